What follows belongs to an exercise in optimizing a design on an open flow for small area; a production flow would make more cautious choices. Where RTL was checked, it was by simulation tests only, not by an equivalence proof against the original. Order is by start time. A run may have started before the one above it ended, and the first run may already hold edits. Not every run is shown, and edits may drop behaviour that the tests do not exercise. Only the layout flow was run in runs 10, 17 and 18; the RTL was not checked for function there. No activity file was given, so power comes from the tool's default toggle rates.

===== flow/config.mk =====
export PLATFORM = sky130hd
export DESIGN_NAME = iq_to_fifo_shifted
export DESIGN_NICKNAME = iq_to_fifo_shifted
export VERILOG_FILES = /design/flow/design.v
export SDC_FILE = /design/flow/constraint.sdc
export NUM_CORES = 4
export LEC_CHECK = 0
export CAP_MARGIN = 20
export CORE_MARGIN = 2
export CORE_UTILIZATION = 40
export SLEW_MARGIN = 20

===== flow/constraint.sdc =====
create_clock -name core_clock -period 5.0 [get_ports {axis_aclk}]
set_input_delay 1.0000 -clock core_clock [delete_from_list [all_inputs] [get_ports {axis_aclk}]]
set_output_delay 1.0000 -clock core_clock [all_outputs]
set_load 0.01 [all_outputs]

===== flow/design.v =====
module iq_to_fifo_shifted #
(
    parameter iq_width = 56 
)
(
    input wire axis_aclk,
    input wire aresetn,
    input [7:0] distance,
    input s00_axis_i48_tvalid,
    input [iq_width-1 : 0] s00_axis_i48_tdata,
    input s01_axis_q48_tvalid,
    input [iq_width-1 : 0] s01_axis_q48_tdata,
	input s02_axis_i48_sub_tvalid,
    input [iq_width-1 : 0] s02_axis_i48_sub_tdata,
    input s03_axis_q48_sub_tvalid,
    input [iq_width-1 : 0] s03_axis_q48_sub_tdata,
    input s04_axis_i96_tvalid,
    input [31 : 0] s04_axis_i96_tdata,
    input s05_axis_q96_tvalid,
    input [31 : 0] s05_axis_q96_tdata,
    input wire m00_axis_tready,
    output reg [31 : 0] m00_axis_tdata,
    output reg m00_axis_tlast,
    output reg m00_axis_tvalid
);
localparam S0 = 0;  
localparam S1 = 1; 
localparam S2 = 2;  
localparam S3 = 3;
localparam S4 = 4;
localparam S5 = 5;
localparam S6 = 6;
localparam S7 = 7;
localparam S8 = 8;
localparam S9 = 9;
localparam S10 = 10;
localparam S11 = 11;
localparam S12 = 12;
localparam S13 = 13;
localparam S14 = 14;
localparam S15 = 15;
localparam S16 = 16;
localparam RX0I	= 0;
localparam RX0Q	= 1;
localparam RX1I	= 2;
localparam RX1Q	= 3;
localparam RTS0I = 4;
localparam RTS0Q = 5;
localparam RTS1I = 6;
localparam RTS1Q = 7;
reg [2:0] step_96k;
reg [7:0] state;
reg data48k_ready;
reg data48k_sub_ready;
reg data96k_ready;
reg [31:0] data [0:7];
reg [31:0] data_shifted;
wire [287:0] pad_i48     = {{(256-iq_width){1'b0}}, s00_axis_i48_tdata, 32'b0};
wire [287:0] pad_q48     = {{(256-iq_width){1'b0}}, s01_axis_q48_tdata, 32'b0};
wire [287:0] pad_i48_sub = {{(256-iq_width){1'b0}}, s02_axis_i48_sub_tdata, 32'b0};
wire [287:0] pad_q48_sub = {{(256-iq_width){1'b0}}, s03_axis_q48_sub_tdata, 32'b0};
always @(posedge axis_aclk) 
begin
    if (aresetn == 0)
    begin
        state <= S0;
        step_96k <= 0;
        data48k_ready <= 0;
        data48k_sub_ready <= 0;
        data96k_ready <= 0;
        m00_axis_tvalid <= 0;
        m00_axis_tlast <= 0;
        m00_axis_tdata <= 32'b0;
    end
    else
    case (state)
    S0: begin
        m00_axis_tvalid <= 0;
        m00_axis_tlast <= 0;
        m00_axis_tdata <= 32'b0;
        if (s00_axis_i48_tvalid == 1)
        begin         
            data_shifted = pad_i48[distance +: 32];
			data [RX0I] <= data_shifted;
            data_shifted = pad_q48[distance +: 32];
            data [RX0Q] <= data_shifted;
            data48k_ready <= 1;
        end
		if (s02_axis_i48_sub_tvalid == 1)
        begin     
			data_shifted = pad_i48_sub[distance +: 32];
            data [RX1I] <= data_shifted;
            data_shifted = pad_q48_sub[distance +: 32];
            data [RX1Q] <= data_shifted;
            data48k_sub_ready <= 1;
        end 
        if (s04_axis_i96_tvalid == 1 && step_96k == 0)
        begin
            data [RTS0I] <= s04_axis_i96_tdata;
            data [RTS0Q] <= s05_axis_q96_tdata;
            step_96k <= 1;
        end
        else if (s04_axis_i96_tvalid == 1 && step_96k == 1)
        begin
            data [RTS1I] <= s04_axis_i96_tdata;
            data [RTS1Q] <= s05_axis_q96_tdata;
            step_96k <= 0;
            data96k_ready <= 1;
        end
        if (data48k_ready == 1 && data48k_sub_ready == 1 && data96k_ready == 1)
        begin
            state <= S1;
        end
    end
    S1: begin
        if (m00_axis_tready == 1)
        begin
            m00_axis_tvalid <= 1;
            m00_axis_tdata <= data [RX0I];
            state <= S3;
        end
    end
    S2: begin
        m00_axis_tvalid <= 0;
        state <= S3;
    end
    S3: begin
        if (m00_axis_tready == 1)
        begin
            m00_axis_tvalid <= 1;
            m00_axis_tdata <= data [RX0Q];
            state <= S5;
        end
    end
    S4: begin
        m00_axis_tvalid <= 0;
        state <= S5;
    end
    S5: begin
        if (m00_axis_tready == 1)
        begin
            m00_axis_tvalid <= 1;
            m00_axis_tdata <= data [RX1I];
            state <= S7;
        end 
    end
    S6: begin
        m00_axis_tvalid <= 0;
        state <= S7;
    end
    S7: begin
        if (m00_axis_tready == 1)
        begin
            m00_axis_tvalid <= 1;
            m00_axis_tdata <= data [RX1Q];
            state <= S9;
        end 
    end
    S8: begin
        m00_axis_tvalid <= 0;
        state <= S9;
    end
    S9: begin
        if (m00_axis_tready == 1)
        begin
            m00_axis_tvalid <= 1;
            m00_axis_tdata <= data [RTS0I];
            state <= S11;
        end
    end
    S10: begin
        m00_axis_tvalid <= 0;
        state <= S11;
    end
    S11: begin
        if (m00_axis_tready == 1)
        begin
            m00_axis_tvalid <= 1;
            m00_axis_tdata <= data [RTS0Q];
            state <= S13;
        end        
    end
    S12: begin
        m00_axis_tvalid <= 0;
        state <= S13;
    end
    S13: begin
        if (m00_axis_tready == 1)
        begin
            m00_axis_tvalid <= 1;
            m00_axis_tdata <= data [RTS1I];
            state <= S15;
        end
    end
    S14: begin
        m00_axis_tvalid <= 0;
        state <= S15;
    end
    S15: begin
        if (m00_axis_tready == 1)
        begin
            m00_axis_tvalid <= 1;
            m00_axis_tlast <= 1;
            m00_axis_tdata <= data [RTS1Q];
            state <= S16;
        end        
    end
    S16: begin
        if (m00_axis_tready == 1)
        begin
            m00_axis_tvalid <= 0;
            m00_axis_tlast <= 0;
            state <= S0;
            data48k_ready <= 0;
			data48k_sub_ready <= 0;
            data96k_ready <= 0;
        end
    end
    endcase
end
endmodule

===== flow/run.sh =====
#!/bin/bash
# synth_recipe.tcl (not shown) runs the flow's synth.tcl, then flattens the netlist and writes it again
# the make line also repeats each setting of config.mk as NAME=value (left out here)
make -C /OpenROAD-flow-scripts/flow DESIGN_CONFIG=/design/flow/config.mk WORK_HOME=/design/flow/orfs CLKGATE_MAP_FILE= SYNTH_SCRIPT=/design/flow/synth_recipe.tcl finish

==> results.txt, run 1 <==
status=finished clean; Pwr Density=262 nW/µm²; Num CTS Buffers=25; reg2reg start=state[0]; area leader, netlist=edfxtp_1; IO buf count=335; sw frac=0.343; fin nets=2,957; first-pass GRT wire length=163,000 µm; # IOs=about 340; initial core utilization=0.404; H-Tree Level Count=1; Via Count=23,500; final non-filler cell total=between 3,000 and 4,000; CP Max Fanout=103; CP Capture Type=flip-flop; top cells by area, synth=edfxtp_1 (31%), mux4_2 (17%), mux2i_1 (8.3%); Slew Viols, Final=0; CORE AREA=61,600 µm²; Crit path required time=5.24 ns; cell row count=a little over 90; Final Hold Viols=0; largest net degree at the start of global routing=124; routed wire length=117,000 µm; Tmin final=between 3 and 4 ns; synthesis-stage register bit count=299; clock latency (worst-skew pair)=0.54 ns; Post-CTS Repair Setup Buffers=0; layout cell share with drive strength beyond 1=0.185; Hold WS=around 0.45 ns; MaxCap Viol Count=0; clock buffer depth=3; Post-DRT Antenna Nets=0; CTS tree=done; post-DP HPWL=92,000 µm; sequential power share=0.402; crit path DAT=3.82 ns; post-cts sizing count=0; Post-synth EDFFs=256; Net Sw Power=2.72 mW; initial antenna violation count=10; DR pass1 iterations=6; period utilisation layout=0.717; setup TNS=0 ns; Worst R2R Setup Slack=between 1.5 and 2 ns; Seq/Total Area, Yosys=0.343; hold path depth=2; Leak=roughly 11 nW; Crit Path Class=in2reg; clk slew on worst S/H paths=0.07 ns; syn nets=2,698; syn_area_per_cell=10.4 µm²; GRT overflow=0; Hold WC Path Type=reg2reg; Die ar.=~64,000 µm²; Worst Skew=0.0236 ns; ys flop type=edfxtp_1; relative max-transition margin=0.247; GPL Wtd Cong=1.00; placed cell count=3,462; combinational power share=0.346; Syn Inst Count=2,393; Synth warnings=2; Cell Area, Synth=roughly 25,000 µm²; RSZ-0062 raised after global routing=false; vias in the first global route=21,800; cell-internal power=5.21 mW; Area Overhead vs Synth=21.4%; HP Start=m00_axis_tdata[4]; top cell type's share of synthesized area=0.309; R2R depth=7; Tot Pwr=7.93 mW; CP startpoint kind=input pin; via/cell ratio=6.69; fmax=279 MHz; Die X=254 µm; Routed WL per cell=33.3 µm; setup ws final=1.42 ns; Die H=approximately 250 µm; worst slack at placement=a little over 1 ns; clock power share=0.252; DRC Markers=0; CTS Root Cell=clkbuf_16; Yosys cell types=74; hold_buf cts=0; Tot GR Track Use=0.355; Hold Path Sink=m00_axis_tdata[4]; Slew @ Worst Pin=1.12 ns; FF-to-FF End=m00_axis_tdata[25]; Max IR drop VDD=216 µV; setup violators final=0; CTS sink count=between 200 and 300; violation count after the first detailed-routing iteration=3,158; asr flop ratio synth=0
==> synthesized netlist by cell type (10+ instances only) <==
cell type,count
dfxtp_1,43
clkbuf_1,135
a211oi_1,11
a31oi_1,10
and2_1,16
buf_4,11
mux2i_1,207
edfxtp_1,256
o22a_1,31
o2bb2ai_1,12
nor2_1,157
o21ai_0,106
o21ai_1,14
a21o_1,14
buf_1,34
o211ai_1,31
or3_1,10
a2bb2oi_1,15
o221ai_1,57
mux4_2,186
buf_2,36
nand3_1,20
a211o_1,18
a21oi_1,85
nor3_1,23
a22oi_1,162
buf_6,16
mux2_2,99
a41o_1,32
o22ai_1,57
a21boi_1,10
nand2_1,360
==> routing by layer <==
metal  global-route usage  share of wire
met5               0.0139         0.0014
met3               0.0689           0.10
met2                0.520           0.43
met4               0.0808          0.025
met1                0.538           0.44
==> state kept, by name, indices dropped and copies added (netlist names) <==
register / cells
data: 256
data48k_ready: 1
data48k_sub_ready: 1
data96k_ready: 1
m00_axis_tdata: 32
m00_axis_tlast: 1
m00_axis_tvalid: 1
state: 5
step_96k: 1
==> worst max-delay path: stages <==
cell	delay, ns
buf_6	0.47
buf_12	0.46
mux4_2	0.44
and2_1	0.19
o31ai_1	0.46
nor2_1	0.08
or4_1	0.61
==> cell usage in the layout, fill, tap and decap left out, types with 31 or more instances in the layout <==
cell type | synthesis | routed
mux4_2 | 186 | 186
edfxtp_1 | 256 | 256
mux2i_1 | 207 | 207
a41o_1 | 32 | 32
nor2_1 | 157 | 154
mux2_2 | 99 | 99
dfxtp_1 | 43 | 43
a21oi_1 | 85 | 85
o22ai_1 | 57 | 57
o22a_1 | 31 | 31
a22oi_1 | 162 | 162
o21ai_0 | 106 | 106
nand2_1 | 360 | 357
clkdlybuf4s50_1 | 0 | 331
o211ai_1 | 31 | 31
buf_4 | 11 | 122
o221ai_1 | 57 | 57
==> power by group through the flow <==
stage	Combinational, mW	Sequential [mW]	Clock, mW
after global placement	2.63	3.24	0
after global routing	2.87	3.20	2.11
after floorplan	1.54	3.17	0
after detailed placement	2.66	3.24	0
after CTS	2.67	3.19	2.02
final	2.74	3.19	2.00
==> logic make-up (layout without fill, tap and decap cells) <==
kind of cell,Yosys count,in the layout,share of synthesized area
mux,494,494,0.297
other cells,0,1,0
buf+inv,245,523,0.0457
simple gates,629,629,0.106
compound gates,725,725,0.208
xor+xnor,1,1,0.000352
flops,299,299,0.343
==> area by class of cell <==
type | instances | area, µm²
Antenna cell | 1 | 2.50
Clock buffer | 35 | 703
Clock inverter | 11 | 133
Fill cell | 5622 | 31400
Inverter | 12 | 55.1
Multi-Input combinational cell | 1849 | 15300
Sequential cell | 299 | 8550
Tap cell | 837 | 1050
Timing Repair Buffer | 465 | 4450
==> through the flow <==
stage,utilization,cell area [µm²]
global route,0.491,30200
floorplan,-,24900
detailed placement,0.477,29400
finish,0.491,30200
CTS,0.491,30200
global placement,0.477,29400
==> how the worst max path moves through the flow <==
stage                      startpoint     endpoint  slack [ns]  depth (start not counted)
after floorplan               aresetn   data[4][0]        0.26                          4
final                     distance[1]   data[2][1]        1.42                          7
after CTS                 distance[4]  data[1][19]        1.57                          7
after global placement    distance[4]  data[1][19]        1.05                          7
after detailed placement  distance[1]   data[2][1]        1.01                          7
after global routing      distance[1]   data[2][1]        1.38                          7
==> run 2: changes to the inputs <==
==> flow/design.v (replaced) <==
module iq_to_fifo_shifted #
(
    parameter iq_width = 56
)
(
    input wire axis_aclk,
    input wire aresetn,
    input [7:0] distance,
    input s00_axis_i48_tvalid,
    input [iq_width-1 : 0] s00_axis_i48_tdata,
    input s01_axis_q48_tvalid,
    input [iq_width-1 : 0] s01_axis_q48_tdata,
    input s02_axis_i48_sub_tvalid,
    input [iq_width-1 : 0] s02_axis_i48_sub_tdata,
    input s03_axis_q48_sub_tvalid,
    input [iq_width-1 : 0] s03_axis_q48_sub_tdata,
    input s04_axis_i96_tvalid,
    input [31 : 0] s04_axis_i96_tdata,
    input s05_axis_q96_tvalid,
    input [31 : 0] s05_axis_q96_tdata,
    input wire m00_axis_tready,
    output wire [31 : 0] m00_axis_tdata,
    output wire m00_axis_tlast,
    output reg m00_axis_tvalid
);
reg [iq_width-1:0] rx0i, rx0q, rx1i, rx1q;
reg [31:0] rts0i, rts0q, rts1i, rts1q;
reg busy;           
reg have48, have48s, have96;
reg step_96k;
reg [2:0] idx;      
wire collect = ~busy;
always @(posedge axis_aclk) begin
    if (collect && s00_axis_i48_tvalid) begin
        rx0i <= s00_axis_i48_tdata;
        rx0q <= s01_axis_q48_tdata;
    end
    if (collect && s02_axis_i48_sub_tvalid) begin
        rx1i <= s02_axis_i48_sub_tdata;
        rx1q <= s03_axis_q48_sub_tdata;
    end
    if (collect && s04_axis_i96_tvalid && !step_96k) begin
        rts0i <= s04_axis_i96_tdata;
        rts0q <= s05_axis_q96_tdata;
    end
    if (collect && s04_axis_i96_tvalid && step_96k) begin
        rts1i <= s04_axis_i96_tdata;
        rts1q <= s05_axis_q96_tdata;
    end
end
always @(posedge axis_aclk) begin
    if (aresetn == 0) begin
        busy <= 0;
        m00_axis_tvalid <= 0;
        have48 <= 0;
        have48s <= 0;
        have96 <= 0;
        step_96k <= 0;
    end else if (collect) begin
        if (s00_axis_i48_tvalid) have48 <= 1;
        if (s02_axis_i48_sub_tvalid) have48s <= 1;
        if (s04_axis_i96_tvalid) begin
            step_96k <= ~step_96k;
            if (step_96k) have96 <= 1;
        end
        if (have48 && have48s && have96) busy <= 1;
    end else if (m00_axis_tready) begin
        if (!m00_axis_tvalid)
            m00_axis_tvalid <= 1;
        else if (idx == 3'd7) begin
            m00_axis_tvalid <= 0;
            busy <= 0;
            have48 <= 0;
            have48s <= 0;
            have96 <= 0;
        end
    end
end
always @(posedge axis_aclk) begin
    if (!m00_axis_tvalid)
        idx <= 3'd0;
    else if (m00_axis_tready)
        idx <= idx + 3'd1;
end
assign m00_axis_tlast = (idx == 3'd7);
reg [iq_width-1:0] sel56;
reg [31:0] sel32;
always @(*) begin
    case (idx[1:0])
        2'd0: begin sel56 = rx0i; sel32 = rts0i; end
        2'd1: begin sel56 = rx0q; sel32 = rts0q; end
        2'd2: begin sel56 = rx1i; sel32 = rts1i; end
        default: begin sel56 = rx1q; sel32 = rts1q; end
    endcase
end
wire [iq_width+63:0] pad = {32'b0, sel56, 32'b0};
wire [31:0] win = (distance > iq_width + 31) ? 32'b0 : pad[distance[6:0] +: 32];
assign m00_axis_tdata = idx[2] ? sel32 : win;
endmodule
==> results.txt, run 2 <==
worst slack at placement=-0.0606 ns; post-DP HPWL=roughly 43,000 µm; fin nets=approximately 2,000; clock latency (worst-skew pair)=0.57 ns; Tmin final=5.18 ns; Die X=214 µm; Crit Path Class=reg2out; crit path to=m00_axis_tdata[10]; Crit path required time=4.00 ns; Pwr Density=301 nW/µm²; top cells by area, synth=edfxtp_1 (60%), mux4_2 (9.8%), mux2i_1 (5.0%); Synth warnings=1; # IOs=~340; MaxCap Viol Count=0; initial core utilization=0.407; initial antenna violation count=4; R2R depth=3; area leader, netlist=edfxtp_1; GPL Wtd Cong=0.920; setup TNS=-0.966 ns; period utilisation layout=1.04; CTS Root Cell=clkbuf_16; relative max-transition margin=0.320; reg2reg start=busy; Area Overhead vs Synth=39.6%; Max IR drop VDD=252 µV; Syn Inst Count=1,193; CP Buf/Inv Count=5; Hold WC Path Type=reg2reg; Slew @ Worst Pin=roughly 1.0 ns; CP max stage cell=mux4_2; Final Cell Area=24,700 µm²; CP max stage delay=around 0.55 ns; Post-synth EDFFs=about 350; FF-to-FF End=rts1i[16]; fmax=slightly below 200 MHz; IO buf count=335; violation count after the first detailed-routing iteration=1,298; layout cell share with drive strength beyond 1=0.289; Post-DRT Antenna Nets=0; Worst R2R Setup Slack=2.79 ns; syn_area_per_cell=14.8 µm²; Hold WS=0.476 ns; CP startpoint kind=flip-flop; H-Tree Level Count=2; setup violators final=14; ys flop type=edfxtp_1; DRC Markers=0; Multi-input gate area=6820 µm²; top cells by count, synth=edfxtp_1 (352), mux2i_1 (89), a222oi_1 (88); Num CTS Buffers=38; CP Cell Sequence=inv_2 -> buf_6 -> ha_4 -> buf_4 -> a222oi_1 -> mux2i_1 -> buf_4 -> mux4_2 -> mux4_2 -> mux2_4 -> a221oi_4 -> o21bai_1 -> buf_2; Yosys cell types=58; synthesis-stage register bit count=361; Worst path depth=13; Filler Cell Count=about 3,500; setup ws final=-0.185 ns; Cell Area, Synth=17,700 µm²; CTS tree=done; Die ar.=45,800 µm²; # diodes=0; most common cell in the netlist=edfxtp_1; vias in the first global route=13,300; Final Hold Viols=0; clk slew on worst S/H paths=0.05 ns; CP Capture Type=output pin; Slew Viols, Final=0; commonest non-fill, non-tap cell in the layout=edfxtp_1; Worst setup startpoint=idx[0]; CORE AREA=43,400 µm²; Layout Check Fails=negative setup slack; first-pass GRT wire length=about 86,000 µm; Tot GR Track Use=0.251; Worst Skew=around 0.016 ns; syn nets=around 1,500; Leak=between 9 and 10 nW; register area=~11,000 µm²; HP Start=have48; cell row count=76; Seq/Total Area, Yosys=0.609; Via Count=13,200; status=finished with violations; top cell type's share of synthesized area=0.599; placed inst area=22,700 µm²; commonest cells after routing, fill and taps aside=edfxtp_1 (352), clkdlybuf4s50_1 (302), buf_4 (167), a222oi_1 (88), mux4_2 (77); DR pass1 iterations=8; Util after Layout=0.569; routed wire length=~60,000 µm; Top Family by Delay on Critical Path=multiplexers; asr flop ratio synth=0; largest net degree at the start of global routing=66; GRT overflow=0; RSZ-0062 raised after global routing=true; CP Max Fanout=8; via/cell ratio=5.78; CTS sink count=361; crit path DAT=4.18 ns; Die H=214 µm; clock buffer depth=3; Routed WL per cell=25.8 µm
-- run 2: cell count changes in the layout (fill, tap and decap cells not counted), sizes merged, moves of 52 or more --
cell | previous run | this run
nand2 | 360 | 71
a22oi | 162 | 17
nor2 | 157 | 35
mux2i | 207 | 89
mux4 | 186 | 77
edfxtp | 256 | 352
buf | 134 | 225
o21ai | 120 | 30
a222oi | 2 | 88
mux2 | 101 | 40
o221ai | 57 | 5
-- run 2: per-layer routing --
metal	vias up	routed length, µm	track usage
met5	-	25	0
met4	4	1440	0.0706
met3	83	3850	0.0458
met2	549	28500	0.418
met1	6591	24800	0.338
li1	5929	-	-
-- run 2: how the worst min path moves through the flow --
| stage | end | slack (ns) | cells after the start |
|---|---|---|---|
| 2_1_floorplan | have96 | 0.44 | 2 |
| 3_3_place_gp | busy | 0.46 | 2 |
| 3_5_place_dp | busy | 0.47 | 2 |
| 4_1_cts | busy | 0.48 | 2 |
| 5_1_grt | busy | 0.50 | 2 |
| 6_report | busy | 0.48 | 2 |
-- run 2: area by class of cell --
type,instances,share of cell area
inverter,34,0.00528
multi-input combinational,695,0.277
tap,585,0.0297
timing repair buffer,537,0.206
clock buffer,44,0.0395
clock inverter,20,0.00639
sequential,361,0.436
-- run 2: kinds of logic (layout without fill, tap and decap cells) --
logic type,after synthesis,after routing,share of synthesized area
flops,361,361,0.609
fa+ha+maj,5,5,0.00354
xor+xnor,1,1,0.000496
simple gates,173,173,0.0455
compound gates,310,310,0.135
buf+inv,137,635,0.0322
mux,206,206,0.174
-- run 2: what timing repair did --
action / CTS / global route
setup buffers: 26 / 24
hold buffers: 0 / 0
setup endpoints to repair: 32 / 31
cloned: 1 / 1
pin swaps: 40 / 37
resized for setup: 160 / 88
-- run 2: metrics by stage --
stage,total power [mW],instances
3_3_place_gp,4.75,2162
6_report,7.43,2276
5_1_grt,7.69,2276
2_1_floorplan,4.14,1193
3_5_place_dp,4.76,2162
4_1_cts,7.43,2253
-- run 2: worst min-delay path: cells and delay by family (launching register included) --
family / cells / cell delay [ns]
flops: 1 / 0.31
simple gates: 1 / 0.06
compound gates: 1 / 0.06
-- run 2: where the power goes --
group / leakage [nW] / switching (mW) / internal [mW]
clock network: 0.557 / 1.14 / 1.49
logic: 5.30 / 0.599 / 0.640
registers: 3.46 / 0.0435 / 3.51
==> run 3: changes to the inputs <==
--- a/flow/design.v
+++ b/flow/design.v
@@ -30,3 +30,2 @@
 reg step_96k;
-reg [2:0] idx;      
 wire collect = ~busy;
@@ -69,3 +68,3 @@
             m00_axis_tvalid <= 1;
-        else if (idx == 3'd7) begin
+        else if (m00_axis_tlast) begin
             m00_axis_tvalid <= 0;
@@ -78,22 +77,41 @@
 end
+reg [3:0] wsel;
+reg hi;
 always @(posedge axis_aclk) begin
-    if (!m00_axis_tvalid)
-        idx <= 3'd0;
-    else if (m00_axis_tready)
-        idx <= idx + 3'd1;
+    if (!m00_axis_tvalid) begin
+        wsel <= 4'b0001;
+        hi <= 1'b0;
+    end else if (m00_axis_tready) begin
+        wsel <= {wsel[2:0], wsel[3]};
+        if (wsel[3]) hi <= ~hi;
+    end
 end
-assign m00_axis_tlast = (idx == 3'd7);
-reg [iq_width-1:0] sel56;
-reg [31:0] sel32;
-always @(*) begin
-    case (idx[1:0])
-        2'd0: begin sel56 = rx0i; sel32 = rts0i; end
-        2'd1: begin sel56 = rx0q; sel32 = rts0q; end
-        2'd2: begin sel56 = rx1i; sel32 = rts1i; end
-        default: begin sel56 = rx1q; sel32 = rts1q; end
-    endcase
-end
-wire [iq_width+63:0] pad = {32'b0, sel56, 32'b0};
-wire [31:0] win = (distance > iq_width + 31) ? 32'b0 : pad[distance[6:0] +: 32];
-assign m00_axis_tdata = idx[2] ? sel32 : win;
+assign m00_axis_tlast = hi & wsel[3];
+wire [iq_width-1:0] sel56 = ({iq_width{wsel[0]}} & rx0i) | ({iq_width{wsel[1]}} & rx0q) |
+                            ({iq_width{wsel[2]}} & rx1i) | ({iq_width{wsel[3]}} & rx1q);
+wire c0 = ~distance[7] & ~distance[6] & ~distance[5];
+wire c1 = ~distance[7] & ~distance[6] &  distance[5];
+wire c2 = ~distance[7] &  distance[6] & ~distance[5];
+wire [127:0] p = {40'b0, sel56, 32'b0};
+wire [62:0] s5 = ({63{c0}} & p[62:0]) | ({63{c1}} & p[94:32]) | ({63{c2}} & p[126:64]);
+wire [3:0] e;
+assign e[0] = distance[4:3] == 2'd0;
+assign e[1] = distance[4:3] == 2'd1;
+assign e[2] = distance[4:3] == 2'd2;
+assign e[3] = distance[4:3] == 2'd3;
+wire [38:0] s3 = ({39{e[0]}} & s5[38:0]) | ({39{e[1]}} & s5[46:8]) |
+                 ({39{e[2]}} & s5[54:16]) | ({39{e[3]}} & s5[62:24]);
+wire [3:0] f;
+assign f[0] = distance[2:1] == 2'd0;
+assign f[1] = distance[2:1] == 2'd1;
+assign f[2] = distance[2:1] == 2'd2;
+assign f[3] = distance[2:1] == 2'd3;
+wire [32:0] s1 = ({33{f[0]}} & s3[32:0]) | ({33{f[1]}} & s3[34:2]) |
+                 ({33{f[2]}} & s3[36:4]) | ({33{f[3]}} & s3[38:6]);
+wire g0 = ~hi & ~distance[0];
+wire g1 = ~hi &  distance[0];
+wire [3:0] h = {4{hi}} & wsel;
+assign m00_axis_tdata = ({32{g0}} & s1[31:0]) | ({32{g1}} & s1[32:1]) |
+                        ({32{h[0]}} & rts0i) | ({32{h[1]}} & rts0q) |
+                        ({32{h[2]}} & rts1i) | ({32{h[3]}} & rts1q);
 endmodule
==> results.txt, run 3 <==
status=finished with violations; Layout Check Fails=negative setup slack; CORE AREA=~40,000 µm²; fin nets=about 2,000; syn nets=1,473; Synth warnings=1; commonest non-fill, non-tap cell in the layout=edfxtp_1; Final Hold Viols=0; placed inst area=21,600 µm²; synthesis-stage register bit count=approximately 360; first-pass GRT wire length=87,600 µm; commonest cells after routing, fill and taps aside=edfxtp_1 (352), clkdlybuf4s50_1 (300), buf_4 (216), a22oi_1 (215), nand2_1 (109); asr flop ratio synth=0; crit path DAT=4.00 ns; Die X=205 µm; Syn Inst Count=1,168; CP startpoint kind=input pin; violation count after the first detailed-routing iteration=1,246; initial core utilization=0.406; setup ws final=-0.00424 ns; Slew Viols, Final=0; Num CTS Buffers=39; period utilisation layout=1.00; Hold WC Path Type=reg2reg; placed cell count=2,155; Yosys cell types=between 60 and 70; Routed WL per cell=27.3 µm; post-DP HPWL=approximately 46,000 µm; initial antenna violation count=0; CTS tree=done; top cells by count, synth=edfxtp_1 (352), a22oi_1 (227), nand2_1 (109); # diodes=0; layout cell share with drive strength beyond 1=0.244; syn_area_per_cell=13.9 µm²; relative max-transition margin=0.310; Worst Skew=0.0231 ns; Seq/Total Area, Yosys=0.665; Slew @ Worst Pin=approximately 1.0 ns; Max IR drop VDD=around 290 µV; cell row count=73; Util after Layout=0.587; Cell Area, Synth=16,200 µm²; Die ar.=42,200 µm²; most common cell in the netlist=edfxtp_1; clk slew on worst S/H paths=about 0.060 ns; CP Capture Type=output pin; top cell type's share of synthesized area=0.652; Die H=205 µm; CP Max Fanout=6; IO buf count=approximately 340; routed wire length=61,100 µm; area leader, netlist=edfxtp_1; vias in the first global route=approximately 13,000; # IOs=339; DR pass1 iterations=5; fmax=200 MHz; Tmin final=about 5 ns; via/cell ratio=5.95; Tot GR Track Use=0.285; Crit Path Class=in2out; Tot Pwr=7.37 mW; Final Cell Area=23,400 µm²; CTS sink count=363; clock buffer depth=3; final non-filler cell total=roughly 2,200; Via Count=13,300; Leak=8.45 nW; DRC Markers=0; Area Overhead vs Synth=44.5%; ys flop type=edfxtp_1; setup violators final=1; clock latency (worst-skew pair)=about 0.56 ns; Pwr Density=314 nW/µm²; RSZ-0062 raised after global routing=true; H-Tree Level Count=2; top cells by area, synth=edfxtp_1 (65%), a22oi_1 (11%), nand2_1 (2.5%); largest net degree at the start of global routing=86; GRT overflow=0; CTS Root Cell=clkbuf_16; MaxCap Viol Count=0; Crit path required time=about 4 ns; Post-DRT Antenna Nets=0; GPL Wtd Cong=just under 1; Post-synth EDFFs=352
## run 3: changes by cell type in the layout (fill, tap and decap cells not counted), sizes merged, moves of 16 or more
cell,change
a22oi,+210
a222oi,-88
mux4,-69
mux2i,-49
mux2,-39
nand2,+38
inv,-30
nor2b,-30
a221oi,+22
dlygate4sd2,+22
a221o,+18
a22o,+16
## run 3: final cells by class
type | instances | area, µm²
clock buffers | 49 | 1030
clock inverters | 19 | 183
fillers | 3225 | 16500
inverters | 5 | 18.8
multi-input cells | 713 | 5530
flip-flops and latches | 363 | 10800
well taps | 525 | 657
repair buffers | 566 | 5220
## run 3: final timing paths
kind / slack, ns / to / depth (start not counted) / from
worst min register to register: 0.47 / have96 / 2 / have96
worst min-delay path: 0.47 / have96 / 2 / have96
worst max-delay path: -0.004 / m00_axis_tdata[21] / 13 / distance[6]
worst max register to register: 2.85 / rts1i[26] / 3 / busy
## run 3: cells by family (layout without fill, tap and decap cells)
logic type | Yosys count | after routing | share of synthesized area
AOI/OAI and AO/OA | 460 | 460 | 0.212
DFF | 363 | 363 | 0.665
and+or+nand+nor | 203 | 203 | 0.0595
buffers and inverters | 92 | 639 | 0.0261
muxes | 49 | 49 | 0.0365
xor gates and xnor gates | 1 | 1 | 0.000540
## run 3: power by group
group / switching [mW] / internal [mW]
sequential: 0.0451 / 3.53
clock: 1.16 / 1.62
combinational: 0.502 / 0.505
total: 1.71 / 5.66
## run 3: repair_timing
action	4_1_cts	5_1_grt
cloned	0	2
hold buffers	0	0
pin swaps	18	17
setup buffers	6	9
resized for setup	117	47
hold endpoints to repair	0	0
setup endpoints to repair	32	29
## run 3: critical path, cell delays in order
cell and delay, ns:
clkdlybuf4s50_1 0.45, buf_4 0.18, buf_4 0.14, nor3b_4 0.27, buf_4 0.19, clkbuf_16 0.15, buf_4 0.11, a22o_1 0.19
mux4_2 0.36, mux2i_4 0.10, mux4_2 0.49, o21ai_1 0.14, clkdlybuf4s15_2 0.23
## run 3: through the flow
step                      setup TNS, ns  hold slack (ns)  worst slack (ns)
final                          -0.00424            0.474          -0.00424
after global routing             -0.314            0.493           -0.0898
after CTS                        -0.166            0.480            -0.135
after detailed placement         -11.17            0.467            -0.532
after global placement           -11.35            0.462            -0.540
after floorplan                       0            0.441             0.622
## run 3: routing by layer
metal / routed length [µm] / global-route usage / share of wire
met1: 27100 / 0.406 / 0.44
met2: 28600 / 0.456 / 0.47
met3: 4080 / 0.0436 / 0.067
met4: 1250 / 0.0722 / 0.020
met5: 0 / 0 / 0
==> run 4: changes to the inputs <==
==> flow/flow/run.sh (new file) <==
#!/bin/bash
# Standard layout, with the port buffers made from the smallest buffer cell.
cat standard.sh > standard_sh_copy.log
export BUFFER_PORTS_ARGS="-buffer_cell sky130_fd_sc_hd__buf_1"
bash standard.sh > standard.log 2>&1
==> flow/standard.sh (new file) <==
#!/bin/bash
# synth_recipe.tcl (not shown) runs the flow's synth.tcl, then flattens the netlist and writes it again
# the make line also repeats each setting of config.mk as NAME=value (left out here)
make -C /OpenROAD-flow-scripts/flow DESIGN_CONFIG=/design/flow/config.mk WORK_HOME=/design/flow/orfs CLKGATE_MAP_FILE= SYNTH_SCRIPT=/design/flow/synth_recipe.tcl "${@:-finish}"
removed: flow/run.sh
==> results.txt, run 4 <==
most common cell in the netlist=edfxtp_1; DR pass1 iterations=6; Tmin final=4.83 ns; asr flop ratio synth=0; Seq/Total Area, Yosys=0.665; top cells by count, synth=edfxtp_1 (352), a22oi_1 (227), nand2_1 (109); GPL Wtd Cong=1.02; sw frac=0.234; Leak=6.60 nW; via/cell ratio=about 6; crit path DAT=between 3 and 4 ns; violation count after the first detailed-routing iteration=1,297; MaxCap Viol Count=0; Post-synth EDFFs=352; placed cell count=between 2,000 and 2,500; setup violators final=0; Hold WC Path Type=reg2reg; CP Capture Type=output pin; Net Sw Power=1.65 mW; commonest cells after routing, fill and taps aside=edfxtp_1 (352), buf_1 (334), a22oi_1 (227), nand2_1 (109), buf_4 (68); Filler Cell Count=3,551; period utilisation layout=0.966; Via Count=roughly 13,000; post-DP HPWL=a little over 40,000 µm; Synth warnings=1; clk slew on worst S/H paths=0.06 ns; setup TNS=0 ns; syn_area_per_cell=13.9 µm²; combinational power share=0.097; cell row count=73; fin nets=1,838; top cell type's share of synthesized area=0.652; sequential power share=0.508; # diodes=0; area leader, netlist=edfxtp_1; clock power share=0.396; CTS sink count=363; GRT overflow=0; Pwr Density=358 nW/µm²; relative max-transition margin=0.303; Syn Inst Count=around 1,200; commonest non-fill, non-tap cell in the layout=edfxtp_1; fmax=207 MHz; Die H=205 µm; Final Hold Viols=0; vias in the first global route=12,600; top cells by area, synth=edfxtp_1 (65%), a22oi_1 (11%), nand2_1 (2.5%); initial core utilization=0.406; Tot GR Track Use=0.260; Num CTS Buffers=40; CTS tree=done; Slew @ Worst Pin=between 1 and 1.5 ns; Post-DRT Antenna Nets=0; syn nets=1,473; Tot Pwr=7.05 mW; ys flop type=edfxtp_1; synthesis-stage register bit count=363; layout cell share with drive strength beyond 1=0.110; clock buffer depth=3; initial antenna violation count=0; Die ar.=42,200 µm²; routed wire length=55,300 µm; CP Max Fanout=26; CTS Root Cell=clkbuf_16; Worst Skew=0.0122 ns; Max IR drop VDD=around 330 µV; cell-internal power=5.40 mW; Util after Layout=0.493; # IOs=339; Crit path required time=4.00 ns; H-Tree Level Count=2; RSZ-0062 raised after global routing=false; first-pass GRT wire length=80,300 µm; Cell Area, Synth=between 15,000 and 20,000 µm²; Routed WL per cell=26.5 µm; clock latency (worst-skew pair)=approximately 0.55 ns; CP startpoint kind=flip-flop; Die X=205 µm; status=finished clean; Crit Path Class=reg2out; final non-filler cell total=2,087; IO buf count=335; Slew Viols, Final=0; CORE AREA=around 40,000 µm²; Area Overhead vs Synth=21.2%; DRC Markers=0; largest net degree at the start of global routing=114; Yosys cell types=63
==> run 4: cell counts after synthesis <==
No cell type changed its count.
==> run 4: layout make-up <==
type / count / area (µm²) / area share
clock buffer: 46 / 1020 / 0.0520
clock inverter: 25 / 211 / 0.0108
inverter: 5 / 18.8 / 0.000954
multi-input combinational: 713 / 5050 / 0.257
sequential: 363 / 10800 / 0.549
tap: 525 / 657 / 0.0334
timing repair buffer: 410 / 1910 / 0.0971
==> run 4: final timing paths <==
| kind | start | end | slack (ns) | cells past startpoint |
|---|---|---|---|---|
| worst min-delay path | have96 | have96 | 0.47 | 2 |
| worst min register to register | have96 | have96 | 0.47 | 2 |
| worst max register to register | busy | rts1i[28] | 2.75 | 3 |
| worst max-delay path | wsel[3] | m00_axis_tdata[21] | 0.17 | 9 |
==> run 4: routing by layer <==
metal,vias up,wire length (µm),track usage
met5,-,0,0
met4,0,1680,0.0856
met3,119,4240,0.0489
met2,604,26200,0.419
met1,6263,23100,0.355
li1,5593,-,-
==> run 4: cell families after synthesis <==
family          count (synthesis)  share of synthesized area
compound gates                460                      0.212
xor+xnor                        1                   0.000540
buf+inv                        92                     0.0261
flops                         363                      0.665
mux                            49                     0.0365
simple gates                  203                     0.0595
==> run 4: repair_timing <==
item / in CTS / in global routing
setup buffers: 0 / 0
endpoints found under the setup margin: 0 / 2
gates resized for setup: 0 / 2
hold buffers: 0 / 0
==> run 4: power by group through the flow <==
stage,combinational (mW),sequential (mW),clock [mW]
global placement,0.662,3.63,0
floorplan,0.350,3.64,0
finish,0.682,3.58,2.79
global route,0.728,3.59,2.97
CTS,0.672,3.58,2.85
detailed placement,0.669,3.64,0
==> run 4: metrics by stage <==
stage | worst slack [ns] | hold slack (ns) | area (µm²)
6_report | 0.171 | 0.474 | 19700
5_1_grt | 0.0103 | 0.520 | 19700
4_1_cts | 0.164 | 0.478 | 19700
3_5_place_dp | 0.206 | 0.464 | 18400
3_3_place_gp | 0.245 | 0.450 | 18400
2_1_floorplan | 0.622 | 0.441 | 16200
==> run 4: worst max-delay path, cell delays in order, from the launching register on <==
cell	delay [ns]
dfxtp_2	0.70
buf_4	0.42
a22oi_1	0.12
nand2_1	0.37
a22o_1	0.31
mux4_2	0.35
a21oi_1	0.14
mux4_2	0.50
o21ai_1	0.17
buf_1	0.17
==> run 5: changes to the inputs <==
--- a/flow/config.mk
+++ b/flow/config.mk
@@ -7,5 +7,6 @@
 export LEC_CHECK = 0
-export CAP_MARGIN = 20
+export CAP_MARGIN = 0
 export CORE_MARGIN = 2
 export CORE_UTILIZATION = 40
-export SLEW_MARGIN = 20
+export CTS_BUF_LIST = sky130_fd_sc_hd__clkbuf_4 sky130_fd_sc_hd__clkbuf_8
+export SLEW_MARGIN = 0
==> results.txt, run 5 <==
area leader, netlist=edfxtp_1; CP Max Fanout=18; Util after Layout=0.493; Crit Path Class=reg2out; met3 WL post-DR=a little under 5000 µm; commonest non-fill, non-tap cell in the layout=edfxtp_1; RSZ-0062 raised after global routing=false; Max IR drop VDD=roughly 260 µV; Worst Skew=0.0259 ns; Syn Inst Count=1,168; vias in the first global route=between 10,000 and 15,000; Synth warnings=1; top cells by count, synth=edfxtp_1 (352), a22oi_1 (227), nand2_1 (109); Multi-input gate area=between 5000 and 6000 µm²; CORE AREA=39,900 µm²; first-pass GRT wire length=80,800 µm; initial core utilization=0.406; highest routed layer=met4; clock buffer depth=3; Post-DRT Antenna Nets=0; synthesis-stage register bit count=363; Pwr Density=~350 nW/µm²; M1 WL=22,900 µm; Yosys cell types=63; CP startpoint kind=flip-flop; register area=10,800 µm²; layout cell share with drive strength beyond 1=0.134; largest net degree at the start of global routing=114; setup violators final=0; top cells by area, synth=edfxtp_1 (65%), a22oi_1 (11%), nand2_1 (2.5%); syn_area_per_cell=around 14 µm²; post-DP HPWL=40,800 µm; Slew @ Worst Pin=approximately 1.1 ns; Final Hold Viols=0; initial antenna violation count=0; worst slack at placement=0.206 ns; CTS Root Cell=clkbuf_8; routed wire length=55,700 µm; final non-filler cell total=2,124; setup TNS=0 ns; Die ar.=42,200 µm²; placed cell count=2,016; syn nets=~1,500; Die X=205 µm; H-Tree Level Count=2; # IOs=339; CP Capture Type=output pin; Via Count=12,700; Routed WL per cell=26.2 µm; setup ws final=0.0971 ns; DRC Markers=0; Filler Cell Count=3,573; # diodes=0; Die H=roughly 200 µm; commonest cells after routing, fill and taps aside=edfxtp_1 (352), buf_1 (334), a22oi_1 (227), nand2_1 (109), buf_4 (68); Tmin final=4.90 ns; Hold WS=0.477 ns; relative max-transition margin=0.284; Hold WC Path Type=reg2reg; asr flop ratio synth=0; status=finished clean; DR WL met2=26,500 µm; IO buf count=335; Post-CTS Repair Setup Buffers=0; clock latency (worst-skew pair)=between 0.6 and 0.7 ns; via/cell ratio=5.97; Tot Pwr=6.93 mW; Area Overhead vs Synth=21.3%; CTS tree=done; MaxCap Viol Count=0; violation count after the first detailed-routing iteration=1,209; Cell Area, Synth=~16,000 µm²; Final Cell Area=just under 20,000 µm²; GPL Wtd Cong=1.02; ys flop type=edfxtp_1; CTS sink count=363; crit path DAT=3.90 ns; most common cell in the netlist=edfxtp_1; Leak=roughly 6.6 nW; GRT overflow=0; clk slew on worst S/H paths=0.06 ns; Crit path required time=around 4 ns; Seq/Total Area, Yosys=0.665; Tot GR Track Use=0.261; Slew Viols, Final=0; DR pass1 iterations=6; period utilisation layout=0.981; fin nets=approximately 1,900; placed inst area=between 15,000 and 20,000 µm²; Post-synth EDFFs=352; top cell type's share of synthesized area=0.652; fmax=204 MHz; cell row count=73; Num CTS Buffers=60
==> run 5: cell types whose count changed in the layout (fill, tap and decap cells not counted) <==
cell and change:
a221oi_1 -1, a221oi_2 +1, clkbuf_1 -6, clkbuf_16 -40, clkbuf_4 +17, clkbuf_8 +65, clkinv_1 +1, clkinv_2 +1
clkinv_4 +1, dfxtp_2 -1, dfxtp_4 +1, inv_6 -2
==> run 5: worst paths after layout <==
kind              startpoint                 to  slack, ns  depth (start not counted)
hold reg to reg       have96             have96       0.48                          2
setup / recovery     wsel[0]  m00_axis_tdata[2]        0.1                         10
hold / removal        have96             have96       0.48                          2
setup reg to reg        busy           rts1i[5]       2.74                          3
==> run 5: report_power, final <==
group	total [mW]	leakage, nW	switching [mW]	internal (mW)
Sequential	3.58	3.48	0.0450	3.53
Combinational	0.683	2.52	0.445	0.237
Clock	2.67	0.650	1.19	1.48
Total	6.93	6.65	1.68	5.25
==> run 5: cells by family (layout without fill, tap and decap cells) <==
| family | count (synthesis) | count (layout) | synth area share |
|---|---|---|---|
| flops | 363 | 363 | 0.665 |
| mux | 49 | 49 | 0.0365 |
| compound gates | 460 | 460 | 0.212 |
| xor+xnor | 1 | 1 | 0.000540 |
| buf+inv | 92 | 523 | 0.0261 |
| simple gates | 203 | 203 | 0.0595 |
==> run 5: area by class of cell <==
type,count,area share
Clock buffer,82,0.0520
Multi-Input combinational cell,713,0.257
Timing Repair Buffer,410,0.0971
Clock inverter,26,0.0107
Sequential cell,363,0.549
Inverter,5,0.000954
Tap cell,525,0.0334
==> run 5: worst max-delay path, stage by stage (launching register included) <==
cell	delay (ns)
dfxtp_2	0.47
a22oi_1	0.68
nand2_1	0.27
a211oi_1	0.30
buf_4	0.19
o21ai_0	0.07
o22ai_1	0.42
buf_4	0.20
mux2i_1	0.11
a221o_1	0.38
buf_1	0.15
==> run 5: timing repair <==
item,CTS,global route
endpoints found under the setup margin,0,11
resized for setup,0,4
hold buffers,0,0
==> run 5: metal layers <==
metal  track usage  vias to the layer above
li1              -                     5651
met1         0.352                     6271
met2         0.422                      661
met3        0.0567                      105
met4        0.0840                        0
met5             0                        -
==> run 6: changes to the inputs <==
--- a/flow/config.mk
+++ b/flow/config.mk
@@ -9,4 +9,5 @@
 export CORE_MARGIN = 2
-export CORE_UTILIZATION = 40
-export CTS_BUF_LIST = sky130_fd_sc_hd__clkbuf_4 sky130_fd_sc_hd__clkbuf_8
+export CORE_UTILIZATION = 60
+export CTS_BUF_LIST = sky130_fd_sc_hd__clkbuf_2 sky130_fd_sc_hd__clkbuf_4
+export CTS_CLUSTER_SIZE = 20
 export SLEW_MARGIN = 0
==> results.txt, run 6 <==
status=finished clean; period utilisation layout=0.978; Post-synth EDFFs=352; violation count after the first detailed-routing iteration=1,567; cell row count=60; CORE AREA=26,700 µm²; Yosys cell types=63; CP Max Fanout=9; IO buf count=between 300 and 400; setup violators final=0; Via Count=between 10,000 and 15,000; hold path depth=1; largest net degree at the start of global routing=66; Syn Inst Count=1,168; commonest non-fill, non-tap cell in the layout=edfxtp_1; CP startpoint kind=input pin; fmax=204 MHz; ys flop type=edfxtp_1; CTS Root Cell=clkbuf_4; synthesis-stage register bit count=363; Final Hold Viols=0; crit path DAT=approximately 3.9 ns; Slew Viols, Final=0; clock latency (worst-skew pair)=0.73 ns; CP Capture Type=output pin; layout cell share with drive strength beyond 1=0.150; GPL Wtd Cong=0.972; top cell type's share of synthesized area=0.652; setup TNS=0 ns; fin nets=1,878; initial antenna violation count=1; Cell Area, Synth=16,200 µm²; commonest cells after routing, fill and taps aside=edfxtp_1 (352), buf_1 (334), a22oi_1 (227), clkbuf_4 (126), nand2_1 (109); area leader, netlist=edfxtp_1; Seq/Total Area, Yosys=0.665; MaxCap Viol Count=0; clk slew on worst S/H paths=~0.06 ns; Pwr Density=347 nW/µm²; Crit Path Class=in2out; final non-filler cell total=approximately 2,000; vias in the first global route=13,000; worst slack at placement=0.214 ns; GRT overflow=0; CTS sink count=363; Post-DRT Antenna Nets=0; Crit path required time=around 4.0 ns; Hold WC Path Type=in2reg; Routed WL per cell=26.5 µm; Die X=168 µm; Post-CTS Repair Setup Buffers=0; H-Tree Level Count=3; top cells by area, synth=edfxtp_1 (65%), a22oi_1 (11%), nand2_1 (2.5%); Worst Skew=between 0.04 and 0.05 ns; syn_area_per_cell=between 10 and 15 µm²; Die H=168 µm; syn nets=1,473; Slew @ Worst Pin=1.04 ns; Num CTS Buffers=87; Area Overhead vs Synth=18.9%; Die ar.=28,400 µm²; RSZ-0062 raised after global routing=false; DR pass1 iterations=6; DRC Markers=0; asr flop ratio synth=0; hold_buf cts=0; post-DP HPWL=36,700 µm; top cells by count, synth=edfxtp_1 (352), a22oi_1 (227), nand2_1 (109); routed wire length=52,300 µm; placed cell count=1,825; Synth warnings=1; setup ws final=between 0.1 and 0.15 ns; relative max-transition margin=0.302; Tmin final=a little under 5 ns; R2R depth=3; first-pass GRT wire length=77,100 µm; initial core utilization=0.607; via/cell ratio=roughly 6.7; CTS tree=done; # IOs=339; most common cell in the netlist=edfxtp_1; Tot GR Track Use=0.366; clock buffer depth=3; Leak=roughly 6.6 nW; Max IR drop VDD=276 µV; Filler Cell Count=1,714
## run 6: changes by cell type in the layout (fill, tap and decap cells not counted), sizes merged
cell | before | now
diode | 0 | 2
buf | 409 | 402
clkinv | 24 | 18
bufinv | 3 | 2
clkbuf | 83 | 127
clkinvlp | 1 | 2
inv | 3 | 5
## run 6: layout make-up
cell class              instances  area (µm²)  share of cell area
inverters                       5        18.8            0.000973
diodes                          2        5.00            0.000259
flip-flops and latches        363       10800               0.560
clock inverters                22         168             0.00869
repair buffers                403        1880              0.0975
clock buffers                 126         946              0.0490
multi-input cells             713        5050               0.262
well taps                     341         427              0.0221
## run 6: metrics by stage
stage | instance area, µm² | hold slack, ns | power [mW] | util
finish | 19300 | 0.438 | 6.69 | 0.722
global route | 19300 | 0.383 | 6.92 | 0.722
CTS | 19300 | 0.398 | 6.71 | 0.722
detailed placement | 18200 | 0.478 | 4.29 | 0.679
global placement | 18200 | 0.455 | 4.27 | 0.679
floorplan | 16200 | 0.441 | 3.99 | -
## run 6: timing repair
action	CTS	global route
gates resized for setup	2	3
endpoints found under the hold margin	0	0
setup endpoints to repair	1	22
## run 6: final timing paths
kind	start	endpoint	slack, ns
worst max-delay path	distance[7]	m00_axis_tdata[28]	0.11
worst min-delay path	s00_axis_i48_tdata[49]	rx0i[49]	0.44
worst max register to register	busy	rts1i[22]	2.68
worst min register to register	have48	busy	0.51
## run 6: logic make-up after synthesis
family,count (synthesis),share of synthesized area
XOR/XNOR,1,0.000540
AND/OR/NAND/NOR,203,0.0595
AO/OA/AOI/OAI,460,0.212
buffers and inverters,92,0.0261
flip-flops,363,0.665
multiplexers,49,0.0365
## run 6: worst max-delay path, cell delays in order
cell	delay [ns]
buf_1	0.21
or3_1	0.50
a21oi_1	0.37
a211oi_1	0.23
buf_4	0.19
a221oi_1	0.30
o21ai_1	0.19
mux4_2	0.54
o211ai_1	0.20
buf_1	0.17
## run 6: per-layer routing
layer	vias to the layer above	part of all wire	global-route usage
li1	5728	-	-
met1	6358	0.37	0.494
met3	120	0.12	0.0931
met5	-	0	0
met2	1027	0.48	0.581
met4	0	0.031	0.136
## run 6: power breakdown
part / internal, mW / switching (mW)
clock: 1.27 / 1.17
combinational: 0.234 / 0.436
sequential: 3.53 / 0.0496
total: 5.03 / 1.66
==> run 7: changes to the inputs <==
--- a/flow/config.mk
+++ b/flow/config.mk
@@ -10,4 +10,6 @@
 export CORE_UTILIZATION = 60
-export CTS_BUF_LIST = sky130_fd_sc_hd__clkbuf_2 sky130_fd_sc_hd__clkbuf_4
+export CTS_BUF_LIST = sky130_fd_sc_hd__clkbuf_8
+export CTS_CLUSTER_DIAMETER = 60
 export CTS_CLUSTER_SIZE = 20
+export GPL_TIMING_DRIVEN = 0
 export SLEW_MARGIN = 0
==> results.txt, run 7 <==
syn nets=1,473; xor-xnor portion of the synthesized cell area=0.000540; Hold WC Path Type=reg2reg; clk slew on worst S/H paths=0.11 ns; post-DP HPWL=just under 40,000 µm; Slew @ Worst Pin=roughly 0.91 ns; Post-synth EDFFs=352; ys flop type=edfxtp_1; status=finished with violations; multiplexer share of the synthesized area=0.0365; initial core utilization=0.607; hold_buf cts=0; Synth warnings=1; GPL Wtd Cong=1.06; Area Overhead vs Synth=15.7%; Global Route met2 Usage=0.576; Routed WL per cell=27.7 µm; Filler Cell Count=1,855; Via Count=around 13,000; commonest non-fill, non-tap cell in the layout=edfxtp_1; CORE AREA=26,700 µm²; Leak=6.24 nW; clock buffer depth=3; Seq/Total Area, Yosys=0.665; Die ar.=about 28,000 µm²; Die X=between 150 and 200 µm; MaxCap Viol Count=0; setup ws final=-0.0801 ns; via/cell ratio=6.90; Crit Path Class=in2out; Crit path required time=4.00 ns; syn_area_per_cell=13.9 µm²; Tot GR Track Use=0.363; routed wire length=~52,000 µm; simple-gate share of the synthesized area=0.0595; CP Capture Type=output pin; Synth Area in Compound Gates=0.212; CTS Root Cell=clkbuf_8; adder-cell area share of the yosys netlist=0; CP Max Fanout=9; top cell type's share of synthesized area=0.652; IO buf count=330; Pwr Density=314 nW/µm²; clock latency (worst-skew pair)=0.61 ns; Syn Inst Count=about 1,200; Hold WS=0.489 ns; synthesis-stage register bit count=363; layout cell share with drive strength beyond 1=0.0857; Post-DRT Antenna Nets=0; CP startpoint kind=input pin; CTS tree=done; crit path DAT=between 4 and 5 ns; Tmin final=between 5 and 6 ns; Num CTS Buffers=26; GRT overflow=0; # IOs=339; commonest cells after routing, fill and taps aside=edfxtp_1 (352), buf_1 (333), a22oi_1 (224), nand2_1 (109), a21oi_1 (53); Die H=168 µm; Slew Viols, Final=0; grt peak-use layer=met2; top cells by area, synth=edfxtp_1 (65%), a22oi_1 (11%), nand2_1 (2.5%); CTS sink count=363; period utilisation layout=1.02; relative max-transition margin=0.396; Cell Area, Synth=16,200 µm²; area leader, netlist=edfxtp_1; fin nets=1,839; Global Route met1 Usage=0.499; Final Hold Viols=0; Yosys cell types=63; most common cell in the netlist=edfxtp_1; Util after Layout=0.702; DR pass1 iterations=7; RSZ-0062 raised after global routing=true; vias in the first global route=12,500; largest net degree at the start of global routing=66; violation count after the first detailed-routing iteration=1,865; initial antenna violation count=0; cell row count=60; asr flop ratio synth=0; largest family of logic cells by synthesized area=compound AO/OA/AOI/OAI gates; Max IR drop VDD=around 370 µV; setup TNS=-0.225 ns; fmax=197 MHz; met3 usage=0.0846; H-Tree Level Count=1; top cells by count, synth=edfxtp_1 (352), a22oi_1 (227), nand2_1 (109); DRC Markers=0; Worst Skew=0.0172 ns; setup violators final=5; first-pass GRT wire length=about 76,000 µm; # diodes=0; Layout Check Fails=negative setup slack
## run 7: cell counts after synthesis
No cell type changed its count.
## run 7: final timing paths
kind / cells past startpoint / to / startpoint / slack, ns
setup / recovery: 10 / m00_axis_tdata[5] / distance[6] / -0.08
setup reg to reg: 7 / have48 / wsel[3] / 2.69
hold reg to reg: 2 / have96 / have96 / 0.49
hold / removal: 2 / have96 / have96 / 0.49
## run 7: layer usage
layer | vias to the layer above | share of wire
met5 | - | 0
met4 | 0 | 0.043
met3 | 157 | 0.12
met2 | 996 | 0.46
met1 | 6316 | 0.38
li1 | 5593 | -
## run 7: kinds of logic (layout without fill, tap and decap cells)
family,after synthesis,after routing
buf+inv,92,476
mux,49,49
flops,363,363
simple gates,203,203
xor+xnor,1,1
compound gates,460,460
## run 7: metrics by stage
stage	power, mW	instances	setup WS (ns)	instance area, µm²
after floorplan	3.99	1168	0.622	16200
after global placement	4.27	1839	-0.495	17900
after detailed placement	4.29	1848	-0.229	18100
after CTS	5.89	1893	-0.0105	18700
after global routing	6.05	1893	-0.108	18800
final	5.90	1893	-0.0801	18800
## run 7: layout make-up
type                    count  area [µm²]  share of cell area
inverters                   5        18.8             0.00100
well taps                 341         427              0.0227
plain buffers              86         414              0.0221
multi-input cells         713        5120               0.273
flip-flops and latches    363       10800               0.575
clock buffers              28         385              0.0205
repair buffers            339        1420              0.0755
clock inverters            18         193              0.0103
## run 7: power by group
| part | internal, mW | switching (mW) | total [mW] |
|---|---|---|---|
| combinational | 0.234 | 0.445 | 0.679 |
| clock | 0.669 | 0.978 | 1.65 |
| sequential | 3.52 | 0.0489 | 3.57 |
## run 7: worst max-delay path, stage by stage
cell and delay, ns:
buf_1 0.32, or3b_1 0.41, clkbuf_2 0.23, nor2_1 0.64, nand2_1 0.15, nand4_1 0.20
o22ai_1 0.23, mux4_2 0.57, o211ai_2 0.16, buf_1 0.17
## run 7: timing repair
item,4_1_cts,5_1_grt
setup buffers,0,0
setup endpoints to repair,19,22
resized for setup,7,17
pin swaps,0,2
==> run 8: changes to the inputs <==
--- a/flow/config.mk
+++ b/flow/config.mk
@@ -10,6 +10,5 @@
 export CORE_UTILIZATION = 60
-export CTS_BUF_LIST = sky130_fd_sc_hd__clkbuf_8
+export CTS_BUF_LIST = sky130_fd_sc_hd__clkbuf_16
 export CTS_CLUSTER_DIAMETER = 60
-export CTS_CLUSTER_SIZE = 20
-export GPL_TIMING_DRIVEN = 0
+export CTS_CLUSTER_SIZE = 30
 export SLEW_MARGIN = 0
==> results.txt, run 8 <==
Post-CTS Repair Setup Buffers=0; Util after Layout=0.715; area leader, netlist=edfxtp_1; DR pass1 iterations=6; synthesis-stage register bit count=between 300 and 400; crit path DAT=3.90 ns; Tmin final=between 4 and 5 ns; clock power share=0.348; Cell Area, Synth=16,200 µm²; # diodes=0; Pwr Density=340 nW/µm²; clock latency (worst-skew pair)=0.57 ns; first-pass GRT wire length=74,000 µm; top cells by area, synth=edfxtp_1 (65%), a22oi_1 (11%), nand2_1 (2.5%); period utilisation layout=0.980; setup TNS=0 ns; clock buffer depth=3; GRT overflow=0; clk slew on worst S/H paths=0.08 ns; cell row count=60; R2R depth=3; MaxCap Viol Count=0; hold path depth=2; layout cell share with drive strength beyond 1=0.0992; GPL Wtd Cong=0.972; relative max-transition margin=0.309; vias in the first global route=12,400; # IOs=~340; most common cell in the netlist=edfxtp_1; Area Overhead vs Synth=17.9%; Die ar.=28,400 µm²; Slew @ Worst Pin=1.03 ns; Filler Cell Count=roughly 1,700; fmax=204 MHz; cell-internal power=4.85 mW; Slew Viols, Final=0; setup ws final=between 0.1 and 0.15 ns; Max IR drop VDD=294 µV; Die X=168 µm; asr flop ratio synth=0; worst slack at placement=0.214 ns; Crit Path Class=in2out; CP startpoint kind=input pin; Leak=6.44 nW; Post-DRT Antenna Nets=0; commonest non-fill, non-tap cell in the layout=edfxtp_1; DRC Markers=0; RSZ-0062 raised after global routing=false; routed wire length=50,200 µm; Yosys cell types=63; IO buf count=335; top cells by count, synth=edfxtp_1 (352), a22oi_1 (227), nand2_1 (109); CTS tree=done; top cell type's share of synthesized area=0.652; CTS sink count=363; ys flop type=edfxtp_1; Num CTS Buffers=26; Synth warnings=1; setup violators final=0; Die H=approximately 170 µm; Final Hold Viols=0; H-Tree Level Count=1; largest net degree at the start of global routing=66; Tot GR Track Use=0.349; Crit path required time=4.00 ns; post-DP HPWL=roughly 37,000 µm; Worst Skew=0.0279 ns; Net Sw Power=approximately 1.7 mW; status=finished clean; Routed WL per cell=roughly 27 µm; CTS Root Cell=clkbuf_16; syn_area_per_cell=between 10 and 15 µm²; CP Capture Type=output pin; combinational power share=0.102; syn nets=between 1,000 and 1,500; initial antenna violation count=0; Tot Pwr=6.50 mW; CP Max Fanout=15; Hold WC Path Type=reg2reg; violation count after the first detailed-routing iteration=between 1,000 and 1,500; commonest cells after routing, fill and taps aside=edfxtp_1 (352), buf_1 (334), a22oi_1 (227), nand2_1 (109), buf_4 (59); sequential power share=0.549; CORE AREA=26,700 µm²; via/cell ratio=6.77; Via Count=12,700; Post-synth EDFFs=352; Syn Inst Count=~1,200; sw frac=0.255; fin nets=1,817; Seq/Total Area, Yosys=0.665; initial core utilization=0.607
run 8: cell count changes in the layout (fill, tap and decap cells not counted), sizes merged:
| cell | before | now |
|---|---|---|
| buf | 372 | 402 |
| clkinv | 4 | 13 |
| inv | 17 | 13 |
| bufinv | 2 | 0 |
| clkbuf | 81 | 28 |
run 8: final timing paths:
path / from / to / slack (ns)
max: distance[5] / m00_axis_tdata[28] / 0.10
min reg2reg: have96 / have96 / 0.51
min: have96 / have96 / 0.51
max reg2reg: busy / rts1i[26] / 2.73
run 8: per-layer routing:
layer	share of wire	global-route usage	vias up
li1	-	-	5556
met1	0.38	0.487	6098
met2	0.47	0.562	891
met3	0.11	0.0597	135
met4	0.038	0.126	0
met5	0	0	-
run 8: final cells by class:
type / count / area [µm²] / share of cell area
clock buffer: 27 / 676 / 0.0353
clock inverter: 21 / 279 / 0.0146
inverter: 5 / 18.8 / 0.000981
multi-input combinational: 713 / 5040 / 0.263
sequential: 363 / 10800 / 0.565
tap: 341 / 427 / 0.0223
timing repair buffer: 403 / 1880 / 0.0984
run 8: logic make-up (layout without fill, tap and decap cells):
kind of cell | after synthesis | in the layout | synth area share
AO/OA/AOI/OAI | 460 | 460 | 0.212
XOR/XNOR | 1 | 1 | 0.000540
buffers and inverters | 92 | 456 | 0.0261
flip-flops | 363 | 363 | 0.665
multiplexers | 49 | 49 | 0.0365
AND/OR/NAND/NOR | 203 | 203 | 0.0595
run 8: stage by stage:
stage	cells	area, µm²	hold WS [ns]
5_1_grt	1873	19100	0.544
4_1_cts	1873	19100	0.505
3_5_place_dp	1825	18200	0.478
2_1_floorplan	1168	16200	0.441
6_report	1873	19100	0.509
3_3_place_gp	1825	18200	0.455
run 8: what timing repair did:
| item | CTS | global route |
|---|---|---|
| endpoints found under the setup margin | 0 | 2 |
| hold buffers | 0 | 0 |
| resized for setup | 0 | 3 |
run 8: critical path, cell delays in order:
cell and delay, ns:
buf_1 0.29, or3b_1 0.43, buf_12 0.19, nor2_2 0.37
buf_4 0.22, a22oi_1 0.08, nand4_1 0.26, o21ai_1 0.16
mux4_2 0.53, o211ai_1 0.19, buf_1 0.17
run 8: power groups by stage:
stage / combinational [mW] / sequential (mW) / clock, mW
after global placement: 0.640 / 3.63 / 0
after CTS: 0.651 / 3.57 / 2.28
after floorplan: 0.350 / 3.64 / 0
after detailed placement: 0.646 / 3.64 / 0
after global routing: 0.709 / 3.58 / 2.39
final: 0.664 / 3.57 / 2.27
==> run 9: changes to the inputs <==
==> flow/flow/run.sh (replaced) <==
#!/bin/bash
# Standard layout (standard.sh, all steps), with two changes:
#  - the port buffers are made from the smallest buffer cell;
#  - clock tree: larger sink clusters driven by clkbuf_16, no dummy loads.
cat standard.sh > standard_sh_copy.log
export BUFFER_PORTS_ARGS="-buffer_cell sky130_fd_sc_hd__buf_1"
export CTS_ARGS="-sink_clustering_enable -repair_clock_nets -dont_use_dummy_load -sink_clustering_size 30 -sink_clustering_max_diameter 60 -buf_list sky130_fd_sc_hd__clkbuf_16"
bash standard.sh > standard.log 2>&1
--- a/flow/config.mk
+++ b/flow/config.mk
@@ -10,5 +10,2 @@
 export CORE_UTILIZATION = 60
-export CTS_BUF_LIST = sky130_fd_sc_hd__clkbuf_16
-export CTS_CLUSTER_DIAMETER = 60
-export CTS_CLUSTER_SIZE = 30
 export SLEW_MARGIN = 0
==> results.txt, run 9 <==
via/cell ratio=approximately 6.8; placed cell count=1,825; cell row count=60; IO buf count=between 300 and 400; Pwr Density=321 nW/µm²; top cells by count, synth=edfxtp_1 (352), a22oi_1 (227), nand2_1 (109); CP max stage cell=mux4_2; CP Capture Type=output pin; Crit path required time=4.00 ns; crit path DAT=between 3 and 4 ns; initial core utilization=0.607; cell repeated most along the worst path=buf_1; CTS tree=done; hold_buf cts=0; fin nets=1,817; syn nets=1,473; R2R depth=3; period utilisation layout=0.976; GRT overflow=0; Crit Path Class=in2out; Die X=between 150 and 200 µm; Post-CTS Repair Setup Buffers=0; commonest non-fill, non-tap cell in the layout=edfxtp_1; setup violators final=0; Post-DRT Antenna Nets=0; Yosys cell types=63; H-Tree Level Count=1; most common cell in the netlist=edfxtp_1; Filler Cell Count=1,760; synthesis-stage register bit count=roughly 360; Slew @ Worst Pin=1.04 ns; HP Start=have48; Hold WC Path Type=reg2reg; final non-filler cell total=1,851; Area Overhead vs Synth=16.0%; fmax=205 MHz; placed inst area=18,200 µm²; # IOs=339; Leak=6.29 nW; top cell type's share of synthesized area=0.652; reg2reg start=busy; CP Cell Sequence=buf_1 -> or3b_1 -> buf_12 -> nor2_2 -> buf_4 -> a22oi_1 -> nand4_1 -> o21ai_1 -> mux4_2 -> o211ai_1 -> buf_1; Worst setup startpoint=distance[5]; commonest cells after routing, fill and taps aside=edfxtp_1 (352), buf_1 (334), a22oi_1 (227), nand2_1 (109), buf_4 (59); CTS Root Cell=clkbuf_16; Worst Skew=0.0593 ns; Seq/Total Area, Yosys=0.665; syn_area_per_cell=13.9 µm²; Via Count=approximately 13,000; CP Max Fanout=15; RSZ-0062 raised after global routing=false; Final Cell Area=18,800 µm²; Top Family by Delay on Critical Path=simple AND/OR/NAND/NOR gates; CP max stage delay=0.53 ns; Hold Path Sink=busy; FF-to-FF End=rts1q[21]; Routed WL per cell=about 27 µm; Num CTS Buffers=26; # diodes=0; MaxCap Viol Count=0; Syn Inst Count=1,168; Final Hold Viols=0; Synth warnings=1; asr flop ratio synth=0; ys flop type=edfxtp_1; Worst R2R Setup Slack=about 2.7 ns; routed wire length=approximately 50,000 µm; Tmin final=4.88 ns; initial antenna violation count=0; GPL Wtd Cong=0.972; top cells by area, synth=edfxtp_1 (65%), a22oi_1 (11%), nand2_1 (2.5%); Hold WS=0.487 ns; area leader, netlist=edfxtp_1; clock buffer depth=3; largest net degree at the start of global routing=66; status=finished clean; Slew Viols, Final=0; clock latency (worst-skew pair)=0.55 ns; violation count after the first detailed-routing iteration=approximately 1,500; Tot Pwr=roughly 6 mW; hold path depth=2; first-pass GRT wire length=73,200 µm; Die H=168 µm; Post-synth EDFFs=352; post-DP HPWL=36,700 µm; layout cell share with drive strength beyond 1=0.0881; vias in the first global route=12,300; DRC Markers=0; relative max-transition margin=0.304; Worst path depth=11; CP startpoint kind=input pin; Die ar.=around 28,000 µm²; Max IR drop VDD=just under 300 µV; DR pass1 iterations=8; CORE AREA=26,700 µm²; Tot GR Track Use=0.346; CP Buf/Inv Count=4; clk slew on worst S/H paths=0.08 ns; CTS sink count=363; setup TNS=0 ns; Cell Area, Synth=approximately 16,000 µm²
[run 9: cell count changes in the layout (fill, tap and decap cells not counted), sizes merged]
cell	delta
inv	-11
clkinv	-10
clkbuf	-1
[run 9: worst max-delay path by stage]
stage	endpoint	slack (ns)
6_report	m00_axis_tdata[28]	0.12
5_1_grt	m00_axis_tdata[28]	0.04
3_3_place_gp	m00_axis_tdata[28]	0.23
3_5_place_dp	m00_axis_tdata[28]	0.21
4_1_cts	m00_axis_tdata[18]	0.19
2_1_floorplan	rx0i[0]	0.62
[run 9: cell families after synthesis]
| group | count (synthesis) | synth area share |
|---|---|---|
| XOR/XNOR | 1 | 0.000540 |
| AND/OR/NAND/NOR | 203 | 0.0595 |
| flip-flops | 363 | 0.665 |
| AO/OA/AOI/OAI | 460 | 0.212 |
| buffers and inverters | 92 | 0.0261 |
| multiplexers | 49 | 0.0365 |
[run 9: worst register-to-register path, stage by stage (launching register included)]
cell	delay, ns
dfxtp_1	0.45
inv_1	0.16
and3_2	0.83
buf_4	0.49
[run 9: what timing repair did]
action                     in CTS  in global routing
hold endpoints to repair        0                  0
gates resized for setup         0                  4
setup endpoints to repair       0                  2
[run 9: cell type report]
class / count / area (µm²) / area share
Tap cell: 341 / 427 / 0.0227
Clock buffer: 26 / 651 / 0.0346
Inverter: 5 / 18.8 / 0.000997
Multi-Input combinational cell: 713 / 5040 / 0.268
Timing Repair Buffer: 403 / 1880 / 0.100
Sequential cell: 363 / 10800 / 0.574
[run 9: through the flow]
stage	setup WS, ns	utilization
2_1_floorplan	0.622	-
3_3_place_gp	0.228	0.679
3_5_place_dp	0.214	0.679
4_1_cts	0.191	0.704
5_1_grt	0.0444	0.704
6_report	0.119	0.704
[run 9: where the power goes]
| part | switching (mW) | internal (mW) |
|---|---|---|
| Combinational | 0.431 | 0.233 |
| Clock | 0.893 | 0.912 |
| Sequential | 0.0479 | 3.53 |
| Total | 1.37 | 4.67 |
[run 9: routing by layer]
layer / vias up / wire length, µm / global-route usage
met5: - / 0 / 0
met3: 123 / 5130 / 0.0609
met4: 0 / 1720 / 0.125
met1: 6097 / 19500 / 0.484
li1: 5529 / - / -
met2: 876 / 23600 / 0.554
==> run 10: changes to the inputs <==
--- a/flow/design.v
+++ b/flow/design.v
@@ -91,23 +91,26 @@
                             ({iq_width{wsel[2]}} & rx1i) | ({iq_width{wsel[3]}} & rx1q);
-wire c0 = ~distance[7] & ~distance[6] & ~distance[5];
-wire c1 = ~distance[7] & ~distance[6] &  distance[5];
-wire c2 = ~distance[7] &  distance[6] & ~distance[5];
+reg c0, c1, c2, d0;
+reg [3:0] e, f;
+always @(posedge axis_aclk) begin
+    c0 <= ~distance[7] & ~distance[6] & ~distance[5];
+    c1 <= ~distance[7] & ~distance[6] &  distance[5];
+    c2 <= ~distance[7] &  distance[6] & ~distance[5];
+    e[0] <= distance[4:3] == 2'd0;
+    e[1] <= distance[4:3] == 2'd1;
+    e[2] <= distance[4:3] == 2'd2;
+    e[3] <= distance[4:3] == 2'd3;
+    f[0] <= distance[2:1] == 2'd0;
+    f[1] <= distance[2:1] == 2'd1;
+    f[2] <= distance[2:1] == 2'd2;
+    f[3] <= distance[2:1] == 2'd3;
+    d0 <= distance[0];
+end
 wire [127:0] p = {40'b0, sel56, 32'b0};
 wire [62:0] s5 = ({63{c0}} & p[62:0]) | ({63{c1}} & p[94:32]) | ({63{c2}} & p[126:64]);
-wire [3:0] e;
-assign e[0] = distance[4:3] == 2'd0;
-assign e[1] = distance[4:3] == 2'd1;
-assign e[2] = distance[4:3] == 2'd2;
-assign e[3] = distance[4:3] == 2'd3;
 wire [38:0] s3 = ({39{e[0]}} & s5[38:0]) | ({39{e[1]}} & s5[46:8]) |
                  ({39{e[2]}} & s5[54:16]) | ({39{e[3]}} & s5[62:24]);
-wire [3:0] f;
-assign f[0] = distance[2:1] == 2'd0;
-assign f[1] = distance[2:1] == 2'd1;
-assign f[2] = distance[2:1] == 2'd2;
-assign f[3] = distance[2:1] == 2'd3;
 wire [32:0] s1 = ({33{f[0]}} & s3[32:0]) | ({33{f[1]}} & s3[34:2]) |
                  ({33{f[2]}} & s3[36:4]) | ({33{f[3]}} & s3[38:6]);
-wire g0 = ~hi & ~distance[0];
-wire g1 = ~hi &  distance[0];
+wire g0 = ~hi & ~d0;
+wire g1 = ~hi &  d0;
 wire [3:0] h = {4{hi}} & wsel;
==> results.txt, run 10 <==
Tmin final=between 4 and 5 ns; Tot GR Track Use=0.330; via/cell ratio=6.66; Worst Skew=between 0.03 and 0.04 ns; DRC Markers=0; Synth warnings=1; Hold Path Sink=wsel[0]; period utilisation layout=0.987; Die ar.=29,200 µm²; violation count after the first detailed-routing iteration=roughly 1,800; hold_buf cts=0; Area Overhead vs Synth=14.9%; ys flop type=edfxtp_1; fin nets=1,806; H-Tree Level Count=1; met3 usage=0.0583; Die H=171 µm; worst slack at placement=0.672 ns; MaxCap Viol Count=0; commonest non-fill, non-tap cell in the layout=edfxtp_1; Post-synth EDFFs=352; CP Buf/Inv Count=2; top cell type's share of synthesized area=0.633; R2R depth=5; top cells by count, synth=edfxtp_1 (352), a21oi_1 (179), a22oi_1 (84); CP max stage delay=0.59 ns; CTS Root Cell=clkbuf_16; post-DP HPWL=approximately 36,000 µm; Util after Layout=0.695; commonest cells after routing, fill and taps aside=edfxtp_1 (352), buf_1 (335), a21oi_1 (179), a22oi_1 (83), a22o_1 (64); Tot Pwr=6.04 mW; setup ws final=0.0640 ns; clock buffer depth=3; Crit Path Class=reg2out; # IOs=339; grt peak-use layer=met2; initial core utilization=0.605; clk slew on worst S/H paths=0.07 ns; CTS tree=done; Via Count=approximately 12,000; CORE AREA=27,600 µm²; Max IR drop VDD=352 µV; CP Cell Sequence=buf_4 -> a22oi_1 -> a21oi_1 -> a2111oi_2 -> nand2_1 -> a2111oi_2 -> o221ai_1 -> buf_1; Crit path required time=roughly 4.0 ns; Seq/Total Area, Yosys=0.660; Global Route met2 Usage=0.523; setup TNS=0 ns; Slew Viols, Final=0; hold path depth=1; Cell Area, Synth=around 17,000 µm²; setup violators final=0; RSZ-0062 raised after global routing=false; crit path DAT=between 3 and 4 ns; CP Max Fanout=34; Hold WC Path Type=reg2reg; synthesis-stage register bit count=around 380; cell repeated most along the worst path=a2111oi_2; first-pass GRT wire length=71,300 µm; CP startpoint kind=flip-flop; syn nets=1,473; FF-to-FF End=have48s; reg2reg start=wsel[3]; asr flop ratio synth=0; Yosys cell types=44; CTS sink count=375; Syn Inst Count=1,168; Global Route met1 Usage=0.465; GRT overflow=0; Routed WL per cell=26.3 µm; Slew @ Worst Pin=1.23 ns; area leader, netlist=edfxtp_1; initial antenna violation count=0; layout cell share with drive strength beyond 1=0.123; syn_area_per_cell=14.3 µm²; relative max-transition margin=0.179; HP Start=m00_axis_tvalid; top cells by area, synth=edfxtp_1 (63%), a21oi_1 (5.4%), a2111oi_2 (4.4%); GPL Wtd Cong=0.994; placed cell count=1,843; CP max stage cell=dfxtp_2; Final Hold Viols=0; clock latency (worst-skew pair)=~0.56 ns; DR pass1 iterations=9; IO buf count=335; Leak=just over 6 nW; Worst R2R Setup Slack=~2.4 ns; Num CTS Buffers=26; Die X=about 170 µm; fmax=203 MHz; # diodes=0; vias in the first global route=11,800; largest net degree at the start of global routing=74; routed wire length=49,400 µm; Pwr Density=315 nW/µm²; Filler Cell Count=2,007; status=finished clean; CP Capture Type=output pin; Post-DRT Antenna Nets=0; cell row count=61; Top Family by Delay on Critical Path=compound AO/OA/AOI/OAI gates; most common cell in the netlist=edfxtp_1; Worst setup startpoint=wsel[3]; final non-filler cell total=1,877
==> run 10: cell count changes after synthesis, moves of 31 or more <==
cell       change
a22oi_1      -143
a22oi_2       +34
a2111oi_2     +49
a21oi_1      +126
a21boi_0      +31
a22o_1        +47
mux2i_1       -37
nand2_1       -53
==> run 10: power by group <==
part / total (mW) / switching (mW) / internal [mW]
Sequential: 3.70 / 0.0715 / 3.63
Clock: 1.85 / 0.937 / 0.914
Combinational: 0.486 / 0.312 / 0.174
Total: 6.04 / 1.32 / 4.72
==> run 10: timing repair <==
action	CTS	global route
endpoints found under the setup margin	0	21
gates resized for setup	0	6
buffers inserted	0	8
==> run 10: per-layer routing <==
metal / up-vias / part of all wire
li1: 5526 / -
met1: 6011 / 0.40
met2: 820 / 0.46
met3: 138 / 0.10
met4: 0 / 0.043
met5: - / 0
==> run 10: final cells by class <==
type                    count  area (µm²)  area share
flip-flops and latches    375       11000       0.575
multi-input cells         702        5290       0.276
repair buffers            392        1720      0.0898
clock buffers              26         651      0.0339
well taps                 378         473      0.0246
inverters                   4        15.0    0.000782
==> run 10: worst max-delay path by stage <==
stage | end | slack [ns] | cells after the start
finish | m00_axis_tdata[18] | 0.06 | 8
global route | m00_axis_tdata[24] | 0.003 | 8
CTS | m00_axis_tdata[8] | 0.09 | 8
detailed placement | m00_axis_tdata[8] | 0.67 | 8
global placement | m00_axis_tdata[8] | 0.76 | 8
floorplan | rx0i[0] | 0.62 | 1
==> run 10: kinds of logic after synthesis <==
kind of cell	after synthesis	synth area share
XOR/XNOR	1	0.000524
flip-flops	375	0.660
AO/OA/AOI/OAI	555	0.269
AND/OR/NAND/NOR	143	0.0400
multiplexers	3	0.00180
buffers and inverters	91	0.0284
==> run 10: worst register-to-register path: cells and delay by family (launching register included) <==
| kind | cells | cell delay (ns) |
|---|---|---|
| AND/OR/NAND/NOR | 3 | 1.08 |
| flip-flops | 1 | 0.93 |
| buffers and inverters | 1 | 0.30 |
| AO/OA/AOI/OAI | 1 | 0.20 |
==> run 10: metrics by stage <==
step / hold WS (ns) / instance area [µm²]
2_1_floorplan: 0.441 / 16700
3_3_place_gp: 0.456 / 18400
3_5_place_dp: 0.486 / 18400
4_1_cts: 0.503 / 19100
5_1_grt: 0.540 / 19200
6_report: 0.500 / 19200
==> run 11: changes to the inputs <==
--- a/flow/design.v
+++ b/flow/design.v
@@ -91,26 +91,23 @@
                             ({iq_width{wsel[2]}} & rx1i) | ({iq_width{wsel[3]}} & rx1q);
-reg c0, c1, c2, d0;
-reg [3:0] e, f;
-always @(posedge axis_aclk) begin
-    c0 <= ~distance[7] & ~distance[6] & ~distance[5];
-    c1 <= ~distance[7] & ~distance[6] &  distance[5];
-    c2 <= ~distance[7] &  distance[6] & ~distance[5];
-    e[0] <= distance[4:3] == 2'd0;
-    e[1] <= distance[4:3] == 2'd1;
-    e[2] <= distance[4:3] == 2'd2;
-    e[3] <= distance[4:3] == 2'd3;
-    f[0] <= distance[2:1] == 2'd0;
-    f[1] <= distance[2:1] == 2'd1;
-    f[2] <= distance[2:1] == 2'd2;
-    f[3] <= distance[2:1] == 2'd3;
-    d0 <= distance[0];
-end
+wire c0 = ~distance[7] & ~distance[6] & ~distance[5];
+wire c1 = ~distance[7] & ~distance[6] &  distance[5];
+wire c2 = ~distance[7] &  distance[6] & ~distance[5];
 wire [127:0] p = {40'b0, sel56, 32'b0};
 wire [62:0] s5 = ({63{c0}} & p[62:0]) | ({63{c1}} & p[94:32]) | ({63{c2}} & p[126:64]);
+wire [3:0] e;
+assign e[0] = distance[4:3] == 2'd0;
+assign e[1] = distance[4:3] == 2'd1;
+assign e[2] = distance[4:3] == 2'd2;
+assign e[3] = distance[4:3] == 2'd3;
 wire [38:0] s3 = ({39{e[0]}} & s5[38:0]) | ({39{e[1]}} & s5[46:8]) |
                  ({39{e[2]}} & s5[54:16]) | ({39{e[3]}} & s5[62:24]);
+wire [3:0] f;
+assign f[0] = distance[2:1] == 2'd0;
+assign f[1] = distance[2:1] == 2'd1;
+assign f[2] = distance[2:1] == 2'd2;
+assign f[3] = distance[2:1] == 2'd3;
 wire [32:0] s1 = ({33{f[0]}} & s3[32:0]) | ({33{f[1]}} & s3[34:2]) |
                  ({33{f[2]}} & s3[36:4]) | ({33{f[3]}} & s3[38:6]);
-wire g0 = ~hi & ~d0;
-wire g1 = ~hi &  d0;
+wire g0 = ~hi & ~distance[0];
+wire g1 = ~hi &  distance[0];
 wire [3:0] h = {4{hi}} & wsel;
==> flow/flow/run.sh (replaced) <==
#!/bin/bash
# Standard layout (standard.sh, all steps), with three changes:
#  - synthesis maps the logic with an area-oriented ABC script (abc_area_nf.script);
#    everything else in synthesis is the standard flow's own script;
#  - the port buffers are made from the smallest buffer cell;
#  - clock tree: larger sink clusters driven by clkbuf_16, no dummy loads.
set -euo pipefail
cat standard.sh > standard_sh_copy.log
export AREA_ABC_SCRIPT="$PWD/flow/abc_area_nf.script"
export BUFFER_PORTS_ARGS="-buffer_cell sky130_fd_sc_hd__buf_1"
export CTS_ARGS="-sink_clustering_enable -repair_clock_nets -dont_use_dummy_load -sink_clustering_size 30 -sink_clustering_max_diameter 60 -buf_list sky130_fd_sc_hd__clkbuf_16"
sed "s#SYNTH_SCRIPT=[^ ]*#SYNTH_SCRIPT=$PWD/flow/synth_area.tcl#" standard.sh > standard_area.sh
grep -q "SYNTH_SCRIPT=$PWD/flow/synth_area.tcl" standard_area.sh
bash standard_area.sh > standard.log 2>&1
==> flow/flow/abc_area_nf.script (new file) <==
&get -n
&st
&dch -f
&nf -R 1000
&put
==> flow/flow/synth_area.tcl (new file) <==
proc synth {args} { yosys synth -nofsm -noshare {*}$args }
# Map the logic with an area-oriented ABC script instead of ORFS's speed script.
proc abc {args} {
  set i [lsearch -exact $args -script]
  if { $i >= 0 && [string match {*/abc_*.script} [lindex $args [expr {$i + 1}]]] } {
    lset args [expr {$i + 1}] $::env(AREA_ABC_SCRIPT)
  }
  yosys abc {*}$args
}
source $::env(SCRIPTS_DIR)/synth.tcl
# left out here: clear keep_hierarchy, flatten, clean up, hide names made inside functions, write 1_2_yosys.v
==> results.txt, run 11 <==
commonest cells after routing, fill and taps aside=edfxtp_1 (352), buf_1 (335), nand2_1 (203), o22ai_1 (91), a222oi_1 (72); Post-DRT Antenna Nets=0; initial core utilization=0.606; top cells by area, synth=edfxtp_1 (72%), nand2_1 (5.2%), a222oi_1 (4.9%); largest net degree at the start of global routing=72; clk slew on worst S/H paths=0.09 ns; Area Overhead vs Synth=18.9%; commonest non-fill, non-tap cell in the layout=edfxtp_1; Post-CTS Repair Setup Buffers=0; initial antenna violation count=0; routed wire length=roughly 38,000 µm; fmax=roughly 210 MHz; GRT overflow=0; # diodes=0; Cell Area, Synth=approximately 15,000 µm²; relative max-transition margin=0.301; Max IR drop VDD=310 µV; area leader, netlist=edfxtp_1; CP Buf/Inv Count=5; post-DP HPWL=between 20,000 and 30,000 µm; syn nets=1,319; reg2reg start=busy; syn_area_per_cell=14.4 µm²; cell row count=between 50 and 60; Num CTS Buffers=22; synthesis-stage register bit count=~360; cell repeated most along the worst path=buf_4; Tot GR Track Use=0.290; layout cell share with drive strength beyond 1=0.0680; setup violators final=0; via/cell ratio=6.26; top cells by count, synth=edfxtp_1 (352), nand2_1 (203), o22ai_1 (91); Post-synth EDFFs=352; violation count after the first detailed-routing iteration=1,384; Synth warnings=1; Worst setup startpoint=distance[7]; Die X=about 160 µm; Tot Pwr=~5.7 mW; Slew @ Worst Pin=roughly 1.0 ns; CTS tree=done; Leak=between 5 and 6 nW; clock buffer depth=3; Routed WL per cell=21.9 µm; HP Start=have96; DR pass1 iterations=6; Via Count=10,900; crit path DAT=3.82 ns; CORE AREA=about 24,000 µm²; H-Tree Level Count=1; Hold WC Path Type=reg2reg; Worst Skew=0.0356 ns; Crit path required time=4.00 ns; DRC Markers=0; status=finished clean; CP Cell Sequence=buf_1 -> nor3b_2 -> buf_4 -> buf_4 -> a22oi_1 -> o22ai_1 -> a211oi_1 -> buf_4 -> nor2_1 -> a211oi_1 -> o22ai_1 -> a221oi_2 -> nand3_1 -> buf_1; # IOs=339; MaxCap Viol Count=0; Util after Layout=0.721; RSZ-0062 raised after global routing=true; IO buf count=335; Yosys cell types=32; CP startpoint kind=input pin; Seq/Total Area, Yosys=0.736; CP max stage delay=about 0.38 ns; Syn Inst Count=just over 1,000; CP Capture Type=output pin; Die ar.=25,700 µm²; fin nets=1,719; Die H=160 µm; Tmin final=between 4 and 5 ns; CTS sink count=363; GPL Wtd Cong=0.922; Pwr Density=roughly 330 nW/µm²; vias in the first global route=10,500; most common cell in the netlist=edfxtp_1; top cell type's share of synthesized area=0.721; CP max stage cell=a211oi_1; clock latency (worst-skew pair)=0.53 ns; asr flop ratio synth=0; CP Max Fanout=11; Slew Viols, Final=0; Crit Path Class=in2out; ys flop type=edfxtp_1; first-pass GRT wire length=57,100 µm; Final Hold Viols=0; CTS Root Cell=clkbuf_16; setup TNS=0 ns; hold_buf cts=0; Top Family by Delay on Critical Path=compound AO/OA/AOI/OAI gates; period utilisation layout=0.965
run 11: power breakdown:
part	internal, mW	total [mW]	leakage (nW)	switching [mW]
registers	3.53	3.58	3.48	0.0456
logic	0.189	0.518	1.83	0.330
clock network	0.781	1.63	0.271	0.847
run 11: kinds of logic after synthesis:
family / count (synthesis) / share of synthesized area
AOI/OAI and AO/OA: 329 / 0.172
and+or+nand+nor: 318 / 0.0898
muxes: 1 / 0.000683
buffers and inverters: 3 / 0.000769
DFF: 363 / 0.736
run 11: area by class of cell:
cell class	count	area [µm²]
Inverter	3	11.3
Multi-Input combinational cell	648	4010
Timing Repair Buffer	376	1650
Sequential cell	363	10800
Fill cell	1691	6760
Clock buffer	22	551
Tap cell	324	405
run 11: worst paths after layout:
check / end / slack [ns] / cells after the start
min reg2reg: busy / 0.47 / 2
max: m00_axis_tdata[5] / 0.18 / 14
min: busy / 0.47 / 2
max reg2reg: rts1i[7] / 2.93 / 3
run 11: tightest hold or removal path, delay by kind of cell, from the launching register on:
kind	cells	cell delay, ns
and+or+nand+nor	2	0.14
DFF	1	0.32
run 11: stage by stage:
step	hold slack, ns	area, µm²	cells	setup slack, ns
after floorplan	0.436	14700	1014	0.165
after detailed placement	0.460	16800	1714	0.208
after CTS	0.470	17300	1736	0.0102
after global routing	0.487	17400	1736	-0.0300
final	0.465	17400	1736	0.177
after global placement	0.451	16800	1714	0.254
run 11: per-layer routing:
layer	global-route usage	share of wire	vias to the layer above
li1	-	-	5053
met1	0.408	0.40	5195
met2	0.482	0.49	566
met3	0.0442	0.093	57
met4	0.0745	0.021	0
met5	0	0	-
run 11: what timing repair did:
item | 4_1_cts | 5_1_grt
gates cloned | 0 | 0
pin swaps | 0 | 3
setup endpoints to repair | 3 | 23
resized for setup | 2 | 26
==> run 12: changes to the inputs <==
--- a/flow/flow/run.sh
+++ b/flow/flow/run.sh
@@ -5,3 +5,3 @@
 #  - the port buffers are made from the smallest buffer cell;
-#  - clock tree: larger sink clusters driven by clkbuf_16, no dummy loads.
+#  - clock tree: larger sink clusters driven by clkbuf_8, no dummy loads.
 set -euo pipefail
@@ -10,3 +10,3 @@
 export BUFFER_PORTS_ARGS="-buffer_cell sky130_fd_sc_hd__buf_1"
-export CTS_ARGS="-sink_clustering_enable -repair_clock_nets -dont_use_dummy_load -sink_clustering_size 30 -sink_clustering_max_diameter 60 -buf_list sky130_fd_sc_hd__clkbuf_16"
+export CTS_ARGS="-sink_clustering_enable -repair_clock_nets -dont_use_dummy_load -sink_clustering_size 20 -sink_clustering_max_diameter 45 -buf_list sky130_fd_sc_hd__clkbuf_8"
 sed "s#SYNTH_SCRIPT=[^ ]*#SYNTH_SCRIPT=$PWD/flow/synth_area.tcl#" standard.sh > standard_area.sh
==> results.txt, run 12 <==
status=finished clean; area leader, netlist=edfxtp_1; Post-synth EDFFs=352; cell repeated most along the worst path=o22ai_1; Pwr Density=321 nW/µm²; clock latency (worst-skew pair)=0.56 ns; top cell type's share of synthesized area=0.721; met3 usage=0.0512; Hold WC Path Type=reg2reg; Global Route met1 Usage=0.411; first-pass GRT wire length=57,600 µm; cell row count=57; grt peak-use layer=met2; Cell Area, Synth=14,700 µm²; DR pass1 iterations=6; Seq/Total Area, Yosys=0.736; fin nets=1,732; CTS tree=done; Leak=5.58 nW; Crit path required time=4.00 ns; CORE AREA=24,200 µm²; post-DP HPWL=26,500 µm; clk slew on worst S/H paths=approximately 0.07 ns; CP Buf/Inv Count=2; CP startpoint kind=flip-flop; syn_area_per_cell=roughly 14 µm²; hold_buf cts=0; relative max-transition margin=0.283; Routed WL per cell=21.9 µm; CP Cell Sequence=buf_12 -> a222oi_1 -> nand2_1 -> a22oi_1 -> o22ai_1 -> nor2_1 -> o22ai_1 -> a221oi_1 -> o22ai_1 -> a221oi_1 -> nand3_1 -> buf_1; initial antenna violation count=0; Crit Path Class=reg2out; Die X=160 µm; Slew Viols, Final=0; Via Count=11,000; GRT overflow=0; Top Family by Delay on Critical Path=compound AO/OA/AOI/OAI gates; Slew @ Worst Pin=~1.1 ns; routed wire length=between 30,000 and 40,000 µm; DRC Markers=0; most common cell in the netlist=edfxtp_1; largest net degree at the start of global routing=72; Tot GR Track Use=0.293; synthesis-stage register bit count=between 300 and 400; CP max stage cell=a222oi_1; Die H=160 µm; CTS sink count=approximately 360; Final Cell Area=17,400 µm²; Filler Cell Count=1,718; period utilisation layout=0.969; Die ar.=approximately 26,000 µm²; vias in the first global route=10,600; commonest cells after routing, fill and taps aside=edfxtp_1 (352), buf_1 (335), nand2_1 (203), o22ai_1 (90), a222oi_1 (72); crit path DAT=3.84 ns; CTS Root Cell=clkbuf_8; Num CTS Buffers=35; # IOs=between 300 and 400; fmax=206 MHz; Global Route met2 Usage=0.481; IO buf count=335; setup ws final=0.157 ns; commonest non-fill, non-tap cell in the layout=edfxtp_1; Max IR drop VDD=268 µV; H-Tree Level Count=2; Synth warnings=1; Tmin final=between 4 and 5 ns; Syn Inst Count=1,014; via/cell ratio=approximately 6.3; ys flop type=edfxtp_1; top cells by area, synth=edfxtp_1 (72%), nand2_1 (5.2%), a222oi_1 (4.9%); worst slack at placement=0.208 ns; MaxCap Viol Count=0; Post-DRT Antenna Nets=0; violation count after the first detailed-routing iteration=1,324; initial core utilization=0.606; Area Overhead vs Synth=18.7%; syn nets=1,319; clock buffer depth=3; CP Capture Type=output pin; layout cell share with drive strength beyond 1=0.0800; placed inst area=16,800 µm²; Final Hold Viols=0; CP Max Fanout=29; Worst Skew=0.0672 ns; setup violators final=0; GPL Wtd Cong=slightly above 0.9; asr flop ratio synth=0; Yosys cell types=32; top cells by count, synth=edfxtp_1 (352), nand2_1 (203), o22ai_1 (91); CP max stage delay=0.43 ns; # diodes=0
==> run 12: cell counts after synthesis <==
No cell type changed its count.
==> run 12: repair_timing <==
item / in CTS / in global routing
pin swaps: 0 / 4
setup buffers: 0 / 0
resized for setup: 3 / 31
endpoints found under the setup margin: 5 / 25
==> run 12: worst register-to-register path, delay by kind of cell (launching register included) <==
kind,cells,cell delay (ns)
AND/OR/NAND/NOR,2,0.81
buffers and inverters,1,0.46
flip-flops,1,0.41
==> run 12: final timing paths <==
path	startpoint	to	slack, ns	cells after the start
setup / recovery	wsel[1]	m00_axis_tdata[13]	0.16	12
hold / removal	have48	busy	0.46	2
setup reg to reg	busy	rts1q[16]	2.96	3
hold reg to reg	have48	busy	0.46	2
==> run 12: kinds of logic after synthesis <==
family | Yosys count | synth area share
simple gates | 318 | 0.0898
mux | 1 | 0.000683
flops | 363 | 0.736
buf+inv | 3 | 0.000769
compound gates | 329 | 0.172
==> run 12: area by class of cell <==
cell class | count | area [µm²] | share of cell area
Sequential cell | 363 | 10800 | 0.621
Inverter | 3 | 11.3 | 0.000648
Clock buffer | 35 | 482 | 0.0277
Multi-Input combinational cell | 648 | 4040 | 0.233
Tap cell | 324 | 405 | 0.0233
Timing Repair Buffer | 376 | 1650 | 0.0950
==> run 12: metrics by stage <==
step / std cells / utilization / hold slack (ns) / TNS (ns) / total power [mW]
2_1_floorplan: 1014 / - / 0.436 / 0 / 3.91
3_3_place_gp: 1714 / 0.693 / 0.451 / 0 / 4.13
3_5_place_dp: 1714 / 0.693 / 0.460 / 0 / 4.15
4_1_cts: 1749 / 0.713 / 0.468 / 0 / 5.61
5_1_grt: 1749 / 0.719 / 0.493 / -0.0573 / 5.78
6_report: 1749 / 0.719 / 0.463 / 0 / 5.59
==> run 12: per-layer routing <==
metal / share of wire / vias to the layer above / routed length (µm)
met5: 0 / - / 0
met1: 0.40 / 5275 / 15400
met4: 0.021 / 0 / 801
li1: - / 5070 / -
met2: 0.48 / 593 / 18500
met3: 0.095 / 63 / 3650
==> run 12: report_power, final <==
part | internal, mW | switching, mW
clock network | 0.625 | 0.863
logic | 0.190 | 0.330
registers | 3.54 | 0.0468
total | 4.35 | 1.24
==> run 13: changes to the inputs <==
--- a/flow/flow/run.sh
+++ b/flow/flow/run.sh
@@ -5,3 +5,3 @@
 #  - the port buffers are made from the smallest buffer cell;
-#  - clock tree: larger sink clusters driven by clkbuf_8, no dummy loads.
+#  - clock tree: larger sink clusters driven by clkbuf_16, no dummy loads.
 set -euo pipefail
@@ -10,3 +10,3 @@
 export BUFFER_PORTS_ARGS="-buffer_cell sky130_fd_sc_hd__buf_1"
-export CTS_ARGS="-sink_clustering_enable -repair_clock_nets -dont_use_dummy_load -sink_clustering_size 20 -sink_clustering_max_diameter 45 -buf_list sky130_fd_sc_hd__clkbuf_8"
+export CTS_ARGS="-sink_clustering_enable -repair_clock_nets -dont_use_dummy_load -sink_clustering_size 30 -sink_clustering_max_diameter 60 -buf_list sky130_fd_sc_hd__clkbuf_16"
 sed "s#SYNTH_SCRIPT=[^ ]*#SYNTH_SCRIPT=$PWD/flow/synth_area.tcl#" standard.sh > standard_area.sh
==> flow/flow/abc_area_nf.script (replaced) <==
strash
dch -f
amap -F 1000 -A 1000
topo
==> results.txt, run 13 <==
Seq/Total Area, Yosys=0.739; CP Cell Sequence=buf_12 -> a222oi_1 -> a21boi_2 -> o22ai_1 -> a222oi_1 -> o21ai_1 -> buf_4 -> a222oi_1 -> o21ai_1 -> a222oi_1 -> o21ai_1 -> a221o_1 -> buf_1; setup violators final=11; DRC Markers=0; CTS tree=done; GRT overflow=0; IO buf count=335; cell repeated most along the worst path=a222oi_1; CP Max Fanout=39; area leader, netlist=edfxtp_1; Leak=5.72 nW; crit path DAT=just over 4 ns; CORE AREA=24,100 µm²; CTS Root Cell=clkbuf_16; Die ar.=25,600 µm²; CP Buf/Inv Count=3; vias in the first global route=10,600; violation count after the first detailed-routing iteration=a little under 2,000; routed wire length=38,900 µm; clk slew on worst S/H paths=0.09 ns; CP max stage delay=0.46 ns; clock latency (worst-skew pair)=approximately 0.51 ns; Tot Pwr=5.78 mW; MaxCap Viol Count=0; synthesis-stage register bit count=363; ys flop type=edfxtp_1; asr flop ratio synth=0; syn nets=1,231; Slew Viols, Final=0; Routed WL per cell=23.3 µm; Yosys cell types=28; Max IR drop VDD=~290 µV; Crit path required time=4.00 ns; Top Family by Delay on Critical Path=compound AO/OA/AOI/OAI gates; Tot GR Track Use=0.295; CP max stage cell=a222oi_1; Worst Skew=0.0367 ns; top cell type's share of synthesized area=0.724; # IOs=approximately 340; status=finished with violations; initial antenna violation count=2; fin nets=1,658; hold_buf cts=0; Post-DRT Antenna Nets=0; first-pass GRT wire length=58,800 µm; Layout Check Fails=negative setup slack; post-DP HPWL=27,100 µm; Num CTS Buffers=22; final non-filler cell total=1,675; placed inst area=16,800 µm²; H-Tree Level Count=1; Final Hold Viols=0; commonest non-fill, non-tap cell in the layout=edfxtp_1; Syn Inst Count=926; commonest cells after routing, fill and taps aside=edfxtp_1 (352), buf_1 (332), a222oi_1 (151), nand2_1 (82), clkinv_1 (64); Die X=approximately 160 µm; via/cell ratio=6.52; RSZ-0062 raised after global routing=true; relative max-transition margin=0.205; Crit Path Class=reg2out; setup ws final=-0.134 ns; Area Overhead vs Synth=21.3%; Die H=between 150 and 200 µm; cell row count=57; period utilisation layout=1.03; DR pass1 iterations=14; CTS sink count=363; Post-synth EDFFs=352; layout cell share with drive strength beyond 1=0.113; Via Count=approximately 11,000; Cell Area, Synth=between 10,000 and 15,000 µm²; syn_area_per_cell=15.8 µm²; largest net degree at the start of global routing=94; Synth warnings=1; top cells by area, synth=edfxtp_1 (72%), a222oi_1 (10%), a21boi_0 (2.8%); placed cell count=1,630; clock buffer depth=3; CP startpoint kind=flip-flop; Hold WC Path Type=reg2reg; GPL Wtd Cong=0.909; Slew @ Worst Pin=roughly 1.2 ns; Tmin final=5.13 ns; Pwr Density=327 nW/µm²; top cells by count, synth=edfxtp_1 (352), a222oi_1 (151), nand2_1 (83); Final Cell Area=17,700 µm²; fmax=195 MHz; initial core utilization=0.606; # diodes=0; most common cell in the netlist=edfxtp_1; CP Capture Type=output pin
-- run 13: cell types whose count changed in the layout (fill, tap and decap cells not counted), moves of 35 or more --
cell	delta
nand2_1	-121
a222oi_1	+79
nor2_1	-40
o22ai_1	-46
clkinv_1	+61
clkbuf_8	-35
-- run 13: cell families after synthesis --
family,Yosys count,share of synthesized area
compound gates,373,0.209
flops,363,0.739
buf+inv,64,0.0165
simple gates,126,0.0352
-- run 13: cell type report --
type / count / area, µm²
clock buffers: 22 / 551
well taps: 324 / 405
repair buffers: 403 / 1920
inverters: 64 / 240
flip-flops and latches: 363 / 10800
fillers: 1697 / 6400
multi-input cells: 499 / 3790
-- run 13: path summary, 6_finish.rpt --
path                start            endpoint  slack [ns]  cells past startpoint
setup reg to reg     busy           rts0q[10]        2.87                      4
setup / recovery  wsel[0]  m00_axis_tdata[23]       -0.13                     13
hold / removal    have48s             have48s        0.48                      1
hold reg to reg   have48s             have48s        0.48                      1
-- run 13: through the flow --
stage / hold WS, ns / setup TNS [ns] / setup slack (ns) / utilization
6_report: 0.480 / -0.729 / -0.134 / 0.734
2_1_floorplan: 0.439 / -338.07 / -1.56 / -
5_1_grt: 0.494 / -4.19 / -0.257 / 0.734
3_5_place_dp: 0.459 / -0.217 / -0.0884 / 0.697
4_1_cts: 0.480 / -0.383 / -0.0592 / 0.731
3_3_place_gp: 0.457 / 0 / 0.0378 / 0.697
-- run 13: repair_timing --
item | 4_1_cts | 5_1_grt
pin swaps | 24 | 53
gates cloned | 0 | 0
buffers inserted | 18 | 5
endpoints found under the setup margin | 23 | 23
gates resized for setup | 100 | 38
-- run 13: routing by layer --
metal | GRT usage | wire, µm | up-vias
li1 | - | - | 4931
met1 | 0.407 | 15200 | 5346
met2 | 0.501 | 19100 | 584
met3 | 0.0618 | 3990 | 50
met4 | 0.0504 | 576 | 4
met5 | 0 | 28 | -
-- run 13: power by group --
part / total [mW] / switching [mW] / leakage [nW] / internal, mW
registers: 3.58 / 0.0495 / 3.48 / 3.53
clock network: 1.65 / 0.866 / 0.271 / 0.782
logic: 0.559 / 0.334 / 1.97 / 0.225
total: 5.78 / 1.25 / 5.72 / 4.54
-- run 13: worst register-to-register path: cells and delay by family (launching register included) --
family	cells	cell delay (ns)
buffers and inverters	2	0.51
flip-flops	1	0.37
AND/OR/NAND/NOR	2	0.91
==> run 14: changes to the inputs <==
--- a/flow/flow/run.sh
+++ b/flow/flow/run.sh
@@ -10,3 +10,3 @@
 export BUFFER_PORTS_ARGS="-buffer_cell sky130_fd_sc_hd__buf_1"
-export CTS_ARGS="-sink_clustering_enable -repair_clock_nets -dont_use_dummy_load -sink_clustering_size 30 -sink_clustering_max_diameter 60 -buf_list sky130_fd_sc_hd__clkbuf_16"
+export CTS_ARGS="-sink_clustering_enable -repair_clock_nets -dont_use_dummy_load -sink_clustering_size 40 -sink_clustering_max_diameter 60 -buf_list sky130_fd_sc_hd__clkbuf_16"
 sed "s#SYNTH_SCRIPT=[^ ]*#SYNTH_SCRIPT=$PWD/flow/synth_area.tcl#" standard.sh > standard_area.sh
==> flow/flow/abc_area_nf.script (replaced) <==
&get -n
&st
&dch -f
&nf -R 1000
&put
--- a/flow/config.mk
+++ b/flow/config.mk
@@ -10,2 +10,3 @@
 export CORE_UTILIZATION = 60
+export GPL_TIMING_DRIVEN = 0
 export SLEW_MARGIN = 0
==> results.txt, run 14 <==
CORE AREA=approximately 24,000 µm²; Seq/Total Area, Yosys=0.736; cell row count=57; placed inst area=roughly 17,000 µm²; violation count after the first detailed-routing iteration=~1,700; top cells by area, synth=edfxtp_1 (72%), nand2_1 (5.2%), a222oi_1 (4.9%); cell repeated most along the worst path=a222oi_1; Routed WL per cell=22.3 µm; sequential power share=0.604; # IOs=339; MaxCap Viol Count=0; CP Buf/Inv Count=2; Die X=between 150 and 200 µm; first-pass GRT wire length=57,800 µm; Yosys cell types=32; clock buffer depth=3; via/cell ratio=6.45; post-DP HPWL=26,300 µm; CP max stage cell=dfxtp_4; routed wire length=38,500 µm; Slew @ Worst Pin=between 1 and 1.5 ns; Leak=roughly 5.6 nW; RSZ-0062 raised after global routing=true; top cells by count, synth=edfxtp_1 (352), nand2_1 (203), o22ai_1 (91); layout cell share with drive strength beyond 1=0.0714; Pwr Density=337 nW/µm²; Post-DRT Antenna Nets=0; initial antenna violation count=0; combinational power share=0.089; largest net degree at the start of global routing=67; CP Max Fanout=38; CP max stage delay=0.45 ns; Hold WC Path Type=reg2reg; Net Sw Power=1.29 mW; setup TNS=0 ns; fin nets=1,708; relative max-transition margin=0.193; CP startpoint kind=flip-flop; Tot GR Track Use=0.294; Worst Skew=0.0351 ns; Tmin final=4.87 ns; CP Cell Sequence=buf_12 -> a222oi_1 -> nand2_1 -> a22o_1 -> a221o_1 -> a222oi_1 -> a21boi_2 -> o22ai_2 -> a221oi_2 -> nand3_1 -> buf_1; Die ar.=25,700 µm²; clk slew on worst S/H paths=0.07 ns; setup ws final=0.126 ns; Crit Path Class=reg2out; IO buf count=around 340; period utilisation layout=0.975; clock latency (worst-skew pair)=0.54 ns; most common cell in the netlist=edfxtp_1; Post-synth EDFFs=about 350; Cell Area, Synth=between 10,000 and 15,000 µm²; ys flop type=edfxtp_1; GPL Wtd Cong=0.903; clock power share=0.308; hold_buf cts=0; Filler Cell Count=between 1,500 and 2,000; commonest non-fill, non-tap cell in the layout=edfxtp_1; DRC Markers=0; Die H=160 µm; Max IR drop VDD=364 µV; Slew Viols, Final=0; Hold WS=0.483 ns; crit path DAT=slightly below 4 ns; sw frac=0.217; H-Tree Level Count=1; Via Count=11,100; CTS Root Cell=clkbuf_16; CTS sink count=363; syn_area_per_cell=14.4 µm²; cell-internal power=4.64 mW; Crit path required time=4.00 ns; GRT overflow=0; initial core utilization=0.606; Num CTS Buffers=26; Area Overhead vs Synth=20.1%; asr flop ratio synth=0; top cell type's share of synthesized area=0.721; syn nets=1,319; CP Capture Type=output pin; DR pass1 iterations=6; Synth warnings=1; Final Hold Viols=0; Syn Inst Count=1,014; synthesis-stage register bit count=363; status=finished clean; Final Cell Area=17,600 µm²; setup violators final=0; area leader, netlist=edfxtp_1; commonest cells after routing, fill and taps aside=edfxtp_1 (352), buf_1 (335), nand2_1 (203), o22ai_1 (90), a222oi_1 (72); worst slack at placement=-0.473 ns; fmax=205 MHz; Top Family by Delay on Critical Path=compound AO/OA/AOI/OAI gates; vias in the first global route=around 11,000; CTS tree=done
==> run 14: power groups by stage <==
| stage | clock network, mW | logic (mW) | registers [mW] |
|---|---|---|---|
| global placement | 0 | 0.460 | 3.66 |
| CTS | 1.85 | 0.510 | 3.58 |
| finish | 1.82 | 0.526 | 3.58 |
| floorplan | 0 | 0.263 | 3.65 |
| global route | 1.96 | 0.571 | 3.59 |
| detailed placement | 0 | 0.500 | 3.65 |
==> run 14: final timing paths <==
| check | from | endpoint | slack (ns) | depth (start not counted) |
|---|---|---|---|---|
| worst max-delay path | wsel[1] | m00_axis_tdata[8] | 0.13 | 11 |
| worst min-delay path | have48s | have48s | 0.48 | 1 |
| worst max register to register | busy | rx0i[5] | 2.86 | 4 |
| worst min register to register | have48s | have48s | 0.48 | 1 |
==> run 14: cell families (layout without fill, tap and decap cells) <==
kind of cell / Yosys count / count (layout) / share of synthesized area
other: 0 / 1 / 0
and+or+nand+nor: 318 / 318 / 0.0898
DFF: 363 / 363 / 0.736
AOI/OAI and AO/OA: 329 / 329 / 0.172
buffers and inverters: 3 / 390 / 0.000769
muxes: 1 / 1 / 0.000683
==> run 14: layout make-up <==
class | instances | area (µm²) | area share
flip-flops and latches | 363 | 10800 | 0.614
multi-input cells | 648 | 4070 | 0.231
repair buffers | 361 | 1660 | 0.0944
clock buffers | 26 | 651 | 0.0370
well taps | 324 | 405 | 0.0230
inverters | 3 | 11.3 | 0.000640
diodes | 1 | 2.50 | 0.000142
==> run 14: metrics by stage <==
step | cells | utilization | total power, mW
finish | 1726 | 0.728 | 5.93
global route | 1725 | 0.728 | 6.12
CTS | 1717 | 0.721 | 5.94
detailed placement | 1691 | 0.691 | 4.15
global placement | 1673 | 0.675 | 4.12
floorplan | 1014 | - | 3.91
==> run 14: routing by layer <==
metal / part of all wire / up-vias / GRT usage
li1: - / 5033 / -
met1: 0.38 / 5374 / 0.397
met5: 0 / - / 0
met3: 0.10 / 81 / 0.0629
met4: 0.030 / 0 / 0.0839
met2: 0.48 / 644 / 0.489
==> run 14: timing repair <==
item	CTS	global route
endpoints found under the setup margin	25	26
endpoints found under the hold margin	0	0
pin swaps	1	7
gates resized for setup	23	26
buffers inserted	0	8
==> run 15: changes to the inputs <==
--- a/flow/flow/run.sh
+++ b/flow/flow/run.sh
@@ -10,3 +10,3 @@
 export BUFFER_PORTS_ARGS="-buffer_cell sky130_fd_sc_hd__buf_1"
-export CTS_ARGS="-sink_clustering_enable -repair_clock_nets -dont_use_dummy_load -sink_clustering_size 40 -sink_clustering_max_diameter 60 -buf_list sky130_fd_sc_hd__clkbuf_16"
+export CTS_ARGS="-sink_clustering_enable -repair_clock_nets -dont_use_dummy_load -sink_clustering_size 30 -sink_clustering_max_diameter 60 -buf_list {sky130_fd_sc_hd__clkbuf_8 sky130_fd_sc_hd__clkbuf_16}"
 sed "s#SYNTH_SCRIPT=[^ ]*#SYNTH_SCRIPT=$PWD/flow/synth_area.tcl#" standard.sh > standard_area.sh
--- a/flow/config.mk
+++ b/flow/config.mk
@@ -10,3 +10,2 @@
 export CORE_UTILIZATION = 60
-export GPL_TIMING_DRIVEN = 0
 export SLEW_MARGIN = 0
==> results.txt, run 15 <==
status=finished clean; ys flop type=edfxtp_1; cell row count=57; Tmin final=4.82 ns; Post-DRT Antenna Nets=0; CORE AREA=24,200 µm²; first-pass GRT wire length=57,100 µm; crit path DAT=3.82 ns; Pwr Density=329 nW/µm²; via/cell ratio=6.26; Hold WC Path Type=reg2reg; Area Overhead vs Synth=18.9%; syn nets=1,319; setup TNS=0 ns; commonest cells after routing, fill and taps aside=edfxtp_1 (352), buf_1 (335), nand2_1 (203), o22ai_1 (91), a222oi_1 (72); Crit path required time=4.00 ns; commonest non-fill, non-tap cell in the layout=edfxtp_1; MaxCap Viol Count=0; # IOs=between 300 and 400; Worst R2R Setup Slack=2.93 ns; Cell Area, Synth=14,700 µm²; CP Capture Type=output pin; clock buffer depth=3; Util after Layout=0.721; top cell type's share of synthesized area=0.721; DR pass1 iterations=6; RSZ-0062 raised after global routing=true; reg2reg start=busy; setup violators final=0; top cells by count, synth=edfxtp_1 (352), nand2_1 (203), o22ai_1 (91); Num CTS Buffers=22; Die H=160 µm; clk slew on worst S/H paths=0.09 ns; violation count after the first detailed-routing iteration=between 1,000 and 1,500; most common cell in the netlist=edfxtp_1; Max IR drop VDD=310 µV; Hold Path Sink=busy; Crit Path Class=in2out; initial antenna violation count=0; post-DP HPWL=26,500 µm; routed wire length=38,000 µm; asr flop ratio synth=0; Seq/Total Area, Yosys=0.736; layout cell share with drive strength beyond 1=0.0680; Via Count=10,900; syn_area_per_cell=14.4 µm²; CTS Root Cell=clkbuf_16; GRT overflow=0; Worst setup startpoint=distance[7]; cell repeated most along the worst path=buf_4; FF-to-FF End=rts1i[7]; Die X=160 µm; CP max stage cell=a211oi_1; GPL Wtd Cong=0.922; CTS sink count=363; fmax=207 MHz; Yosys cell types=32; hold path depth=2; fin nets=around 1,700; top cells by area, synth=edfxtp_1 (72%), nand2_1 (5.2%), a222oi_1 (4.9%); Top Family by Delay on Critical Path=compound AO/OA/AOI/OAI gates; period utilisation layout=0.965; Die ar.=25,700 µm²; Syn Inst Count=about 1,000; H-Tree Level Count=1; area leader, netlist=edfxtp_1; Slew @ Worst Pin=1.05 ns; Filler Cell Count=between 1,500 and 2,000; relative max-transition margin=0.301; CTS tree=done; Synth warnings=1; Slew Viols, Final=0; clock latency (worst-skew pair)=between 0.5 and 0.6 ns; register area=10,800 µm²; CP Max Fanout=11; Routed WL per cell=roughly 22 µm; IO buf count=roughly 340; CP startpoint kind=input pin; R2R depth=3; vias in the first global route=10,500; CP Cell Sequence=buf_1 -> nor3b_2 -> buf_4 -> buf_4 -> a22oi_1 -> o22ai_1 -> a211oi_1 -> buf_4 -> nor2_1 -> a211oi_1 -> o22ai_1 -> a221oi_2 -> nand3_1 -> buf_1; Multi-input gate area=4010 µm²; Tot GR Track Use=0.290; HP Start=have96; Final Hold Viols=0; CP max stage delay=0.38 ns; Post-synth EDFFs=352; DRC Markers=0; Worst Skew=0.0356 ns; CP Buf/Inv Count=5; Leak=5.58 nW; synthesis-stage register bit count=363; initial core utilization=0.606; largest net degree at the start of global routing=72; # diodes=0
==> run 15: worst max-delay path by stage <==
stage,to,cells past startpoint
2_1_floorplan,m00_axis_tdata[6],10
4_1_cts,m00_axis_tdata[5],12
3_3_place_gp,m00_axis_tdata[22],12
3_5_place_dp,m00_axis_tdata[15],11
6_report,m00_axis_tdata[5],14
5_1_grt,m00_axis_tdata[10],13
==> run 15: logic make-up after synthesis <==
| kind of cell | share of synthesized area |
|---|---|
| AO/OA/AOI/OAI | 0.172 |
| AND/OR/NAND/NOR | 0.0898 |
| flip-flops | 0.736 |
| buffers and inverters | 0.000769 |
| multiplexers | 0.000683 |
==> run 15: power breakdown <==
| group | switching (mW) | internal, mW |
|---|---|---|
| registers | 0.0456 | 3.53 |
| clock network | 0.847 | 0.781 |
| logic | 0.330 | 0.189 |
| total | 1.22 | 4.50 |
==> run 15: per-stage QoR <==
stage | std cells | cell area (µm²) | hold WS [ns] | setup WS (ns) | total power [mW]
floorplan | 1014 | 14700 | 0.436 | 0.165 | 3.91
global placement | 1714 | 16800 | 0.451 | 0.254 | 4.13
detailed placement | 1714 | 16800 | 0.460 | 0.208 | 4.15
CTS | 1736 | 17300 | 0.470 | 0.0102 | 5.74
global route | 1736 | 17400 | 0.487 | -0.0300 | 5.91
finish | 1736 | 17400 | 0.465 | 0.177 | 5.73
==> run 15: layout make-up <==
class / instances / area share
clock buffer: 22 / 0.0316
inverter: 3 / 0.000646
multi-input combinational: 648 / 0.230
sequential: 363 / 0.620
tap: 324 / 0.0233
timing repair buffer: 376 / 0.0949
==> run 15: per-layer routing <==
metal	routed length, µm	up-vias	global-route usage
li1	-	5053	-
met1	15200	5195	0.408
met2	18500	566	0.482
met3	3550	57	0.0442
met4	785	0	0.0745
met5	0	-	0
==> run 15: what timing repair did <==
action	4_1_cts	5_1_grt
endpoints found under the setup margin	3	23
setup buffers	0	0
pin swaps	0	3
resized for setup	2	26
hold buffers	0	0
==> run 15: worst min-delay path: stages (launching register included) <==
cell and delay (ns):
dfxtp_1 0.32, nand4_1 0.09, nand2_1 0.05
==> run 16: changes to the inputs <==
--- a/flow/flow/run.sh
+++ b/flow/flow/run.sh
@@ -10,3 +10,3 @@
 export BUFFER_PORTS_ARGS="-buffer_cell sky130_fd_sc_hd__buf_1"
-export CTS_ARGS="-sink_clustering_enable -repair_clock_nets -dont_use_dummy_load -sink_clustering_size 30 -sink_clustering_max_diameter 60 -buf_list {sky130_fd_sc_hd__clkbuf_8 sky130_fd_sc_hd__clkbuf_16}"
+export CTS_ARGS="-sink_clustering_enable -repair_clock_nets -dont_use_dummy_load -sink_clustering_size 36 -sink_clustering_max_diameter 70 -buf_list sky130_fd_sc_hd__clkbuf_16"
 sed "s#SYNTH_SCRIPT=[^ ]*#SYNTH_SCRIPT=$PWD/flow/synth_area.tcl#" standard.sh > standard_area.sh
==> results.txt, run 16 <==
status=finished clean; fin nets=1,714; CTS tree=done; Yosys cell types=32; syn_area_per_cell=14.4 µm²; setup violators final=0; initial core utilization=0.606; Crit Path Class=in2out; via/cell ratio=6.31; ys flop type=edfxtp_1; commonest cells after routing, fill and taps aside=edfxtp_1 (352), buf_1 (335), nand2_1 (203), o22ai_1 (91), a222oi_1 (72); Worst Skew=0.0390 ns; DR pass1 iterations=9; Top Family by Delay on Critical Path=compound AO/OA/AOI/OAI gates; relative max-transition margin=0.303; Post-DRT Antenna Nets=0; Crit path required time=4.00 ns; Leak=5.51 nW; Tmin final=4.84 ns; CTS sink count=between 300 and 400; Post-synth EDFFs=between 300 and 400; period utilisation layout=0.968; cell row count=57; Via Count=approximately 11,000; Syn Inst Count=1,014; routed wire length=38,100 µm; top cells by area, synth=edfxtp_1 (72%), nand2_1 (5.2%), a222oi_1 (4.9%); # diodes=0; layout cell share with drive strength beyond 1=0.0633; Slew @ Worst Pin=1.04 ns; post-cts sizing count=0; post-DP HPWL=roughly 26,000 µm; GPL Wtd Cong=0.922; CP Cell Sequence=buf_1 -> nor3b_2 -> buf_4 -> buf_4 -> a22oi_1 -> o22ai_1 -> a211oi_1 -> buf_4 -> nor2_1 -> a211oi_1 -> o22ai_1 -> a221oi_1 -> nand3_1 -> buf_1; CP max stage cell=a211oi_1; fmax=207 MHz; Synth warnings=1; clock buffer depth=3; area leader, netlist=edfxtp_1; Util after Layout=0.715; clock latency (worst-skew pair)=0.51 ns; GRT overflow=0; Final Hold Viols=0; top cells by count, synth=edfxtp_1 (352), nand2_1 (203), o22ai_1 (91); CP Max Fanout=11; Num CTS Buffers=17; Post-CTS Repair Setup Buffers=0; Final Cell Area=17,300 µm²; syn nets=between 1,000 and 1,500; Max IR drop VDD=295 µV; CP Capture Type=output pin; vias in the first global route=about 10,000; Die H=160 µm; Die X=160 µm; CP startpoint kind=input pin; placed inst area=16,800 µm²; Die ar.=~26,000 µm²; MaxCap Viol Count=0; Routed WL per cell=22.0 µm; Area Overhead vs Synth=18.0%; Filler Cell Count=between 1,500 and 2,000; Hold WC Path Type=reg2reg; cell repeated most along the worst path=buf_4; largest net degree at the start of global routing=72; commonest non-fill, non-tap cell in the layout=edfxtp_1; initial antenna violation count=0; most common cell in the netlist=edfxtp_1; Pwr Density=320 nW/µm²; CTS Root Cell=clkbuf_16; Seq/Total Area, Yosys=0.736; CP Buf/Inv Count=5; Slew Viols, Final=0; violation count after the first detailed-routing iteration=1,281; CORE AREA=24,200 µm²; hold_buf cts=0; # IOs=339; Cell Area, Synth=14,700 µm²; Tot GR Track Use=0.291; clk slew on worst S/H paths=0.09 ns; DRC Markers=0; first-pass GRT wire length=57,300 µm; asr flop ratio synth=0; IO buf count=335; synthesis-stage register bit count=363; CP max stage delay=0.37 ns; top cell type's share of synthesized area=0.721; crit path DAT=approximately 3.8 ns; H-Tree Level Count=1
[run 16: cells by family (layout without fill, tap and decap cells)]
family | after synthesis | after routing | share of synthesized area
compound gates | 329 | 329 | 0.172
mux | 1 | 1 | 0.000683
buf+inv | 3 | 396 | 0.000769
simple gates | 318 | 318 | 0.0898
flops | 363 | 363 | 0.736
[run 16: final timing paths]
| kind | startpoint | to | slack [ns] | cells after the start |
|---|---|---|---|---|
| min | have48 | busy | 0.47 | 2 |
| min reg2reg | have48 | busy | 0.47 | 2 |
| max | distance[7] | m00_axis_tdata[6] | 0.16 | 14 |
| max reg2reg | busy | rts1i[7] | 2.93 | 3 |
[run 16: report_power, final]
part / internal (mW) / total (mW) / switching (mW) / leakage [nW]
Combinational: 0.188 / 0.517 / 0.329 / 1.82
Clock: 0.613 / 1.44 / 0.827 / 0.209
Sequential: 3.53 / 3.58 / 0.0453 / 3.48
[run 16: through the flow]
stage	cells	total power, mW	worst slack, ns	setup TNS (ns)	hold slack, ns
detailed placement	1714	4.15	0.208	0	0.460
CTS	1731	5.55	0.00314	0	0.470
floorplan	1014	3.91	0.165	0	0.436
finish	1731	5.54	0.161	0	0.467
global placement	1714	4.13	0.254	0	0.451
global route	1731	5.72	-0.0295	-0.0568	0.495
[run 16: per-layer routing]
| metal | up-vias | wire (µm) | track usage | share of wire |
|---|---|---|---|---|
| li1 | 5042 | - | - | - |
| met1 | 5232 | 15000 | 0.409 | 0.39 |
| met2 | 588 | 18500 | 0.486 | 0.49 |
| met3 | 56 | 3750 | 0.0429 | 0.098 |
| met4 | 0 | 803 | 0.0737 | 0.021 |
| met5 | - | 0 | 0 | 0 |
[run 16: area by class of cell]
cell class / count / area [µm²] / area share
sequential: 363 / 10800 / 0.625
multi-input combinational: 648 / 3990 / 0.231
timing repair buffer: 376 / 1650 / 0.0956
clock buffer: 17 / 425 / 0.0246
tap: 324 / 405 / 0.0235
inverter: 3 / 11.3 / 0.000652
[run 16: worst register-to-register path, stage by stage (launching register included)]
cell	delay, ns
dfxtp_1	0.41
nor2b_1	0.21
and2_2	0.62
buf_4	0.46
==> run 17: changes to the inputs <==
--- a/flow/design.v
+++ b/flow/design.v
@@ -77,14 +77,12 @@
 end
-reg [3:0] wsel;
-reg hi;
+reg [2:0] idx;
 always @(posedge axis_aclk) begin
-    if (!m00_axis_tvalid) begin
-        wsel <= 4'b0001;
-        hi <= 1'b0;
-    end else if (m00_axis_tready) begin
-        wsel <= {wsel[2:0], wsel[3]};
-        if (wsel[3]) hi <= ~hi;
-    end
+    if (!m00_axis_tvalid)
+        idx <= 3'd0;
+    else if (m00_axis_tready)
+        idx <= idx + 3'd1;
 end
-assign m00_axis_tlast = hi & wsel[3];
+wire hi = idx[2];
+wire [3:0] wsel = 4'b0001 << idx[1:0];
+assign m00_axis_tlast = idx == 3'd7;
 wire [iq_width-1:0] sel56 = ({iq_width{wsel[0]}} & rx0i) | ({iq_width{wsel[1]}} & rx0q) |
--- a/flow/flow/run.sh
+++ b/flow/flow/run.sh
@@ -10,3 +10,3 @@
 export BUFFER_PORTS_ARGS="-buffer_cell sky130_fd_sc_hd__buf_1"
-export CTS_ARGS="-sink_clustering_enable -repair_clock_nets -dont_use_dummy_load -sink_clustering_size 36 -sink_clustering_max_diameter 70 -buf_list sky130_fd_sc_hd__clkbuf_16"
+export CTS_ARGS="-sink_clustering_enable -repair_clock_nets -dont_use_dummy_load -sink_clustering_size 30 -sink_clustering_max_diameter 60 -buf_list sky130_fd_sc_hd__clkbuf_16"
 sed "s#SYNTH_SCRIPT=[^ ]*#SYNTH_SCRIPT=$PWD/flow/synth_area.tcl#" standard.sh > standard_area.sh
==> results.txt, run 17 <==
RSZ-0062 raised after global routing=true; final non-filler cell total=1,753; Top Family by Delay on Critical Path=compound AO/OA/AOI/OAI gates; relative max-transition margin=0.214; period utilisation layout=0.976; Max IR drop VDD=274 µV; DR pass1 iterations=6; Leak=5.65 nW; initial antenna violation count=1; vias in the first global route=~11,000; first-pass GRT wire length=roughly 57,000 µm; CTS tree=done; area leader, netlist=edfxtp_1; syn nets=~1,300; Die ar.=25,600 µm²; clk slew on worst S/H paths=0.06 ns; CP Buf/Inv Count=3; Routed WL per cell=21.9 µm; Tmin final=approximately 4.9 ns; Die H=160 µm; fin nets=approximately 1,700; CP Capture Type=output pin; Synth warnings=1; syn_area_per_cell=about 14 µm²; Util after Layout=0.735; synthesis-stage register bit count=361; CTS Root Cell=clkbuf_16; # IOs=339; clock latency (worst-skew pair)=0.53 ns; CORE AREA=24,100 µm²; crit path DAT=3.88 ns; initial core utilization=0.606; GPL Wtd Cong=0.933; H-Tree Level Count=1; largest net degree at the start of global routing=77; Syn Inst Count=between 1,000 and 1,500; fmax=205 MHz; IO buf count=335; Seq/Total Area, Yosys=0.735; Yosys cell types=32; worst slack at placement=0.147 ns; hold_buf cts=0; Pwr Density=around 330 nW/µm²; HP Start=have96; Post-synth EDFFs=352; post-DP HPWL=26,600 µm; Hold WC Path Type=reg2reg; CP Max Fanout=27; most common cell in the netlist=edfxtp_1; Crit Path Class=reg2out; Die X=160 µm; Area Overhead vs Synth=21.3%; Num CTS Buffers=23; top cells by area, synth=edfxtp_1 (72%), nand2_1 (5.0%), o22ai_1 (4.9%); commonest cells after routing, fill and taps aside=edfxtp_1 (352), buf_1 (334), nand2_1 (193), o22ai_1 (107), a222oi_1 (62); reg2reg start=busy; MaxCap Viol Count=0; Worst Skew=about 0.063 ns; Cell Area, Synth=14,600 µm²; clock buffer depth=3; Via Count=11,100; GRT overflow=0; ys flop type=edfxtp_1; placed cell count=1,716; CP Cell Sequence=inv_4 -> ha_4 -> buf_16 -> a222oi_1 -> nand2_1 -> a22o_4 -> a221o_1 -> a21oi_4 -> o22ai_1 -> a211oi_2 -> o22ai_2 -> a221oi_2 -> nand3_1 -> buf_1; CP startpoint kind=flip-flop; top cells by count, synth=edfxtp_1 (352), nand2_1 (193), o22ai_1 (114); asr flop ratio synth=0; Worst setup startpoint=idx[1]; CP max stage cell=a222oi_1; commonest non-fill, non-tap cell in the layout=edfxtp_1; top cell type's share of synthesized area=0.723; cell row count=57; CTS sink count=361; setup TNS=0 ns; Crit path required time=4.00 ns; setup violators final=0; layout cell share with drive strength beyond 1=0.0981; violation count after the first detailed-routing iteration=1,605; Tot GR Track Use=0.289; Slew @ Worst Pin=1.18 ns; Slew Viols, Final=0; Final Hold Viols=0; status=finished clean; Post-DRT Antenna Nets=0; via/cell ratio=6.32; DRC Markers=0; CP max stage delay=0.38 ns; setup ws final=0.121 ns; routed wire length=~38,000 µm
==> run 17: changes by cell type after synthesis, moves of 4 or more <==
cell,previous run,this run
o22ai_1,91,114
a222oi_1,72,62
nand2_1,203,193
nor2_1,54,64
o21ai_0,24,14
ha_1,0,5
nand3_1,26,30
==> run 17: cell families (layout without fill, tap and decap cells) <==
| kind of cell | after synthesis | count (layout) | share of synthesized area |
|---|---|---|---|
| flip-flops | 361 | 361 | 0.735 |
| buffers and inverters | 3 | 414 | 0.000770 |
| XOR/XNOR | 1 | 1 | 0.000599 |
| AND/OR/NAND/NOR | 320 | 320 | 0.0906 |
| other | 0 | 2 | 0 |
| adder cells (fa/ha/maj) | 5 | 5 | 0.00428 |
| AO/OA/AOI/OAI | 326 | 326 | 0.168 |
==> run 17: cell type report <==
cell class	count	area (µm²)
Antenna cell	2	5.00
Fill cell	1717	6380
Inverter	3	16.3
Timing Repair Buffer	388	1770
Sequential cell	361	10800
Clock buffer	23	576
Multi-Input combinational cell	652	4200
Tap cell	324	405
==> run 17: final timing paths <==
path | cells past startpoint | to | slack (ns)
worst max-delay path | 14 | m00_axis_tdata[26] | 0.12
worst max register to register | 3 | rts0q[3] | 2.62
worst min register to register | 1 | have96 | 0.48
worst min-delay path | 1 | have96 | 0.48
==> run 17: layer usage <==
metal | GRT usage | vias to the layer above | part of all wire
met5 | 0 | - | 0.00031
met4 | 0.0725 | 2 | 0.025
met3 | 0.0512 | 69 | 0.088
met2 | 0.477 | 580 | 0.49
met1 | 0.407 | 5348 | 0.39
li1 | - | 5074 | -
==> run 17: worst register-to-register path, stage by stage (launching register included) <==
cell and delay [ns]:
dfxtp_1 0.41, nor2b_1 0.21, nor2b_4 0.80, buf_4 0.55
==> run 17: where the power goes <==
group,internal (mW),total (mW),switching [mW]
Clock,0.813,1.67,0.860
Combinational,0.206,0.549,0.344
Sequential,3.52,3.56,0.0474
==> run 17: per-stage QoR <==
stage / power, mW / hold WS, ns / area, µm²
floorplan: 3.90 / 0.441 / 14600
global placement: 4.12 / 0.452 / 16700
detailed placement: 4.14 / 0.461 / 16700
CTS: 5.78 / 0.483 / 17400
global route: 5.96 / 0.493 / 17700
finish: 5.79 / 0.475 / 17700
==> run 17: what timing repair did <==
action	CTS	global route
pin swaps	5	21
buffers inserted	1	10
setup endpoints to repair	29	30
gates cloned	0	1
resized for setup	29	38
==> run 18: changes to the inputs <==
--- a/flow/design.v
+++ b/flow/design.v
@@ -31,19 +31,15 @@
 wire collect = ~busy;
+wire ld0 = collect & s00_axis_i48_tvalid;
+wire ld2 = collect & s02_axis_i48_sub_tvalid;
+wire ld4 = collect & s04_axis_i96_tvalid & ~step_96k;
+wire ld6 = collect & s04_axis_i96_tvalid & step_96k;
 always @(posedge axis_aclk) begin
-    if (collect && s00_axis_i48_tvalid) begin
-        rx0i <= s00_axis_i48_tdata;
-        rx0q <= s01_axis_q48_tdata;
-    end
-    if (collect && s02_axis_i48_sub_tvalid) begin
-        rx1i <= s02_axis_i48_sub_tdata;
-        rx1q <= s03_axis_q48_sub_tdata;
-    end
-    if (collect && s04_axis_i96_tvalid && !step_96k) begin
-        rts0i <= s04_axis_i96_tdata;
-        rts0q <= s05_axis_q96_tdata;
-    end
-    if (collect && s04_axis_i96_tvalid && step_96k) begin
-        rts1i <= s04_axis_i96_tdata;
-        rts1q <= s05_axis_q96_tdata;
-    end
+    rx0i <= ({iq_width{ld0}} & s00_axis_i48_tdata) | ({iq_width{~ld0}} & rx0i);
+    rx0q <= ({iq_width{ld0}} & s01_axis_q48_tdata) | ({iq_width{~ld0}} & rx0q);
+    rx1i <= ({iq_width{ld2}} & s02_axis_i48_sub_tdata) | ({iq_width{~ld2}} & rx1i);
+    rx1q <= ({iq_width{ld2}} & s03_axis_q48_sub_tdata) | ({iq_width{~ld2}} & rx1q);
+    rts0i <= ({32{ld4}} & s04_axis_i96_tdata) | ({32{~ld4}} & rts0i);
+    rts0q <= ({32{ld4}} & s05_axis_q96_tdata) | ({32{~ld4}} & rts0q);
+    rts1i <= ({32{ld6}} & s04_axis_i96_tdata) | ({32{~ld6}} & rts1i);
+    rts1q <= ({32{ld6}} & s05_axis_q96_tdata) | ({32{~ld6}} & rts1q);
 end
@@ -77,12 +73,14 @@
 end
-reg [2:0] idx;
+reg [3:0] wsel;
+reg hi;
 always @(posedge axis_aclk) begin
-    if (!m00_axis_tvalid)
-        idx <= 3'd0;
-    else if (m00_axis_tready)
-        idx <= idx + 3'd1;
+    if (!m00_axis_tvalid) begin
+        wsel <= 4'b0001;
+        hi <= 1'b0;
+    end else if (m00_axis_tready) begin
+        wsel <= {wsel[2:0], wsel[3]};
+        if (wsel[3]) hi <= ~hi;
+    end
 end
-wire hi = idx[2];
-wire [3:0] wsel = 4'b0001 << idx[1:0];
-assign m00_axis_tlast = idx == 3'd7;
+assign m00_axis_tlast = hi & wsel[3];
 wire [iq_width-1:0] sel56 = ({iq_width{wsel[0]}} & rx0i) | ({iq_width{wsel[1]}} & rx0q) |
==> flow/flow/abc_area_nf.script (replaced) <==
&get -n
&st
&dch -f
&nf -R 1000
&put
strash
dch -f
amap -F 1000 -A 1000
==> results.txt, run 18 <==
fin nets=1,616; top cells by count, synth=edfxtp_1 (352), a222oi_1 (98), a21boi_0 (89); most common cell in the netlist=edfxtp_1; Slew @ Worst Pin=1.04 ns; combinational power share=0.084; CTS sink count=363; relative max-transition margin=0.306; layout cell share with drive strength beyond 1=0.0695; RSZ-0062 raised after global routing=false; first-pass GRT wire length=57,000 µm; initial core utilization=0.606; period utilisation layout=0.973; CTS Root Cell=clkbuf_16; Post-synth EDFFs=about 350; Tmin final=between 4 and 5 ns; Hold WC Path Type=reg2reg; violation count after the first detailed-routing iteration=1,518; Area Overhead vs Synth=19.0%; ys flop type=edfxtp_1; post-DP HPWL=25,800 µm; clk slew on worst S/H paths=approximately 0.10 ns; CORE AREA=24,000 µm²; syn nets=1,218; initial antenna violation count=1; Die ar.=approximately 26,000 µm²; GRT overflow=0; Cell Area, Synth=14,600 µm²; Top Family by Delay on Critical Path=compound AO/OA/AOI/OAI gates; Post-DRT Antenna Nets=0; CP Buf/Inv Count=3; clock buffer depth=3; Yosys cell types=27; CP max stage cell=dfxtp_4; setup violators final=0; Tot GR Track Use=0.288; routed wire length=38,000 µm; CP Max Fanout=36; Synth warnings=1; setup TNS=0 ns; syn_area_per_cell=15.9 µm²; CP Capture Type=output pin; Post-CTS Repair Setup Buffers=0; Max IR drop VDD=~350 µV; sw frac=0.215; cell-internal power=4.55 mW; status=finished clean; Via Count=10,700; fmax=206 MHz; CP startpoint kind=flip-flop; Seq/Total Area, Yosys=0.741; clock power share=0.300; largest net degree at the start of global routing=114; GPL Wtd Cong=about 0.90; Crit Path Class=reg2out; H-Tree Level Count=1; Leak=roughly 5.4 nW; commonest non-fill, non-tap cell in the layout=edfxtp_1; DRC Markers=0; vias in the first global route=10,200; asr flop ratio synth=0; via/cell ratio=6.52; # IOs=339; commonest cells after routing, fill and taps aside=edfxtp_1 (352), buf_1 (335), a222oi_1 (98), o22ai_1 (87), a21boi_0 (80); top cells by area, synth=edfxtp_1 (73%), a222oi_1 (6.7%), a21boi_0 (4.6%); Die X=160 µm; synthesis-stage register bit count=between 300 and 400; sequential power share=0.616; Net Sw Power=1.25 mW; Routed WL per cell=23.2 µm; Die H=160 µm; top cell type's share of synthesized area=0.726; DR pass1 iterations=9; MaxCap Viol Count=0; cell row count=57; Num CTS Buffers=24; Worst Skew=around 0.055 ns; crit path DAT=just under 4 ns; CP max stage delay=roughly 0.47 ns; Slew Viols, Final=0; Hold WS=0.478 ns; CTS tree=done; CP Cell Sequence=buf_12 -> a222oi_1 -> a21boi_1 -> o22a_1 -> o22ai_1 -> a211oi_1 -> buf_4 -> o22ai_1 -> nor3_1 -> o221ai_1 -> buf_1; area leader, netlist=edfxtp_1; Crit path required time=roughly 4 ns; clock latency (worst-skew pair)=0.55 ns; cell repeated most along the worst path=o22ai_1; IO buf count=around 340; Pwr Density=335 nW/µm²; Util after Layout=0.721; Final Hold Viols=0; Syn Inst Count=between 900 and 1,000
==> run 18: path summary, 6_finish.rpt <==
check,to,startpoint,cells past startpoint,slack (ns)
min reg2reg,have48s,have48s,2,0.48
max,m00_axis_tdata[12],wsel[2],11,0.13
min,have48s,have48s,2,0.48
max reg2reg,have48,wsel[3],6,2.74
==> run 18: worst min-delay path: cells and delay by family (launching register included) <==
family           cells  cell delay, ns
AND/OR/NAND/NOR      2            0.12
flip-flops           1            0.33
==> run 18: kinds of logic (layout without fill, tap and decap cells) <==
family,after synthesis,in the layout,share of synthesized area
and+or+nand+nor,140,140,0.0409
AOI/OAI and AO/OA,383,383,0.211
other,0,1,0
buffers and inverters,27,423,0.00696
DFF,363,363,0.741
==> run 18: power groups by stage <==
stage               Sequential (mW)  Combinational (mW)  Clock, mW
floorplan                      3.64               0.241          0
detailed placement             3.64               0.473          0
finish                         3.57               0.486       1.74
CTS                            3.57               0.477       1.76
global placement               3.63               0.464          0
global route                   3.59               0.533       1.86
==> run 18: routing by layer <==
layer | up-vias | global-route usage | share of wire
met5 | - | 0 | 0
met4 | 0 | 0.0880 | 0.035
met3 | 87 | 0.0694 | 0.11
met2 | 584 | 0.460 | 0.47
met1 | 5143 | 0.401 | 0.39
li1 | 4841 | - | -
==> run 18: timing repair <==
action / in CTS / in global routing
gates resized for setup: 4 / 24
endpoints found under the setup margin: 9 / 32
hold buffers: 0 / 0
gates cloned: 0 / 0
==> run 18: final cells by class <==
cell class,count,area (µm²)
Tap cell,324,405
Antenna cell,1,2.50
Sequential cell,363,10800
Multi-Input combinational cell,523,3810
Timing Repair Buffer,372,1610
Clock buffer,24,601
Inverter,27,101
Fill cell,1691,6710
==> run 18: stage by stage <==
stage                     instance area (µm²)  cells  power, mW  setup WS, ns
after floorplan                         14600    913       3.88         0.514
after global placement                  16600   1609       4.10         0.496
after detailed placement                16600   1609       4.12         0.489
after CTS                               17200   1633       5.81       0.00607
after global routing                    17300   1634       5.98       0.00182
final                                   17300   1634       5.80         0.134
==> run 19: changes to the inputs <==
--- a/flow/design.v
+++ b/flow/design.v
@@ -31,15 +31,19 @@
 wire collect = ~busy;
-wire ld0 = collect & s00_axis_i48_tvalid;
-wire ld2 = collect & s02_axis_i48_sub_tvalid;
-wire ld4 = collect & s04_axis_i96_tvalid & ~step_96k;
-wire ld6 = collect & s04_axis_i96_tvalid & step_96k;
 always @(posedge axis_aclk) begin
-    rx0i <= ({iq_width{ld0}} & s00_axis_i48_tdata) | ({iq_width{~ld0}} & rx0i);
-    rx0q <= ({iq_width{ld0}} & s01_axis_q48_tdata) | ({iq_width{~ld0}} & rx0q);
-    rx1i <= ({iq_width{ld2}} & s02_axis_i48_sub_tdata) | ({iq_width{~ld2}} & rx1i);
-    rx1q <= ({iq_width{ld2}} & s03_axis_q48_sub_tdata) | ({iq_width{~ld2}} & rx1q);
-    rts0i <= ({32{ld4}} & s04_axis_i96_tdata) | ({32{~ld4}} & rts0i);
-    rts0q <= ({32{ld4}} & s05_axis_q96_tdata) | ({32{~ld4}} & rts0q);
-    rts1i <= ({32{ld6}} & s04_axis_i96_tdata) | ({32{~ld6}} & rts1i);
-    rts1q <= ({32{ld6}} & s05_axis_q96_tdata) | ({32{~ld6}} & rts1q);
+    if (collect && s00_axis_i48_tvalid) begin
+        rx0i <= s00_axis_i48_tdata;
+        rx0q <= s01_axis_q48_tdata;
+    end
+    if (collect && s02_axis_i48_sub_tvalid) begin
+        rx1i <= s02_axis_i48_sub_tdata;
+        rx1q <= s03_axis_q48_sub_tdata;
+    end
+    if (collect && s04_axis_i96_tvalid && !step_96k) begin
+        rts0i <= s04_axis_i96_tdata;
+        rts0q <= s05_axis_q96_tdata;
+    end
+    if (collect && s04_axis_i96_tvalid && step_96k) begin
+        rts1i <= s04_axis_i96_tdata;
+        rts1q <= s05_axis_q96_tdata;
+    end
 end
==> results.txt, run 19 <==
Worst Skew=0.0498 ns; setup TNS=0 ns; top cell type's share of synthesized area=0.728; Leak=5.26 nW; top cells by area, synth=edfxtp_1 (73%), a222oi_1 (7.3%), a21boi_0 (4.4%); most common cell in the netlist=edfxtp_1; violation count after the first detailed-routing iteration=1,331; CP Max Fanout=56; first-pass GRT wire length=56,800 µm; Die H=160 µm; Syn Inst Count=893; initial core utilization=0.615; CORE AREA=23,600 µm²; sequential power share=0.620; top cells by count, synth=edfxtp_1 (352), a222oi_1 (106), a21boi_0 (86); Die X=between 150 and 200 µm; H-Tree Level Count=1; cell-internal power=4.52 mW; Via Count=10,600; CP Capture Type=output pin; placed cell count=1,578; period utilisation layout=0.973; syn nets=1,198; fmax=206 MHz; Max IR drop VDD=298 µV; Area Overhead vs Synth=18.3%; cell row count=56; DR pass1 iterations=9; post-DP HPWL=~27,000 µm; vias in the first global route=roughly 10,000; initial antenna violation count=1; Slew @ Worst Pin=1.03 ns; CTS Root Cell=clkbuf_16; Tmin final=~4.9 ns; clock power share=0.295; Final Hold Viols=0; Die ar.=25,500 µm²; relative max-transition margin=0.314; Crit path required time=roughly 4.0 ns; syn_area_per_cell=16.3 µm²; commonest cells after routing, fill and taps aside=edfxtp_1 (352), buf_1 (335), a222oi_1 (106), o22ai_1 (82), a21boi_0 (81); Num CTS Buffers=23; DRC Markers=0; Seq/Total Area, Yosys=0.743; clock buffer depth=3; Post-synth EDFFs=around 350; Slew Viols, Final=0; Tot GR Track Use=0.288; CP startpoint kind=flip-flop; Routed WL per cell=approximately 24 µm; GRT overflow=0; Synth warnings=1; status=finished clean; Post-CTS Repair Setup Buffers=0; clk slew on worst S/H paths=~0.080 ns; Pwr Density=336 nW/µm²; GPL Wtd Cong=0.893; combinational power share=0.085; # IOs=339; CTS sink count=363; Net Sw Power=1.25 mW; area leader, netlist=edfxtp_1; layout cell share with drive strength beyond 1=0.0616; Cell Area, Synth=14,500 µm²; Hold WC Path Type=reg2reg; routed wire length=38,200 µm; fin nets=between 1,500 and 2,000; CTS tree=done; via/cell ratio=6.60; IO buf count=335; RSZ-0062 raised after global routing=false; largest net degree at the start of global routing=57; commonest non-fill, non-tap cell in the layout=edfxtp_1; ys flop type=edfxtp_1; sw frac=0.216; Yosys cell types=24; crit path DAT=3.86 ns; final non-filler cell total=1,603; Post-DRT Antenna Nets=0; setup violators final=0; MaxCap Viol Count=0; synthesis-stage register bit count=363; clock latency (worst-skew pair)=0.54 ns; asr flop ratio synth=0; Tot Pwr=5.76 mW; Crit Path Class=reg2out
[run 19: changes by cell type in the layout (fill, tap and decap cells not counted), sizes merged, moves of 5 or more]
cell / change
a21oi: +6
a222oi: +8
buf: -6
clkinv: +8
nor2: -24
nor3: -17
o22ai: -5
or2: -6
[run 19: layout make-up]
type | instances | area, µm²
clock buffers | 23 | 576
well taps | 319 | 399
inverters | 37 | 145
flip-flops and latches | 363 | 10800
repair buffers | 366 | 1550
diodes | 2 | 5.00
fillers | 1625 | 6450
multi-input cells | 493 | 3690
[run 19: worst max-delay path, cell delays in order, from the launching register on]
cell      delay [ns]
dfxtp_2         0.35
buf_12          0.19
a222oi_1        0.34
a21boi_0        0.46
o22ai_1         0.21
a222oi_1        0.38
o21ai_0         0.36
a211oi_1        0.53
o221ai_1        0.25
buf_1           0.19
[run 19: power groups by stage]
stage | combinational (mW) | clock (mW) | sequential [mW]
6_report | 0.491 | 1.70 | 3.57
5_1_grt | 0.535 | 1.81 | 3.58
4_1_cts | 0.480 | 1.71 | 3.57
3_5_place_dp | 0.476 | 0 | 3.64
3_3_place_gp | 0.466 | 0 | 3.63
2_1_floorplan | 0.247 | 0 | 3.64
[run 19: final timing paths]
kind,startpoint,to,slack [ns],depth (start not counted)
setup / recovery,wsel[1],m00_axis_tdata[10],0.14,9
hold / removal,have48,have48,0.47,2
setup reg to reg,busy,rts0q[0],2.82,4
hold reg to reg,have48,have48,0.47,2
[run 19: repair_timing]
item / CTS / global route
hold buffers: 0 / 0
setup endpoints to repair: 10 / 29
hold endpoints to repair: 0 / 0
gates resized for setup: 1 / 20
[run 19: cell families after synthesis]
group	share of synthesized area
flip-flops	0.743
AND/OR/NAND/NOR	0.0261
buffers and inverters	0.00957
AO/OA/AOI/OAI	0.221
[run 19: layer usage]
metal / share of wire / GRT usage / vias up / wire length (µm)
met5: 0 / 0 / - / 0
met4: 0.036 / 0.104 / 0 / 1360
met3: 0.10 / 0.0748 / 91 / 3950
met2: 0.48 / 0.474 / 549 / 18400
met1: 0.38 / 0.375 / 5143 / 14500
li1: - / - / 4795 / -
[run 19: metrics by stage]
step / util / hold WS (ns) / cell area, µm² / worst slack (ns)
finish: 0.727 / 0.475 / 17200 / 0.137
global route: 0.727 / 0.498 / 17200 / 0.00469
CTS: 0.724 / 0.472 / 17100 / 0.0539
detailed placement: 0.699 / 0.460 / 16500 / -0.0991
global placement: 0.699 / 0.454 / 16500 / 0.0140
floorplan: - / 0.435 / 14500 / 0.596
==> run 20: changes to the inputs <==
--- a/flow/design.v
+++ b/flow/design.v
@@ -25,3 +25,4 @@
 );
-reg [iq_width-1:0] rx0i, rx0q, rx1i, rx1q;
+localparam SW = 44;    
+reg [SW-1:0] rx0i, rx0q, rx1i, rx1q;
 reg [31:0] rts0i, rts0q, rts1i, rts1q;
@@ -31,12 +32,17 @@
 wire collect = ~busy;
+wire hiw = distance >= 8'd44;
+wire ld0 = collect & s00_axis_i48_tvalid;
+wire ld2 = collect & s02_axis_i48_sub_tvalid;
+wire ld4 = collect & s04_axis_i96_tvalid & ~step_96k;
+wire ld6 = collect & s04_axis_i96_tvalid & step_96k;
+wire la0 = ld0 & ~hiw, lb0 = ld0 & hiw;
+wire la2 = ld2 & ~hiw, lb2 = ld2 & hiw;
 always @(posedge axis_aclk) begin
-    if (collect && s00_axis_i48_tvalid) begin
-        rx0i <= s00_axis_i48_tdata;
-        rx0q <= s01_axis_q48_tdata;
-    end
-    if (collect && s02_axis_i48_sub_tvalid) begin
-        rx1i <= s02_axis_i48_sub_tdata;
-        rx1q <= s03_axis_q48_sub_tdata;
-    end
-    if (collect && s04_axis_i96_tvalid && !step_96k) begin
+    rx0i <= ({SW{la0}} & s00_axis_i48_tdata[SW-1:0]) | ({SW{lb0}} & s00_axis_i48_tdata[SW+11:12]) | ({SW{~ld0}} & rx0i);
+    rx0q <= ({SW{la0}} & s01_axis_q48_tdata[SW-1:0]) | ({SW{lb0}} & s01_axis_q48_tdata[SW+11:12]) | ({SW{~ld0}} & rx0q);
+    rx1i <= ({SW{la2}} & s02_axis_i48_sub_tdata[SW-1:0]) | ({SW{lb2}} & s02_axis_i48_sub_tdata[SW+11:12]) | ({SW{~ld2}} & rx1i);
+    rx1q <= ({SW{la2}} & s03_axis_q48_sub_tdata[SW-1:0]) | ({SW{lb2}} & s03_axis_q48_sub_tdata[SW+11:12]) | ({SW{~ld2}} & rx1q);
+end
+always @(posedge axis_aclk) begin
+    if (ld4) begin
         rts0i <= s04_axis_i96_tdata;
@@ -44,3 +50,3 @@
     end
-    if (collect && s04_axis_i96_tvalid && step_96k) begin
+    if (ld6) begin
         rts1i <= s04_axis_i96_tdata;
@@ -89,25 +95,29 @@
 assign m00_axis_tlast = hi & wsel[3];
-wire [iq_width-1:0] sel56 = ({iq_width{wsel[0]}} & rx0i) | ({iq_width{wsel[1]}} & rx0q) |
-                            ({iq_width{wsel[2]}} & rx1i) | ({iq_width{wsel[3]}} & rx1q);
-wire c0 = ~distance[7] & ~distance[6] & ~distance[5];
-wire c1 = ~distance[7] & ~distance[6] &  distance[5];
-wire c2 = ~distance[7] &  distance[6] & ~distance[5];
-wire [127:0] p = {40'b0, sel56, 32'b0};
+wire [SW-1:0] sel56 = ({SW{wsel[0]}} & rx0i) | ({SW{wsel[1]}} & rx0q) |
+                            ({SW{wsel[2]}} & rx1i) | ({SW{wsel[3]}} & rx1q);
+wire [7:0] dd = hiw ? distance - 8'd12 : distance;
+reg c0, c1, c2, d0;
+reg [3:0] e, f;
+always @(posedge axis_aclk) begin
+    c0 <= ~dd[7] & ~dd[6] & ~dd[5];
+    c1 <= ~dd[7] & ~dd[6] &  dd[5];
+    c2 <= ~dd[7] &  dd[6] & ~dd[5];
+    e[0] <= dd[4:3] == 2'd0;
+    e[1] <= dd[4:3] == 2'd1;
+    e[2] <= dd[4:3] == 2'd2;
+    e[3] <= dd[4:3] == 2'd3;
+    f[0] <= dd[2:1] == 2'd0;
+    f[1] <= dd[2:1] == 2'd1;
+    f[2] <= dd[2:1] == 2'd2;
+    f[3] <= dd[2:1] == 2'd3;
+    d0 <= dd[0];
+end
+wire [127:0] p = {52'b0, sel56, 32'b0};
 wire [62:0] s5 = ({63{c0}} & p[62:0]) | ({63{c1}} & p[94:32]) | ({63{c2}} & p[126:64]);
-wire [3:0] e;
-assign e[0] = distance[4:3] == 2'd0;
-assign e[1] = distance[4:3] == 2'd1;
-assign e[2] = distance[4:3] == 2'd2;
-assign e[3] = distance[4:3] == 2'd3;
 wire [38:0] s3 = ({39{e[0]}} & s5[38:0]) | ({39{e[1]}} & s5[46:8]) |
                  ({39{e[2]}} & s5[54:16]) | ({39{e[3]}} & s5[62:24]);
-wire [3:0] f;
-assign f[0] = distance[2:1] == 2'd0;
-assign f[1] = distance[2:1] == 2'd1;
-assign f[2] = distance[2:1] == 2'd2;
-assign f[3] = distance[2:1] == 2'd3;
 wire [32:0] s1 = ({33{f[0]}} & s3[32:0]) | ({33{f[1]}} & s3[34:2]) |
                  ({33{f[2]}} & s3[36:4]) | ({33{f[3]}} & s3[38:6]);
-wire g0 = ~hi & ~distance[0];
-wire g1 = ~hi &  distance[0];
+wire g0 = ~hi & ~d0;
+wire g1 = ~hi &  d0;
 wire [3:0] h = {4{hi}} & wsel;
--- a/flow/config.mk
+++ b/flow/config.mk
@@ -9,3 +9,4 @@
 export CORE_MARGIN = 2
-export CORE_UTILIZATION = 60
+export CORE_UTILIZATION = 40
+export SETUP_SLACK_MARGIN = 0.1
 export SLEW_MARGIN = 0
==> results.txt, run 20 <==
status=finished clean; clock latency (worst-skew pair)=between 0.5 and 0.6 ns; fin nets=1,898; Slew @ Worst Pin=1.20 ns; Seq/Total Area, Yosys=0.567; top cells by count, synth=a222oi_1 (297), clkinv_1 (232), dfxtp_1 (199); most common cell in the netlist=a222oi_1; largest net degree at the start of global routing=around 90; Post-synth EDFFs=about 130; initial antenna violation count=1; CP max stage delay=0.59 ns; CP max stage cell=a221oi_1; first-pass GRT wire length=67,400 µm; clock buffer depth=3; commonest cells after routing, fill and taps aside=buf_1 (335), a222oi_1 (297), clkinv_1 (231), dfxtp_1 (193), edfxtp_1 (128); Final Hold Viols=0; register area=approximately 8000 µm²; Multi-input gate area=5280 µm²; routed wire length=44,900 µm; Leak=5.45 nW; Routed WL per cell=21.9 µm; fmax=207 MHz; placed cell count=2,017; GPL Wtd Cong=0.888; Via Count=12,700; clk slew on worst S/H paths=0.06 ns; Die ar.=36,000 µm²; ys flop type=dfxtp_1; Hold WC Path Type=reg2reg; Synth warnings=1; RSZ-0062 raised after global routing=true; DR pass1 iterations=14; initial core utilization=0.403; Die H=190 µm; top cell type's share of synthesized area=0.288; DRC Markers=0; Top Family by Delay on Critical Path=compound AO/OA/AOI/OAI gates; CP Buf/Inv Count=3; asr flop ratio synth=0; setup TNS=0 ns; Filler Cell Count=3,188; area leader, netlist=dfxtp_1; IO buf count=335; Crit path required time=4.00 ns; Die X=190 µm; CTS sink count=327; CP Capture Type=output pin; synthesis-stage register bit count=around 330; # diodes=0; Num CTS Buffers=27; # IOs=approximately 340; Tot GR Track Use=0.236; Syn Inst Count=1,192; top cells by area, synth=dfxtp_1 (29%), edfxtp_1 (28%), a222oi_1 (22%); syn nets=1,498; MaxCap Viol Count=0; hold_buf cts=0; cell repeated most along the worst path=a222oi_1; Area Overhead vs Synth=21.8%; Max IR drop VDD=252 µV; CP startpoint kind=flip-flop; vias in the first global route=12,000; crit path DAT=3.83 ns; period utilisation layout=0.967; syn_area_per_cell=11.6 µm²; CTS tree=done; layout cell share with drive strength beyond 1=0.0616; relative max-transition margin=0.197; cell row count=68; Slew Viols, Final=0; CP Max Fanout=16; Cell Area, Synth=13,800 µm²; Tmin final=4.83 ns; CORE AREA=34,300 µm²; post-DP HPWL=32,400 µm; Crit Path Class=reg2out; via/cell ratio=6.20; Pwr Density=351 nW/µm²; H-Tree Level Count=1; setup violators final=0; Yosys cell types=28; CP Cell Sequence=buf_4 -> a222oi_1 -> a21oi_1 -> a222oi_1 -> o21ai_0 -> clkinv_1 -> o22ai_1 -> a221oi_1 -> o221ai_1 -> buf_1; commonest non-fill, non-tap cell in the layout=buf_1; CTS Root Cell=clkbuf_16; Worst Skew=0.0422 ns; Post-DRT Antenna Nets=0; GRT overflow=0; final non-filler cell total=2,045; violation count after the first detailed-routing iteration=1,888
run 20: cell types whose count changed in the layout (fill, tap and decap cells not counted), sizes merged, moves of 7 or more:
cell    change
dfxtp     +188
a21boi     -26
o21a        +7
a222oi    +191
edfxtp    -224
nand2      +20
a21oi       +9
clkinv    +196
o22ai      -42
nor2       -27
o21ai      +25
a211oi      -7
run 20: final cells by class:
class,instances,share of cell area
clock buffers,27,0.0402
inverters,232,0.0520
multi-input cells,633,0.314
flip-flops and latches,327,0.466
well taps,455,0.0339
repair buffers,371,0.0938
run 20: worst reg2reg max path, cell delays in order, from the launching register on:
cell	delay, ns
dfxtp_1	0.30
clkinv_1	0.17
nand2_4	0.21
nor2_4	0.82
buf_4	0.58
a222oi_1	0.19
clkinv_1	0.08
run 20: what timing repair did:
action,CTS,global route
setup buffers,0,1
pin swaps,0,4
endpoints found under the setup margin,28,32
gates resized for setup,13,34
run 20: final timing paths:
path | from | end | slack (ns) | cells past startpoint
min reg2reg | rx1q[35] | rx1q[35] | 0.45 | 2
min | rx1q[35] | rx1q[35] | 0.45 | 2
max | wsel[1] | m00_axis_tdata[22] | 0.17 | 10
max reg2reg | busy | rx1i[38] | 2.57 | 6
run 20: logic make-up after synthesis:
kind of cell | share of synthesized area
DFF | 0.567
adders and majority gates | 0.000906
buffers and inverters | 0.0631
and+or+nand+nor | 0.0255
AOI/OAI and AO/OA | 0.344
run 20: report_power, final:
group	total, mW	switching [mW]	internal (mW)
combinational	0.903	0.549	0.354
sequential	3.19	0.155	3.03
clock	1.81	0.867	0.944
run 20: per-stage QoR:
stage / hold slack, ns / setup slack (ns) / util / cell area (µm²) / total power, mW
3_5_place_dp: 0.439 / 0.471 / 0.467 / 16000 / 4.12
6_report: 0.453 / 0.166 / 0.490 / 16800 / 5.90
3_3_place_gp: 0.429 / 0.570 / 0.467 / 16000 / 4.09
4_1_cts: 0.454 / 0.0612 / 0.489 / 16800 / 5.94
5_1_grt: 0.469 / 0.0231 / 0.490 / 16800 / 6.16
2_1_floorplan: 0.418 / 0.667 / - / 13800 / 3.73
run 20: routing by layer:
layer / GRT usage / vias to the layer above / wire (µm)
li1: - / 5962 / -
met1: 0.313 / 6030 / 18800
met2: 0.395 / 637 / 20700
met3: 0.0533 / 56 / 4310
met4: 0.0575 / 2 / 1110
met5: 0 / - / 13
==> run 21: changes to the inputs <==
--- a/flow/config.mk
+++ b/flow/config.mk
@@ -9,4 +9,4 @@
 export CORE_MARGIN = 2
-export CORE_UTILIZATION = 40
-export SETUP_SLACK_MARGIN = 0.1
+export CORE_UTILIZATION = 50
+export SETUP_SLACK_MARGIN = 0.15
 export SLEW_MARGIN = 0
==> results.txt, run 21 <==
status=finished clean; CP max stage cell=a221oi_1; Via Count=between 10,000 and 15,000; clock buffer depth=3; HP Start=have48s; fmax=approximately 200 MHz; fin nets=around 1,900; period utilisation layout=0.974; syn_area_per_cell=11.6 µm²; violation count after the first detailed-routing iteration=2,204; Crit path required time=4.00 ns; Yosys cell types=28; reg2reg start=busy; Pwr Density=355 nW/µm²; Slew Viols, Final=0; GPL Wtd Cong=approximately 0.94; sequential power share=0.534; combinational power share=0.152; Net Sw Power=1.56 mW; relative max-transition margin=0.243; Die ar.=~29,000 µm²; highest routed layer=met5; met3 WL post-DR=4230 µm; MaxCap Viol Count=0; Worst Skew=between 0.02 and 0.025 ns; commonest cells after routing, fill and taps aside=buf_1 (335), a222oi_1 (297), clkinv_1 (232), dfxtp_1 (195), edfxtp_1 (128); area leader, netlist=dfxtp_1; CP Max Fanout=41; Final Hold Viols=0; cell row count=60; initial antenna violation count=2; Top Family by Delay on Critical Path=compound AO/OA/AOI/OAI gates; post-DP HPWL=30,300 µm; Cell Area, Synth=between 10,000 and 15,000 µm²; # diodes=0; hold path depth=2; Final Cell Area=16,700 µm²; top cells by area, synth=dfxtp_1 (29%), edfxtp_1 (28%), a222oi_1 (22%); asr flop ratio synth=0; Util after Layout=0.618; top cells by count, synth=a222oi_1 (297), clkinv_1 (232), dfxtp_1 (199); final non-filler cell total=1,933; DR pass1 iterations=9; R2R depth=3; clk slew on worst S/H paths=~0.07 ns; CP startpoint kind=flip-flop; Max IR drop VDD=336 µV; first-pass GRT wire length=~65,000 µm; via/cell ratio=around 6.6; Hold WC Path Type=reg2reg; Hold Path Sink=have48s; Crit Path Class=reg2out; Tot Pwr=5.92 mW; ys flop type=dfxtp_1; largest net degree at the start of global routing=89; M1 WL=around 17,000 µm; CP max stage delay=0.65 ns; placed inst area=around 16,000 µm²; CP Capture Type=output pin; synthesis-stage register bit count=327; cell-internal power=4.36 mW; DR WL met2=20,200 µm; CTS sink count=between 300 and 400; setup TNS=0 ns; DRC Markers=0; setup violators final=0; routed wire length=about 43,000 µm; commonest non-fill, non-tap cell in the layout=buf_1; Area Overhead vs Synth=20.8%; Worst R2R Setup Slack=2.86 ns; Hold WS=roughly 0.45 ns; FF-to-FF End=rts1i[31]; setup ws final=0.130 ns; Filler Cell Count=2,365; # IOs=about 340; CP Cell Sequence=a222oi_1 -> a21boi_0 -> o22ai_1 -> a222oi_1 -> o21ai_0 -> clkinv_1 -> o22ai_1 -> a221oi_1 -> o221ai_1 -> buf_1; Die X=170 µm; clock power share=0.314; crit path DAT=approximately 3.9 ns; top cell type's share of synthesized area=0.288; worst slack at placement=around 0.6 ns; RSZ-0062 raised after global routing=true; initial core utilization=0.511; Tmin final=roughly 4.9 ns; CTS Root Cell=clkbuf_16; Post-DRT Antenna Nets=0; placed cell count=1,902; Seq/Total Area, Yosys=0.567; syn nets=1,498; Synth warnings=1; sw frac=0.264; layout cell share with drive strength beyond 1=0.0572; Routed WL per cell=about 22 µm; CP Buf/Inv Count=2; Slew @ Worst Pin=around 1.1 ns; Tot GR Track Use=0.283; Leak=roughly 5.5 nW; CTS tree=done; CORE AREA=approximately 27,000 µm²; Post-synth EDFFs=128; GRT overflow=0; Die H=170 µm; most common cell in the netlist=a222oi_1; Syn Inst Count=between 1,000 and 1,500; H-Tree Level Count=1; clock latency (worst-skew pair)=between 0.5 and 0.6 ns; vias in the first global route=12,000; Num CTS Buffers=28; IO buf count=335
==> run 21: cell count changes in the layout (fill, tap and decap cells not counted), moves of 2 or more <==
cell      previous run  this run
a21boi_0            44        53
a21boi_1            14         6
a221oi_1            14        17
a221oi_2            13        10
dfxtp_1            193       195
dfxtp_2              4         0
dfxtp_4              2         4
o21ai_0             36        42
o21ai_1              7         3
o21ai_2              2         0
==> run 21: logic make-up after synthesis <==
group / after synthesis / synth area share
AO/OA/AOI/OAI: 548 / 0.344
adder cells (fa/ha/maj): 1 / 0.000906
buffers and inverters: 232 / 0.0631
flip-flops: 327 / 0.567
AND/OR/NAND/NOR: 84 / 0.0255
==> run 21: routing by layer <==
metal / GRT usage / vias to the layer above
met5: 0 / -
met1: 0.364 / 6129
met3: 0.0679 / 82
met2: 0.471 / 627
li1: - / 5950
met4: 0.0977 / 4
==> run 21: layout make-up <==
cell class / count / area [µm²] / share of cell area
Sequential cell: 327 / 7840 / 0.470
Clock buffer: 28 / 701 / 0.0420
Timing Repair Buffer: 372 / 1600 / 0.0957
Tap cell: 341 / 427 / 0.0256
Multi-Input combinational cell: 633 / 5250 / 0.315
Inverter: 232 / 871 / 0.0522
==> run 21: repair_timing <==
action	CTS	global route
hold buffers	0	0
endpoints found under the hold margin	0	0
endpoints found under the setup margin	28	27
resized for setup	6	19
setup buffers	0	3
pin swaps	1	1
==> run 21: worst max path at each step <==
stage	from	end	slack, ns	depth (start not counted)
2_1_floorplan	distance[2]	rx1i[0]	0.67	7
4_1_cts	wsel[0]	m00_axis_tdata[3]	0.16	10
6_report	wsel[0]	m00_axis_tdata[15]	0.13	10
3_3_place_gp	wsel[0]	m00_axis_tdata[14]	0.62	11
3_5_place_dp	wsel[0]	m00_axis_tdata[14]	0.61	10
5_1_grt	wsel[0]	m00_axis_tdata[15]	-0.04	10
==> run 21: worst reg2reg max path, cell delays in order (launching register included) <==
cell	delay (ns)
dfxtp_1	0.30
clkinv_1	0.16
and3_2	0.84
buf_4	0.49
==> run 21: power by group through the flow <==
stage | Clock, mW | Combinational, mW | Sequential, mW
floorplan | 0 | 0.530 | 3.20
global placement | 0 | 0.870 | 3.21
detailed placement | 0 | 0.884 | 3.21
CTS | 1.89 | 0.889 | 3.16
global route | 1.98 | 1.00 | 3.19
finish | 1.86 | 0.903 | 3.16
==> run 22: changes to the inputs <==
--- a/flow/flow/run.sh
+++ b/flow/flow/run.sh
@@ -10,3 +10,3 @@
 export BUFFER_PORTS_ARGS="-buffer_cell sky130_fd_sc_hd__buf_1"
-export CTS_ARGS="-sink_clustering_enable -repair_clock_nets -dont_use_dummy_load -sink_clustering_size 30 -sink_clustering_max_diameter 60 -buf_list sky130_fd_sc_hd__clkbuf_16"
+export CTS_ARGS="-sink_clustering_enable -repair_clock_nets -dont_use_dummy_load -sink_clustering_size 36 -sink_clustering_max_diameter 70 -buf_list sky130_fd_sc_hd__clkbuf_16"
 sed "s#SYNTH_SCRIPT=[^ ]*#SYNTH_SCRIPT=$PWD/flow/synth_area.tcl#" standard.sh > standard_area.sh
--- a/flow/config.mk
+++ b/flow/config.mk
@@ -9,4 +9,4 @@
 export CORE_MARGIN = 2
-export CORE_UTILIZATION = 50
-export SETUP_SLACK_MARGIN = 0.15
+export CORE_UTILIZATION = 40
+export SETUP_SLACK_MARGIN = 0.1
 export SLEW_MARGIN = 0
==> results.txt, run 22 <==
Seq/Total Area, Yosys=0.567; FF-to-FF End=rx1q[10]; CTS tree=done; Yosys cell types=28; commonest cells after routing, fill and taps aside=buf_1 (335), a222oi_1 (297), clkinv_1 (232), dfxtp_1 (193), edfxtp_1 (128); Tot GR Track Use=0.236; synthesis-stage register bit count=327; Worst setup startpoint=wsel[0]; CORE AREA=34,300 µm²; top cell type's share of synthesized area=0.288; relative max-transition margin=0.154; met3 usage=0.0588; CP max stage delay=0.56 ns; syn nets=1,498; setup TNS=0 ns; syn_area_per_cell=approximately 12 µm²; Crit Path Class=reg2out; vias in the first global route=12,000; top cells by area, synth=dfxtp_1 (29%), edfxtp_1 (28%), a222oi_1 (22%); Routed WL per cell=22.0 µm; Global Route met1 Usage=0.308; reg2reg start=busy; Syn Inst Count=1,192; # IOs=339; Post-synth EDFFs=128; DR pass1 iterations=12; clk slew on worst S/H paths=0.06 ns; area leader, netlist=dfxtp_1; Tmin final=4.76 ns; crit path DAT=3.76 ns; RSZ-0062 raised after global routing=true; DRC Markers=0; H-Tree Level Count=1; crit path to=m00_axis_tdata[14]; hold_buf cts=0; setup violators final=0; ys flop type=dfxtp_1; Worst Skew=between 0.02 and 0.03 ns; Post-DRT Antenna Nets=0; cell row count=68; clock buffer depth=3; xor-xnor portion of the synthesized cell area=0; Global Route met2 Usage=0.393; IO buf count=335; Worst R2R Setup Slack=2.58 ns; Synth Area in Compound Gates=0.344; CP Max Fanout=27; most common cell in the netlist=a222oi_1; fin nets=around 1,900; routed wire length=44,800 µm; initial core utilization=0.403; Slew @ Worst Pin=about 1.3 ns; largest family of logic cells by synthesized area=compound AO/OA/AOI/OAI gates; Num CTS Buffers=22; Cell Area, Synth=roughly 14,000 µm²; multiplexer share of the synthesized area=0; Pwr Density=342 nW/µm²; Hold WC Path Type=reg2reg; largest net degree at the start of global routing=89; first-pass GRT wire length=between 60,000 and 70,000 µm; Final Hold Viols=0; asr flop ratio synth=0; GRT overflow=0; Slew Viols, Final=0; R2R depth=6; layout cell share with drive strength beyond 1=0.0593; # diodes=0; Util after Layout=0.487; CP Capture Type=output pin; via/cell ratio=6.19; Via Count=12,600; Die H=190 µm; fmax=210 MHz; commonest non-fill, non-tap cell in the layout=buf_1; clock latency (worst-skew pair)=0.55 ns; MaxCap Viol Count=0; status=finished clean; Area Overhead vs Synth=21.0%; Crit path required time=4.00 ns; CTS sink count=between 300 and 400; top cells by count, synth=a222oi_1 (297), clkinv_1 (232), dfxtp_1 (199); CP Cell Sequence=a222oi_1 -> a21boi_1 -> o22ai_1 -> a222oi_1 -> o21ai_0 -> clkinv_1 -> o22ai_1 -> a221oi_1 -> buf_4 -> o221ai_1 -> buf_1; Leak=5.39 nW; CTS Root Cell=clkbuf_16; CP startpoint kind=flip-flop; period utilisation layout=0.952; simple-gate share of the synthesized area=0.0255; Synth warnings=1; GPL Wtd Cong=between 0.8 and 0.9; Tot Pwr=around 5.7 mW; Die X=190 µm; adder-cell area share of the yosys netlist=0.000906; Die ar.=36,000 µm²; post-DP HPWL=32,400 µm; Max IR drop VDD=275 µV; CP max stage cell=a222oi_1; grt peak-use layer=met2; initial antenna violation count=1; violation count after the first detailed-routing iteration=1,916
## run 22: cell counts after synthesis
No cell type changed its count.
## run 22: critical path, delay by kind of cell (launching register included)
family                 cells  cell delay (ns)
AOI/OAI and AO/OA          8             2.21
DFF                        1             0.45
buffers and inverters      3             0.54
## run 22: worst min-delay path by stage
stage                   from  endpoint  depth (start not counted)
floorplan            have48s   have48s                          2
global placement     have48s   have48s                          2
CTS                 rx1q[37]  rx1q[37]                          2
detailed placement  rx1q[37]  rx1q[37]                          2
finish               have48s   have48s                          2
global route         have48s   have48s                          2
## run 22: routing by layer
metal | share of wire | vias to the layer above
met5 | 0.00029 | -
met4 | 0.026 | 2
met3 | 0.10 | 52
met2 | 0.46 | 638
met1 | 0.42 | 5986
li1 | - | 5954
## run 22: final cells by class
cell class	count	area, µm²
Clock buffer	22	551
Fill cell	3198	17600
Inverter	232	871
Multi-Input combinational cell	633	5300
Sequential cell	327	7840
Tap cell	455	569
Timing Repair Buffer	371	1580
## run 22: kinds of logic (layout without fill, tap and decap cells)
family / after synthesis / count (layout)
and+or+nand+nor: 84 / 84
AOI/OAI and AO/OA: 548 / 548
DFF: 327 / 327
buffers and inverters: 232 / 625
adders and majority gates: 1 / 1
## run 22: power breakdown
group / internal (mW) / leakage, nW / switching [mW]
combinational: 0.355 / 2.25 / 0.551
clock: 0.778 / 0.271 / 0.843
sequential: 3.03 / 2.87 / 0.155
total: 4.16 / 5.39 / 1.55
## run 22: repair_timing
action	in CTS	in global routing
setup endpoints to repair	25	32
pin swaps	0	6
setup buffers	0	1
endpoints found under the hold margin	0	0
resized for setup	9	41
## run 22: through the flow
step	setup slack [ns]	instances	area [µm²]	hold slack (ns)
after floorplan	0.667	1192	13800	0.418
after global placement	0.570	2017	16000	0.429
after detailed placement	0.471	2017	16000	0.439
after CTS	-0.0354	2039	16600	0.453
after global routing	0.0665	2040	16700	0.469
final	0.241	2040	16700	0.456
==> run 23: changes to the inputs <==
--- a/flow/design.v
+++ b/flow/design.v
@@ -97,27 +97,26 @@
                             ({SW{wsel[2]}} & rx1i) | ({SW{wsel[3]}} & rx1q);
-wire [7:0] dd = hiw ? distance - 8'd12 : distance;
-reg c0, c1, c2, d0;
-reg [3:0] e, f;
-always @(posedge axis_aclk) begin
-    c0 <= ~dd[7] & ~dd[6] & ~dd[5];
-    c1 <= ~dd[7] & ~dd[6] &  dd[5];
-    c2 <= ~dd[7] &  dd[6] & ~dd[5];
-    e[0] <= dd[4:3] == 2'd0;
-    e[1] <= dd[4:3] == 2'd1;
-    e[2] <= dd[4:3] == 2'd2;
-    e[3] <= dd[4:3] == 2'd3;
-    f[0] <= dd[2:1] == 2'd0;
-    f[1] <= dd[2:1] == 2'd1;
-    f[2] <= dd[2:1] == 2'd2;
-    f[3] <= dd[2:1] == 2'd3;
-    d0 <= dd[0];
-end
+reg [7:0] dd;
+always @(posedge axis_aclk)
+    dd <= hiw ? distance - 8'd12 : distance;
+wire c0 = ~dd[7] & ~dd[6] & ~dd[5];
+wire c1 = ~dd[7] & ~dd[6] &  dd[5];
+wire c2 = ~dd[7] &  dd[6] & ~dd[5];
 wire [127:0] p = {52'b0, sel56, 32'b0};
 wire [62:0] s5 = ({63{c0}} & p[62:0]) | ({63{c1}} & p[94:32]) | ({63{c2}} & p[126:64]);
+wire [3:0] e;
+assign e[0] = dd[4:3] == 2'd0;
+assign e[1] = dd[4:3] == 2'd1;
+assign e[2] = dd[4:3] == 2'd2;
+assign e[3] = dd[4:3] == 2'd3;
 wire [38:0] s3 = ({39{e[0]}} & s5[38:0]) | ({39{e[1]}} & s5[46:8]) |
                  ({39{e[2]}} & s5[54:16]) | ({39{e[3]}} & s5[62:24]);
+wire [3:0] f;
+assign f[0] = dd[2:1] == 2'd0;
+assign f[1] = dd[2:1] == 2'd1;
+assign f[2] = dd[2:1] == 2'd2;
+assign f[3] = dd[2:1] == 2'd3;
 wire [32:0] s1 = ({33{f[0]}} & s3[32:0]) | ({33{f[1]}} & s3[34:2]) |
                  ({33{f[2]}} & s3[36:4]) | ({33{f[3]}} & s3[38:6]);
-wire g0 = ~hi & ~d0;
-wire g1 = ~hi &  d0;
+wire g0 = ~hi & ~dd[0];
+wire g1 = ~hi &  dd[0];
 wire [3:0] h = {4{hi}} & wsel;
--- a/flow/flow/run.sh
+++ b/flow/flow/run.sh
@@ -10,3 +10,3 @@
 export BUFFER_PORTS_ARGS="-buffer_cell sky130_fd_sc_hd__buf_1"
-export CTS_ARGS="-sink_clustering_enable -repair_clock_nets -dont_use_dummy_load -sink_clustering_size 36 -sink_clustering_max_diameter 70 -buf_list sky130_fd_sc_hd__clkbuf_16"
+export CTS_ARGS="-sink_clustering_enable -repair_clock_nets -dont_use_dummy_load -sink_clustering_size 30 -sink_clustering_max_diameter 60 -buf_list sky130_fd_sc_hd__clkbuf_16"
 sed "s#SYNTH_SCRIPT=[^ ]*#SYNTH_SCRIPT=$PWD/flow/synth_area.tcl#" standard.sh > standard_area.sh
==> results.txt, run 23 <==
status=finished clean; placed cell count=2,008; Tot Pwr=between 6 and 7 mW; first-pass GRT wire length=68,100 µm; Tmin final=4.77 ns; Synth warnings=1; post-DP HPWL=roughly 32,000 µm; setup TNS=0 ns; Worst Skew=0.0301 ns; fmax=209 MHz; commonest non-fill, non-tap cell in the layout=buf_1; Syn Inst Count=between 1,000 and 1,500; Post-synth EDFFs=roughly 130; HP Start=rx1q[32]; MaxCap Viol Count=0; clk slew on worst S/H paths=0.07 ns; GRT overflow=0; RSZ-0062 raised after global routing=true; final non-filler cell total=2,045; fin nets=roughly 1,900; most common cell in the netlist=a222oi_1; DR pass1 iterations=12; Worst setup startpoint=wsel[0]; Leak=5.50 nW; clock latency (worst-skew pair)=0.56 ns; Pwr Density=358 nW/µm²; placed inst area=15,900 µm²; CP Max Fanout=46; reg2reg start=busy; Area Overhead vs Synth=23.1%; sw frac=0.269; setup violators final=0; CORE AREA=33,600 µm²; violation count after the first detailed-routing iteration=2,211; Final Cell Area=16,900 µm²; initial antenna violation count=3; CTS sink count=323; CP Capture Type=output pin; synthesis-stage register bit count=323; crit path DAT=3.77 ns; clock buffer depth=3; IO buf count=335; Routed WL per cell=~22 µm; setup ws final=about 0.23 ns; syn_area_per_cell=11.6 µm²; via/cell ratio=6.28; top cell type's share of synthesized area=0.285; sequential power share=0.517; cell-internal power=4.41 mW; vias in the first global route=11,900; syn nets=between 1,000 and 1,500; DRC Markers=0; Tot GR Track Use=0.241; commonest cells after routing, fill and taps aside=buf_1 (335), a222oi_1 (282), clkinv_1 (218), dfxtp_1 (192), edfxtp_1 (128); Hold WC Path Type=reg2reg; relative max-transition margin=0.266; Die H=189 µm; Yosys cell types=29; combinational power share=0.160; Max IR drop VDD=301 µV; Seq/Total Area, Yosys=0.565; ys flop type=dfxtp_1; Slew Viols, Final=0; Net Sw Power=1.62 mW; area leader, netlist=dfxtp_1; worst slack at placement=0.404 ns; Crit Path Class=reg2out; top cells by count, synth=a222oi_1 (282), clkinv_1 (219), dfxtp_1 (195); CP startpoint kind=flip-flop; Die ar.=between 30,000 and 40,000 µm²; Cell Area, Synth=between 10,000 and 15,000 µm²; H-Tree Level Count=1; Crit path required time=roughly 4 ns; layout cell share with drive strength beyond 1=0.0716; Post-DRT Antenna Nets=0; initial core utilization=0.408; period utilisation layout=0.955; GPL Wtd Cong=0.930; Final Hold Viols=0; asr flop ratio synth=0; routed wire length=45,500 µm; clock power share=0.324; largest net degree at the start of global routing=between 90 and 100; # IOs=~340; CTS tree=done; cell row count=67; Slew @ Worst Pin=1.10 ns; Filler Cell Count=3,133; Via Count=12,800; CTS Root Cell=clkbuf_16; Die X=between 150 and 200 µm; Num CTS Buffers=30; top cells by area, synth=dfxtp_1 (28%), edfxtp_1 (28%), a222oi_1 (21%)
==> run 23: cell count changes after synthesis, moves of 5 or more <==
cell,delta
nor2_1,+23
a222oi_1,-15
nand2_1,-15
a21oi_1,-9
a211oi_1,+5
a21boi_0,+12
a22oi_1,+6
clkinv_1,-13
==> run 23: final timing paths <==
kind	endpoint	slack, ns	cells after the start
setup reg to reg	rx0q[15]	2.23	6
hold / removal	rx1q[32]	0.46	2
hold reg to reg	rx1q[32]	0.46	2
setup / recovery	m00_axis_tdata[11]	0.23	10
==> run 23: kinds of logic (layout without fill, tap and decap cells) <==
group | after synthesis | count (layout) | share of synthesized area
DFF | 323 | 323 | 0.565
buffers and inverters | 219 | 628 | 0.0600
other | 0 | 5 | 0
and+or+nand+nor | 87 | 87 | 0.0254
AOI/OAI and AO/OA | 553 | 553 | 0.348
adders and majority gates | 1 | 1 | 0.000913
==> run 23: what timing repair did <==
| item | CTS | global route |
|---|---|---|
| pin swaps | 0 | 1 |
| resized for setup | 25 | 36 |
| setup endpoints to repair | 31 | 31 |
| buffers inserted | 0 | 2 |
| hold buffers | 0 | 0 |
==> run 23: power groups by stage <==
stage	combinational (mW)	sequential [mW]	clock [mW]
finish	0.962	3.12	1.95
global route	1.06	3.14	2.11
CTS	0.941	3.11	2.01
detailed placement	0.928	3.17	0
global placement	0.914	3.16	0
floorplan	0.558	3.14	0
==> run 23: cell type report <==
cell class | count | area [µm²] | area share
inverters | 219 | 822 | 0.0487
repair buffers | 379 | 1630 | 0.0968
flip-flops and latches | 323 | 7760 | 0.460
clock buffers | 30 | 751 | 0.0445
well taps | 448 | 561 | 0.0332
multi-input cells | 641 | 5330 | 0.316
diodes | 5 | 12.5 | 0.000742
==> run 23: worst max-delay path, stage by stage (launching register included) <==
cell      delay [ns]
dfxtp_4         0.51
a222oi_1        0.41
a21boi_0        0.43
nor2_1          0.14
a222oi_1        0.36
o21ai_1         0.24
clkinv_1        0.12
o22ai_1         0.08
a211oi_1        0.48
o221ai_1        0.22
buf_1           0.20
==> run 23: routing by layer <==
metal  part of all wire  vias up  global-route usage
met4              0.029        0              0.0835
met3               0.10       74              0.0573
met2               0.45      674               0.381
met5                  0        -                   0
met1               0.42     6136               0.323
li1                   -     5957                   -
==> run 23: per-stage QoR <==
step / utilization / hold slack, ns
6_report: 0.502 / 0.455
3_5_place_dp: 0.474 / 0.442
5_1_grt: 0.502 / 0.470
4_1_cts: 0.498 / 0.458
3_3_place_gp: 0.474 / 0.435
2_1_floorplan: - / 0.426
==> run 24: changes to the inputs <==
--- a/flow/flow/run.sh
+++ b/flow/flow/run.sh
@@ -10,3 +10,3 @@
 export BUFFER_PORTS_ARGS="-buffer_cell sky130_fd_sc_hd__buf_1"
-export CTS_ARGS="-sink_clustering_enable -repair_clock_nets -dont_use_dummy_load -sink_clustering_size 30 -sink_clustering_max_diameter 60 -buf_list sky130_fd_sc_hd__clkbuf_16"
+export CTS_ARGS="-sink_clustering_enable -repair_clock_nets -dont_use_dummy_load -sink_clustering_size 36 -sink_clustering_max_diameter 70 -buf_list sky130_fd_sc_hd__clkbuf_16"
 sed "s#SYNTH_SCRIPT=[^ ]*#SYNTH_SCRIPT=$PWD/flow/synth_area.tcl#" standard.sh > standard_area.sh
==> results.txt, run 24 <==
status=finished clean; GPL Wtd Cong=0.930; Num CTS Buffers=24; CTS Root Cell=clkbuf_16; commonest non-fill, non-tap cell in the layout=buf_1; Tot GR Track Use=0.239; R2R depth=6; crit path DAT=3.78 ns; cell-internal power=4.21 mW; top cells by area, synth=dfxtp_1 (28%), edfxtp_1 (28%), a222oi_1 (21%); post-DP HPWL=32,100 µm; Worst R2R Setup Slack=2.25 ns; routed wire length=45,400 µm; initial core utilization=0.408; clk slew on worst S/H paths=0.07 ns; top cell type's share of synthesized area=0.285; asr flop ratio synth=0; CP max stage delay=0.59 ns; Slew @ Worst Pin=1.09 ns; HP Start=rx1q[35]; Seq/Total Area, Yosys=0.565; clock power share=0.296; DR pass1 iterations=10; Yosys cell types=29; fin nets=approximately 1,900; sequential power share=0.539; via/cell ratio=6.25; cell row count=67; H-Tree Level Count=1; placed inst area=around 16,000 µm²; ys flop type=dfxtp_1; combinational power share=0.166; met3 WL post-DR=4700 µm; reg2reg start=busy; M1 WL=between 15,000 and 20,000 µm; CORE AREA=33,600 µm²; initial antenna violation count=2; relative max-transition margin=0.270; Final Cell Area=approximately 17,000 µm²; Slew Viols, Final=0; Tmin final=4.78 ns; IO buf count=335; GRT overflow=0; Cell Area, Synth=around 14,000 µm²; final non-filler cell total=between 2,000 and 2,500; CP Capture Type=output pin; RSZ-0062 raised after global routing=true; clock buffer depth=3; sw frac=0.272; Util after Layout=0.496; CP startpoint kind=flip-flop; largest net degree at the start of global routing=92; period utilisation layout=0.957; Pwr Density=347 nW/µm²; Die X=189 µm; Multi-input gate area=approximately 5300 µm²; CP max stage cell=a211oi_1; hold path depth=2; CTS tree=done; CP Cell Sequence=a222oi_1 -> a21boi_0 -> nor2_1 -> a222oi_1 -> o21ai_0 -> a211oi_1 -> o221ai_1 -> buf_1; Net Sw Power=1.57 mW; DRC Markers=0; Crit path required time=4.00 ns; CTS sink count=323; top cells by count, synth=a222oi_1 (282), clkinv_1 (219), dfxtp_1 (195); Area Overhead vs Synth=21.7%; placed cell count=2,008; fmax=209 MHz; highest routed layer=met4; register area=7760 µm²; Worst Skew=0.0275 ns; Hold Path Sink=rx1q[35]; Syn Inst Count=1,183; violation count after the first detailed-routing iteration=roughly 2,300; Post-DRT Antenna Nets=0; vias in the first global route=11,900; Filler Cell Count=between 3,000 and 4,000; DR WL met2=20,500 µm; Leak=5.42 nW; Die H=189 µm; cell repeated most along the worst path=a222oi_1; setup TNS=0 ns; setup violators final=0; syn nets=1,489; syn_area_per_cell=11.6 µm²; Max IR drop VDD=244 µV; Tot Pwr=5.78 mW; CP Max Fanout=46; most common cell in the netlist=a222oi_1; layout cell share with drive strength beyond 1=0.0637; # IOs=between 300 and 400; Die ar.=35,800 µm²; Hold WC Path Type=reg2reg; Top Family by Delay on Critical Path=compound AO/OA/AOI/OAI gates; synthesis-stage register bit count=323; area leader, netlist=dfxtp_1; clock latency (worst-skew pair)=0.56 ns; Routed WL per cell=22.3 µm; Final Hold Viols=0; Post-synth EDFFs=128; commonest cells after routing, fill and taps aside=buf_1 (335), a222oi_1 (282), clkinv_1 (218), dfxtp_1 (192), edfxtp_1 (128); MaxCap Viol Count=0; CP Buf/Inv Count=1; Via Count=12,700; Crit Path Class=reg2out; first-pass GRT wire length=around 68,000 µm; Synth warnings=1; FF-to-FF End=rx0q[15]
-- run 24: cell counts after synthesis --
No cell type changed its count.
-- run 24: power by group through the flow --
| stage | sequential, mW | combinational [mW] | clock (mW) |
|---|---|---|---|
| floorplan | 3.14 | 0.558 | 0 |
| global placement | 3.16 | 0.914 | 0 |
| detailed placement | 3.17 | 0.928 | 0 |
| CTS | 3.11 | 0.940 | 1.75 |
| global route | 3.14 | 1.05 | 1.85 |
| finish | 3.11 | 0.958 | 1.71 |
-- run 24: through the flow --
step | hold WS [ns] | setup slack [ns]
floorplan | 0.426 | 0.523
global placement | 0.435 | 0.507
detailed placement | 0.442 | 0.404
CTS | 0.458 | 0.0737
global route | 0.467 | 0.0563
finish | 0.455 | 0.217
-- run 24: worst max path at each step --
stage | endpoint | slack [ns] | start | cells after the start
floorplan | rx1i[0] | 0.52 | distance[2] | 7
global placement | m00_axis_tdata[12] | 0.51 | wsel[0] | 10
detailed placement | m00_axis_tdata[6] | 0.40 | wsel[0] | 9
global route | m00_axis_tdata[15] | 0.06 | wsel[1] | 11
CTS | m00_axis_tdata[24] | 0.07 | wsel[2] | 12
finish | m00_axis_tdata[11] | 0.22 | wsel[0] | 8
-- run 24: layer usage --
layer,GRT usage,vias up
li1,-,5930
met1,0.320,6068
met2,0.382,676
met3,0.0582,73
met4,0.0775,0
met5,0,-
-- run 24: worst min-delay path: cells and delay by family, from the launching register on --
family,cells,cell delay (ns)
AO/OA/AOI/OAI,1,0.07
flip-flops,1,0.32
buffers and inverters,1,0.05
-- run 24: area by class of cell --
| class | count | area share |
|---|---|---|
| timing repair buffer | 379 | 0.0975 |
| tap | 448 | 0.0336 |
| inverter | 219 | 0.0493 |
| sequential | 323 | 0.465 |
| multi-input combinational | 641 | 0.318 |
| clock buffer | 24 | 0.0360 |
| antenna | 4 | 0.000600 |
-- run 24: cells by family (layout without fill, tap and decap cells) --
kind of cell    Yosys count  in the layout  share of synthesized area
other cells               0              4                          0
fa+ha+maj                 1              1                   0.000913
flops                   323            323                      0.565
simple gates             87             87                     0.0254
buf+inv                 219            622                     0.0600
compound gates          553            553                      0.348
-- run 24: repair_timing --
| action | CTS | global route |
|---|---|---|
| endpoints found under the setup margin | 31 | 31 |
| resized for setup | 19 | 31 |
| endpoints found under the hold margin | 0 | 0 |
| hold buffers | 0 | 0 |
| setup buffers | 0 | 2 |
==> run 25: changes to the inputs <==
--- a/flow/design.v
+++ b/flow/design.v
@@ -97,26 +97,27 @@
                             ({SW{wsel[2]}} & rx1i) | ({SW{wsel[3]}} & rx1q);
-reg [7:0] dd;
-always @(posedge axis_aclk)
-    dd <= hiw ? distance - 8'd12 : distance;
-wire c0 = ~dd[7] & ~dd[6] & ~dd[5];
-wire c1 = ~dd[7] & ~dd[6] &  dd[5];
-wire c2 = ~dd[7] &  dd[6] & ~dd[5];
+wire [7:0] dd = hiw ? distance - 8'd12 : distance;
+reg c0, c1, c2, d0;
+reg [3:0] e, f;
+always @(posedge axis_aclk) begin
+    c0 <= ~dd[7] & ~dd[6] & ~dd[5];
+    c1 <= ~dd[7] & ~dd[6] &  dd[5];
+    c2 <= ~dd[7] &  dd[6] & ~dd[5];
+    e[0] <= dd[4:3] == 2'd0;
+    e[1] <= dd[4:3] == 2'd1;
+    e[2] <= dd[4:3] == 2'd2;
+    e[3] <= dd[4:3] == 2'd3;
+    f[0] <= dd[2:1] == 2'd0;
+    f[1] <= dd[2:1] == 2'd1;
+    f[2] <= dd[2:1] == 2'd2;
+    f[3] <= dd[2:1] == 2'd3;
+    d0 <= dd[0];
+end
 wire [127:0] p = {52'b0, sel56, 32'b0};
 wire [62:0] s5 = ({63{c0}} & p[62:0]) | ({63{c1}} & p[94:32]) | ({63{c2}} & p[126:64]);
-wire [3:0] e;
-assign e[0] = dd[4:3] == 2'd0;
-assign e[1] = dd[4:3] == 2'd1;
-assign e[2] = dd[4:3] == 2'd2;
-assign e[3] = dd[4:3] == 2'd3;
 wire [38:0] s3 = ({39{e[0]}} & s5[38:0]) | ({39{e[1]}} & s5[46:8]) |
                  ({39{e[2]}} & s5[54:16]) | ({39{e[3]}} & s5[62:24]);
-wire [3:0] f;
-assign f[0] = dd[2:1] == 2'd0;
-assign f[1] = dd[2:1] == 2'd1;
-assign f[2] = dd[2:1] == 2'd2;
-assign f[3] = dd[2:1] == 2'd3;
 wire [32:0] s1 = ({33{f[0]}} & s3[32:0]) | ({33{f[1]}} & s3[34:2]) |
                  ({33{f[2]}} & s3[36:4]) | ({33{f[3]}} & s3[38:6]);
-wire g0 = ~hi & ~dd[0];
-wire g1 = ~hi &  dd[0];
+wire g0 = ~hi & ~d0;
+wire g1 = ~hi &  d0;
 wire [3:0] h = {4{hi}} & wsel;
--- a/flow/flow/run.sh
+++ b/flow/flow/run.sh
@@ -10,3 +10,3 @@
 export BUFFER_PORTS_ARGS="-buffer_cell sky130_fd_sc_hd__buf_1"
-export CTS_ARGS="-sink_clustering_enable -repair_clock_nets -dont_use_dummy_load -sink_clustering_size 36 -sink_clustering_max_diameter 70 -buf_list sky130_fd_sc_hd__clkbuf_16"
+export CTS_ARGS="-sink_clustering_enable -repair_clock_nets -dont_use_dummy_load -sink_clustering_size 40 -sink_clustering_max_diameter 80 -buf_list sky130_fd_sc_hd__clkbuf_16"
 sed "s#SYNTH_SCRIPT=[^ ]*#SYNTH_SCRIPT=$PWD/flow/synth_area.tcl#" standard.sh > standard_area.sh
==> results.txt, run 25 <==
crit path DAT=around 3.8 ns; Hold WC Path Type=reg2reg; # IOs=339; clock buffer depth=3; via/cell ratio=6.23; Routed WL per cell=around 22 µm; Synth warnings=1; Slew @ Worst Pin=1.27 ns; Hold WS=roughly 0.46 ns; clk slew on worst S/H paths=0.08 ns; Area Overhead vs Synth=19.9%; initial antenna violation count=1; top cells by area, synth=dfxtp_1 (29%), edfxtp_1 (28%), a222oi_1 (22%); Final Hold Viols=0; CP Max Fanout=18; syn_area_per_cell=11.6 µm²; routed wire length=between 40,000 and 50,000 µm; Via Count=12,700; Post-DRT Antenna Nets=0; post-DP HPWL=32,400 µm; most common cell in the netlist=a222oi_1; Syn Inst Count=between 1,000 and 1,500; clock latency (worst-skew pair)=0.54 ns; setup violators final=0; Seq/Total Area, Yosys=0.567; CTS Root Cell=clkbuf_16; Die X=190 µm; period utilisation layout=0.954; area leader, netlist=dfxtp_1; DRC Markers=0; largest net degree at the start of global routing=89; top cells by count, synth=a222oi_1 (297), clkinv_1 (232), dfxtp_1 (199); commonest non-fill, non-tap cell in the layout=buf_1; Num CTS Buffers=17; layout cell share with drive strength beyond 1=0.0544; Crit Path Class=reg2out; first-pass GRT wire length=67,200 µm; violation count after the first detailed-routing iteration=1,856; Pwr Density=332 nW/µm²; Filler Cell Count=about 3,200; Post-synth EDFFs=128; CTS tree=done; IO buf count=335; setup TNS=0 ns; H-Tree Level Count=1; Leak=5.32 nW; CORE AREA=34,300 µm²; syn nets=1,498; CP Capture Type=output pin; DR pass1 iterations=11; Die ar.=36,000 µm²; Max IR drop VDD=approximately 260 µV; # diodes=0; asr flop ratio synth=0; Tmin final=4.77 ns; RSZ-0062 raised after global routing=true; commonest cells after routing, fill and taps aside=buf_1 (335), a222oi_1 (297), clkinv_1 (232), dfxtp_1 (193), edfxtp_1 (128); CP startpoint kind=flip-flop; synthesis-stage register bit count=327; CTS sink count=327; GPL Wtd Cong=between 0.8 and 0.9; top cell type's share of synthesized area=0.288; Worst Skew=~0.040 ns; status=finished clean; fmax=between 200 and 250 MHz; GRT overflow=0; MaxCap Viol Count=0; relative max-transition margin=0.154; Yosys cell types=28; Cell Area, Synth=between 10,000 and 15,000 µm²; ys flop type=dfxtp_1; cell row count=68; Crit path required time=4.00 ns; vias in the first global route=11,900; Die H=190 µm; initial core utilization=0.403; Tot GR Track Use=0.236; fin nets=1,888; Slew Viols, Final=0
[run 25: cell count changes after synthesis, sizes merged, moves of 3 or more]
cell,delta
a21oi,+9
a21boi,-12
nand2,+15
a222oi,+15
dfxtp,+4
nor2,-23
o21a,-3
o22a,+3
a211oi,-5
a22oi,-6
clkinv,+13
o22ai,-4
[run 25: report_power, final]
part / switching [mW] / internal, mW
Combinational: 0.550 / 0.354
Sequential: 0.154 / 3.03
Clock: 0.809 / 0.611
Total: 1.51 / 3.99
[run 25: timing repair]
action                     in CTS  in global routing
pin swaps                       1                  4
hold buffers                    0                  0
setup buffers                   0                  1
setup endpoints to repair      21                 32
gates resized for setup         6                 39
[run 25: layout make-up]
type	count	area, µm²	area share
sequential	327	7840	0.473
multi-input combinational	633	5280	0.319
timing repair buffer	371	1580	0.0953
inverter	232	871	0.0526
tap	455	569	0.0344
clock buffer	17	425	0.0257
[run 25: critical path, stage by stage (launching register included)]
cell and delay (ns):
dfxtp_2 0.66, buf_4 0.32, a222oi_1 0.11, a21boi_0 0.22, o22ai_1 0.31, clkinv_1 0.16, o21ai_0 0.49, clkinv_1 0.18
o22ai_1 0.18, a221oi_2 0.10, o221ai_1 0.33, buf_1 0.19
[run 25: cell families (layout without fill, tap and decap cells)]
| family | Yosys count | count (layout) | synth area share |
|---|---|---|---|
| buffers and inverters | 232 | 620 | 0.0631 |
| adders and majority gates | 1 | 1 | 0.000906 |
| AOI/OAI and AO/OA | 548 | 548 | 0.344 |
| and+or+nand+nor | 84 | 84 | 0.0255 |
| DFF | 327 | 327 | 0.567 |
[run 25: per-stage QoR]
step	instances	utilization	power, mW	instance area (µm²)	worst slack (ns)
5_1_grt	2035	0.483	5.74	16600	0.0546
4_1_cts	2034	0.480	5.53	16500	0.0513
3_3_place_gp	2017	0.467	4.09	16000	0.570
2_1_floorplan	1192	-	3.73	13800	0.667
3_5_place_dp	2017	0.467	4.12	16000	0.471
6_report	2035	0.483	5.51	16600	0.232
[run 25: path summary, 6_finish.rpt]
path,startpoint,end,slack [ns],depth (start not counted)
setup reg to reg,busy,rx1q[22],2.59,6
hold reg to reg,have48s,have48s,0.46,2
setup / recovery,wsel[2],m00_axis_tdata[17],0.23,11
hold / removal,have48s,have48s,0.46,2
[run 25: per-layer routing]
layer / GRT usage / wire length (µm) / vias to the layer above
met4: 0.0575 / 1090 / 2
li1: - / - / 5929
met1: 0.308 / 18700 / 6051
met5: 0 / 13 / -
met2: 0.397 / 20700 / 634
met3: 0.0563 / 4390 / 52
==> run 26: changes to the inputs <==
--- a/flow/design.v
+++ b/flow/design.v
@@ -97,27 +97,26 @@
                             ({SW{wsel[2]}} & rx1i) | ({SW{wsel[3]}} & rx1q);
-wire [7:0] dd = hiw ? distance - 8'd12 : distance;
-reg c0, c1, c2, d0;
-reg [3:0] e, f;
-always @(posedge axis_aclk) begin
-    c0 <= ~dd[7] & ~dd[6] & ~dd[5];
-    c1 <= ~dd[7] & ~dd[6] &  dd[5];
-    c2 <= ~dd[7] &  dd[6] & ~dd[5];
-    e[0] <= dd[4:3] == 2'd0;
-    e[1] <= dd[4:3] == 2'd1;
-    e[2] <= dd[4:3] == 2'd2;
-    e[3] <= dd[4:3] == 2'd3;
-    f[0] <= dd[2:1] == 2'd0;
-    f[1] <= dd[2:1] == 2'd1;
-    f[2] <= dd[2:1] == 2'd2;
-    f[3] <= dd[2:1] == 2'd3;
-    d0 <= dd[0];
-end
+reg [7:0] dd;
+always @(posedge axis_aclk)
+    dd <= hiw ? distance - 8'd12 : distance;
+wire c0 = ~dd[7] & ~dd[6] & ~dd[5];
+wire c1 = ~dd[7] & ~dd[6] &  dd[5];
+wire c2 = ~dd[7] &  dd[6] & ~dd[5];
 wire [127:0] p = {52'b0, sel56, 32'b0};
 wire [62:0] s5 = ({63{c0}} & p[62:0]) | ({63{c1}} & p[94:32]) | ({63{c2}} & p[126:64]);
+wire [3:0] e;
+assign e[0] = dd[4:3] == 2'd0;
+assign e[1] = dd[4:3] == 2'd1;
+assign e[2] = dd[4:3] == 2'd2;
+assign e[3] = dd[4:3] == 2'd3;
 wire [38:0] s3 = ({39{e[0]}} & s5[38:0]) | ({39{e[1]}} & s5[46:8]) |
                  ({39{e[2]}} & s5[54:16]) | ({39{e[3]}} & s5[62:24]);
+wire [3:0] f;
+assign f[0] = dd[2:1] == 2'd0;
+assign f[1] = dd[2:1] == 2'd1;
+assign f[2] = dd[2:1] == 2'd2;
+assign f[3] = dd[2:1] == 2'd3;
 wire [32:0] s1 = ({33{f[0]}} & s3[32:0]) | ({33{f[1]}} & s3[34:2]) |
                  ({33{f[2]}} & s3[36:4]) | ({33{f[3]}} & s3[38:6]);
-wire g0 = ~hi & ~d0;
-wire g1 = ~hi &  d0;
+wire g0 = ~hi & ~dd[0];
+wire g1 = ~hi &  dd[0];
 wire [3:0] h = {4{hi}} & wsel;
==> results.txt, run 26 <==
Worst setup startpoint=wsel[1]; Yosys cell types=29; CP Cell Sequence=buf_4 -> a222oi_1 -> a21boi_1 -> nor2_1 -> a222oi_1 -> o21a_1 -> o22ai_1 -> a221oi_1 -> o221ai_1 -> buf_1; period utilisation layout=0.952; status=finished clean; most common cell in the netlist=a222oi_1; Crit Path Class=reg2out; CP Capture Type=output pin; Crit path required time=4.00 ns; vias in the first global route=between 10,000 and 15,000; MaxCap Viol Count=0; Die X=189 µm; largest family of logic cells by synthesized area=compound AO/OA/AOI/OAI gates; Post-synth EDFFs=between 100 and 150; asr flop ratio synth=0; Hold Path Sink=busy; Final Hold Viols=0; RSZ-0062 raised after global routing=true; CTS tree=done; Die ar.=35,800 µm²; Syn Inst Count=1,183; setup violators final=0; sequential power share=0.568; H-Tree Level Count=1; CP Buf/Inv Count=2; xor-xnor portion of the synthesized cell area=0; Top Family by Delay on Critical Path=compound AO/OA/AOI/OAI gates; Worst Skew=0.0451 ns; synthesis-stage register bit count=approximately 320; CTS sink count=~320; Cell Area, Synth=roughly 14,000 µm²; first-pass GRT wire length=67,600 µm; cell repeated most along the worst path=a222oi_1; R2R depth=6; hold path depth=2; Area Overhead vs Synth=20.4%; CORE AREA=between 30,000 and 40,000 µm²; GPL Wtd Cong=0.930; adder-cell area share of the yosys netlist=0.000913; CTS Root Cell=clkbuf_16; Util after Layout=0.491; Filler Cell Count=about 3,200; clk slew on worst S/H paths=0.09 ns; initial antenna violation count=2; crit path DAT=between 3 and 4 ns; via/cell ratio=approximately 6.3; Num CTS Buffers=17; ys flop type=dfxtp_1; area leader, netlist=dfxtp_1; combinational power share=0.175; clock power share=0.257; HP Start=have48s; sw frac=0.275; Hold WC Path Type=reg2reg; simple-gate share of the synthesized area=0.0254; layout cell share with drive strength beyond 1=0.0595; fin nets=1,887; top cells by area, synth=dfxtp_1 (28%), edfxtp_1 (28%), a222oi_1 (21%); Leak=5.33 nW; cell-internal power=3.97 mW; clock buffer depth=3; DR pass1 iterations=14; Die H=189 µm; CP max stage delay=about 0.45 ns; relative max-transition margin=0.268; GRT overflow=0; CP startpoint kind=flip-flop; top cell type's share of synthesized area=0.285; violation count after the first detailed-routing iteration=2,341; hold_buf cts=0; Synth Area in Compound Gates=0.348; Via Count=between 10,000 and 15,000; Seq/Total Area, Yosys=0.565; Slew @ Worst Pin=1.10 ns; post-DP HPWL=32,100 µm; Net Sw Power=approximately 1.5 mW; Slew Viols, Final=0; CP Max Fanout=26; syn nets=roughly 1,500; reg2reg start=busy; CP max stage cell=dfxtp_4; Synth warnings=1; routed wire length=around 45,000 µm; multiplexer share of the synthesized area=0; initial core utilization=0.408; syn_area_per_cell=11.6 µm²; IO buf count=between 300 and 400; clock latency (worst-skew pair)=roughly 0.52 ns; Tmin final=4.76 ns; cell row count=67; commonest non-fill, non-tap cell in the layout=buf_1; top cells by count, synth=a222oi_1 (282), clkinv_1 (219), dfxtp_1 (195); Worst R2R Setup Slack=2.26 ns; Worst path depth=10; # IOs=339; fmax=about 210 MHz; Tot GR Track Use=0.239; commonest cells after routing, fill and taps aside=buf_1 (335), a222oi_1 (282), clkinv_1 (218), dfxtp_1 (192), edfxtp_1 (128); Post-DRT Antenna Nets=0; FF-to-FF End=rx0q[5]; DRC Markers=0; Max IR drop VDD=271 µV; Pwr Density=between 300 and 400 nW/µm²; largest net degree at the start of global routing=92; setup TNS=0 ns; Routed WL per cell=about 22 µm
==> run 26: cell count changes after synthesis, sizes merged, moves of 9 or more <==
cell,previous run,this run
a21oi,18,9
a222oi,297,282
clkinv,232,219
a21boi,60,72
nand2,39,24
nor2,29,52
==> run 26: worst max-delay path by stage <==
stage / to / slack, ns
2_1_floorplan: rx1i[0] / 0.52
3_3_place_gp: m00_axis_tdata[12] / 0.51
3_5_place_dp: m00_axis_tdata[6] / 0.40
4_1_cts: m00_axis_tdata[6] / 0.09
5_1_grt: m00_axis_tdata[15] / 0.06
6_report: m00_axis_tdata[15] / 0.24
==> run 26: cell families after synthesis <==
logic type / count (synthesis)
flip-flops: 323
buffers and inverters: 219
AO/OA/AOI/OAI: 553
AND/OR/NAND/NOR: 87
adder cells (fa/ha/maj): 1
==> run 26: worst reg2reg max path, cell delays in order (launching register included) <==
cell and delay [ns]:
dfxtp_1 0.32, clkinv_1 0.24, nand2_4 0.82, nor2_4 0.41, buf_12 0.31, a222oi_1 0.42
clkinv_1 0.11
==> run 26: power groups by stage <==
stage	clock, mW	combinational [mW]	sequential (mW)
finish	1.41	0.959	3.11
global route	1.56	1.05	3.14
CTS	1.46	0.938	3.11
detailed placement	0	0.928	3.17
global placement	0	0.914	3.16
floorplan	0	0.558	3.14
==> run 26: routing by layer <==
metal  track usage  up-vias  share of wire
met1         0.324     6143           0.42
li1              -     5915              -
met2         0.388      673           0.46
met5             0        -              0
met4        0.0646        0          0.022
met3        0.0482       48          0.097
==> run 26: what timing repair did <==
item | in CTS | in global routing
resized for setup | 16 | 34
setup endpoints to repair | 29 | 31
pin swaps | 0 | 1
hold endpoints to repair | 0 | 0
setup buffers | 0 | 2
==> run 26: cell type report <==
cell class	instances	area, µm²	share of cell area
multi-input combinational	641	5300	0.321
antenna	5	12.5	0.000758
clock buffer	17	425	0.0258
sequential	323	7760	0.470
inverter	219	822	0.0498
timing repair buffer	379	1630	0.0985
tap	448	561	0.0340
==> run 26: per-stage QoR <==
step / setup slack, ns / hold WS, ns / total power, mW / instances / instance area [µm²]
2_1_floorplan: 0.523 / 0.426 / 3.69 / 1183 / 13700
3_3_place_gp: 0.507 / 0.435 / 4.08 / 2008 / 15900
3_5_place_dp: 0.404 / 0.442 / 4.10 / 2008 / 15900
4_1_cts: 0.0903 / 0.450 / 5.51 / 2025 / 16400
5_1_grt: 0.0558 / 0.462 / 5.74 / 2028 / 16500
6_report: 0.242 / 0.446 / 5.48 / 2032 / 16500

[what the ideal ports hide]
No port has a modelled driver above. Below, the same layouts with a new extraction and two added sets of constraints. Step 1, drivers: a clkbuf_16 drives axis_aclk and a buf_2 each remaining input, both assumed. Step 2, shift: input delay + t, output delay - t, t = (earliest + latest rising clock arrival at the registers) / 2. This alone moves slack from input paths to output paths. Three values: no drivers, after step 1, after step 2; two values: the first two.
run	shift t [ns]	slack for setup (ns)	worst setup path at the end	worst register clock-pin slew, ns	worst data-port slew with drivers (ns)
run 1	0.588	1.416 / 1.435 / 0.847	input to register	0.07 / 0.07	0.11
run 2	0.619	-0.185 / -0.242 / 0.325	input to output	0.06 / 0.06	0.07
run 3	0.609	-0.004 / -0.047 / -0.047	input to output	0.07 / 0.07	0.08
run 4	0.603	0.171 / 0.119 / 0.125	input to output	0.06 / 0.06	0.06
run 5	0.688	0.097 / 0.049 / 0.122	input to output	0.07 / 0.07	0.06
run 6	0.749	0.110 / 0.069 / 0.069	input to output	0.08 / 0.08	0.06
run 7	0.653	-0.080 / -0.122 / -0.122	input to output	0.12 / 0.12	0.06
run 8	0.605	0.101 / 0.051 / 0.051	input to output	0.10 / 0.10	0.06
run 9	0.573	0.119 / 0.071 / 0.071	input to output	0.10 / 0.10	0.06
run 10	0.599	0.064 / 0.013 / 0.613	register to output	0.10 / 0.10	0.06
run 11	0.566	0.177 / 0.120 / 0.120	input to output	0.10 / 0.10	0.07
run 12	0.576	0.157 / 0.109 / 0.148	input to output	0.11 / 0.11	0.07
run 13	0.554	-0.134 / -0.184 / 0.054	input to output	0.09 / 0.09	0.07
run 14	0.585	0.126 / 0.074 / 0.184	input to output	0.08 / 0.08	0.07
run 15	0.566	0.177 / 0.120 / 0.120	input to output	0.10 / 0.10	0.07
run 16	0.551	0.161 / 0.105 / 0.105	input to output	0.12 / 0.12	0.07
run 17	0.557	0.121 / 0.070 / 0.289	input to output	0.10 / 0.10	0.08
run 18	0.571	0.134 / 0.083 / 0.385	input to output	0.10 / 0.10	0.08
run 19	0.575	0.137 / 0.087 / 0.247	input to output	0.11 / 0.11	0.09
run 20	0.584	0.166 / 0.116 / 0.699	register to output	0.08 / 0.08	0.07
run 21	0.595	0.130 / 0.079 / 0.674	register to output	0.07 / 0.07	0.07
run 22	0.578	0.241 / 0.190 / 0.768	register to output	0.10 / 0.10	0.07
run 23	0.603	0.225 / 0.177 / 0.780	register to output	0.08 / 0.08	0.09
run 24	0.584	0.217 / 0.168 / 0.752	register to output	0.09 / 0.09	0.09
run 25	0.556	0.232 / 0.180 / 0.737	register to output	0.12 / 0.12	0.07
run 26	0.547	0.242 / 0.193 / 0.740	register to output	0.11 / 0.11	0.09
The setup slack of run 1, which loses most, moves by +0.019 ns with the drivers and by -0.569 ns with both steps.
